Source: an optimization exercise on an open RTL-to-GDS flow (aim: a short achievable clock period and few clock cycles). Production flows keep margins and buffers that such runs may drop. In this exercise RTL edits were held to simulation tests only and were not proved equivalent to the original. Runs are listed by start time; runs that overlapped did not see each other's results, and the first one shown may already differ from the original design. The series may have gaps, and a smaller design here may also do less where the tests do not look. No driver is modelled on the clock port, so clocking that relies on it looks cheaper here than on a real chip. No activity file was given, so power comes from the tool's default toggle rates.

===== run.sh =====
#!/bin/bash
# synth_recipe.tcl (not shown) runs the flow's synth.tcl, then flattens the netlist and writes it again
# the make line also repeats each setting of config.mk as NAME=value (left out here)
make -C /OpenROAD-flow-scripts/flow DESIGN_CONFIG=/design/flow/config.mk WORK_HOME=/design/flow/orfs CLKGATE_MAP_FILE= SYNTH_SCRIPT=/design/flow/synth_recipe.tcl finish

===== config.mk =====
export PLATFORM = sky130hd
export DESIGN_NAME = MCPU
export DESIGN_NICKNAME = MCPU
export VERILOG_FILES = /design/flow/design.v
export SDC_FILE = /design/flow/constraint.sdc
export NUM_CORES = 8
export LEC_CHECK = 0
export CAP_MARGIN = 20
export CORE_MARGIN = 2
export CORE_UTILIZATION = 30
export SETUP_SLACK_MARGIN = 5
export SLEW_MARGIN = 20

===== constraint.sdc =====
create_clock -name core_clock -period 10.0 [get_ports {clk}]
set_input_delay 2.0000 -clock core_clock [delete_from_list [all_inputs] [get_ports {clk}]]
set_output_delay 2.0000 -clock core_clock [all_outputs]
set_load 0.01 [all_outputs]

===== design.v =====
module ALU(
    input [31:0] a, b, pass,
    input [4:0] shamt,
    input sub,
    input s_add, s_slt, s_and, s_or, s_xor, s_nor, s_sll, s_srl, s_pass,
    output [31:0] res,
    output [31:0] sum,
    output eq
);
    wire [31:0] bx = sub ? ~b : b;
    assign sum = a + bx + {31'd0, sub};
    wire lt = (a[31] ^ b[31]) ? a[31] : sum[31];
    assign eq = (a == b);
    wire [31:0] sl = b << shamt;
    wire [31:0] sr = b >> shamt;
    assign res = ({32{s_add}} & sum)
               | ({32{s_slt}} & {31'd0, lt})
               | ({32{s_and}} & (a & b))
               | ({32{s_or }} & (a | b))
               | ({32{s_xor}} & (a ^ b))
               | ({32{s_nor}} & ~(a | b))
               | ({32{s_sll}} & sl)
               | ({32{s_srl}} & sr)
               | ({32{s_pass}} & pass);
endmodule
module Regs(
    input clk, rst, we,
    input [4:0] ra, rb, wa,
    input [31:0] wd,
    output [31:0] qa, qb
);
    reg [31:0] r [1:31];
    integer i;
    assign qa = (ra == 5'd0) ? 32'd0 : r[ra];
    assign qb = (rb == 5'd0) ? 32'd0 : r[rb];
    always @(posedge clk or posedge rst) begin
        if (rst) begin
            for (i = 1; i < 32; i = i + 1) r[i] <= 32'd0;
        end else if (we && wa != 5'd0) begin
            r[wa] <= wd;
        end
    end
endmodule
module MCPU(
    input clk,
    input reset,
    input [31:0] Data_in,
    output mem_w,
    output [31:0] Data_out,
    output [31:0] Addr_out
);
    reg [31:0] pc;           
    reg [31:0] ras;          
    reg        fd_v;
    reg [31:0] fd_ir;
    reg [31:0] fd_pc4;
    reg        fd_redir;     
    reg [31:0] fd_tgt;
    reg        de_v;
    reg [31:0] de_a, de_b, de_imm, de_sd;
    reg        de_fa, de_fb, de_fs;
    reg        de_sub, de_add, de_slt, de_and, de_or, de_xor, de_nor, de_sll, de_srl, de_pass;
    reg        de_shv;
    reg [4:0]  de_sh;
    reg [4:0]  de_rd;
    reg        de_wr, de_load, de_store, de_br, de_bne, de_pt, de_jr;
    reg [31:0] de_pred, de_alt;
    reg        em_v;
    reg [31:0] em_res, em_sd;
    reg [4:0]  em_rd;
    reg        em_wr, em_load, em_store;
    reg        em_redir;
    reg [31:0] em_tgt;
    wire fd_go = fd_v & fd_redir;
    wire [31:0] fetch_addr = em_redir ? em_tgt : (fd_go ? fd_tgt : pc);
    wire port_busy = em_v & (em_load | em_store);
    assign Addr_out = port_busy ? em_res : fetch_addr;
    assign mem_w = em_v & em_store;
    assign Data_out = em_sd;
    wire [31:0] f_pc4 = fetch_addr + 32'd4;
    wire [5:0]  f_op = Data_in[31:26];
    wire [5:0]  f_fn = Data_in[5:0];
    wire        f_j  = (f_op == 6'h02) | (f_op == 6'h03);
    wire        f_br = (f_op == 6'h04) | (f_op == 6'h05);
    wire        f_jr = (f_op == 6'h00) & (f_fn == 6'h08);
    wire        f_same = (Data_in[25:21] == Data_in[20:16]);
    wire        f_brt = f_same ? ~f_op[0] : (Data_in[15] | f_op[0]);
    wire [31:0] f_btgt = f_pc4 + {{14{Data_in[15]}}, Data_in[15:0], 2'b00};
    wire [31:0] f_jtgt = {f_pc4[31:28], Data_in[25:0], 2'b00};
    wire [5:0] op = fd_ir[31:26];
    wire [5:0] fn = fd_ir[5:0];
    wire [4:0] rs = fd_ir[25:21];
    wire [4:0] rt = fd_ir[20:16];
    wire [4:0] rd = fd_ir[15:11];
    wire [15:0] imm = fd_ir[15:0];
    wire [31:0] sx = {{16{imm[15]}}, imm};
    wire [31:0] zx = {16'd0, imm};
    wire isR    = (op == 6'h00);
    wire r_add  = isR & ((fn == 6'h20) | (fn == 6'h21));
    wire r_sub  = isR & ((fn == 6'h22) | (fn == 6'h23));
    wire r_and  = isR & (fn == 6'h24);
    wire r_or   = isR & (fn == 6'h25);
    wire r_xor  = isR & (fn == 6'h26);
    wire r_nor  = isR & (fn == 6'h27);
    wire r_slt  = isR & (fn == 6'h2a);
    wire r_sll  = isR & (fn == 6'h00);
    wire r_srl  = isR & (fn == 6'h02);
    wire r_sllv = isR & (fn == 6'h04);
    wire r_srlv = isR & (fn == 6'h06);
    wire r_jr   = isR & (fn == 6'h08);
    wire r_jalr = isR & (fn == 6'h09);
    wire r_known = r_add | r_sub | r_and | r_or | r_xor | r_nor | r_slt |
                   r_sll | r_srl | r_sllv | r_srlv | r_jr | r_jalr;
    wire r_other = isR & ~r_known;      
    wire i_addi = (op == 6'h08);
    wire i_slti = (op == 6'h0a);
    wire i_andi = (op == 6'h0c);
    wire i_ori  = (op == 6'h0d);
    wire i_xori = (op == 6'h0e);
    wire i_lui  = (op == 6'h0f);
    wire i_lw   = (op == 6'h23);
    wire i_sw   = (op == 6'h2b);
    wire i_beq  = (op == 6'h04);
    wire i_bne  = (op == 6'h05);
    wire i_j    = (op == 6'h02);
    wire i_jal  = (op == 6'h03);
    wire link   = i_jal | r_jalr;
    wire wr_rd  = isR & ~r_jr & ~r_jalr;
    wire wr_rt  = i_addi | i_slti | i_andi | i_ori | i_xori | i_lui | i_lw;
    wire [4:0] dest = link ? 5'd31 : (wr_rd ? rd : rt);
    wire d_wr   = (link | wr_rd | wr_rt) & (dest != 5'd0);
    wire use_rs = (isR & ~r_sll & ~r_srl) | i_addi | i_slti | i_andi | i_ori | i_xori |
                  i_lw | i_sw | i_beq | i_bne;
    wire use_rt = isR | i_sw | i_beq | i_bne;
    wire use_imm = i_addi | i_slti | i_andi | i_ori | i_xori | i_lw | i_sw;
    wire imm_zx = i_andi | i_ori | i_xori;
    wire [31:0] rf_a, rf_b;
    wire m_we = em_v & em_wr;
    wire [31:0] m_wd = em_load ? Data_in : em_res;
    Regs regs (.clk(clk), .rst(reset), .we(m_we), .ra(rs), .rb(rt), .wa(em_rd),
               .wd(m_wd), .qa(rf_a), .qb(rf_b));
    wire [31:0] rs_val = (m_we && em_rd == rs) ? m_wd : rf_a;
    wire [31:0] rt_val = (m_we && em_rd == rt) ? m_wd : rf_b;
    wire e_wr_rs = de_v & de_wr & (de_rd == rs);
    wire e_wr_rt = de_v & de_wr & (de_rd == rt);
    wire d_stall = fd_v & de_v & de_load & ((use_rs & e_wr_rs) | (use_rt & e_wr_rt));
    wire [31:0] fa = de_fa ? em_res : de_a;
    wire [31:0] fb = de_fb ? em_res : de_b;
    wire [31:0] fs = de_fs ? em_res : de_sd;
    wire [31:0] e_res, e_sum;
    wire e_eq;
    ALU alu (.a(fa), .b(fb), .pass(de_imm), .shamt(de_shv ? fa[4:0] : de_sh),
             .sub(de_sub), .s_add(de_add), .s_slt(de_slt), .s_and(de_and), .s_or(de_or),
             .s_xor(de_xor), .s_nor(de_nor), .s_sll(de_sll), .s_srl(de_srl), .s_pass(de_pass),
             .res(e_res), .sum(e_sum), .eq(e_eq));
    wire e_taken = de_bne ? ~e_eq : e_eq;
    wire e_misp = de_v & ((de_br & (e_taken != de_pt)) | (de_jr & (e_sum != de_pred)));
    always @(posedge clk or posedge reset) begin
        if (reset) begin
            pc <= 32'd0;
            ras <= 32'd0;
            fd_v <= 1'b0;
            fd_ir <= 32'd0;
            fd_pc4 <= 32'd0;
            fd_redir <= 1'b0;
            fd_tgt <= 32'd0;
            de_v <= 1'b0;
            em_v <= 1'b0;
            em_redir <= 1'b0;
        end else begin
            if (~d_stall) begin
                fd_v <= ~port_busy & ~e_misp;
                fd_ir <= Data_in;
                fd_pc4 <= f_pc4;
                fd_redir <= f_j | (f_br & f_brt) | f_jr;
                fd_tgt <= f_jr ? ras : (f_j ? f_jtgt : f_btgt);
            end
            pc <= (d_stall | port_busy) ? fetch_addr : f_pc4;
            if (fd_v & ~d_stall & link) ras <= fd_pc4;
            de_v <= fd_v & ~d_stall & ~e_misp;
            em_v <= de_v;
            em_redir <= e_misp;
        end
    end
    always @(posedge clk) begin
        de_a <= rs_val;
        de_b <= use_imm ? (imm_zx ? zx : sx) : rt_val;
        de_fa <= e_wr_rs;
        de_fb <= e_wr_rt & ~use_imm;
        de_sd <= rt_val;
        de_fs <= e_wr_rt;
        de_imm <= i_lui ? {imm, 16'd0} : fd_pc4;
        de_sub <= r_sub | r_slt | i_slti;
        de_add <= r_add | r_sub | r_other | i_addi | i_lw | i_sw;
        de_slt <= r_slt | i_slti;
        de_and <= r_and | i_andi;
        de_or  <= r_or | i_ori;
        de_xor <= r_xor | i_xori;
        de_nor <= r_nor;
        de_sll <= r_sll | r_sllv;
        de_srl <= r_srl | r_srlv;
        de_pass <= i_lui | link;
        de_shv <= r_sllv | r_srlv;
        de_sh <= fd_ir[10:6];
        de_rd <= dest;
        de_wr <= d_wr;
        de_load <= i_lw;
        de_store <= i_sw;
        de_br <= i_beq | i_bne;
        de_bne <= i_bne;
        de_pt <= fd_redir;
        de_jr <= r_jr | r_jalr;
        de_pred <= fd_redir ? fd_tgt : fd_pc4;
        de_alt <= fd_redir ? fd_pc4 : fd_tgt;
        em_res <= e_res;
        em_sd <= fs;
        em_rd <= de_rd;
        em_wr <= de_wr;
        em_load <= de_load;
        em_store <= de_store;
        em_tgt <= de_br ? de_alt : e_sum;
    end
endmodule

==> metrics.md, run 1 <==
| Metric | Value |
|---|---|
| Fmax | `between 150 and 200 MHz` |
| Initial DRC Count | `about 14000` |
| NumNets Final | `about 8300` |
| Detailed Routing Iterations Pass 1 | `13` |
| RSZ-0062 raised after global routing | `true` |
| GRT Resource Usage Total | `29.1%` |
| Top cells by area, synth | `dfrtp_1 (38%), dfxtp_1 (8.7%), a21oi_1 (6.0%)` |
| Hold crit path type | `reg -> reg` |
| Synthesis Warnings | `3` |
| CTS root buffer | `clkbuf_16` |
| Slew @ Worst Pin | `approximately 1.3 ns` |
| Clock-pin slew on the worst setup and hold paths | `0.07 ns` |
| Min Tclk post-route | `approximately 5 ns` |
| VDD IR-drop max | `0.183 mV` |
| Crit path launch | `fd_redir$_DFFE_PP0N_` |
| Max_cap viols | `0` |
| Layout cells sized above 1 | `13.9%` |
| Multi-input combinational cell area | `39000 um2` |
| Library cells used by synthesis | `between 90 and 100` |
| CTS tree | `built` |
| Final setup violation count | `0` |
| WP data arrival | `5.84 ns` |
| Largest net degree at the start of global routing | `187` |
| Largest Register | `regs.r` |
| Setup crit end kind | `flip-flop` |
| DR vias | `between 70000 and 80000` |
| Asr flop ratio synth | `just under 80%` |
| PwrDens | `~240 nW/um2` |
| Register area share after synthesis | `46.9%` |
| Largest register FFs | `around 990` |
| #FFs+latches synth | `about 1500` |
| Site Rows | `184` |
| Post-synth EDFFs | `0` |
| Mean post-synth cell area | `roughly 9.1 um2` |
| GRT overflow | `0` |
| Final Hold Vio Count | `0` |
| Clk_skew | `about 0.079 ns` |
| Setup TNS Final | `0 ns` |
| Post-synth top area share | `between 30% and 40%` |
| Storage cell area | `approximately 36000 um2` |
| Clk sinks | `~1500` |
| Total die area | `256000 um2` |
| Outcome | `timing/DRC/antenna clean` |
| I/O pin cnt | `~100` |
| Initial core utilization | `a little under a third` |
| DRC violations left | `0` |
| Pleak | `0.0352 uW` |
| Maximum clock insertion buffer count | `3` |
| R2R Path Start | `fd_redir$_DFFE_PP0N_` |
| Final period util | `51.1%` |
| Antenna violations before repair | `33` |
| Predominant post-synthesis flop cell | `dfrtp_1` |
| Crit Path Category | `reg -> reg` |
| Die width | `between 500 and 600 um` |
| Final Wtd Congestion | `between 0.9 and 1` |
| Mapped cell area | `around 76000 um2` |
| First-pass GRT wire length | `around 540 mm` |
| Area Overhead vs Synth | `17.5%` |
| CP Launch Type | `flip-flop` |
| Vias in the first global route | `~68000` |
| TritonCTS Buffers | `159` |
| CP required | `10.73 ns` |
| Avg Vias per Cell | `around 6.4` |
| Hold Crit Start | `de_store$_DFF_P_` |
| Slew HR | `13.1%` |
| Final WS setup | `about 4.9 ns` |
| Final WL | `approximately 390 mm` |
| Die H | `between 500 and 600 um` |
| Antenna Violating Nets Remaining | `0` |
| Dpl ws | `around 3.6 ns` |
| Leading area contributor after synthesis | `dfrtp_1` |
| WL/cell | `~33 um` |
| Fillers | `approximately 25000` |
| Core area | `roughly 250000 um2` |
| Detail Placement HPWL | `between 200 and 250 mm` |
| CTS hold repair buffers | `0` |
| Synth Instances | `a little over 8000` |
| Design Power | `around 21000 uW` |
| Port bufs | `approximately 100` |
| CTS H-tree depth | `4` |
| Crit-path max FO | `26` |
| Skew-Pair Late Insertion Delay | `0.87 ns` |
| Pins over their slew limit | `0` |
## Yosys cell counts, types with 11 or more instances
| library cell | instances |
|---|---|
| or4_1 | 29 |
| nand4_1 | 139 |
| nor3_1 | 77 |
| and2_1 | 19 |
| a21o_1 | 37 |
| nor2b_1 | 35 |
| a32oi_1 | 17 |
| nor4_1 | 35 |
| and3_1 | 49 |
| a22o_1 | 168 |
| ha_1 | 124 |
| o2111ai_1 | 11 |
| buf_1 | 49 |
| nand3b_1 | 11 |
| o21a_1 | 13 |
| inv_1 | 106 |
| o41ai_1 | 12 |
| xnor2_1 | 122 |
| a22oi_1 | 510 |
| mux2_2 | 240 |
| buf_2 | 14 |
| dfxtp_1 | 327 |
| a221oi_1 | 175 |
| o21ai_0 | 541 |
| o31ai_1 | 32 |
| o211ai_1 | 45 |
| or3_1 | 33 |
| a222oi_1 | 94 |
| nor3b_1 | 13 |
| clkbuf_1 | 650 |
| a21boi_0 | 24 |
| mux2i_1 | 216 |
| nand3_1 | 179 |
| o311ai_0 | 17 |
| a211oi_1 | 27 |
| nand2_1 | 847 |
| dfrtp_1 | 1157 |
| a21oi_1 | 911 |
| a31oi_1 | 11 |
| xor2_1 | 52 |
| nor2_1 | 938 |
| a221o_1 | 18 |
| nand2b_1 | 43 |
## what timing repair did
item / 4_1_cts / 5_1_grt
gates resized for setup: 155 / 116
setup buffers: 21 / 40
pin swaps: 11 / 35
setup endpoints to repair: 62 / 44
cloned: 1 / 5
## placed cells by master (no fill, tap or decap), types with 22 or more instances in the layout
cell and n:
a221oi_1 174, xnor2_1 117, mux2_2 240, mux2i_2 33, a222oi_1 94, buf_4 268, nand3_1 171, clkbuf_8 37
and3_1 47, clkbuf_16 169, ha_1 119, nor2_4 82, nand2_1 838, nand2b_1 42, o211ai_1 45, inv_1 104
clkinv_2 27, mux2i_1 157, clkbuf_1 24, mux2i_4 27, clkdlybuf4s50_1 76, or4_1 29, a21o_1 34, a21oi_1 898
a22oi_1 510, xor2_1 50, nor3_1 62, dfrtp_1 1151, a211oi_1 25, nand4_1 139, nor4_1 27, or3_1 32
nor2b_1 34, o21ai_2 22, nor2_1 852, a22o_1 168, dfxtp_1 317, o21ai_0 513
## path summary, 6_finish.rpt
kind | to | slack (ns) | cells after the start
hold reg to reg | em_store$_DFF_P_ | 0.34 | 0
max in group asynchronous | regs.r[10][20]$_DFFE_PP0P_ | 6.14 | 4
min in group asynchronous | regs.r[1][1]$_DFFE_PP0P_ | 1.60 | 2
setup reg to reg | fd_tgt[31]$_DFFE_PP0N_ | 4.89 | 22
setup / recovery | fd_tgt[31]$_DFFE_PP0N_ | 4.89 | 22
hold / removal | em_store$_DFF_P_ | 0.34 | 0
## metal layers
| metal | global-route usage [%] | wire length (um) |
|---|---|---|
| met5 | 0.185 | 530 |
| met4 | 16.0 | 28300 |
| met3 | 12.4 | 56500 |
| met2 | 40.9 | 157000 |
| met1 | 37.3 | 148000 |
## cells by family (layout without fill, tap and decap cells)
group	after synthesis	count (layout)	synth area share [%]
AOI/OAI and AO/OA	2751	2751	23.7
muxes	460	460	6.49
adders and majority gates	126	126	2.10
and+or+nand+nor	2486	2486	14.5
other	0	21	0
DFF	1484	1484	46.9
xor gates and xnor gates	181	181	2.22
buffers and inverters	825	816	4.14
## power breakdown
part | switching (uW) | internal, uW
sequential | 1260 | 7320
clock | 2840 | 3680
combinational | 3660 | 2410
## metrics by stage
step | hold slack (ns) | utilization, % | area, um2 | cells
6_report | 0.343 | 35.4 | 88900 | 11700
5_1_grt | 0.349 | 35.4 | 88800 | 11700
4_1_cts | 0.345 | 34.9 | 87700 | 11600
3_5_place_dp | 0.335 | 32.3 | 81100 | 11300
3_3_place_gp | 0.320 | 32.2 | 81000 | 11300
2_1_floorplan | 0.310 | - | 75700 | 8313
## area by class of cell
cell class	count	area share [%]
timing repair buffer	408	4.41
sequential	1484	40.0
tap	3348	4.71
antenna	21	0.0591
multi-input combinational	6004	43.9
clock inverter	74	1.16
clock buffer	225	5.29
inverter	109	0.470
## critical path, cell delays in order (launching register included)
cell	delay, ns
dfrtp_4	0.51
buf_6	0.17
buf_16	0.17
nand2_8	0.16
mux2_2	0.37
mux2i_4	0.17
buf_4	0.14
buf_4	0.14
nor2_1	0.04
nand2_1	0.16
xor2_2	0.17
ha_1	0.28
and2_1	0.20
a221o_1	0.33
a41oi_1	0.17
buf_4	0.17
o211ai_1	0.16
a21bo_2	0.29
a41o_1	0.28
mux2i_2	0.24
a21oi_1	0.09
or3b_1	0.42
a21oi_2	0.12
Testbench counts, summed over its fixed seeds: cycles 185,241.
==> run 2, diff against run 1 <==
--- a/design.v
+++ b/design.v
@@ -30,15 +30,23 @@
     output [31:0] qa, qb
 );
-    reg [31:0] r [1:31];
-    integer i;
-    assign qa = (ra == 5'd0) ? 32'd0 : r[ra];
-    assign qb = (rb == 5'd0) ? 32'd0 : r[rb];
-    always @(posedge clk or posedge rst) begin
-        if (rst) begin
-            for (i = 1; i < 32; i = i + 1) r[i] <= 32'd0;
-        end else if (we && wa != 5'd0) begin
-            r[wa] <= wd;
-        end
-    end
+    reg [32*32-1:32] r;      
+    reg [31:1] w;            
+    wire [32*32-1:0] rv;     
+    assign rv[31:0] = 32'd0;
+    genvar i;
+    generate
+        for (i = 1; i < 32; i = i + 1) begin : g
+            assign rv[i*32 +: 32] = w[i] ? r[i*32 +: 32] : 32'd0;
+            always @(posedge clk or posedge rst) begin
+                if (rst) w[i] <= 1'b0;
+                else if (we && wa == i) w[i] <= 1'b1;
+            end
+            always @(posedge clk) begin
+                if (we && wa == i) r[i*32 +: 32] <= wd;
+            end
+        end
+    endgenerate
+    assign qa = rv[ra*32 +: 32];
+    assign qb = rv[rb*32 +: 32];
 endmodule
 module MCPU(
@@ -50,6 +58,7 @@
     output [31:0] Addr_out
 );
-    reg [31:0] pc;           
+    reg [31:0] nfa;          
     reg [31:0] ras;          
+    reg [31:0] jlast;        
     reg        fd_v;
     reg [31:0] fd_ir;
@@ -61,31 +70,63 @@
     reg        de_fa, de_fb, de_fs;
     reg        de_sub, de_add, de_slt, de_and, de_or, de_xor, de_nor, de_sll, de_srl, de_pass;
-    reg        de_shv;
+    reg        de_shv, de_rt0;
     reg [4:0]  de_sh;
     reg [4:0]  de_rd;
-    reg        de_wr, de_load, de_store, de_br, de_bne, de_pt, de_jr;
+    reg        de_wr, de_load, de_store, de_br, de_bne, de_pt, de_jr, de_jalr;
     reg [31:0] de_pred, de_alt;
     reg        em_v;
     reg [31:0] em_res, em_sd;
     reg [4:0]  em_rd;
-    reg        em_wr, em_load, em_store;
-    reg        em_redir;
+    reg        em_wr, em_load, em_store, em_jalr;
+    reg        em_redir;     
     reg [31:0] em_tgt;
-    wire fd_go = fd_v & fd_redir;
-    wire [31:0] fetch_addr = em_redir ? em_tgt : (fd_go ? fd_tgt : pc);
+    wire [31:0] fetch_addr = em_redir ? em_tgt : nfa;
+    wire [31:0] f_pc4 = fetch_addr + 32'd4;
     wire port_busy = em_v & (em_load | em_store);
     assign Addr_out = port_busy ? em_res : fetch_addr;
     assign mem_w = em_v & em_store;
     assign Data_out = em_sd;
-    wire [31:0] f_pc4 = fetch_addr + 32'd4;
-    wire [5:0]  f_op = Data_in[31:26];
-    wire [5:0]  f_fn = Data_in[5:0];
+    localparam IC_B = 6;
+    localparam IC_N = 1 << IC_B;
+    reg [31:0]        ic_data [0:IC_N-1];
+    reg [16:0]        ic_blo  [0:IC_N-1];
+    reg [15-IC_B:0]   ic_tag  [0:IC_N-1];
+    reg [IC_N-1:0]    ic_val;
+    wire [IC_B-1:0]   ic_idx = fetch_addr[IC_B+1:2];
+    wire              ic_hit = ic_val[ic_idx] & (ic_tag[ic_idx] == fetch_addr[17:IC_B+2]);
+    wire              f_ok = ~port_busy | ic_hit;
+    wire [31:0]       f_ir = port_busy ? ic_data[ic_idx] : Data_in;
+    wire [5:0]  f_op = f_ir[31:26];
+    wire [5:0]  f_fn = f_ir[5:0];
     wire        f_j  = (f_op == 6'h02) | (f_op == 6'h03);
     wire        f_br = (f_op == 6'h04) | (f_op == 6'h05);
     wire        f_jr = (f_op == 6'h00) & (f_fn == 6'h08);
-    wire        f_same = (Data_in[25:21] == Data_in[20:16]);
-    wire        f_brt = f_same ? ~f_op[0] : (Data_in[15] | f_op[0]);
-    wire [31:0] f_btgt = f_pc4 + {{14{Data_in[15]}}, Data_in[15:0], 2'b00};
-    wire [31:0] f_jtgt = {f_pc4[31:28], Data_in[25:0], 2'b00};
+    wire        f_jalr = (f_op == 6'h00) & (f_fn == 6'h09);
+    wire        f_same = (f_ir[25:21] == f_ir[20:16]);
+    wire        f_brt = f_same ? ~f_op[0] : (f_ir[15] | f_op[0]);
+    wire [16:0] f_blo_m = {1'b0, f_pc4[17:2]} + {1'b0, Data_in[15:0]};
+    wire [16:0] f_blo = port_busy ? ic_blo[ic_idx] : f_blo_m;
+    wire [13:0] f_hi  = f_pc4[31:18];
+    wire [13:0] f_hip = f_hi + 14'd1;
+    wire [13:0] f_him = f_hi - 14'd1;
+    wire [13:0] f_bhi = (f_blo[16] == f_ir[15]) ? f_hi : (f_blo[16] ? f_hip : f_him);
+    wire [31:0] f_btgt = {f_bhi, f_blo[15:0], f_pc4[1:0]};
+    wire [31:0] f_jtgt = {f_pc4[31:28], f_ir[25:0], 2'b00};
+    wire        f_redir = f_j | (f_br & f_brt) | f_jr | f_jalr;
+    wire [31:0] f_tgt = f_jr ? ras : (f_jalr ? jlast : (f_j ? f_jtgt : f_btgt));
+    wire              st_mem = mem_w & (em_res[31:14] == 18'd0);
+    wire [IC_B-1:0]   st_idx = em_res[IC_B+1:2];
+    always @(posedge clk or posedge reset) begin
+        if (reset) ic_val <= {IC_N{1'b0}};
+        else if (~port_busy) ic_val[ic_idx] <= 1'b1;
+        else if (st_mem && ic_tag[st_idx][11-IC_B:0] == em_res[13:IC_B+2]) ic_val[st_idx] <= 1'b0;
+    end
+    always @(posedge clk) begin
+        if (~port_busy) begin
+            ic_data[ic_idx] <= Data_in;
+            ic_blo[ic_idx] <= f_blo_m;
+            ic_tag[ic_idx] <= fetch_addr[17:IC_B+2];
+        end
+    end
     wire [5:0] op = fd_ir[31:26];
     wire [5:0] fn = fd_ir[5:0];
@@ -123,5 +164,4 @@
     wire i_beq  = (op == 6'h04);
     wire i_bne  = (op == 6'h05);
-    wire i_j    = (op == 6'h02);
     wire i_jal  = (op == 6'h03);
     wire link   = i_jal | r_jalr;
@@ -155,33 +195,32 @@
              .res(e_res), .sum(e_sum), .eq(e_eq));
     wire e_taken = de_bne ? ~e_eq : e_eq;
-    wire e_misp = de_v & ((de_br & (e_taken != de_pt)) | (de_jr & (e_sum != de_pred)));
+    wire e_misp = de_v & ((de_br & (e_taken != de_pt)) | (de_jr & ~(de_rt0 & (fa == de_pred))));
+    wire f_take = f_ok & ~d_stall;
     always @(posedge clk or posedge reset) begin
         if (reset) begin
-            pc <= 32'd0;
+            nfa <= 32'd0;
             ras <= 32'd0;
+            jlast <= 32'd0;
             fd_v <= 1'b0;
-            fd_ir <= 32'd0;
-            fd_pc4 <= 32'd0;
-            fd_redir <= 1'b0;
-            fd_tgt <= 32'd0;
             de_v <= 1'b0;
             em_v <= 1'b0;
             em_redir <= 1'b0;
         end else begin
-            if (~d_stall) begin
-                fd_v <= ~port_busy & ~e_misp;
-                fd_ir <= Data_in;
-                fd_pc4 <= f_pc4;
-                fd_redir <= f_j | (f_br & f_brt) | f_jr;
-                fd_tgt <= f_jr ? ras : (f_j ? f_jtgt : f_btgt);
-            end
-            pc <= (d_stall | port_busy) ? fetch_addr : f_pc4;
-            if (fd_v & ~d_stall & link) ras <= fd_pc4;
+            if (~d_stall) fd_v <= f_ok & ~e_misp;
+            nfa <= f_take ? (f_redir ? f_tgt : f_pc4) : fetch_addr;
             de_v <= fd_v & ~d_stall & ~e_misp;
             em_v <= de_v;
             em_redir <= e_misp;
+            if (fd_v & ~d_stall & link) ras <= fd_pc4;
+            if (em_v & em_jalr) jlast <= em_tgt;
         end
     end
     always @(posedge clk) begin
+        if (~d_stall) begin
+            fd_ir <= f_ir;
+            fd_pc4 <= f_pc4;
+            fd_redir <= f_redir;
+            fd_tgt <= f_tgt;
+        end
         de_a <= rs_val;
         de_b <= use_imm ? (imm_zx ? zx : sx) : rt_val;
@@ -211,4 +250,6 @@
         de_pt <= fd_redir;
         de_jr <= r_jr | r_jalr;
+        de_jalr <= r_jalr;
+        de_rt0 <= (rt == 5'd0);
         de_pred <= fd_redir ? fd_tgt : fd_pc4;
         de_alt <= fd_redir ? fd_pc4 : fd_tgt;
@@ -219,5 +260,6 @@
         em_load <= de_load;
         em_store <= de_store;
-        em_tgt <= de_br ? de_alt : e_sum;
+        em_jalr <= de_jalr;
+        em_tgt <= de_br ? de_alt : (de_rt0 ? fa : e_sum);
     end
 endmodule
==> flow/run.sh (new file) <==
#!/bin/bash
# The standard layout, except that synthesis leaves adders to ABC instead
# of mapping them to full/half adder cells, and that timing repair aims for a
# 6 ns setup margin on the worst 5% of endpoints. make's output goes to
# flow.log; ORFS keeps each step's log under orfs/logs.
set -uo pipefail
bash standard.sh ADDER_MAP_FILE= SETUP_SLACK_MARGIN=6 TNS_END_PERCENT=5 finish > flow.log 2>&1
==> standard.sh (new file) <==
#!/bin/bash
# synth_recipe.tcl (not shown) runs the flow's synth.tcl, then flattens the netlist and writes it again
# the make line also repeats each setting of config.mk as NAME=value (left out here)
make -C /OpenROAD-flow-scripts/flow DESIGN_CONFIG=/design/flow/config.mk WORK_HOME=/design/flow/orfs CLKGATE_MAP_FILE= SYNTH_SCRIPT=/design/flow/synth_recipe.tcl "${@:-finish}"
--- a/config.mk
+++ b/config.mk
@@ -9,4 +9,3 @@
 export CORE_MARGIN = 2
 export CORE_UTILIZATION = 30
-export SETUP_SLACK_MARGIN = 5
 export SLEW_MARGIN = 20
removed: run.sh
==> run 2 against run 1 <==
Effect of this change:
- first-iteration DRC count increased by 83%
- critical path depth decreased by 1
- die area increased to 3.1 times the previous value
- via count increased by 110%
- sequential cell count increased by 3906
- synthesized area increased to 3.1 times the previous value
- core utilization increased by 0.30 points
- final area increased to 3.1 times the previous value
- critical path type unchanged
- non-clock buffer count increased by 716
- clock-buffer cell count increased by 528
- cell count increased by 140%
==> metrics.md, run 2 <==
| Metric | Value |
|---|---|
| #FFs+latches synth | `5390 (was 1484)` |
| R2R Path Start | `em_redir$_DFF_PP0_ (was fd_redir$_DFFE_PP0N_)` |
| Initial DRC Count | `26200 (was 14300)` |
| Design Area, Final | `279000 um2 (was 88900 um2)` |
| Final Wtd Congestion | `0.948 (was 0.960)` |
| CTS H-tree depth | `6 (was 4)` |
| Antenna Violating Nets Remaining | `0 (unchanged)` |
| RR Endpoint | `nfa[14]$_DFF_PP0_ (was fd_tgt[31]$_DFFE_PP0N_)` |
| Detail Placement HPWL | `482 mm (was 239 mm)` |
| Count leader, synth | `edfxtp_1 (was dfrtp_1)` |
| WP data arrival | `6.33 ns (was 5.84 ns)` |
| NumNets Final | `16500 (was 8326)` |
| WL/cell | `32.5 um (was 33.5 um)` |
| DR vias | `159000 (was 74700)` |
| Clk_skew | `0.124 ns (was 0.0788 ns)` |
| Register area share after synthesis | `66.8% (was 46.9%)` |
| PwrDens | `295 nW/um2 (was 238 nW/um2)` |
| CTS tree | `built (unchanged)` |
| Die width | `890 um (was 506 um)` |
| Reg2reg setup slack | `4.66 ns (was 4.89 ns)` |
| First-pass GRT wire length | `1210 mm (was 538 mm)` |
| Setup TNS Final | `0 ns (unchanged)` |
| Leading area contributor after synthesis | `edfxtp_1 (was dfrtp_1)` |
| Mean post-synth cell area | `14.7 um2 (was 9.10 um2)` |
| Port bufs | `98 (unchanged)` |
| CP required | `11.00 ns (was 10.73 ns)` |
| Final Hold Vio Count | `0 (unchanged)` |
| Largest Register | `ic_data (was regs.r)` |
| Site Rows | `325 (was 184)` |
| Top cells by area, synth | `edfxtp_1 (62%), mux4_2 (11%), nand2_1 (3.8%) (was dfrtp_1 (38%), dfxtp_1 (8.7%), a21oi_1 (6.0%))` |
| Clock-pin slew on the worst setup and hold paths | `0.06 ns (was 0.07 ns)` |
| RSZ-0062 raised after global routing | `true (unchanged)` |
| Fillers | `73500 (was 25200)` |
| CTS hold repair buffers | `0 (unchanged)` |
| Fmax | `187 MHz (was 196 MHz)` |
| Post-synth EDFFs | `4865 (was 0)` |
| TritonCTS Buffers | `566 (was 159)` |
| Clk sinks | `5390 (was 1484)` |
| Core area | `783000 um2 (was 251000 um2)` |
| Largest net degree at the start of global routing | `242 (was 187)` |
| Commonest non-fill, non-tap cell in the layout | `edfxtp_1 (was dfrtp_1)` |
| Crit path launch | `em_redir$_DFF_PP0_ (was fd_redir$_DFFE_PP0N_)` |
| Slew HR | `14.5% (was 13.1%)` |
| Crit Path Category | `reg -> reg (unchanged)` |
| Final WL | `892 mm (was 391 mm)` |
| Asr flop ratio synth | `3.62% (was 78.0%)` |
| Pleak | `0.0908 uW (was 0.0352 uW)` |
| Skew-Pair Late Insertion Delay | `1.13 ns (was 0.87 ns)` |
| Vias in the first global route | `149000 (was 68500)` |
| Post-synth top area share | `62.0% (was 38.3%)` |
| Maximum clock insertion buffer count | `4 (was 3)` |
| Avg Vias per Cell | `5.81 (was 6.40)` |
| Worst reg2reg path depth | `21 (was 22)` |
| Area Overhead vs Synth | `18.6% (was 17.5%)` |
| Library cells used by synthesis | `108 (was 94)` |
| VDD IR-drop max | `0.347 mV (was 0.183 mV)` |
| CP Launch Type | `flip-flop (unchanged)` |
| Most frequent cells in the layout | `edfxtp_1 (4865), nand2_1 (2376), mux4_2 (1154) (was dfrtp_1 (1151), a21oi_1 (898), nor2_1 (852))` |
| Outcome | `timing/DRC/antenna clean (unchanged)` |
| Min Tclk post-route | `5.34 ns (was 5.11 ns)` |
| Worst hold slack | `0.328 ns (was 0.343 ns)` |
| Detailed Routing Iterations Pass 1 | `7 (was 13)` |
| Final period util | `53.4% (was 51.1%)` |
| CP endpoint | `nfa[14]$_DFF_PP0_ (was fd_tgt[31]$_DFFE_PP0N_)` |
| Mapped cell area | `236000 um2 (was 75700 um2)` |
| DRC violations left | `0 (unchanged)` |
| Synthesis Warnings | `2 (was 3)` |
| Die H | `890 um (was 506 um)` |
| Post-synth top cells | `edfxtp_1 (4865), nand2_1 (2401), nand3_1 (1158), mux4_2 (1154), o21ai_0 (948) (was dfrtp_1 (1157), nor2_1 (938), a21oi_1 (911), nand2_1 (847), clkbuf_1 (650))` |
| Pins over their slew limit | `0 (unchanged)` |
| Largest register FFs | `2048 (was 992)` |
| GRT overflow | `0 (unchanged)` |
| GRT Resource Usage Total | `21.3% (was 29.1%)` |
| Hold crit path type | `reg -> reg (unchanged)` |
| Largest registers | `ic_data: 2048 flops, ic_blo: 1088 flops, regs.r: 992 flops` |
| Post-DP Area | `250000 um2 (was 81100 um2)` |
| Final setup violation count | `0 (unchanged)` |
| Total die area | `793000 um2 (was 256000 um2)` |
| CTS root buffer | `clkbuf_16 (unchanged)` |
| Setup crit end kind | `flip-flop (unchanged)` |
| I/O pin cnt | `99 (unchanged)` |
| Crit-path max FO | `39 (was 26)` |
| Max_cap viols | `0 (unchanged)` |
| Layout cells sized above 1 | `23.3% (was 13.9%)` |
| Initial core utilization | `30.1% (about the same)` |
| Slew @ Worst Pin | `1.25 ns (was 1.29 ns)` |
| Predominant post-synthesis flop cell | `edfxtp_1 (was dfrtp_1)` |
| Synth Instances | `16000 (was 8313)` |
| Antenna violations before repair | `63 (was 33)` |
## run 2: cell count changes after synthesis, sizes merged, moves of 228 or more
cell | previous run | this run
a21oi | 911 | 477
mux2i | 217 | 445
nor2 | 938 | 569
mux4 | 0 | 1154
o21ai | 549 | 954
edfxtp | 0 | 4865
nand3 | 179 | 1159
buf | 66 | 594
nand2 | 847 | 2403
a22oi | 510 | 31
dfrtp | 1157 | 195
## run 2: cells by family (layout without fill, tap and decap cells)
| group | count (synthesis) | after routing | share of synthesized area [%] |
|---|---|---|---|
| compound gates | 2453 | 2456 | 6.52 |
| xor+xnor | 263 | 263 | 0.986 |
| fa+ha+maj | 19 | 19 | 0.0807 |
| buf+inv | 1303 | 2233 | 2.61 |
| flops | 5390 | 5390 | 66.8 |
| mux | 1858 | 1864 | 14.2 |
| other cells | 0 | 44 | 0 |
| simple gates | 4714 | 4717 | 8.79 |
## run 2: layout make-up
cell class | instances | area [um2] | area share [%]
Inverter | 73 | 344 | 0.123
Antenna cell | 44 | 110 | 0.0394
Timing Repair Buffer | 1124 | 13700 | 4.91
Tap cell | 10500 | 13100 | 4.68
Timing Repair inverter | 6 | 92.6 | 0.0331
Multi-Input combinational cell | 9319 | 76300 | 27.3
Sequential cell | 5390 | 158000 | 56.4
Clock buffer | 753 | 15300 | 5.47
Clock inverter | 277 | 2900 | 1.04
## run 2: how the worst min path moves through the flow
stage,from,end,slack [ns],depth (start not counted)
after floorplan,de_jalr$_DFF_P_,em_jalr$_DFF_P_,0.31,0
after global placement,de_jalr$_DFF_P_,em_jalr$_DFF_P_,0.31,0
after detailed placement,de_jalr$_DFF_P_,em_jalr$_DFF_P_,0.32,0
after CTS,de_jalr$_DFF_P_,em_jalr$_DFF_P_,0.33,0
after global routing,de_store$_DFF_P_,em_store$_DFF_P_,0.34,0
final,de_store$_DFF_P_,em_store$_DFF_P_,0.33,0
## run 2: worst max-delay path, cell delays in order (launching register included)
cell	delay, ns
dfrtp_4	0.50
buf_12	0.15
buf_6	0.16
mux2_8	0.28
buf_12	0.16
buf_16	0.22
nand3_1	0.21
a311oi_4	0.40
a31oi_1	0.08
a222oi_1	0.89
o21ai_1	0.12
buf_4	0.20
or3b_4	0.41
nand4b_4	0.20
buf_12	0.16
buf_8	0.13
buf_12	0.15
buf_8	0.13
a211oi_4	0.25
o21ai_1	0.11
o21ai_1	0.13
a21oi_1	0.11
## run 2: power by group
part           total [uW]  switching [uW]  internal (uW)
Sequential          30800            1570          29200
Combinational       30700           19500          11200
Clock               21000            9310          11700
Total               82500           30300          52100
## run 2: timing repair
| item | CTS | global route |
|---|---|---|
| hold endpoints to repair | 0 | 0 |
| buffers inserted | 196 | 205 |
| gates cloned | 90 | 33 |
| setup endpoints to repair | 5107 | 3165 |
| pin swaps | 114 | 138 |
| gates resized for setup | 721 | 362 |
## run 2: routing by layer
metal	global-route usage, %	routed length (um)	vias to the layer above
met1	28.1	328000	81800
met5	0	141	-
li1	-	-	63300
met4	10.6	56000	22
met2	32.5	393000	11800
met3	5.58	115000	2540
## run 2: through the flow
step / total power [uW] / util [%] / std cells / worst slack [ns]
final: 82500 / 35.7 / 27500 / 4.66
after floorplan: 46400 / - / 16000 / 4.17
after detailed placement: 56400 / 31.9 / 25900 / 2.67
after global routing: 84500 / 35.7 / 27400 / 4.64
after global placement: 56200 / 31.9 / 25800 / 2.65
after CTS: 80400 / 35.2 / 27200 / 4.84
Testbench counts for the RTL of run 2, summed over its fixed seeds: cycles 164,903.
==> run 3, diff against run 2 <==
==> flow/run.sh (replaced) <==
#!/bin/bash
# The standard layout, except that synthesis leaves adders to ABC instead
# of mapping them to full/half adder cells, and that timing repair aims for a
# 7 ns setup margin on the worst 5% of endpoints. make's output goes to
# flow.log; ORFS keeps each step's log under orfs/logs.
set -uo pipefail
bash standard.sh ADDER_MAP_FILE= SETUP_SLACK_MARGIN=7 TNS_END_PERCENT=5 finish > flow.log 2>&1
==> run 3 against run 2 <==
Effect of this change:
- synthesized cell count stayed put
- cell count increased by 0.11%
- combinational power increased by 2%
- sequential cell count unchanged
- critical endpoint is now nfa[17]$_DFF_PP0_
- largest power group is now combinational logic
- highest routed layer unchanged
==> metrics.md, run 3 <==
| Metric | Value |
|---|---|
| Outcome | `timing/DRC/antenna clean (unchanged)` |
| Post-synth EDFFs | `4865 (unchanged)` |
| Final period util | `52.7% (was 53.4%)` |
| Initial DRC Count | `27300 (was 26200)` |
| Vias in the first global route | `150000 (was 149000)` |
| Top cells by area, synth | `edfxtp_1 (62%), mux4_2 (11%), nand2_1 (3.8%) (unchanged)` |
| CTS hold repair buffers | `0 (unchanged)` |
| Commonest non-fill, non-tap cell in the layout | `edfxtp_1 (unchanged)` |
| TritonCTS Buffers | `566 (unchanged)` |
| Port bufs | `98 (unchanged)` |
| CP Launch Type | `flip-flop (unchanged)` |
| Fmax | `190 MHz (was 187 MHz)` |
| Clock-pin slew on the worst setup and hold paths | `0.06 ns (about the same)` |
| Detail Placement HPWL | `482 mm (unchanged)` |
| Pins over their slew limit | `0 (unchanged)` |
| Core area | `783000 um2 (unchanged)` |
| PwrDens | `296 nW/um2 (was 295 nW/um2)` |
| Post-synth top cells | `edfxtp_1 (4865), nand2_1 (2401), nand3_1 (1158), mux4_2 (1154), o21ai_0 (948) (unchanged)` |
| VDD IR-drop max | `0.352 mV (was 0.347 mV)` |
| Count leader, synth | `edfxtp_1 (unchanged)` |
| Predominant post-synthesis flop cell | `edfxtp_1 (unchanged)` |
| CTS root buffer | `clkbuf_16 (unchanged)` |
| WL/cell | `32.7 um (was 32.5 um)` |
| Antenna Violating Nets Remaining | `0 (unchanged)` |
| Asr flop ratio synth | `3.62% (unchanged)` |
| Detailed Routing Iterations Pass 1 | `9 (was 7)` |
| Synthesis Warnings | `2 (unchanged)` |
| Layout cells sized above 1 | `23.5% (was 23.3%)` |
| Crit Path Category | `reg -> reg (unchanged)` |
| Final Util | `35.9% (was 35.7%)` |
| Skew-Pair Late Insertion Delay | `1.12 ns (was 1.13 ns)` |
| Register area share after synthesis | `66.8% (unchanged)` |
| Final Wtd Congestion | `0.948 (unchanged)` |
| Maximum clock insertion buffer count | `4 (unchanged)` |
| GRT overflow | `0 (unchanged)` |
| First-pass GRT wire length | `1220 mm (was 1210 mm)` |
| CTS tree | `built (unchanged)` |
| Pleak | `0.0914 uW (was 0.0908 uW)` |
| Largest Register | `ic_data (unchanged)` |
| Hold crit path type | `reg -> reg (unchanged)` |
| Dpl ws | `2.67 ns (unchanged)` |
| Min Tclk post-route | `5.27 ns (was 5.34 ns)` |
| RSZ-0062 raised after global routing | `true (unchanged)` |
| Crit-path max FO | `18 (was 39)` |
| Site Rows | `325 (unchanged)` |
| Final WL | `899 mm (was 892 mm)` |
| Synth Instances | `16000 (unchanged)` |
| CTS H-tree depth | `6 (unchanged)` |
| Slew HR | `15.9% (was 14.5%)` |
| Final WS setup | `4.73 ns (was 4.66 ns)` |
| Design Power | `83000 uW (was 82500 uW)` |
| Max_cap viols | `0 (unchanged)` |
| Mapped cell area | `236000 um2 (unchanged)` |
| #FFs+latches synth | `5390 (unchanged)` |
| Clk_skew | `0.114 ns (was 0.124 ns)` |
| GRT Resource Usage Total | `21.5% (was 21.3%)` |
| Initial core utilization | `30.1% (unchanged)` |
| Slew @ Worst Pin | `1.26 ns (was 1.25 ns)` |
| I/O pin cnt | `99 (unchanged)` |
| Setup crit end kind | `flip-flop (unchanged)` |
| Most frequent cells in the layout | `edfxtp_1 (4865), nand2_1 (2380), mux4_2 (1154) (was edfxtp_1 (4865), nand2_1 (2376), mux4_2 (1154))` |
| DR vias | `160000 (was 159000)` |
| Die H | `890 um (unchanged)` |
| Final Hold Vio Count | `0 (unchanged)` |
| Largest registers | `ic_data: 2048 flops, ic_blo: 1088 flops, regs.r: 992 flops (unchanged)` |
| DRC violations left | `0 (unchanged)` |
| CP required | `11.01 ns (was 11.00 ns)` |
| Largest register FFs | `2048 (unchanged)` |
| Avg Vias per Cell | `5.81 (about the same)` |
| Setup TNS Final | `0 ns (unchanged)` |
| Die width | `890 um (unchanged)` |
| Clk sinks | `5390 (unchanged)` |
| Mean post-synth cell area | `14.7 um2 (unchanged)` |
| Final setup violation count | `0 (unchanged)` |
| Leading area contributor after synthesis | `edfxtp_1 (unchanged)` |
| Library cells used by synthesis | `108 (unchanged)` |
| Post-synth top area share | `62.0% (unchanged)` |
| Largest net degree at the start of global routing | `242 (unchanged)` |
| WP data arrival | `6.28 ns (was 6.33 ns)` |
| Area Overhead vs Synth | `19.1% (was 18.6%)` |
| Worst hold slack | `0.330 ns (was 0.328 ns)` |
| Antenna violations before repair | `53 (was 63)` |
| Total die area | `793000 um2 (unchanged)` |
| NumNets Final | `16600 (was 16500)` |
==> run 3: metal layers <==
| metal | up-vias | routed length [um] | global-route usage (%) |
|---|---|---|---|
| li1 | 63400 | - | - |
| met1 | 81900 | 328000 | 28.1 |
| met2 | 11900 | 395000 | 32.7 |
| met3 | 2561 | 117000 | 5.80 |
| met4 | 28 | 59300 | 11.2 |
| met5 | - | 355 | 0.149 |
==> run 3: critical path: stages, from the launching register on <==
cell      delay [ns]
dfrtp_4         0.50
buf_12          0.15
mux2_8          0.37
buf_12          0.17
buf_4           0.15
buf_16          0.16
buf_16          0.17
nand2_1         0.08
and3_1          0.17
a311oi_1        0.06
o311ai_2        0.33
o31ai_2         0.16
a222oi_1        0.90
o21ai_2         0.08
buf_6           0.19
buf_12          0.13
buf_4           0.13
nand2_1         0.06
o21a_1          0.15
and3_4          0.27
buf_12          0.12
buf_16          0.14
inv_16          0.06
or4_1           0.40
o221ai_1        0.08
==> run 3: cell type report <==
cell class / count / area, um2
Multi-Input combinational cell: 9319 / 76400
Tap cell: 10500 / 13100
Clock inverter: 277 / 2900
Sequential cell: 5390 / 158000
Timing Repair Buffer: 1164 / 15000
Clock buffer: 753 / 15300
Timing Repair inverter: 6 / 82.6
Antenna cell: 33 / 82.6
Fill cell: 73400 / 502000
Inverter: 73 / 343
==> run 3: timing repair <==
action	4_1_cts	5_1_grt
setup buffers	229	187
gates resized for setup	788	456
pin swaps	117	148
gates cloned	113	36
endpoints found under the setup margin	6503	6466
==> run 3: cell families (layout without fill, tap and decap cells) <==
logic type	Yosys count	in the layout	synth area share [%]
other	0	33	0
buffers and inverters	1303	2273	2.61
adder cells (fa/ha/maj)	19	19	0.0807
multiplexers	1858	1864	14.2
flip-flops	5390	5390	66.8
AO/OA/AOI/OAI	2453	2456	6.52
AND/OR/NAND/NOR	4714	4717	8.79
XOR/XNOR	263	263	0.986
==> run 3: through the flow <==
stage	area (um2)	std cells
2_1_floorplan	236000	16000
3_3_place_gp	250000	25800
3_5_place_dp	250000	25900
4_1_cts	277000	27200
5_1_grt	281000	27500
6_report	281000	27500
==> run 3: where the power goes <==
group          total (uW)  internal [uW]  switching, uW
clock network       21000          11700           9300
registers           30800          29200           1590
logic               31200          11600          19700
total               83000          52500          30500
==> run 3: final timing paths <==
kind / start / to / slack, ns / cells after the start
setup / recovery: em_redir$_DFF_PP0_ / nfa[17]$_DFF_PP0_ / 4.73 / 24
hold / removal: de_store$_DFF_P_ / em_store$_DFF_P_ / 0.33 / 0
setup reg to reg: em_redir$_DFF_PP0_ / nfa[17]$_DFF_PP0_ / 4.73 / 24
hold reg to reg: de_store$_DFF_P_ / em_store$_DFF_P_ / 0.33 / 0
max in group asynchronous: reset / ic_val[26]$_DFFE_PP0P_ / 6.37 / 4
min in group asynchronous: reset / regs.w[7]$_DFFE_PP0P_ / 1.44 / 2
==> run 4, diff against run 3 <==
==> design.v (replaced) <==
module Mux32(input s, input [31:0] a, input [31:0] b, output [31:0] y);
    assign y = s ? a : b;
endmodule
module AddrMux(input sel_m, sel_r, input [31:0] m, r, n, output [31:0] y);
    assign y = sel_m ? m : (sel_r ? r : n);
endmodule
module NfaSel(input sel_b, c, s, input [13:0] h, hp, hm, input [15:0] lo,
              input [1:0] l2, input [31:0] nb, output [31:0] y);
    wire [13:0] b1 = s ? h : hp;
    wire [13:0] b0 = s ? hm : h;
    assign y = sel_b ? {c ? b1 : b0, lo, l2} : nb;
endmodule
module ALU(
    input [31:0] ra, rb,         
    input [31:0] fwd,            
    input fa, fb,                
    input [31:0] pass,
    input shv,                   
    input [4:0] sh,
    input inv,
    input [3:0] lut,             
    input s_sum, s_slt, s_lu, s_sll, s_srl, s_pass,
    output [31:0] res,
    output [31:0] sum,
    output eq
);
    wire [31:0] fwdb = fwd ^ {32{inv}};
    Add32F add (.ra(ra), .rb(rb), .fwda(fwd), .fwdb(fwdb), .fa(fa), .fb(fb), .cin(inv), .s(sum));
    wire a31 = fa ? fwd[31] : ra[31];
    wire b31 = fb ? fwdb[31] : rb[31];
    wire lt = (a31 ^ ~b31) ? a31 : sum[31];
    Eq32F cmp (.ra(ra), .rb(rb), .fwd(fwd), .fa(fa), .fb(fb), .eq(eq));
    wire [31:0] lu, sl, sr;
    Logic32F lg (.ra(ra), .rb(rb), .fwd(fwd), .fa(fa), .fb(fb), .lut(lut), .y(lu));
    Shift32F shf (.ra(ra[4:0]), .rb(rb), .fwd(fwd), .fa(fa), .fb(fb), .shv(shv), .sh(sh),
                  .sl(sl), .sr(sr));
    assign res = ({32{s_sum}} & sum)
               | ({32{s_slt}} & {31'd0, lt})
               | ({32{s_lu}}  & lu)
               | ({32{s_sll}} & sl)
               | ({32{s_srl}} & sr)
               | ({32{s_pass}} & pass);
endmodule
module Add32F(input [31:0] ra, rb, fwda, fwdb, input fa, fb, cin, output [31:0] s);
    wire [31:0] a = fa ? fwda : ra;
    wire [31:0] b = fb ? fwdb : rb;
    assign s = a + b + {31'd0, cin};
endmodule
module Eq32F(input [31:0] ra, rb, fwd, input fa, fb, output eq);
    wire [31:0] a = fa ? fwd : ra;
    wire [31:0] b = fb ? fwd : rb;
    assign eq = (a == b);
endmodule
module Logic32F(input [31:0] ra, rb, fwd, input fa, fb, input [3:0] lut, output [31:0] y);
    wire [31:0] a = fa ? fwd : ra;
    wire [31:0] b = fb ? fwd : rb;
    assign y = ({32{lut[3]}} & a & b) | ({32{lut[2]}} & a & ~b) |
               ({32{lut[1]}} & ~a & b) | ({32{lut[0]}} & ~a & ~b);
endmodule
module Shift32F(input [4:0] ra, input [31:0] rb, fwd, input fa, fb, shv, input [4:0] sh,
                output [31:0] sl, sr);
    wire [4:0] amt = shv ? (fa ? fwd[4:0] : ra) : sh;
    wire [31:0] b = fb ? fwd : rb;
    assign sl = b << amt;
    assign sr = b >> amt;
endmodule
module Regs(
    input clk, rst, we,
    input [31:0] ra, rb,
    input [4:0] wa,
    input [31:0] wd,
    output [31:0] qa, qb
);
    reg [32*32-1:32] r;      
    reg [31:1] w;            
    wire [32*32-1:0] pa, pb;     
    assign pa[31:0] = 32'd0;
    assign pb[31:0] = 32'd0;
    genvar i;
    generate
        for (i = 1; i < 32; i = i + 1) begin : g
            assign pa[i*32 +: 32] = {32{ra[i] & w[i]}} & r[i*32 +: 32];
            assign pb[i*32 +: 32] = {32{rb[i] & w[i]}} & r[i*32 +: 32];
            always @(posedge clk or posedge rst) begin
                if (rst) w[i] <= 1'b0;
                else if (we && wa == i) w[i] <= 1'b1;
            end
            always @(posedge clk) begin
                if (we && wa == i) r[i*32 +: 32] <= wd;
            end
        end
    endgenerate
    OrTree32 ta (.x(pa), .y(qa));
    OrTree32 tb (.x(pb), .y(qb));
endmodule
module OrTree32(input [32*32-1:0] x, output [31:0] y);
    integer j;
    reg [31:0] acc;
    always @* begin
        acc = 32'd0;
        for (j = 0; j < 32; j = j + 1) acc = acc | x[j*32 +: 32];
    end
    assign y = acc;
endmodule
module BrLo(input [15:0] a, input [15:0] b, output [16:0] s);
    assign s = {1'b0, a} + {1'b0, b} + 17'd1;
endmodule
module BrHi(input [13:0] h, output [13:0] hp, output [13:0] hm);
    assign hp = h + 14'd1;
    assign hm = h - 14'd1;
endmodule
module Inc4(input [31:0] a, output [31:0] y);
    assign y = a + 32'd4;
endmodule
module MCPU(
    input clk,
    input reset,
    input [31:0] Data_in,
    output mem_w,
    output [31:0] Data_out,
    output [31:0] Addr_out
);
    reg [31:0] nfa;          
    reg [31:0] ras;          
    reg [31:0] jlast;        
    reg        fd_v;
    reg [31:0] fd_ir;
    reg [31:0] fd_rs_oh, fd_rt_oh;   
    reg [31:0] fd_pc4;
    reg        fd_redir;     
    reg [31:0] fd_tgt;
    reg        de_v;
    reg [31:0] de_a, de_b, de_imm, de_sd;
    reg        de_fa, de_fb, de_fs;
    reg        de_inv;       
    reg [3:0]  de_lut;       
    reg        de_s_sum, de_s_slt, de_s_lu, de_s_sll, de_s_srl, de_s_pass;
    reg        de_shv, de_rt0;
    reg [4:0]  de_sh;
    reg [4:0]  de_rd;
    reg        de_wr, de_load, de_store, de_br, de_bne, de_pt, de_jr, de_jalr;
    reg [31:0] de_pred, de_alt;
    reg        em_v;
    reg        em_mem;       
    reg        em_st;        
    reg [31:0] em_res, em_sd;
    reg [4:0]  em_rd;
    reg        em_wr, em_load, em_jalr;
    reg        em_redir;     
    reg [31:0] em_tgt;
    reg        mw_we;
    reg [4:0]  mw_rd;
    reg [31:0] mw_res;
    reg em_redir_c, em_redir_p, em_mem_p;
    wire [31:0] fetch_addr, fetch_addr_c;
    Mux32 fam (.s(em_redir), .a(em_tgt), .b(nfa), .y(fetch_addr));
    Mux32 fac (.s(em_redir_c), .a(em_tgt), .b(nfa), .y(fetch_addr_c));
    wire [31:0] f_pc4;
    Inc4 finc (.a(fetch_addr), .y(f_pc4));
    wire port_busy = em_mem;
    AddrMux amx (.sel_m(em_mem_p), .sel_r(em_redir_p), .m(em_res), .r(em_tgt), .n(nfa), .y(Addr_out));
    assign mem_w = em_st;
    assign Data_out = em_sd;
    localparam IC_B = 6;
    localparam IC_N = 1 << IC_B;
    reg [31:0]        ic_data [0:IC_N-1];
    reg [16:0]        ic_blo  [0:IC_N-1];
    reg [15-IC_B:0]   ic_tag  [0:IC_N-1];
    reg [IC_N-1:0]    ic_val;
    wire [IC_B-1:0]   ic_idx = fetch_addr_c[IC_B+1:2];
    wire              ic_hit = ic_val[ic_idx] & (ic_tag[ic_idx] == fetch_addr_c[17:IC_B+2]);
    wire              f_ok = ~port_busy | ic_hit;
    wire [31:0]       f_ir = port_busy ? ic_data[ic_idx] : Data_in;
    wire [5:0]  f_op = f_ir[31:26];
    wire [5:0]  f_fn = f_ir[5:0];
    wire        f_j  = (f_op == 6'h02) | (f_op == 6'h03);
    wire        f_br = (f_op == 6'h04) | (f_op == 6'h05);
    wire        f_jr = (f_op == 6'h00) & (f_fn == 6'h08);
    wire        f_jalr = (f_op == 6'h00) & (f_fn == 6'h09);
    wire        f_same = (f_ir[25:21] == f_ir[20:16]);
    wire        f_brt = f_same ? ~f_op[0] : (f_ir[15] | f_op[0]);
    wire [16:0] f_blo_m;
    BrLo fblo (.a(fetch_addr[17:2]), .b(Data_in[15:0]), .s(f_blo_m));
    wire [16:0] f_blo = port_busy ? ic_blo[ic_idx] : f_blo_m;
    wire [13:0] f_hi  = fetch_addr[31:18];
    wire [13:0] f_hip, f_him;
    BrHi fbhi (.h(f_hi), .hp(f_hip), .hm(f_him));
    wire [13:0] f_bhi1 = f_ir[15] ? f_hi : f_hip;      
    wire [13:0] f_bhi0 = f_ir[15] ? f_him : f_hi;      
    wire [31:0] f_btgt = {f_blo[16] ? f_bhi1 : f_bhi0, f_blo[15:0], fetch_addr[1:0]};
    wire [31:0] f_jtgt = {f_pc4[31:28], f_ir[25:0], 2'b00};
    wire        f_redir = f_j | (f_br & f_brt) | f_jr | f_jalr;
    wire [31:0] f_tgt_nb = f_jr ? ras : (f_jalr ? jlast : f_jtgt);
    wire [31:0] f_tgt = f_br ? f_btgt : f_tgt_nb;
    reg               fl_v;
    reg [15:0]        fl_a;            
    reg [31:0]        fl_data;
    reg [16:0]        fl_blo;
    wire              st_mem = em_st & (em_res[31:14] == 18'd0);
    wire [IC_B-1:0]   st_idx = em_res[IC_B+1:2];
    wire [IC_B-1:0]   fl_idx = fl_a[IC_B-1:0];
    wire              fl_ok = fl_v & ~(st_mem & (em_res[13:2] == fl_a[11:0]));
    genvar k;
    generate
        for (k = 0; k < IC_N; k = k + 1) begin : icv
            always @(posedge clk or posedge reset) begin
                if (reset) ic_val[k] <= 1'b0;
                else if (fl_v && fl_idx == k) ic_val[k] <= fl_ok;
                else if (st_mem && st_idx == k && ic_tag[k][11-IC_B:0] == em_res[13:IC_B+2])
                    ic_val[k] <= 1'b0;
            end
        end
    endgenerate
    always @(posedge clk) begin
        if (fl_v) begin
            ic_data[fl_idx] <= fl_data;
            ic_blo[fl_idx] <= fl_blo;
            ic_tag[fl_idx] <= fl_a[15:IC_B];
        end
    end
    wire [5:0] op = fd_ir[31:26];
    wire [5:0] fn = fd_ir[5:0];
    wire [4:0] rs = fd_ir[25:21];
    wire [4:0] rt = fd_ir[20:16];
    wire [4:0] rd = fd_ir[15:11];
    wire [15:0] imm = fd_ir[15:0];
    wire [31:0] sx = {{16{imm[15]}}, imm};
    wire [31:0] zx = {16'd0, imm};
    wire isR    = (op == 6'h00);
    wire r_add  = isR & ((fn == 6'h20) | (fn == 6'h21));
    wire r_sub  = isR & ((fn == 6'h22) | (fn == 6'h23));
    wire r_and  = isR & (fn == 6'h24);
    wire r_or   = isR & (fn == 6'h25);
    wire r_xor  = isR & (fn == 6'h26);
    wire r_nor  = isR & (fn == 6'h27);
    wire r_slt  = isR & (fn == 6'h2a);
    wire r_sll  = isR & (fn == 6'h00);
    wire r_srl  = isR & (fn == 6'h02);
    wire r_sllv = isR & (fn == 6'h04);
    wire r_srlv = isR & (fn == 6'h06);
    wire r_jr   = isR & (fn == 6'h08);
    wire r_jalr = isR & (fn == 6'h09);
    wire r_known = r_add | r_sub | r_and | r_or | r_xor | r_nor | r_slt |
                   r_sll | r_srl | r_sllv | r_srlv | r_jr | r_jalr;
    wire r_other = isR & ~r_known;      
    wire i_addi = (op == 6'h08);
    wire i_slti = (op == 6'h0a);
    wire i_andi = (op == 6'h0c);
    wire i_ori  = (op == 6'h0d);
    wire i_xori = (op == 6'h0e);
    wire i_lui  = (op == 6'h0f);
    wire i_lw   = (op == 6'h23);
    wire i_sw   = (op == 6'h2b);
    wire i_beq  = (op == 6'h04);
    wire i_bne  = (op == 6'h05);
    wire i_jal  = (op == 6'h03);
    wire link   = i_jal | r_jalr;
    wire wr_rd  = isR & ~r_jr & ~r_jalr;
    wire wr_rt  = i_addi | i_slti | i_andi | i_ori | i_xori | i_lui | i_lw;
    wire [4:0] dest = link ? 5'd31 : (wr_rd ? rd : rt);
    wire d_wr   = (link | wr_rd | wr_rt) & (dest != 5'd0);
    wire use_rs = (isR & ~r_sll & ~r_srl) | i_addi | i_slti | i_andi | i_ori | i_xori |
                  i_lw | i_sw | i_beq | i_bne;
    wire use_rt = isR | i_sw | i_beq | i_bne;
    wire use_imm = i_addi | i_slti | i_andi | i_ori | i_xori | i_lw | i_sw;
    wire imm_zx = i_andi | i_ori | i_xori;
    wire d_inv  = r_sub | r_slt | i_slti;
    wire [31:0] rf_a, rf_b;
    wire m_we = em_v & em_wr;
    wire [31:0] m_wd = em_load ? Data_in : em_res;
    Regs regs (.clk(clk), .rst(reset), .we(mw_we), .ra(fd_rs_oh), .rb(fd_rt_oh), .wa(mw_rd),
               .wd(mw_res), .qa(rf_a), .qb(rf_b));
    wire [31:0] rs_w = (mw_we && mw_rd == rs) ? mw_res : rf_a;
    wire [31:0] rt_w = (mw_we && mw_rd == rt) ? mw_res : rf_b;
    wire [31:0] rs_val = (m_we && em_rd == rs) ? m_wd : rs_w;
    wire [31:0] rt_val = (m_we && em_rd == rt) ? m_wd : rt_w;
    wire [31:0] d_b = use_imm ? (imm_zx ? zx : sx) : rt_val;
    wire e_wr_rs = de_v & de_wr & (de_rd == rs);
    wire e_wr_rt = de_v & de_wr & (de_rd == rt);
    wire d_stall = fd_v & de_v & de_load & ((use_rs & e_wr_rs) | (use_rt & e_wr_rt));
    wire [31:0] fa = de_fa ? em_res : de_a;
    wire [31:0] fs = de_fs ? em_res : de_sd;
    wire [31:0] e_res, e_sum;
    wire e_eq;
    ALU alu (.ra(de_a), .rb(de_b), .fwd(em_res), .fa(de_fa), .fb(de_fb), .pass(de_imm),
             .shv(de_shv), .sh(de_sh), .inv(de_inv), .lut(de_lut),
             .s_sum(de_s_sum), .s_slt(de_s_slt), .s_lu(de_s_lu), .s_sll(de_s_sll),
             .s_srl(de_s_srl), .s_pass(de_s_pass),
             .res(e_res), .sum(e_sum), .eq(e_eq));
    wire e_taken = de_bne ? ~e_eq : e_eq;
    wire e_misp = de_v & ((de_br & (e_taken != de_pt)) | (de_jr & ~(de_rt0 & (fa == de_pred))));
    wire f_take = f_ok & ~d_stall;
    wire f_sel_b = f_take & f_br & f_brt;
    wire [31:0] nfa_nb = ~f_take ? fetch_addr : (f_redir ? f_tgt_nb : f_pc4);
    wire [31:0] nfa_next;
    NfaSel nsel (.sel_b(f_sel_b), .c(f_blo[16]), .s(f_ir[15]), .h(f_hi), .hp(f_hip), .hm(f_him),
                 .lo(f_blo[15:0]), .l2(fetch_addr[1:0]), .nb(nfa_nb), .y(nfa_next));
    always @(posedge clk or posedge reset) begin
        if (reset) begin
            nfa <= 32'd0;
            ras <= 32'd0;
            jlast <= 32'd0;
            fd_v <= 1'b0;
            de_v <= 1'b0;
            em_v <= 1'b0;
            em_mem <= 1'b0;
            em_st <= 1'b0;
            em_redir <= 1'b0;
            mw_we <= 1'b0;
            fl_v <= 1'b0;
        end else begin
            if (~d_stall) fd_v <= f_ok & ~e_misp;
            nfa <= nfa_next;
            de_v <= fd_v & ~d_stall & ~e_misp;
            em_v <= de_v;
            em_mem <= de_v & (de_load | de_store);
            em_st <= de_v & de_store;
            em_redir <= e_misp;
            mw_we <= m_we;
            fl_v <= ~port_busy;
            if (fd_v & ~d_stall & link) ras <= fd_pc4;
            if (em_v & em_jalr) jlast <= em_tgt;
        end
    end
    always @(posedge clk) begin
        if (~d_stall) begin
            fd_ir <= f_ir;
            fd_rs_oh <= 32'd1 << f_ir[25:21];
            fd_rt_oh <= 32'd1 << f_ir[20:16];
            fd_pc4 <= f_pc4;
            fd_redir <= f_redir;
            fd_tgt <= f_tgt;
        end
        fl_a <= fetch_addr[17:2];
        em_redir_c <= e_misp;
        em_redir_p <= e_misp;
        em_mem_p <= de_v & (de_load | de_store);
        fl_data <= Data_in;
        fl_blo <= f_blo_m;
        de_a <= rs_val;
        de_b <= d_inv ? ~d_b : d_b;
        de_fa <= e_wr_rs;
        de_fb <= e_wr_rt & ~use_imm;
        de_sd <= rt_val;
        de_fs <= e_wr_rt;
        de_imm <= i_lui ? {imm, 16'd0} : fd_pc4;
        de_inv <= d_inv;
        de_lut <= (r_and | i_andi) ? 4'b1000 :
                  (r_or  | i_ori ) ? 4'b1110 :
                  (r_xor | i_xori) ? 4'b0110 : 4'b0001;
        de_s_sum <= r_add | r_sub | r_other | i_addi | i_lw | i_sw;
        de_s_slt <= r_slt | i_slti;
        de_s_lu <= r_and | i_andi | r_or | i_ori | r_xor | i_xori | r_nor;
        de_s_sll <= r_sll | r_sllv;
        de_s_srl <= r_srl | r_srlv;
        de_s_pass <= i_lui | link;
        de_shv <= r_sllv | r_srlv;
        de_sh <= fd_ir[10:6];
        de_rd <= dest;
        de_wr <= d_wr;
        de_load <= i_lw;
        de_store <= i_sw;
        de_br <= i_beq | i_bne;
        de_bne <= i_bne;
        de_pt <= fd_redir;
        de_jr <= r_jr | r_jalr;
        de_jalr <= r_jalr;
        de_rt0 <= (rt == 5'd0);
        de_pred <= fd_redir ? fd_tgt : fd_pc4;
        de_alt <= fd_redir ? fd_pc4 : fd_tgt;
        em_res <= e_res;
        em_sd <= fs;
        em_rd <= de_rd;
        em_wr <= de_wr;
        em_load <= de_load;
        em_jalr <= de_jalr;
        em_tgt <= de_br ? de_alt : (de_rt0 ? fa : e_sum);
        mw_rd <= em_rd;
        mw_res <= m_wd;
    end
endmodule
==> flow/run.sh (replaced) <==
#!/bin/bash
# The standard layout, except that: the port buffers are buf_4 cells
# (not delay cells); timing repair aims for a 6 ns setup margin on the worst
# 5% of endpoints and runs twice more after CTS (flow/post_cts.tcl).
# make's output goes to flow.log; ORFS keeps each step's log under orfs/logs.
set -uo pipefail
bash standard.sh SETUP_SLACK_MARGIN=6 TNS_END_PERCENT=5 \
  "BUFFER_PORTS_ARGS=-buffer_cell sky130_fd_sc_hd__buf_4" \
  POST_CTS_TCL=$PWD/flow/post_cts.tcl finish > flow.log 2>&1
==> flow/post_cts.tcl (new file) <==
# Extra setup repair after CTS: two more passes, without cell footprint
# matching, then legalize the placement again.
estimate_parasitics -placement
repair_timing -setup -setup_margin 6 -repair_tns 5
repair_timing -setup -setup_margin 6 -repair_tns 5
detailed_placement
check_placement -verbose
estimate_parasitics -placement
puts "post_cts worst slack [worst_slack -max]"
--- a/config.mk
+++ b/config.mk
@@ -10,2 +10,3 @@
 export CORE_UTILIZATION = 30
 export SLEW_MARGIN = 20
+export SYNTH_HIERARCHICAL = 1
==> run 4 against run 3 <==
Effect of this change:
- still clean on timing, DRC and antenna
- sequential share of layout area increased by 1.2 points
- global-route usage grew 0.33 points
- clock skew is 0.031 ns lower
- non-clock buffer count decreased by 314
- final area is 0.53% higher
- hold slack worse by 0.00086 ns
- via count fell by 0.57%
- largest cell class unchanged
- largest power group is now sequential cells
- highest routed layer unchanged
==> metrics.md, run 4 <==
| Metric | Value |
|---|---|
| Outcome | `timing/DRC/antenna clean (unchanged)` |
| Pleak | `0.0998 uW (was 0.0914 uW)` |
| Commonest non-fill, non-tap cell in the layout | `edfxtp_1 (unchanged)` |
| Int Pwr | `49800 uW (was 52500 uW)` |
| Busiest grt layer | `met2 (unchanged)` |
| Mapped cell area | `244000 um2 (was 236000 um2)` |
| Slew @ Worst Pin | `1.30 ns (was 1.26 ns)` |
| Antenna Violating Nets Remaining | `0 (unchanged)` |
| Initial core utilization | `30.1% (about the same)` |
| Setup crit end kind | `flip-flop (unchanged)` |
| Fillers | `76400 (was 73400)` |
| WL/cell | `34.8 um (was 32.7 um)` |
| Met3 usage | `6.72% (was 5.80%)` |
| Switching Fraction | `35.5% (was 36.8%)` |
| Slew HR | `12.8% (was 15.9%)` |
| Final period util | `51.3% (was 52.7%)` |
| Multi-input combinational cell area | `79100 um2 (was 76400 um2)` |
| Synthesis Warnings | `9 (was 2)` |
| Grt met1 use | `28.5% (was 28.1%)` |
| VDD IR-drop max | `0.210 mV (was 0.352 mV)` |
| GRT overflow | `0 (unchanged)` |
| Final setup violation count | `0 (unchanged)` |
| PwrDens | `273 nW/um2 (was 296 nW/um2)` |
| Site Rows | `331 (was 325)` |
| DRC violations left | `0 (unchanged)` |
| P_sw | `27400 uW (was 30500 uW)` |
| Vias in the first global route | `150000 (about the same)` |
| Die H | `905 um (was 890 um)` |
| DR vias | `159000 (was 160000)` |
| Comb pwr share | `32.8% (was 37.6%)` |
| Clock-pin slew on the worst setup and hold paths | `0.07 ns (was 0.06 ns)` |
| Layout cells sized above 1 | `23.1% (was 23.5%)` |
| Crit Path Category | `reg -> reg (unchanged)` |
| Skew-Pair Late Insertion Delay | `1.16 ns (was 1.12 ns)` |
| NumNets Final | `15700 (was 16600)` |
| Most frequent cells in the layout | `edfxtp_1 (4927), and3_1 (2007), mux4_2 (1012) (was edfxtp_1 (4865), nand2_1 (2380), mux4_2 (1154))` |
| Largest net degree at the start of global routing | `66 (was 242)` |
| Synth Instances | `15200 (was 16000)` |
| Detailed Routing Iterations Pass 1 | `12 (was 9)` |
| Port bufs | `98 (unchanged)` |
| I/O pin cnt | `99 (unchanged)` |
| GRT Resource Usage Total | `21.8% (was 21.5%)` |
| Final Util | `34.8% (was 35.9%)` |
| Fmax | `195 MHz (was 190 MHz)` |
| Final WL | `936 mm (was 899 mm)` |
| Initial DRC Count | `27900 (was 27300)` |
| Pins over their slew limit | `0 (unchanged)` |
| Largest register FFs | `2048 (unchanged)` |
| Worst Hold Path Cells | `0 (unchanged)` |
| WP data arrival | `6.14 ns (was 6.28 ns)` |
| Area Overhead vs Synth | `15.8% (was 19.1%)` |
| Storage cell area | `162000 um2 (was 158000 um2)` |
| Sequential Power Share | `40.1% (was 37.1%)` |
| Hold crit path type | `reg -> reg (unchanged)` |
| CP Launch Type | `flip-flop (unchanged)` |
| Worst reg2reg path depth | `22 (was 24)` |
| CTS tree | `built (unchanged)` |
| Die width | `905 um (was 890 um)` |
| Clock power frac | `27.1% (was 25.3%)` |
| Mean post-synth cell area | `16.1 um2 (was 14.7 um2)` |
| Max_cap viols | `0 (unchanged)` |
| Core area | `811000 um2 (was 783000 um2)` |
| Largest registers | `ic_data: 2048 flops, ic_blo: 1088 flops, regs.r: 992 flops (unchanged)` |
| Met2 usage | `32.8% (was 32.7%)` |
| Total die area | `820000 um2 (was 793000 um2)` |
| Final Wtd Congestion | `0.950 (was 0.948)` |
| RSZ-0062 raised after global routing | `true (unchanged)` |
| Clk sinks | `5559 (was 5390)` |
| Avg Vias per Cell | `5.90 (was 5.81)` |
| Largest Register | `ic_data (unchanged)` |
| CP required | `11.01 ns (about the same)` |
| Antenna violations before repair | `105 (was 53)` |
| Crit-path max FO | `12 (was 18)` |
| Setup TNS Final | `0 ns (unchanged)` |
| Clk_skew | `0.0825 ns (was 0.114 ns)` |
| Final Hold Vio Count | `0 (unchanged)` |
| Detail Placement HPWL | `537 mm (was 482 mm)` |
| First-pass GRT wire length | `1260 mm (was 1220 mm)` |
| Min Tclk post-route | `5.13 ns (was 5.27 ns)` |
## run 4: path summary, 6_finish.rpt
check	from	to	slack, ns
max in group asynchronous	reset	ras[30]$_DFFE_PP0P_	6.65
min	de_jalr$_DFF_P_	em_jalr$_DFF_P_	0.33
max	em_redir_c$_DFF_P_	nfa[27]$_DFF_PP0_	4.87
min reg2reg	de_jalr$_DFF_P_	em_jalr$_DFF_P_	0.33
max reg2reg	em_redir_c$_DFF_P_	nfa[27]$_DFF_PP0_	4.87
min in group asynchronous	reset	regs.w[13]$_DFFE_PP0P_	1.11
## run 4: final cells by class
type	instances	share of cell area, %
Antenna cell	73	0.0647
Inverter	109	0.156
Timing Repair Buffer	850	3.36
Sequential cell	5559	57.3
Multi-Input combinational cell	8494	28.0
Tap cell	10800	4.80
Timing Repair inverter	1	0.00310
Clock inverter	263	0.997
Clock buffer	742	5.30
## run 4: routing by layer
layer  routed length [um]  vias to the layer above  share of wire [%]
met4                58300                       64                6.2
li1                     -                    61700                  -
met2               408000                    12200                 44
met1               345000                    82400                 37
met5                  490                        -              0.052
met3               125000                     2512                 13
## run 4: power groups by stage
stage                     Combinational (uW)  Clock, uW  Sequential (uW)
after global routing                   25800      22000            31100
final                                  25300      20900            30900
after detailed placement               21900          0            31200
after floorplan                        13500          0            30400
after global placement                 21900          0            31100
## run 4: critical path: stages (launching register included)
cell and delay, ns:
dfxtp_4 0.39, buf_12 0.16, buf_12 0.14, mux2_4 0.40, buf_6 0.21, buf_16 0.17, buf_12 0.16, mux2i_1 0.52
o22ai_1 0.18, nor3_1 0.23, o311a_1 0.24, nor3_1 0.06, a221o_1 0.31, nor4_4 0.36, nand3_4 0.20, a21boi_4 0.22
nor3b_4 0.25, buf_12 0.17, buf_12 0.11, buf_16 0.12, and2b_4 0.24, nand2_1 0.09, o221ai_2 0.06
## run 4: per-stage QoR
stage	std cells	total power [uW]	worst slack, ns	instance area (um2)	hold slack, ns
after floorplan	15200	43800	4.42	244000	0.310
after global placement	25600	53000	2.34	258000	0.319
after detailed placement	25600	53200	2.29	258000	0.313
after global routing	26800	78800	4.80	282000	0.335
final	26900	77200	4.87	282000	0.329
Testbench counts for the RTL of run 4, summed over its fixed seeds: cycles 164,984.
==> run 5, diff against run 4 <==
--- a/design.v
+++ b/design.v
@@ -5,52 +5,70 @@
     assign y = sel_m ? m : (sel_r ? r : n);
 endmodule
-module NfaSel(input sel_b, c, s, input [13:0] h, hp, hm, input [15:0] lo,
-              input [1:0] l2, input [31:0] nb, output [31:0] y);
-    wire [13:0] b1 = s ? h : hp;
-    wire [13:0] b0 = s ? hm : h;
-    assign y = sel_b ? {c ? b1 : b0, lo, l2} : nb;
+module NfaSel(input hold, sq, b, j, jr, jalr, input c, s, input [13:0] h, hp, hm,
+              input [15:0] lo, input [31:0] fa, pc4, jt, ra, jl, output [31:0] y);
+    wire [31:0] bt = {c ? (s ? h : hp) : (s ? hm : h), lo, fa[1:0]};
+    assign y = ({32{hold}} & fa) | ({32{sq}} & pc4) | ({32{j}} & jt) |
+               ({32{jr}} & ra) | ({32{jalr}} & jl) | ({32{b}} & bt);
 endmodule
 module ALU(
+    input clk,
+    input d_fa, d_fb, d_inv,     
     input [31:0] ra, rb,         
     input [31:0] fwd,            
-    input fa, fb,                
     input [31:0] pass,
     input shv,                   
     input [4:0] sh,
-    input inv,
     input [3:0] lut,             
     input s_sum, s_slt, s_lu, s_sll, s_srl, s_pass,
     output [31:0] res,
-    output [31:0] sum,
-    output eq
+    output [31:0] sum
 );
-    wire [31:0] fwdb = fwd ^ {32{inv}};
-    Add32F add (.ra(ra), .rb(rb), .fwda(fwd), .fwdb(fwdb), .fa(fa), .fb(fb), .cin(inv), .s(sum));
-    wire a31 = fa ? fwd[31] : ra[31];
-    wire b31 = fb ? fwdb[31] : rb[31];
-    wire lt = (a31 ^ ~b31) ? a31 : sum[31];
-    Eq32F cmp (.ra(ra), .rb(rb), .fwd(fwd), .fa(fa), .fb(fb), .eq(eq));
+    wire a31, b31;
+    Add32F add (.clk(clk), .d_fa(d_fa), .d_fb(d_fb), .d_inv(d_inv), .ra(ra), .rb(rb), .fwd(fwd),
+                .s(sum), .a31(a31), .b31(b31));
+    wire lt = (a31 ^ b31) ? a31 : sum[31];
     wire [31:0] lu, sl, sr;
-    Logic32F lg (.ra(ra), .rb(rb), .fwd(fwd), .fa(fa), .fb(fb), .lut(lut), .y(lu));
-    Shift32F shf (.ra(ra[4:0]), .rb(rb), .fwd(fwd), .fa(fa), .fb(fb), .shv(shv), .sh(sh),
-                  .sl(sl), .sr(sr));
-    assign res = ({32{s_sum}} & sum)
-               | ({32{s_slt}} & {31'd0, lt})
-               | ({32{s_lu}}  & lu)
-               | ({32{s_sll}} & sl)
-               | ({32{s_srl}} & sr)
-               | ({32{s_pass}} & pass);
-endmodule
-module Add32F(input [31:0] ra, rb, fwda, fwdb, input fa, fb, cin, output [31:0] s);
-    wire [31:0] a = fa ? fwda : ra;
-    wire [31:0] b = fb ? fwdb : rb;
-    assign s = a + b + {31'd0, cin};
-endmodule
-module Eq32F(input [31:0] ra, rb, fwd, input fa, fb, output eq);
+    Logic32F lg (.clk(clk), .d_fa(d_fa), .d_fb(d_fb), .ra(ra), .rb(rb), .fwd(fwd), .lut(lut), .y(lu));
+    Shift32F shf (.clk(clk), .d_fa(d_fa), .d_fb(d_fb), .ra(ra[4:0]), .rb(rb), .fwd(fwd), .shv(shv),
+                  .sh(sh), .sl(sl), .sr(sr));
+    wire [31:0] oth = ({32{s_slt}} & {31'd0, lt})
+                    | ({32{s_lu}}  & lu)
+                    | ({32{s_sll}} & sl)
+                    | ({32{s_srl}} & sr)
+                    | ({32{s_pass}} & pass);
+    AndOr32 rmx (.s(s_sum), .x(sum), .o(oth), .y(res));
+endmodule
+module AndOr32(input s, input [31:0] x, o, output [31:0] y);
+    assign y = ({32{s}} & x) | o;
+endmodule
+module Add32F(input clk, d_fa, d_fb, d_inv, input [31:0] ra, rb, fwd,
+              output [31:0] s, output a31, b31);
+    reg fa, fb, inv;
+    always @(posedge clk) begin
+        fa <= d_fa;
+        fb <= d_fb;
+        inv <= d_inv;
+    end
     wire [31:0] a = fa ? fwd : ra;
-    wire [31:0] b = fb ? fwd : rb;
-    assign eq = (a == b);
+    wire [31:0] b = fb ? (fwd ^ {32{inv}}) : rb;
+    assign s = a + b + {31'd0, inv};
+    assign a31 = a[31];
+    assign b31 = b[31] ^ inv;
+endmodule
+module BrCmp(input [31:0] ra, rb, fwd, pred, input fa, fb, output eq, eqp);
+    wire eq_rr = (ra == rb);
+    wire eq_fr = (fwd == rb);
+    wire eq_rf = (ra == fwd);
+    assign eq = fa ? (fb | eq_fr) : (fb ? eq_rf : eq_rr);
+    wire ep_r = (ra == pred);
+    wire ep_f = (fwd == pred);
+    assign eqp = fa ? ep_f : ep_r;
 endmodule
-module Logic32F(input [31:0] ra, rb, fwd, input fa, fb, input [3:0] lut, output [31:0] y);
+module Logic32F(input clk, d_fa, d_fb, input [31:0] ra, rb, fwd, input [3:0] lut, output [31:0] y);
+    reg fa, fb;
+    always @(posedge clk) begin
+        fa <= d_fa;
+        fb <= d_fb;
+    end
     wire [31:0] a = fa ? fwd : ra;
     wire [31:0] b = fb ? fwd : rb;
@@ -58,6 +76,11 @@
                ({32{lut[1]}} & ~a & b) | ({32{lut[0]}} & ~a & ~b);
 endmodule
-module Shift32F(input [4:0] ra, input [31:0] rb, fwd, input fa, fb, shv, input [4:0] sh,
-                output [31:0] sl, sr);
+module Shift32F(input clk, d_fa, d_fb, input [4:0] ra, input [31:0] rb, fwd, input shv,
+                input [4:0] sh, output [31:0] sl, sr);
+    reg fa, fb;
+    always @(posedge clk) begin
+        fa <= d_fa;
+        fb <= d_fb;
+    end
     wire [4:0] amt = shv ? (fa ? fwd[4:0] : ra) : sh;
     wire [31:0] b = fb ? fwd : rb;
@@ -113,4 +136,20 @@
     assign y = a + 32'd4;
 endmodule
+module Predecode(input [31:0] ir, output [3:0] pd);
+    wire [5:0] op = ir[31:26];
+    wire [5:0] fn = ir[5:0];
+    wire br = (op == 6'h04) | (op == 6'h05);
+    wire same = (ir[25:21] == ir[20:16]);
+    wire brt = same ? ~op[0] : (ir[15] | op[0]);
+    assign pd = {br & brt, (op == 6'h02) | (op == 6'h03),
+                 (op == 6'h00) & (fn == 6'h08), (op == 6'h00) & (fn == 6'h09)};
+endmodule
+module Add32(input [31:0] a, input [31:0] b, input cin, output [31:0] s);
+    assign s = a + b + {31'd0, cin};
+endmodule
+module BrCarry(input [15:0] a, input [15:0] b, output c);
+    wire [16:0] s = {1'b0, a} + {1'b0, b} + 17'd1;
+    assign c = s[16];
+endmodule
 module MCPU(
     input clk,
@@ -152,8 +191,7 @@
     reg [4:0]  mw_rd;
     reg [31:0] mw_res;
-    reg em_redir_c, em_redir_p, em_mem_p;
-    wire [31:0] fetch_addr, fetch_addr_c;
+    reg em_redir_p, em_mem_p;
+    wire [31:0] fetch_addr;
     Mux32 fam (.s(em_redir), .a(em_tgt), .b(nfa), .y(fetch_addr));
-    Mux32 fac (.s(em_redir_c), .a(em_tgt), .b(nfa), .y(fetch_addr_c));
     wire [31:0] f_pc4;
     Inc4 finc (.a(fetch_addr), .y(f_pc4));
@@ -166,38 +204,39 @@
     reg [31:0]        ic_data [0:IC_N-1];
     reg [16:0]        ic_blo  [0:IC_N-1];
+    reg [3:0]         ic_pd   [0:IC_N-1];
     reg [15-IC_B:0]   ic_tag  [0:IC_N-1];
     reg [IC_N-1:0]    ic_val;
-    wire [IC_B-1:0]   ic_idx = fetch_addr_c[IC_B+1:2];
-    wire              ic_hit = ic_val[ic_idx] & (ic_tag[ic_idx] == fetch_addr_c[17:IC_B+2]);
+    wire [IC_B-1:0]   ic_idx = nfa[IC_B+1:2];
+    wire              ic_hit = ic_val[ic_idx] & (ic_tag[ic_idx] == nfa[17:IC_B+2]);
     wire              f_ok = ~port_busy | ic_hit;
     wire [31:0]       f_ir = port_busy ? ic_data[ic_idx] : Data_in;
-    wire [5:0]  f_op = f_ir[31:26];
-    wire [5:0]  f_fn = f_ir[5:0];
-    wire        f_j  = (f_op == 6'h02) | (f_op == 6'h03);
-    wire        f_br = (f_op == 6'h04) | (f_op == 6'h05);
-    wire        f_jr = (f_op == 6'h00) & (f_fn == 6'h08);
-    wire        f_jalr = (f_op == 6'h00) & (f_fn == 6'h09);
-    wire        f_same = (f_ir[25:21] == f_ir[20:16]);
-    wire        f_brt = f_same ? ~f_op[0] : (f_ir[15] | f_op[0]);
+    wire [3:0]  f_pd_m;
+    Predecode fpdm (.ir(Data_in), .pd(f_pd_m));
+    wire [3:0]  f_pd = port_busy ? ic_pd[ic_idx] : f_pd_m;
+    wire        f_ptb = f_pd[3];
+    wire        f_j = f_pd[2];
+    wire        f_jr = f_pd[1];
+    wire        f_jalr = f_pd[0];
     wire [16:0] f_blo_m;
     BrLo fblo (.a(fetch_addr[17:2]), .b(Data_in[15:0]), .s(f_blo_m));
     wire [16:0] f_blo = port_busy ? ic_blo[ic_idx] : f_blo_m;
+    wire        f_bc_m;
+    BrCarry fbc (.a(fetch_addr[17:2]), .b(Data_in[15:0]), .c(f_bc_m));
+    wire        f_bc = port_busy ? ic_blo[ic_idx][16] : f_bc_m;
     wire [13:0] f_hi  = fetch_addr[31:18];
     wire [13:0] f_hip, f_him;
     BrHi fbhi (.h(f_hi), .hp(f_hip), .hm(f_him));
-    wire [13:0] f_bhi1 = f_ir[15] ? f_hi : f_hip;      
-    wire [13:0] f_bhi0 = f_ir[15] ? f_him : f_hi;      
-    wire [31:0] f_btgt = {f_blo[16] ? f_bhi1 : f_bhi0, f_blo[15:0], fetch_addr[1:0]};
     wire [31:0] f_jtgt = {f_pc4[31:28], f_ir[25:0], 2'b00};
-    wire        f_redir = f_j | (f_br & f_brt) | f_jr | f_jalr;
+    wire        f_redir = f_j | f_ptb | f_jr | f_jalr;
     wire [31:0] f_tgt_nb = f_jr ? ras : (f_jalr ? jlast : f_jtgt);
-    wire [31:0] f_tgt = f_br ? f_btgt : f_tgt_nb;
     reg               fl_v;
     reg [15:0]        fl_a;            
+    reg [IC_N-1:0]    fl_oh;           
     reg [31:0]        fl_data;
     reg [16:0]        fl_blo;
     wire              st_mem = em_st & (em_res[31:14] == 18'd0);
     wire [IC_B-1:0]   st_idx = em_res[IC_B+1:2];
-    wire [IC_B-1:0]   fl_idx = fl_a[IC_B-1:0];
+    wire [3:0]        fl_pd;
+    Predecode flpd (.ir(fl_data), .pd(fl_pd));
     wire              fl_ok = fl_v & ~(st_mem & (em_res[13:2] == fl_a[11:0]));
     genvar k;
@@ -206,17 +245,18 @@
             always @(posedge clk or posedge reset) begin
                 if (reset) ic_val[k] <= 1'b0;
-                else if (fl_v && fl_idx == k) ic_val[k] <= fl_ok;
+                else if (fl_v && fl_oh[k]) ic_val[k] <= fl_ok;
                 else if (st_mem && st_idx == k && ic_tag[k][11-IC_B:0] == em_res[13:IC_B+2])
                     ic_val[k] <= 1'b0;
             end
+            always @(posedge clk) begin
+                if (fl_v && fl_oh[k]) begin
+                    ic_data[k] <= fl_data;
+                    ic_blo[k] <= fl_blo;
+                    ic_pd[k] <= fl_pd;
+                    ic_tag[k] <= fl_a[15:IC_B];
+                end
+            end
         end
     endgenerate
-    always @(posedge clk) begin
-        if (fl_v) begin
-            ic_data[fl_idx] <= fl_data;
-            ic_blo[fl_idx] <= fl_blo;
-            ic_tag[fl_idx] <= fl_a[15:IC_B];
-        end
-    end
     wire [5:0] op = fd_ir[31:26];
     wire [5:0] fn = fd_ir[5:0];
@@ -266,4 +306,7 @@
     wire imm_zx = i_andi | i_ori | i_xori;
     wire d_inv  = r_sub | r_slt | i_slti;
+    wire d_br   = i_beq | i_bne;
+    wire [31:0] d_btgt;                  
+    Add32 dbt (.a(fd_pc4), .b({sx[29:0], 2'b00}), .cin(1'b0), .s(d_btgt));
     wire [31:0] rf_a, rf_b;
     wire m_we = em_v & em_wr;
@@ -283,17 +326,21 @@
     wire [31:0] e_res, e_sum;
     wire e_eq;
-    ALU alu (.ra(de_a), .rb(de_b), .fwd(em_res), .fa(de_fa), .fb(de_fb), .pass(de_imm),
-             .shv(de_shv), .sh(de_sh), .inv(de_inv), .lut(de_lut),
+    ALU alu (.clk(clk), .d_fa(e_wr_rs), .d_fb(e_wr_rt & ~use_imm), .d_inv(d_inv),
+             .ra(de_a), .rb(de_b), .fwd(em_res), .pass(de_imm),
+             .shv(de_shv), .sh(de_sh), .lut(de_lut),
              .s_sum(de_s_sum), .s_slt(de_s_slt), .s_lu(de_s_lu), .s_sll(de_s_sll),
              .s_srl(de_s_srl), .s_pass(de_s_pass),
-             .res(e_res), .sum(e_sum), .eq(e_eq));
+             .res(e_res), .sum(e_sum));
+    wire e_eqp;
+    BrCmp bcmp (.ra(de_a), .rb(de_b), .fwd(em_res), .pred(de_pred), .fa(de_fa), .fb(de_fb),
+                .eq(e_eq), .eqp(e_eqp));
     wire e_taken = de_bne ? ~e_eq : e_eq;
-    wire e_misp = de_v & ((de_br & (e_taken != de_pt)) | (de_jr & ~(de_rt0 & (fa == de_pred))));
+    wire e_misp = de_v & ((de_br & (e_taken != de_pt)) | (de_jr & ~(de_rt0 & e_eqp)));
     wire f_take = f_ok & ~d_stall;
-    wire f_sel_b = f_take & f_br & f_brt;
-    wire [31:0] nfa_nb = ~f_take ? fetch_addr : (f_redir ? f_tgt_nb : f_pc4);
     wire [31:0] nfa_next;
-    NfaSel nsel (.sel_b(f_sel_b), .c(f_blo[16]), .s(f_ir[15]), .h(f_hi), .hp(f_hip), .hm(f_him),
-                 .lo(f_blo[15:0]), .l2(fetch_addr[1:0]), .nb(nfa_nb), .y(nfa_next));
+    NfaSel nsel (.hold(~f_take), .sq(f_take & ~f_redir), .b(f_take & f_ptb), .j(f_take & f_j),
+                 .jr(f_take & f_jr), .jalr(f_take & f_jalr),
+                 .c(f_bc), .s(f_ir[15]), .h(f_hi), .hp(f_hip), .hm(f_him), .lo(f_blo[15:0]),
+                 .fa(fetch_addr), .pc4(f_pc4), .jt(f_jtgt), .ra(ras), .jl(jlast), .y(nfa_next));
     always @(posedge clk or posedge reset) begin
         if (reset) begin
@@ -330,8 +377,8 @@
             fd_pc4 <= f_pc4;
             fd_redir <= f_redir;
-            fd_tgt <= f_tgt;
+            fd_tgt <= f_tgt_nb;
         end
         fl_a <= fetch_addr[17:2];
-        em_redir_c <= e_misp;
+        fl_oh <= {{IC_N-1{1'b0}}, 1'b1} << fetch_addr[IC_B+1:2];
         em_redir_p <= e_misp;
         em_mem_p <= de_v & (de_load | de_store);
@@ -367,6 +414,6 @@
         de_jalr <= r_jalr;
         de_rt0 <= (rt == 5'd0);
-        de_pred <= fd_redir ? fd_tgt : fd_pc4;
-        de_alt <= fd_redir ? fd_pc4 : fd_tgt;
+        de_pred <= fd_redir ? (d_br ? d_btgt : fd_tgt) : fd_pc4;
+        de_alt <= fd_redir ? fd_pc4 : d_btgt;
         em_res <= e_res;
         em_sd <= fs;
==> flow/run.sh (replaced) <==
#!/bin/bash
# The standard layout, except that: the port buffers are buf_8 cells
# (not delay cells); timing repair aims for a 6 ns setup margin on the worst
# 5% of endpoints, and runs once more after CTS (flow/post_cts.tcl) and
# after global routing (flow/post_grt.tcl). make's output goes to flow.log;
# ORFS keeps each step's log under orfs/logs.
set -uo pipefail
bash standard.sh SETUP_SLACK_MARGIN=6 TNS_END_PERCENT=5 \
  "BUFFER_PORTS_ARGS=-buffer_cell sky130_fd_sc_hd__buf_8" \
  POST_CTS_TCL=$PWD/flow/post_cts.tcl POST_GLOBAL_ROUTE_TCL=$PWD/flow/post_grt.tcl \
  finish > flow.log 2>&1
==> flow/post_grt.tcl (new file) <==
# Extra setup repair after global routing, without cell footprint matching,
# with the incremental global routing and legalization ORFS uses around its
# own repair.
estimate_parasitics -global_routing
global_route -start_incremental
repair_timing -setup -setup_margin 6 -repair_tns 5
detailed_placement
global_route -end_incremental
check_placement -verbose
estimate_parasitics -global_routing
puts "post_grt worst slack [worst_slack -max]"
==> run 5 against run 4 <==
Effect of this change:
- power decreased by 0.97%
- still clean
- global-route usage rose by 6.3 points
- largest cell class unchanged
- wire length rose by 34%
- register-to-register slack improved by 0.05 ns
- setup slack improved by 0.052 ns
- sequential cell count rose by 326
- clock skew rose by 0.086 ns
- clock power rose by 9%
- die area rose by 2.8%
- critical path depth down 6
==> metrics.md, run 5 <==
| Metric | Value |
|---|---|
| Outcome | `timing/DRC/antenna clean (unchanged)` |
| Largest net degree at the start of global routing | `86 (was 66)` |
| PwrDens | `258 nW/um2 (was 273 nW/um2)` |
| Fillers | `79100 (was 76400)` |
| Clk sinks | `5885 (was 5559)` |
| Worst Hold Path Cells | `0 (unchanged)` |
| Initial core utilization | `30.1% (about the same)` |
| Placed cells | `28600 (was 25600)` |
| Clock-pin slew on the worst setup and hold paths | `0.06 ns (was 0.07 ns)` |
| I/O pin cnt | `99 (unchanged)` |
| Hold crit path type | `reg -> reg (unchanged)` |
| Multi-input combinational cell area | `76700 um2 (was 79100 um2)` |
| First-pass GRT wire length | `1630 mm (was 1260 mm)` |
| Antenna violations before repair | `152 (was 105)` |
| Pleak | `0.106 uW (was 0.0998 uW)` |
| Final WL | `1260 mm (was 936 mm)` |
| Hold endpoint | `em_jalr$_DFF_P_ (unchanged)` |
| VDD IR-drop max | `0.200 mV (was 0.210 mV)` |
| Vias in the first global route | `175000 (was 150000)` |
| Final period util | `50.8% (was 51.3%)` |
| Largest registers | `ic_data: 2048 flops, ic_blo: 1088 flops, regs.r: 992 flops (unchanged)` |
| CP required | `10.94 ns (was 11.01 ns)` |
| Slew @ Worst Pin | `1.32 ns (was 1.30 ns)` |
| Design Power | `76400 uW (was 77200 uW)` |
| Crit-path max FO | `26 (was 12)` |
| WL/cell | `41.4 um (was 34.8 um)` |
| Skew-Pair Late Insertion Delay | `1.23 ns (was 1.16 ns)` |
| Synth Instances | `18100 (was 15200)` |
| Reg2reg setup slack | `4.92 ns (was 4.87 ns)` |
| Die H | `918 um (was 905 um)` |
| Crit Path Category | `reg -> reg (unchanged)` |
| Largest register FFs | `2048 (unchanged)` |
| GRT overflow | `0 (unchanged)` |
| Hold Crit Start | `de_jalr$_DFF_P_ (unchanged)` |
| DR vias | `197000 (was 159000)` |
| R2R Path Start | `nfa[4]$_DFF_PP0_ (was em_redir_c$_DFF_P_)` |
| Non-Filler Instances | `30400 (was 26900)` |
| Slew HR | `11.3% (was 12.8%)` |
| WP data arrival | `6.02 ns (was 6.14 ns)` |
| Core area | `832000 um2 (was 811000 um2)` |
| Pins over their slew limit | `0 (unchanged)` |
| Crit path launch | `nfa[4]$_DFF_PP0_ (was em_redir_c$_DFF_P_)` |
| Final setup violation count | `0 (unchanged)` |
| Initial DRC Count | `42700 (was 27900)` |
| Final Wtd Congestion | `1.01 (was 0.950)` |
| Setup crit end kind | `flip-flop (unchanged)` |
| Clk_skew | `0.169 ns (was 0.0825 ns)` |
| Min Tclk post-route | `5.08 ns (was 5.13 ns)` |
| Die width | `918 um (was 905 um)` |
| Commonest non-fill, non-tap cell in the layout | `edfxtp_1 (unchanged)` |
| Final Hold Vio Count | `0 (unchanged)` |
| Mapped cell area | `251000 um2 (was 244000 um2)` |
| Setup TNS Final | `0 ns (unchanged)` |
| Total die area | `843000 um2 (was 820000 um2)` |
| Port bufs | `98 (unchanged)` |
| DRC violations left | `0 (unchanged)` |
| Fmax | `197 MHz (was 195 MHz)` |
| CP Launch Type | `flip-flop (unchanged)` |
| NumNets Final | `18700 (was 15700)` |
| CTS tree | `built (unchanged)` |
| Detailed Routing Iterations Pass 1 | `13 (was 12)` |
| Max_cap viols | `0 (unchanged)` |
| Synthesis Warnings | `16 (was 9)` |
| Detail Placement HPWL | `716 mm (was 537 mm)` |
| Largest Register | `ic_data (unchanged)` |
| Avg Vias per Cell | `6.47 (was 5.90)` |
| Most frequent cells in the layout | `edfxtp_1 (5183), and3_1 (2285), a22oi_1 (1519) (was edfxtp_1 (4927), and3_1 (2007), mux4_2 (1012))` |
| Antenna Violating Nets Remaining | `0 (unchanged)` |
| Area Overhead vs Synth | `18.1% (was 15.8%)` |
| Layout cells sized above 1 | `16.7% (was 23.1%)` |
| Mean post-synth cell area | `13.9 um2 (was 16.1 um2)` |
| RR Endpoint | `nfa[13]$_DFF_PP0_ (was nfa[27]$_DFF_PP0_)` |
| Storage cell area | `171000 um2 (was 162000 um2)` |
| Site Rows | `335 (was 331)` |
| Worst reg2reg path depth | `16 (was 22)` |
| GRT Resource Usage Total | `28.1% (was 21.8%)` |
==> run 5: cell count changes in the layout (fill, tap and decap cells not counted), moves of 256 or more <==
cell / before / now
and3_1: 2007 / 2285
mux4_2: 1012 / 56
mux2i_1: 762 / 351
nand3_1: 135 / 667
nand4_1: 249 / 684
edfxtp_1: 4927 / 5183
a22oi_1: 183 / 1519
==> run 5: final cells by class <==
type,instances,share of cell area (%)
multi-input cells,10700,25.9
repair buffers,1175,4.58
clock inverters,314,1.07
flip-flops and latches,5885,57.8
clock buffers,784,5.49
diodes,215,0.182
inverters,149,0.304
well taps,11100,4.70
==> run 5: worst max path at each step <==
stage,end,slack (ns),cells past startpoint
detailed placement,nfa[20]$_DFF_PP0_,2.47,15
global placement,nfa[31]$_DFF_PP0_,2.43,15
floorplan,nfa[28]$_DFF_PP0_,5.73,11
finish,nfa[13]$_DFF_PP0_,4.92,16
==> run 5: critical path: stages, from the launching register on <==
cell and delay, ns:
dfrtp_2 0.44, buf_12 0.16, buf_12 0.14, or4bb_4 0.29
buf_4 0.18, nor2_4 0.06, buf_4 0.22, buf_4 0.24
bufbuf_16 0.38, a22oi_1 0.24, nand4_1 0.18, nor4_1 0.82
nand3_1 0.47, o211ai_1 0.31, o21ai_0 0.32, a22oi_1 0.25
nand3_1 0.09
==> run 5: layer usage <==
metal	up-vias	GRT usage, %	wire length (um)
li1	72800	-	-
met1	97900	35.6	431000
met2	21000	40.0	510000
met3	4694	11.1	211000
met4	48	17.5	104000
met5	-	0.0561	325
==> run 5: stage by stage <==
step | worst slack, ns | instance area [um2] | utilization [%] | hold slack [ns]
after floorplan | 5.73 | 251000 | - | 0.310
after global placement | 2.43 | 267000 | 32.1 | 0.335
after detailed placement | 2.47 | 267000 | 32.1 | 0.339
final | 4.92 | 296000 | 35.6 | 0.335
==> run 5: power by group <==
part           leakage (uW)  internal, uW  total, uW  switching, uW
sequential           0.0543         30100      32400           2250
combinational        0.0422          5910      21200          15300
clock               0.00948         12600      22800          10200
Testbench counts for the RTL of run 5, summed over its fixed seeds: cycles 164,984.
==> run 6, diff against run 5 <==
--- a/design.v
+++ b/design.v
@@ -5,4 +5,7 @@
     assign y = sel_m ? m : (sel_r ? r : n);
 endmodule
+module AddrMux4(input sel_m, sel_r, sel_f, input [31:0] m, r, f, n, output [31:0] y);
+    assign y = sel_m ? m : (sel_r ? r : (sel_f ? f : n));
+endmodule
 module NfaSel(input hold, sq, b, j, jr, jalr, input c, s, input [13:0] h, hp, hm,
               input [15:0] lo, input [31:0] fa, pc4, jt, ra, jl, output [31:0] y);
@@ -152,4 +155,13 @@
     assign c = s[16];
 endmodule
+module UseDecode(input [31:0] ir, output urs, urt);
+    wire [5:0] op = ir[31:26];
+    wire [5:0] fn = ir[5:0];
+    wire isR = (op == 6'h00);
+    assign urs = (isR & (fn != 6'h00) & (fn != 6'h02)) | (op == 6'h08) | (op == 6'h0a) |
+                 (op == 6'h0c) | (op == 6'h0d) | (op == 6'h0e) | (op == 6'h23) |
+                 (op == 6'h2b) | (op == 6'h04) | (op == 6'h05);
+    assign urt = isR | (op == 6'h2b) | (op == 6'h04) | (op == 6'h05);
+endmodule
 module MCPU(
     input clk,
@@ -188,14 +200,19 @@
     reg        em_redir;     
     reg [31:0] em_tgt;
+    reg        em_slow;      
+    reg [31:0] em_sum;
+    reg        rfe_v;
+    reg [31:0] rfe_a;
     reg        mw_we;
     reg [4:0]  mw_rd;
     reg [31:0] mw_res;
-    reg em_redir_p, em_mem_p;
+    reg em_redir_p, em_mem_p, rfe_v_p;
     wire [31:0] fetch_addr;
-    Mux32 fam (.s(em_redir), .a(em_tgt), .b(nfa), .y(fetch_addr));
+    AddrMux fam (.sel_m(em_redir), .sel_r(rfe_v), .m(em_tgt), .r(rfe_a), .n(nfa), .y(fetch_addr));
     wire [31:0] f_pc4;
     Inc4 finc (.a(fetch_addr), .y(f_pc4));
     wire port_busy = em_mem;
-    AddrMux amx (.sel_m(em_mem_p), .sel_r(em_redir_p), .m(em_res), .r(em_tgt), .n(nfa), .y(Addr_out));
+    AddrMux4 amx (.sel_m(em_mem_p), .sel_r(em_redir_p), .sel_f(rfe_v_p), .m(em_res), .r(em_tgt),
+                  .f(rfe_a), .n(nfa), .y(Addr_out));
     assign mem_w = em_st;
     assign Data_out = em_sd;
@@ -209,5 +226,5 @@
     wire [IC_B-1:0]   ic_idx = nfa[IC_B+1:2];
     wire              ic_hit = ic_val[ic_idx] & (ic_tag[ic_idx] == nfa[17:IC_B+2]);
-    wire              f_ok = ~port_busy | ic_hit;
+    wire              f_ok = (~port_busy | (ic_hit & ~rfe_v)) & ~em_slow;
     wire [31:0]       f_ir = port_busy ? ic_data[ic_idx] : Data_in;
     wire [3:0]  f_pd_m;
@@ -321,5 +338,9 @@
     wire e_wr_rs = de_v & de_wr & (de_rd == rs);
     wire e_wr_rt = de_v & de_wr & (de_rd == rt);
-    wire d_stall = fd_v & de_v & de_load & ((use_rs & e_wr_rs) | (use_rt & e_wr_rt));
+    reg d_stall;
+    wire f_urs, f_urt;
+    UseDecode fud (.ir(f_ir), .urs(f_urs), .urt(f_urt));
+    wire ds_next = ~d_stall & fd_v & ~e_misp & i_lw & (rt != 5'd0) & f_ok &
+                   ((f_urs & (f_ir[25:21] == rt)) | (f_urt & (f_ir[20:16] == rt)));
     wire [31:0] fa = de_fa ? em_res : de_a;
     wire [31:0] fs = de_fs ? em_res : de_sd;
@@ -337,8 +358,8 @@
     wire e_taken = de_bne ? ~e_eq : e_eq;
     wire e_misp = de_v & ((de_br & (e_taken != de_pt)) | (de_jr & ~(de_rt0 & e_eqp)));
-    wire f_take = f_ok & ~d_stall;
     wire [31:0] nfa_next;
-    NfaSel nsel (.hold(~f_take), .sq(f_take & ~f_redir), .b(f_take & f_ptb), .j(f_take & f_j),
-                 .jr(f_take & f_jr), .jalr(f_take & f_jalr),
+    wire f_go = ~d_stall;
+    NfaSel nsel (.hold(d_stall), .sq(f_go & ~f_redir), .b(f_go & f_ptb), .j(f_go & f_j),
+                 .jr(f_go & f_jr), .jalr(f_go & f_jalr),
                  .c(f_bc), .s(f_ir[15]), .h(f_hi), .hp(f_hip), .hm(f_him), .lo(f_blo[15:0]),
                  .fa(fetch_addr), .pc4(f_pc4), .jt(f_jtgt), .ra(ras), .jl(jlast), .y(nfa_next));
@@ -354,4 +375,7 @@
             em_st <= 1'b0;
             em_redir <= 1'b0;
+            em_slow <= 1'b0;
+            rfe_v <= 1'b0;
+            d_stall <= 1'b0;
             mw_we <= 1'b0;
             fl_v <= 1'b0;
@@ -364,8 +388,11 @@
             em_st <= de_v & de_store;
             em_redir <= e_misp;
+            em_slow <= e_misp & de_jr & ~de_rt0;
+            rfe_v <= ~d_stall & ~f_ok;
+            d_stall <= ds_next;
             mw_we <= m_we;
             fl_v <= ~port_busy;
             if (fd_v & ~d_stall & link) ras <= fd_pc4;
-            if (em_v & em_jalr) jlast <= em_tgt;
+            if (em_v & em_jalr) jlast <= em_slow ? em_sum : em_tgt;
         end
     end
@@ -422,5 +449,8 @@
         em_load <= de_load;
         em_jalr <= de_jalr;
-        em_tgt <= de_br ? de_alt : (de_rt0 ? fa : e_sum);
+        em_tgt <= de_br ? de_alt : fa;
+        em_sum <= e_sum;
+        rfe_a <= em_slow ? em_sum : fetch_addr;
+        rfe_v_p <= ~d_stall & ~f_ok;
         mw_rd <= em_rd;
         mw_res <= m_wd;
==> run 6 against run 5 <==
Effect of this change:
- still clean
- power increased by 0.60%
- clock-buffer cell count increased by 36
- hold slack got worse by 0.0043 ns
- non-clock buffer count increased by 51
- cell count about the same
- die area increased by 0.45%
- setup slack got worse by 0.049 ns
- synthesized area increased by 0.45%
- wire length increased by 2.1%
- synthesized cell count decreased by 0.34%
- critical path type unchanged
- critical endpoint is now d_stall$_DFF_PP0_
==> metrics.md, run 6 <==
| Metric | Value |
|---|---|
| Initial DRC Count | `45000 (was 42700)` |
| Dpl ws | `3.18 ns (was 2.47 ns)` |
| Layout cells sized above 1 | `16.9% (was 16.7%)` |
| Fmax | `195 MHz (was 197 MHz)` |
| Int Pwr | `48900 uW (was 48600 uW)` |
| Port bufs | `98 (unchanged)` |
| First-pass GRT wire length | `1650 mm (was 1630 mm)` |
| Clock-pin slew on the worst setup and hold paths | `0.07 ns (was 0.06 ns)` |
| Clk sinks | `5953 (was 5885)` |
| VDD IR-drop max | `0.234 mV (was 0.200 mV)` |
| Synth Instances | `18000 (was 18100)` |
| Site Rows | `336 (was 335)` |
| Avg Vias per Cell | `6.56 (was 6.47)` |
| NumNets Final | `18700 (about the same)` |
| I/O pin cnt | `99 (unchanged)` |
| P_sw | `28000 uW (was 27800 uW)` |
| Detailed Routing Iterations Pass 1 | `11 (was 13)` |
| Hold crit path type | `reg -> reg (unchanged)` |
| Largest registers | `ic_data: 2048 flops, ic_blo: 1088 flops, regs.r: 992 flops (unchanged)` |
| Mean post-synth cell area | `14.0 um2 (was 13.9 um2)` |
| Worst hold slack | `0.331 ns (was 0.335 ns)` |
| Non-Filler Instances | `30400 (about the same)` |
| Crit-path max cell delay | `0.53 ns (was 0.82 ns)` |
| Die H | `920 um (was 918 um)` |
| Outcome | `timing/DRC/antenna clean (unchanged)` |
| Clk_skew | `0.162 ns (was 0.169 ns)` |
| GRT Resource Usage Total | `28.5% (was 28.1%)` |
| Final Util | `35.6% (about the same)` |
| WL/cell | `42.3 um (was 41.4 um)` |
| Antenna Violating Nets Remaining | `0 (unchanged)` |
| DRC violations left | `0 (unchanged)` |
| CP Launch Type | `flip-flop (unchanged)` |
| Die width | `920 um (was 918 um)` |
| Mapped cell area | `252000 um2 (was 251000 um2)` |
| Largest net degree at the start of global routing | `98 (was 86)` |
| Clock power frac | `30.0% (was 29.8%)` |
| WP data arrival | `6.11 ns (was 6.02 ns)` |
| Pins over their slew limit | `0 (unchanged)` |
| Hold Crit Start | `de_jalr$_DFF_P_ (unchanged)` |
| Final WL | `1280 mm (was 1260 mm)` |
| CTS tree | `built (unchanged)` |
| R2R Path Start | `nfa[7]$_DFF_PP0_ (was nfa[4]$_DFF_PP0_)` |
| Slew @ Worst Pin | `1.39 ns (was 1.32 ns)` |
| Largest Register | `ic_data (unchanged)` |
| CP cell instances | `buf_12 -> nand4b_1 -> buf_4 -> nor2_4 -> buf_8 -> buf_6 -> a22oi_1 -> nand4_1 -> nor3_1 -> nand4_1 -> o211ai_1 -> o21ai_2 -> nand2b_1 -> a21o_1 -> a31oi_4 -> o2111a_1 -> nand3_1 -> a221oi_2 -> nand4_1 -> a21oi_2 (was buf_12 -> buf_12 -> or4bb_4 -> buf_4 -> nor2_4 -> buf_4 -> buf_4 -> bufbuf_16 -> a22oi_1 -> nand4_1 -> nor4_1 -> nand3_1 -> o211ai_1 -> o21ai_0 -> a22oi_1 -> nand3_1)` |
| Placed cells | `28700 (was 28600)` |
| Commonest non-fill, non-tap cell in the layout | `edfxtp_1 (unchanged)` |
| Pleak | `0.106 uW (about the same)` |
| Buffers & Inverters on Critical Path | `4 (was 6)` |
| Total die area | `846000 um2 (was 843000 um2)` |
| Fillers | `79200 (was 79100)` |
| Final Wtd Congestion | `0.994 (was 1.01)` |
| Setup crit end kind | `flip-flop (unchanged)` |
| Antenna violations before repair | `164 (was 152)` |
| Slowest CP cell | `dfrtp_4 (was nor4_1)` |
| Switching Fraction | `36.4% (about the same)` |
| CP required | `10.98 ns (was 10.94 ns)` |
| Largest register FFs | `2048 (unchanged)` |
| Min Tclk post-route | `5.13 ns (was 5.08 ns)` |
| Detail Placement HPWL | `729 mm (was 716 mm)` |
| Final WS setup | `4.87 ns (was 4.92 ns)` |
| Final setup violation count | `0 (unchanged)` |
| PwrDens | `258 nW/um2 (about the same)` |
| Comb pwr share | `28.0% (was 27.8%)` |
| Core area | `837000 um2 (was 832000 um2)` |
| Most frequent cells in the layout | `edfxtp_1 (5183), and3_1 (2154), a22oi_1 (1724) (was edfxtp_1 (5183), and3_1 (2285), a22oi_1 (1519))` |
| GRT overflow | `0 (unchanged)` |
| Initial core utilization | `30.1% (about the same)` |
| Skew-Pair Late Insertion Delay | `1.20 ns (was 1.23 ns)` |
| Final Hold Vio Count | `0 (unchanged)` |
| Crit Path Category | `reg -> reg (unchanged)` |
| DR vias | `199000 (was 197000)` |
| Family with the most delay on the worst path | `compound AO/OA/AOI/OAI gates (was simple AND/OR/NAND/NOR gates)` |
| Slew HR | `6.78% (was 11.3%)` |
| Max_cap viols | `0 (unchanged)` |
| Sequential Power Share | `42.0% (was 42.4%)` |
| Crit-path max FO | `16 (was 26)` |
| Most frequent CP cell | `nand4_1 (was buf_4)` |
| Final period util | `51.3% (was 50.8%)` |
| Area Overhead vs Synth | `18.3% (was 18.1%)` |
| Crit path launch | `nfa[7]$_DFF_PP0_ (was nfa[4]$_DFF_PP0_)` |
| Synthesis Warnings | `16 (unchanged)` |
| Vias in the first global route | `177000 (was 175000)` |
| Setup TNS Final | `0 ns (unchanged)` |
==> run 6: per-layer routing <==
layer	up-vias	GRT usage (%)	wire [um]
met5	-	0.309	957
met4	88	18.7	111000
met3	5433	11.8	222000
met2	22400	40.4	518000
met1	98900	35.5	432000
li1	72600	-	-
==> run 6: worst paths after layout <==
| check | to | slack, ns | cells after the start |
|---|---|---|---|
| setup reg to reg | d_stall$_DFF_PP0_ | 4.87 | 20 |
| hold / removal | em_jalr$_DFF_P_ | 0.33 | 0 |
| max in group asynchronous | ic_val[22]$_DFFE_PP0P_ | 7.33 | 4 |
| setup / recovery | d_stall$_DFF_PP0_ | 4.87 | 20 |
| min in group asynchronous | regs.w[2]$_DFFE_PP0P_ | 1.00 | 3 |
| hold reg to reg | em_jalr$_DFF_P_ | 0.33 | 0 |
==> run 6: per-stage QoR <==
stage	instance area [um2]	power [uW]
after floorplan	252000	40400
final	298000	76900
after detailed placement	269000	50400
after global placement	269000	50300
==> run 6: worst register-to-register path, stage by stage (launching register included) <==
cell and delay (ns):
dfrtp_4 0.53, buf_12 0.17, nand4b_1 0.26, buf_4 0.20, nor2_4 0.41, buf_8 0.34
buf_6 0.33, a22oi_1 0.14, nand4_1 0.17, nor3_1 0.08, nand4_1 0.17, o211ai_1 0.47
o21ai_2 0.28, nand2b_1 0.08, a21o_1 0.21, a31oi_4 0.31, o2111a_1 0.23, nand3_1 0.09
a221oi_2 0.23, nand4_1 0.14, a21oi_2 0.18
==> run 6: cell type report <==
cell class	count	area, um2	area share, %
Sequential cell	5953	172000	57.8
Multi-Input combinational cell	10600	76800	25.8
Clock buffer	820	16400	5.52
Tap cell	11200	14000	4.69
Timing Repair Buffer	1226	13800	4.64
Clock inverter	289	3090	1.04
Inverter	182	1040	0.350
Antenna cell	159	398	0.134
==> run 6: power by group through the flow <==
stage               clock [uW]  sequential (uW)  combinational (uW)
finish                   23100            32200               21600
detailed placement           0            32700               17700
floorplan                    0            32200                8110
global placement             0            32600               17700
Testbench counts for the RTL of run 6, summed over its fixed seeds: cycles 164,984.
==> run 7, diff against run 6 <==
--- a/design.v
+++ b/design.v
@@ -8,54 +8,124 @@
     assign y = sel_m ? m : (sel_r ? r : (sel_f ? f : n));
 endmodule
-module NfaSel(input hold, sq, b, j, jr, jalr, input c, s, input [13:0] h, hp, hm,
-              input [15:0] lo, input [31:0] fa, pc4, jt, ra, jl, output [31:0] y);
+module NfaSel(input hold, pbusy, input [3:0] pd_c, input [31:0] ir_m, input c, s,
+              input [13:0] h, hp, hm, input [15:0] lo, input [31:0] fa, pc4, jt, ra, jl,
+              output [31:0] y);
+    wire [3:0] pd_m;
+    Predecode pdm (.ir(ir_m), .pd(pd_m));
+    wire [3:0] pd = pbusy ? pd_c : pd_m;
+    wire go = ~hold;
+    wire b = go & pd[3], j = go & pd[2], jr = go & pd[1], jalr = go & pd[0];
+    wire sq = go & ~(|pd);
     wire [31:0] bt = {c ? (s ? h : hp) : (s ? hm : h), lo, fa[1:0]};
     assign y = ({32{hold}} & fa) | ({32{sq}} & pc4) | ({32{j}} & jt) |
                ({32{jr}} & ra) | ({32{jalr}} & jl) | ({32{b}} & bt);
 endmodule
+module NfaSelOH(input hold, pbusy, input [3:0] pd_c, input [31:0] ir_m,
+                input [63:0] fa, pc4, jt, ra, jl, bt, output [63:0] y);
+    wire [3:0] pd_m;
+    Predecode pdm (.ir(ir_m), .pd(pd_m));
+    wire [3:0] pd = pbusy ? pd_c : pd_m;
+    wire go = ~hold;
+    wire b = go & pd[3], j = go & pd[2], jr = go & pd[1], jalr = go & pd[0];
+    wire sq = go & ~(|pd);
+    assign y = ({64{hold}} & fa) | ({64{sq}} & pc4) | ({64{j}} & jt) |
+               ({64{jr}} & ra) | ({64{jalr}} & jl) | ({64{b}} & bt);
+endmodule
+module AddrOut(input clk, rst, d_m, d_r, d_f, input [31:0] d_sum, d_tgt, d_rfa, d_nfa,
+               output [31:0] y);
+    reg sm, sr, sf, sn;
+    reg [31:0] m, r, f, n;
+    always @(posedge clk or posedge rst) begin
+        if (rst) begin
+            sm <= 1'b0;
+            sr <= 1'b0;
+            sf <= 1'b0;
+            sn <= 1'b1;
+            n <= 32'd0;
+        end else begin
+            sm <= d_m;
+            sr <= ~d_m & d_r;
+            sf <= ~d_m & ~d_r & d_f;
+            sn <= ~d_m & ~d_r & ~d_f;
+            n <= d_nfa;
+        end
+    end
+    always @(posedge clk) begin
+        m <= d_sum;
+        r <= d_tgt;
+        f <= d_rfa;
+    end
+    assign y = ({32{sm}} & m) | ({32{sr}} & r) | ({32{sf}} & f) | ({32{sn}} & n);
+endmodule
 module ALU(
     input clk,
-    input d_fa, d_fb, d_inv,     
+    input [4:0] d_sa, d_sb,      
+    input d_inv,
     input [31:0] ra, rb,         
-    input [31:0] fwd,            
+    input [31:0] f_sum, f_lu, f_sh, f_pm,    
     input [31:0] pass,
     input shv,                   
     input [4:0] sh,
     input [3:0] lut,             
-    input s_sum, s_slt, s_lu, s_sll, s_srl, s_pass,
-    output [31:0] res,
-    output [31:0] sum
+    input s_slt, s_sll,
+    output [31:0] sum, lu, shr, pm
 );
-    wire a31, b31;
-    Add32F add (.clk(clk), .d_fa(d_fa), .d_fb(d_fb), .d_inv(d_inv), .ra(ra), .rb(rb), .fwd(fwd),
-                .s(sum), .a31(a31), .b31(b31));
-    wire lt = (a31 ^ b31) ? a31 : sum[31];
-    wire [31:0] lu, sl, sr;
-    Logic32F lg (.clk(clk), .d_fa(d_fa), .d_fb(d_fb), .ra(ra), .rb(rb), .fwd(fwd), .lut(lut), .y(lu));
-    Shift32F shf (.clk(clk), .d_fa(d_fa), .d_fb(d_fb), .ra(ra[4:0]), .rb(rb), .fwd(fwd), .shv(shv),
-                  .sh(sh), .sl(sl), .sr(sr));
-    wire [31:0] oth = ({32{s_slt}} & {31'd0, lt})
-                    | ({32{s_lu}}  & lu)
-                    | ({32{s_sll}} & sl)
-                    | ({32{s_srl}} & sr)
-                    | ({32{s_pass}} & pass);
-    AndOr32 rmx (.s(s_sum), .x(sum), .o(oth), .y(res));
-endmodule
-module AndOr32(input s, input [31:0] x, o, output [31:0] y);
-    assign y = ({32{s}} & x) | o;
-endmodule
-module Add32F(input clk, d_fa, d_fb, d_inv, input [31:0] ra, rb, fwd,
-              output [31:0] s, output a31, b31);
-    reg fa, fb, inv;
+    Add32F add (.clk(clk), .d_sa(d_sa), .d_sb(d_sb), .d_inv(d_inv), .ra(ra), .rb(rb),
+                .f_sum(f_sum), .f_lu(f_lu), .f_sh(f_sh), .f_pm(f_pm),
+                .s(sum));
+    wire lt;
+    Lt32F ltc (.clk(clk), .d_sa(d_sa), .d_sb(d_sb), .d_inv(d_inv), .ra(ra), .rb(rb),
+               .f_sum(f_sum), .f_lu(f_lu), .f_sh(f_sh), .f_pm(f_pm), .lt(lt));
+    assign pm = s_slt ? {31'd0, lt} : pass;
+    Logic32F lg (.clk(clk), .d_sa(d_sa), .d_sb(d_sb), .ra(ra), .rb(rb),
+                 .f_sum(f_sum), .f_lu(f_lu), .f_sh(f_sh), .f_pm(f_pm), .lut(lut), .y(lu));
+    wire [31:0] sl, sr;
+    Shift32F shf (.clk(clk), .d_sa(d_sa), .d_sb(d_sb), .ra(ra[4:0]), .rb(rb),
+                  .f_sum(f_sum), .f_lu(f_lu), .f_sh(f_sh), .f_pm(f_pm), .shv(shv), .sh(sh),
+                  .sl(sl), .sr(sr));
+    assign shr = s_sll ? sl : sr;
+endmodule
+module Pick32(input [4:0] s, input [31:0] r, f_sum, f_lu, f_sh, f_pm, output [31:0] y);
+    assign y = ({32{s[0]}} & r) | ({32{s[1]}} & f_sum) | ({32{s[2]}} & f_lu) |
+               ({32{s[3]}} & f_sh) | ({32{s[4]}} & f_pm);
+endmodule
+module PickX32(input [4:0] s, input [4:1] sn, input [31:0] r, f_sum, f_lu, f_sh, f_pm,
+               output [31:0] y);
+    assign y = ({32{s[0]}} & r) | ({32{s[1]}} & f_sum) | ({32{s[2]}} & f_lu) |
+               ({32{s[3]}} & f_sh) | ({32{s[4]}} & f_pm) |
+               ({32{sn[1]}} & ~f_sum) | ({32{sn[2]}} & ~f_lu) |
+               ({32{sn[3]}} & ~f_sh) | ({32{sn[4]}} & ~f_pm);
+endmodule
+module Add32F(input clk, input [4:0] d_sa, d_sb, input d_inv, input [31:0] ra, rb,
+              input [31:0] f_sum, f_lu, f_sh, f_pm, output [31:0] s);
+    reg [4:0] sa, sb;
+    reg [4:1] sbn;               
+    reg inv;
     always @(posedge clk) begin
-        fa <= d_fa;
-        fb <= d_fb;
+        sa <= d_sa;
+        sb <= {d_sb[4:1] & {4{~d_inv}}, d_sb[0]};
+        sbn <= d_sb[4:1] & {4{d_inv}};
         inv <= d_inv;
     end
-    wire [31:0] a = fa ? fwd : ra;
-    wire [31:0] b = fb ? (fwd ^ {32{inv}}) : rb;
+    wire [31:0] a, b;
+    Pick32 pa (.s(sa), .r(ra), .f_sum(f_sum), .f_lu(f_lu), .f_sh(f_sh), .f_pm(f_pm), .y(a));
+    PickX32 pb (.s(sb), .sn(sbn), .r(rb), .f_sum(f_sum), .f_lu(f_lu), .f_sh(f_sh), .f_pm(f_pm), .y(b));
     assign s = a + b + {31'd0, inv};
-    assign a31 = a[31];
-    assign b31 = b[31] ^ inv;
+endmodule
+module Lt32F(input clk, input [4:0] d_sa, d_sb, input d_inv, input [31:0] ra, rb,
+             input [31:0] f_sum, f_lu, f_sh, f_pm, output lt);
+    reg [4:0] sa, sb;
+    reg [4:1] sbn;               
+    reg inv;
+    always @(posedge clk) begin
+        sa <= d_sa;
+        sb <= {d_sb[4:1] & {4{~d_inv}}, d_sb[0]};
+        sbn <= d_sb[4:1] & {4{d_inv}};
+        inv <= d_inv;
+    end
+    wire [31:0] a, b;
+    Pick32 pa (.s(sa), .r(ra), .f_sum(f_sum), .f_lu(f_lu), .f_sh(f_sh), .f_pm(f_pm), .y(a));
+    PickX32 pb (.s(sb), .sn(sbn), .r(rb), .f_sum(f_sum), .f_lu(f_lu), .f_sh(f_sh), .f_pm(f_pm), .y(b));
+    assign lt = $signed(a) < $signed(~b);
 endmodule
 module BrCmp(input [31:0] ra, rb, fwd, pred, input fa, fb, output eq, eqp);
@@ -68,24 +138,29 @@
     assign eqp = fa ? ep_f : ep_r;
 endmodule
-module Logic32F(input clk, d_fa, d_fb, input [31:0] ra, rb, fwd, input [3:0] lut, output [31:0] y);
-    reg fa, fb;
+module Logic32F(input clk, input [4:0] d_sa, d_sb, input [31:0] ra, rb,
+                input [31:0] f_sum, f_lu, f_sh, f_pm, input [3:0] lut, output [31:0] y);
+    reg [4:0] sa, sb;
     always @(posedge clk) begin
-        fa <= d_fa;
-        fb <= d_fb;
+        sa <= d_sa;
+        sb <= d_sb;
     end
-    wire [31:0] a = fa ? fwd : ra;
-    wire [31:0] b = fb ? fwd : rb;
+    wire [31:0] a, b;
+    Pick32 pa (.s(sa), .r(ra), .f_sum(f_sum), .f_lu(f_lu), .f_sh(f_sh), .f_pm(f_pm), .y(a));
+    Pick32 pb (.s(sb), .r(rb), .f_sum(f_sum), .f_lu(f_lu), .f_sh(f_sh), .f_pm(f_pm), .y(b));
     assign y = ({32{lut[3]}} & a & b) | ({32{lut[2]}} & a & ~b) |
                ({32{lut[1]}} & ~a & b) | ({32{lut[0]}} & ~a & ~b);
 endmodule
-module Shift32F(input clk, d_fa, d_fb, input [4:0] ra, input [31:0] rb, fwd, input shv,
-                input [4:0] sh, output [31:0] sl, sr);
-    reg fa, fb;
+module Shift32F(input clk, input [4:0] d_sa, d_sb, input [4:0] ra, input [31:0] rb,
+                input [31:0] f_sum, f_lu, f_sh, f_pm, input shv, input [4:0] sh,
+                output [31:0] sl, sr);
+    reg [4:0] sa, sb;
     always @(posedge clk) begin
-        fa <= d_fa;
-        fb <= d_fb;
+        sa <= d_sa;
+        sb <= d_sb;
     end
-    wire [4:0] amt = shv ? (fa ? fwd[4:0] : ra) : sh;
-    wire [31:0] b = fb ? fwd : rb;
+    wire [31:0] a, b;
+    Pick32 pa (.s(sa), .r({27'd0, ra}), .f_sum(f_sum), .f_lu(f_lu), .f_sh(f_sh), .f_pm(f_pm), .y(a));
+    Pick32 pb (.s(sb), .r(rb), .f_sum(f_sum), .f_lu(f_lu), .f_sh(f_sh), .f_pm(f_pm), .y(b));
+    wire [4:0] amt = shv ? a[4:0] : sh;
     assign sl = b << amt;
     assign sr = b >> amt;
@@ -195,5 +270,8 @@
     reg        em_mem;       
     reg        em_st;        
-    reg [31:0] em_res, em_sd;
+    reg [31:0] em_sd;
+    reg [31:0] em_sum, em_lu, em_sh, em_pm;
+    reg [3:0]  em_k;
+    reg [31:0] em_res;       
     reg [4:0]  em_rd;
     reg        em_wr, em_load, em_jalr;
@@ -201,5 +279,4 @@
     reg [31:0] em_tgt;
     reg        em_slow;      
-    reg [31:0] em_sum;
     reg        rfe_v;
     reg [31:0] rfe_a;
@@ -207,5 +284,4 @@
     reg [4:0]  mw_rd;
     reg [31:0] mw_res;
-    reg em_redir_p, em_mem_p, rfe_v_p;
     wire [31:0] fetch_addr;
     AddrMux fam (.sel_m(em_redir), .sel_r(rfe_v), .m(em_tgt), .r(rfe_a), .n(nfa), .y(fetch_addr));
@@ -213,6 +289,4 @@
     Inc4 finc (.a(fetch_addr), .y(f_pc4));
     wire port_busy = em_mem;
-    AddrMux4 amx (.sel_m(em_mem_p), .sel_r(em_redir_p), .sel_f(rfe_v_p), .m(em_res), .r(em_tgt),
-                  .f(rfe_a), .n(nfa), .y(Addr_out));
     assign mem_w = em_st;
     assign Data_out = em_sd;
@@ -224,11 +298,26 @@
     reg [15-IC_B:0]   ic_tag  [0:IC_N-1];
     reg [IC_N-1:0]    ic_val;
-    wire [IC_B-1:0]   ic_idx = nfa[IC_B+1:2];
-    wire              ic_hit = ic_val[ic_idx] & (ic_tag[ic_idx] == nfa[17:IC_B+2]);
+    reg [IC_N-1:0]    nfa_oh;
+    wire [IC_N-1:0]   ic_match;
+    wire              ic_hit = |(nfa_oh & ic_match);
+    reg [31:0]        ic_word;
+    reg [16:0]        ic_wblo;
+    reg [3:0]         ic_wpd;
+    integer r;
+    always @* begin
+        ic_word = 32'd0;
+        ic_wblo = 17'd0;
+        ic_wpd = 4'd0;
+        for (r = 0; r < IC_N; r = r + 1) begin
+            ic_word = ic_word | ({32{nfa_oh[r]}} & ic_data[r]);
+            ic_wblo = ic_wblo | ({17{nfa_oh[r]}} & ic_blo[r]);
+            ic_wpd = ic_wpd | ({4{nfa_oh[r]}} & ic_pd[r]);
+        end
+    end
     wire              f_ok = (~port_busy | (ic_hit & ~rfe_v)) & ~em_slow;
-    wire [31:0]       f_ir = port_busy ? ic_data[ic_idx] : Data_in;
+    wire [31:0]       f_ir = port_busy ? ic_word : Data_in;
     wire [3:0]  f_pd_m;
     Predecode fpdm (.ir(Data_in), .pd(f_pd_m));
-    wire [3:0]  f_pd = port_busy ? ic_pd[ic_idx] : f_pd_m;
+    wire [3:0]  f_pd = port_busy ? ic_wpd : f_pd_m;
     wire        f_ptb = f_pd[3];
     wire        f_j = f_pd[2];
@@ -237,8 +326,8 @@
     wire [16:0] f_blo_m;
     BrLo fblo (.a(fetch_addr[17:2]), .b(Data_in[15:0]), .s(f_blo_m));
-    wire [16:0] f_blo = port_busy ? ic_blo[ic_idx] : f_blo_m;
+    wire [16:0] f_blo = port_busy ? ic_wblo : f_blo_m;
     wire        f_bc_m;
     BrCarry fbc (.a(fetch_addr[17:2]), .b(Data_in[15:0]), .c(f_bc_m));
-    wire        f_bc = port_busy ? ic_blo[ic_idx][16] : f_bc_m;
+    wire        f_bc = port_busy ? ic_wblo[16] : f_bc_m;
     wire [13:0] f_hi  = fetch_addr[31:18];
     wire [13:0] f_hip, f_him;
@@ -246,5 +335,5 @@
     wire [31:0] f_jtgt = {f_pc4[31:28], f_ir[25:0], 2'b00};
     wire        f_redir = f_j | f_ptb | f_jr | f_jalr;
-    wire [31:0] f_tgt_nb = f_jr ? ras : (f_jalr ? jlast : f_jtgt);
+    wire [31:0] f_tgt_nb = f_jr ? ras : jlast;      
     reg               fl_v;
     reg [15:0]        fl_a;            
@@ -252,16 +341,17 @@
     reg [31:0]        fl_data;
     reg [16:0]        fl_blo;
-    wire              st_mem = em_st & (em_res[31:14] == 18'd0);
-    wire [IC_B-1:0]   st_idx = em_res[IC_B+1:2];
+    wire              st_mem = em_st & (em_sum[31:14] == 18'd0);
+    wire [IC_B-1:0]   st_idx = em_sum[IC_B+1:2];
     wire [3:0]        fl_pd;
     Predecode flpd (.ir(fl_data), .pd(fl_pd));
-    wire              fl_ok = fl_v & ~(st_mem & (em_res[13:2] == fl_a[11:0]));
+    wire              fl_ok = fl_v & ~(st_mem & (em_sum[13:2] == fl_a[11:0]));
     genvar k;
     generate
         for (k = 0; k < IC_N; k = k + 1) begin : icv
+            assign ic_match[k] = ic_val[k] & (ic_tag[k] == nfa[17:IC_B+2]);
             always @(posedge clk or posedge reset) begin
                 if (reset) ic_val[k] <= 1'b0;
                 else if (fl_v && fl_oh[k]) ic_val[k] <= fl_ok;
-                else if (st_mem && st_idx == k && ic_tag[k][11-IC_B:0] == em_res[13:IC_B+2])
+                else if (st_mem && st_idx == k && ic_tag[k][11-IC_B:0] == em_sum[13:IC_B+2])
                     ic_val[k] <= 1'b0;
             end
@@ -338,19 +428,21 @@
     wire e_wr_rs = de_v & de_wr & (de_rd == rs);
     wire e_wr_rt = de_v & de_wr & (de_rd == rt);
-    reg d_stall;
+    reg ds_r;
+    wire d_stall = ds_r & fd_v;
     wire f_urs, f_urt;
     UseDecode fud (.ir(f_ir), .urs(f_urs), .urt(f_urt));
-    wire ds_next = ~d_stall & fd_v & ~e_misp & i_lw & (rt != 5'd0) & f_ok &
+    wire ds_next = ~d_stall & fd_v & ~e_misp & i_lw & (rt != 5'd0) &
                    ((f_urs & (f_ir[25:21] == rt)) | (f_urt & (f_ir[20:16] == rt)));
     wire [31:0] fa = de_fa ? em_res : de_a;
     wire [31:0] fs = de_fs ? em_res : de_sd;
-    wire [31:0] e_res, e_sum;
-    wire e_eq;
-    ALU alu (.clk(clk), .d_fa(e_wr_rs), .d_fb(e_wr_rt & ~use_imm), .d_inv(d_inv),
-             .ra(de_a), .rb(de_b), .fwd(em_res), .pass(de_imm),
-             .shv(de_shv), .sh(de_sh), .lut(de_lut),
-             .s_sum(de_s_sum), .s_slt(de_s_slt), .s_lu(de_s_lu), .s_sll(de_s_sll),
-             .s_srl(de_s_srl), .s_pass(de_s_pass),
-             .res(e_res), .sum(e_sum));
+    wire [31:0] e_sum, e_lu, e_sh, e_pm;
+    wire [3:0]  de_k = {de_s_slt | de_s_pass, de_s_sll | de_s_srl, de_s_lu, de_s_sum};
+    wire        d_fwa = e_wr_rs;
+    wire        d_fwb = e_wr_rt & ~use_imm;
+    ALU alu (.clk(clk), .d_sa({{4{d_fwa}} & de_k, ~d_fwa}), .d_sb({{4{d_fwb}} & de_k, ~d_fwb}),
+             .d_inv(d_inv), .ra(de_a), .rb(de_b),
+             .f_sum(em_sum), .f_lu(em_lu), .f_sh(em_sh), .f_pm(em_pm), .pass(de_imm),
+             .shv(de_shv), .sh(de_sh), .lut(de_lut), .s_slt(de_s_slt), .s_sll(de_s_sll),
+             .sum(e_sum), .lu(e_lu), .shr(e_sh), .pm(e_pm));
     wire e_eqp;
     BrCmp bcmp (.ra(de_a), .rb(de_b), .fwd(em_res), .pred(de_pred), .fa(de_fa), .fb(de_fb),
@@ -359,7 +451,16 @@
     wire e_misp = de_v & ((de_br & (e_taken != de_pt)) | (de_jr & ~(de_rt0 & e_eqp)));
     wire [31:0] nfa_next;
+    wire [IC_N-1:0] oh_emt = {{IC_N-1{1'b0}}, 1'b1} << em_tgt[IC_B+1:2];
+    wire [IC_N-1:0] oh_rfa = {{IC_N-1{1'b0}}, 1'b1} << rfe_a[IC_B+1:2];
+    wire [IC_N-1:0] fa_oh = em_redir ? oh_emt : (rfe_v ? oh_rfa : nfa_oh);
+    wire [IC_N-1:0] nfa_oh_next;
+    NfaSelOH nsoh (.hold(d_stall), .pbusy(port_busy), .pd_c(ic_wpd), .ir_m(Data_in),
+                   .fa(fa_oh), .pc4({fa_oh[IC_N-2:0], fa_oh[IC_N-1]}),
+                   .jt({{IC_N-1{1'b0}}, 1'b1} << f_ir[IC_B-1:0]),
+                   .ra({{IC_N-1{1'b0}}, 1'b1} << ras[IC_B+1:2]),
+                   .jl({{IC_N-1{1'b0}}, 1'b1} << jlast[IC_B+1:2]),
+                   .bt({{IC_N-1{1'b0}}, 1'b1} << f_blo[IC_B-1:0]), .y(nfa_oh_next));
     wire f_go = ~d_stall;
-    NfaSel nsel (.hold(d_stall), .sq(f_go & ~f_redir), .b(f_go & f_ptb), .j(f_go & f_j),
-                 .jr(f_go & f_jr), .jalr(f_go & f_jalr),
+    NfaSel nsel (.hold(d_stall), .pbusy(port_busy), .pd_c(ic_wpd), .ir_m(Data_in),
                  .c(f_bc), .s(f_ir[15]), .h(f_hi), .hp(f_hip), .hm(f_him), .lo(f_blo[15:0]),
                  .fa(fetch_addr), .pc4(f_pc4), .jt(f_jtgt), .ra(ras), .jl(jlast), .y(nfa_next));
@@ -367,4 +468,5 @@
         if (reset) begin
             nfa <= 32'd0;
+            nfa_oh <= {{IC_N-1{1'b0}}, 1'b1};
             ras <= 32'd0;
             jlast <= 32'd0;
@@ -377,5 +479,5 @@
             em_slow <= 1'b0;
             rfe_v <= 1'b0;
-            d_stall <= 1'b0;
+            ds_r <= 1'b0;
             mw_we <= 1'b0;
             fl_v <= 1'b0;
@@ -383,4 +485,5 @@
             if (~d_stall) fd_v <= f_ok & ~e_misp;
             nfa <= nfa_next;
+            nfa_oh <= nfa_oh_next;
             de_v <= fd_v & ~d_stall & ~e_misp;
             em_v <= de_v;
@@ -390,5 +493,5 @@
             em_slow <= e_misp & de_jr & ~de_rt0;
             rfe_v <= ~d_stall & ~f_ok;
-            d_stall <= ds_next;
+            ds_r <= ds_next;
             mw_we <= m_we;
             fl_v <= ~port_busy;
@@ -407,7 +510,5 @@
         end
         fl_a <= fetch_addr[17:2];
-        fl_oh <= {{IC_N-1{1'b0}}, 1'b1} << fetch_addr[IC_B+1:2];
-        em_redir_p <= e_misp;
-        em_mem_p <= de_v & (de_load | de_store);
+        fl_oh <= fa_oh;
         fl_data <= Data_in;
         fl_blo <= f_blo_m;
@@ -441,7 +542,13 @@
         de_jalr <= r_jalr;
         de_rt0 <= (rt == 5'd0);
-        de_pred <= fd_redir ? (d_br ? d_btgt : fd_tgt) : fd_pc4;
+        de_pred <= fd_redir ? fd_tgt : fd_pc4;      
         de_alt <= fd_redir ? fd_pc4 : d_btgt;
-        em_res <= e_res;
+        em_sum <= e_sum;
+        em_lu <= e_lu;
+        em_sh <= e_sh;
+        em_pm <= e_pm;
+        em_k <= de_k;
+        em_res <= ({32{de_k[0]}} & e_sum) | ({32{de_k[1]}} & e_lu) |
+                  ({32{de_k[2]}} & e_sh) | ({32{de_k[3]}} & e_pm);
         em_sd <= fs;
         em_rd <= de_rd;
@@ -450,9 +557,10 @@
         em_jalr <= de_jalr;
         em_tgt <= de_br ? de_alt : fa;
-        em_sum <= e_sum;
         rfe_a <= em_slow ? em_sum : fetch_addr;
-        rfe_v_p <= ~d_stall & ~f_ok;
         mw_rd <= em_rd;
         mw_res <= m_wd;
     end
+    AddrOut aout (.clk(clk), .rst(reset), .d_m(de_v & (de_load | de_store)), .d_r(e_misp),
+                  .d_f(~d_stall & ~f_ok), .d_sum(e_sum), .d_tgt(de_br ? de_alt : fa),
+                  .d_rfa(em_slow ? em_sum : fetch_addr), .d_nfa(nfa_next), .y(Addr_out));
 endmodule
==> flow/run.sh (replaced) <==
#!/bin/bash
# The standard layout, except that: the port buffers are buf_8 cells
# (not delay cells); timing repair aims for a 5.6 ns setup margin on all
# endpoints, and runs again after CTS (flow/post_cts.tcl) and after global
# routing (flow/post_grt.tcl). make's output goes to flow.log; ORFS keeps
# each step's log under orfs/logs.
set -uo pipefail
bash standard.sh SETUP_SLACK_MARGIN=5.6 TNS_END_PERCENT=100 \
  "BUFFER_PORTS_ARGS=-buffer_cell sky130_fd_sc_hd__buf_8" \
  POST_CTS_TCL=$PWD/flow/post_cts.tcl POST_GLOBAL_ROUTE_TCL=$PWD/flow/post_grt.tcl \
  finish > flow.log 2>&1
==> flow/post_cts.tcl (replaced) <==
# Extra setup repair after CTS: two more passes, without cell footprint
# matching, then legalize the placement again.
estimate_parasitics -placement
repair_timing -setup -setup_margin 5.6 -repair_tns 100
repair_timing -setup -setup_margin 5.6 -repair_tns 100
detailed_placement
check_placement -verbose
estimate_parasitics -placement
puts "post_cts worst slack [worst_slack -max]"
--- a/flow/post_grt.tcl
+++ b/flow/post_grt.tcl
@@ -4,5 +4,5 @@
 estimate_parasitics -global_routing
 global_route -start_incremental
-repair_timing -setup -setup_margin 6 -repair_tns 5
+repair_timing -setup -setup_margin 5.6 -repair_tns 100
 detailed_placement
 global_route -end_incremental
==> run 7 against run 6 <==
Effect of this change:
- still clean on timing, DRC and antenna
- sequential share of layout area is 0.32 points higher
- cell count is 5.5% higher
- critical path depth is 15 lower
- power is 15% higher
- first-iteration DRC count is 1.1% lower
- clock power is 3% higher
- register-to-register slack better by 0.59 ns
- critical path type is now reg -> out
- critical endpoint is now Addr_out[9]
==> metrics.md, run 7 <==
| Metric | Value |
|---|---|
| Detailed Routing Iterations Pass 1 | `14 (was 11)` |
| Initial DRC Count | `44500 (was 45000)` |
| Outcome | `timing/DRC/antenna clean (unchanged)` |
| NumNets Final | `19700 (was 18700)` |
| Crit-path max FO | `14 (was 16)` |
| GRT overflow | `0 (unchanged)` |
| Mean post-synth cell area | `13.8 um2 (was 14.0 um2)` |
| WL/cell | `39.3 um (was 42.3 um)` |
| Total die area | `907000 um2 (was 846000 um2)` |
| First-pass GRT wire length | `1660 mm (was 1650 mm)` |
| VDD IR-drop max | `0.286 mV (was 0.234 mV)` |
| Mapped cell area | `270000 um2 (was 252000 um2)` |
| Worst Hold Path Cells | `0 (unchanged)` |
| Largest register FFs | `2048 (unchanged)` |
| Design Power | `88100 uW (was 76900 uW)` |
| Vias in the first global route | `187000 (was 177000)` |
| Avg Vias per Cell | `6.36 (was 6.56)` |
| Clk_skew | `0.0756 ns (was 0.162 ns)` |
| Worst hold slack | `0.332 ns (was 0.331 ns)` |
| Skew-Pair Late Insertion Delay | `1.18 ns (was 1.20 ns)` |
| I/O pin cnt | `99 (unchanged)` |
| Antenna Violating Nets Remaining | `0 (unchanged)` |
| Final Hold Vio Count | `0 (unchanged)` |
| CP Launch Type | `flip-flop (unchanged)` |
| Largest Register | `ic_data (unchanged)` |
| Synthesis Warnings | `19 (was 16)` |
| Commonest non-fill, non-tap cell in the layout | `edfxtp_1 (unchanged)` |
| Max_cap viols | `0 (unchanged)` |
| Initial core utilization | `30.1% (about the same)` |
| Port bufs | `98 (unchanged)` |
| Die width | `953 um (was 920 um)` |
| Clock-pin slew on the worst setup and hold paths | `0.06 ns (was 0.07 ns)` |
| Multi-input combinational cell area | `84900 um2 (was 76800 um2)` |
| DRC violations left | `0 (unchanged)` |
| Area Overhead vs Synth | `14.5% (was 18.3%)` |
| Clk sinks | `6284 (was 5953)` |
| Detail Placement HPWL | `723 mm (was 729 mm)` |
| CP required | `8.00 ns (was 10.98 ns)` |
| Hold crit path type | `reg -> reg (unchanged)` |
| GRT Resource Usage Total | `26.2% (was 28.5%)` |
| Die H | `953 um (was 920 um)` |
| WP data arrival | `2.55 ns (was 6.11 ns)` |
| Layout cells sized above 1 | `14.1% (was 16.9%)` |
| Final WL | `1260 mm (was 1280 mm)` |
| Core area | `897000 um2 (was 837000 um2)` |
| Antenna violations before repair | `132 (was 164)` |
| Most frequent cells in the layout | `edfxtp_1 (5183), and3_1 (2012), a22oi_1 (1203) (was edfxtp_1 (5183), and3_1 (2154), a22oi_1 (1724))` |
| Min Tclk post-route | `4.55 ns (was 5.13 ns)` |
| PwrDens | `285 nW/um2 (was 258 nW/um2)` |
| Final Wtd Congestion | `0.956 (was 0.994)` |
| Setup TNS Final | `0 ns (unchanged)` |
| Fmax | `220 MHz (was 195 MHz)` |
| Final setup violation count | `0 (unchanged)` |
| Pleak | `0.109 uW (was 0.106 uW)` |
| Synth Instances | `19500 (was 18000)` |
| Storage cell area | `180000 um2 (was 172000 um2)` |
| Pins over their slew limit | `0 (unchanged)` |
| Crit Path Category | `reg -> out (was reg -> reg)` |
| DR vias | `204000 (was 199000)` |
| Worst reg2reg path depth | `9 (was 20)` |
| Setup crit end kind | `primary output (was flip-flop)` |
| Slew @ Worst Pin | `1.34 ns (was 1.39 ns)` |
| Largest net degree at the start of global routing | `113 (was 98)` |
| Slew HR | `11.0% (was 6.78%)` |
| CTS tree | `built (unchanged)` |
| Largest registers | `ic_data: 2048 flops, ic_blo: 1088 flops, regs.r: 992 flops (unchanged)` |
| Site Rows | `348 (was 336)` |
| Fillers | `85800 (was 79200)` |
| Final period util | `45.5% (was 51.3%)` |
==> run 7: cell types whose count changed in the layout (fill, tap and decap cells not counted), moves of 77 or more <==
cell      previous run  this run
a221oi_1            34       349
a222oi_1            21       469
a22o_1              53       301
a22oi_1           1724      1203
and3_1            2154      2012
buf_4              804       650
dfxtp_1            479       677
inv_1              108       185
mux2i_1            439       547
nand2_1            691       824
nor4_1             600       687
o21ai_0            263       171
xor2_1             299       950
==> run 7: worst paths after layout <==
| kind | from | end | slack [ns] |
|---|---|---|---|
| worst max-delay path | aout.sm$_DFF_PP0_ | Addr_out[9] | 5.45 |
| min in group asynchronous | reset | ras[0]$_DFFE_PP0P_ | 0.97 |
| worst max register to register | nfa_oh[59]$_DFF_PP0_ | nfa[22]$_DFF_PP0_ | 5.46 |
| worst min-delay path | de_jalr$_DFF_P_ | em_jalr$_DFF_P_ | 0.33 |
| worst min register to register | de_jalr$_DFF_P_ | em_jalr$_DFF_P_ | 0.33 |
| max in group asynchronous | reset | nfa[8]$_DFF_PP0_ | 7.23 |
==> run 7: worst max-delay path, cell delays in order (launching register included) <==
cell	delay [ns]
dfrtp_2	0.45
buf_12	0.17
buf_4	0.14
a22oi_2	0.32
nand2_4	0.17
buf_8	0.16
==> run 7: area by class of cell <==
type,count,area share (%)
Multi-Input combinational cell,11500,27.5
Clock buffer,820,5.44
Antenna cell,94,0.0761
Tap cell,11900,4.82
Clock inverter,321,1.08
Timing Repair Buffer,832,2.54
Inverter,258,0.420
Sequential cell,6284,58.2
==> run 7: routing by layer <==
layer  track usage [%]  share of wire, %
met1              33.9                35
met2              37.6                41
met3              9.66                16
met4              15.3               7.4
met5                 0             0.032
==> run 7: through the flow <==
stage          cell area (um2)  util (%)  cells  setup WS [ns]
2_1_floorplan           270000         -  19600           4.92
3_3_place_gp            286000      31.9  30700           4.35
3_5_place_dp            287000      31.9  30700           4.59
6_report                309000      34.4  32100           5.45
==> run 7: where the power goes <==
group / internal, uW / switching (uW) / total (uW)
Combinational: 7020 / 19300 / 26300
Clock: 12900 / 10900 / 23800
Sequential: 33600 / 4380 / 38000
Testbench counts for the RTL of run 7, summed over its fixed seeds: cycles 164,984.

port drivers added, routing unchanged:
In the flow no input, the clock included, has a driving cell. The finished layouts below were timed again as built, in two steps.
Step 1 assumes that a clkbuf_16 drives the clock port and a buf_2 every other input.
Step 2 also shifts input and output timing later by t, the mid clock arrival at the registers, as if the neighbouring blocks saw the same clock.
a / b / c = ideal / step 1 / step 2; a / b = the first two.
run | t, ns | slack for setup (ns) | hold WS [ns] | worst register clock-pin slew, ns | pins driven straight from the clock port
run 1 | 0.917 | 4.894 / 4.864 / 4.132 | 0.343 / 0.343 / 0.343 | 0.07 / 0.07 | 1
run 2 | 1.194 | 4.663 / 4.633 / 4.054 | 0.328 / 0.328 / 0.328 | 0.07 / 0.07 | 1
run 3 | 1.194 | 4.729 / 4.645 / 4.124 | 0.330 / 0.330 / 0.330 | 0.07 / 0.07 | 1
run 4 | 1.248 | 4.871 / 4.860 / 4.018 | 0.329 / 0.329 / 0.329 | 0.07 / 0.07 | 1
run 5 | 1.280 | 4.923 / 4.923 / 4.333 | 0.335 / 0.335 / 0.335 | 0.08 / 0.08 | 1
run 6 | 1.268 | 4.874 / 4.874 / 4.532 | 0.331 / 0.331 / 0.331 | 0.07 / 0.07 | 1
run 7 | 1.260 | 5.451 / 5.328 / 4.709 | 0.332 / 0.332 / 0.332 | 0.08 / 0.08 | 1
After both steps every run listed still meets setup and hold. For run 4, which loses most, drivers alone change the setup slack by -0.011 ns; drivers and shift together by -0.853 ns.
